From an optimization exercise on the open Yosys and OpenROAD flow, aimed at small area and a short achievable clock period; shortcuts taken in it are not production practice.
At most, simulation tests tie the RTL to the original design; equivalence was not proved.
Runs are listed by start time; runs that overlapped did not see each other's results, and the first one shown may already differ from the original design.
Not every run is shown, and edits may drop behaviour that the tests do not exercise.
For runs 2 to 5, 16 and 20 to 25, only the layout was checked, not whether the RTL still works.
Power is estimated from default activity; no workload was simulated.

--- design/flow/config.mk ---
export PLATFORM = sky130hd
export DESIGN_NAME = cpu
export DESIGN_NICKNAME = cpu
export VERILOG_FILES = /design/flow/design.v
export SDC_FILE = /design/flow/constraint.sdc
export NUM_CORES = 4
export LEC_CHECK = 0
export CAP_MARGIN = 20
export CORE_MARGIN = 2
export CORE_UTILIZATION = 40
export SLEW_MARGIN = 20
--- design/flow/design.v ---
module cpu(
input [15:0] instruction,
input [15:0] memIn,
input reset,
input clk,
output reg [15:0] memOut,
output reg writeM,
output reg [15:0] memAddress,
output reg [15:0] pc);
reg [15:0] regA;
reg [15:0] regD;
reg [15:0] result;
reg not_implemented;
always @ (posedge clk) 
    if ( reset )
    begin
        regA <= 0;
        regD <= 0;
        result = 0;
        pc <= 0;
        writeM <= 0;    
        not_implemented <= 0;
    end else begin
        if ( instruction[15] == 0 )
        begin
            regA <= instruction & 16'b0111111111111111;   
            pc <= pc + 1;          
            writeM <= 0;               
        end
        else begin
            case( instruction[12:6] ) 
                7'b0101010: result = 0;
                7'b0111111: result = 1;
                7'b0111010: result = -1;
                7'b0001100: result = regD;
                7'b0110000: result = regA;
                7'b1110000: result = memIn;
                7'b0001101: result = ~regD;
                7'b0110001: result = ~regA;
                7'b1110001: result = ~memIn;
                7'b0001111: result = 0 - regD;
                7'b0110011: result = 0 - regA;
                7'b1110011: result = 0 - memIn;
                7'b0011111: result = regD + 1;
                7'b0110111: result = regA + 1;
                7'b1110111: result =  memIn + 1;
                7'b0001110: result = regD - 1;
                7'b0110010: result = regA - 1;
                7'b1110010: result =  memIn - 1;
                7'b0000010: result = regD + regA;
                7'b1000010: result = regD + memIn;
                7'b0010011: result = regD - regA;
                7'b1010011: result = regD - memIn;
                7'b0000111: result = regA - regD;
                7'b1000111: result = memIn - regD;
                7'b0000000: result = regD & regA;
                7'b1000000: result = regD & memIn;
                7'b0010101: result = regD | regA;
                7'b1010101: result = regD | memIn;
                default: not_implemented = 1;                 
            endcase
            writeM <= 0;
            case ( instruction[5:3] ) 
                3'b001: begin  
                    memOut <= result;
                    memAddress <= regA;
                    writeM <= 1;
                end
                3'b010: regD <= result;  
                3'b011: begin  
                    memOut <= result;
                    memAddress <= regA;
                    writeM <= 1;
                    regD <= result;
                end
                3'b100: regA <= result;  
                3'b101: begin;  
                    memOut <= result;
                    memAddress <= regA;
                    writeM <= 1;
                    regA <= result;
                end
                3'b110: begin  
                    regA <= result;
                    regD <= result;
                end
                3'b111: begin
                    memOut <= result;
                    memAddress <= regA;
                    writeM <= 1;
                    regA <= result;
                    regD <= result;
                end
                default: begin
                    writeM <= 0;            
                end
            endcase
            case( instruction[2:0] )
                3'b000: begin
                    pc <= pc + 1;
                end
                3'b001: 
                    if ( $signed(result) > 0 )
                        pc <= regA;
                    else
                        pc <= pc + 1;
                3'b010:
                    if ( result == 0 )
                        pc <= regA;      
                    else
                        pc <= pc + 1;                        
                3'b011:
                    if ( $signed(result) >= 0 )
                        pc <= regA;    
                    else
                        pc <= pc + 1;                        
                3'b100:
                    if ( $signed(result) < 0 )
                        pc <= regA;  
                    else
                        pc <= pc + 1;                        
                3'b101: 
                    if ( result != 0 )
                        pc <= regA;         
                    else
                        pc <= pc + 1;                        
                3'b110:
                    if ( $signed(result) <= 0 )
                        pc <= regA;                 
                    else
                        pc <= pc + 1;                        
                3'b111:
                    pc <= regA;                
            endcase        
        end  
    end  
endmodule
--- design/flow/run.sh ---
#!/bin/bash
# synth_recipe.tcl (not shown) runs the flow's synth.tcl, then flattens the netlist and writes it again
# the make line also repeats each setting of config.mk as NAME=value (left out here)
make -C /OpenROAD-flow-scripts/flow DESIGN_CONFIG=/design/flow/config.mk WORK_HOME=/design/flow/orfs CLKGATE_MAP_FILE= SYNTH_SCRIPT=/design/flow/synth_recipe.tcl finish
--- design/flow/constraint.sdc ---
create_clock -name core_clock -period 8.0 [get_ports {clk}]
set_input_delay 1.6000 -clock core_clock [delete_from_list [all_inputs] [get_ports {clk}]]
set_output_delay 1.6000 -clock core_clock [all_outputs]
set_load 0.01 [all_outputs]
==> results.txt, run 1 <==
class of the worst hold path register to register; part of the power in combinational logic a little over a third; detail-routed net length per standard cell around 25 um; Crit path top cell by count sky130_fd_sc_hd__buf_4; number of library cell types mapped by synthesis 90; I/O pins just over 80; setup repair after global routing missed its margin no; number of buffers inserted by port buffering 82; Overflow after GRT 0; post-synth top area share 12.67%; clock tree from TritonCTS built; half-perimeter wire length after detailed placement around 34 mm; synthesized-area fraction occupied by adder cells 6.796%; Compound-Gate Fraction of Synth Area approximately 30%; vias in the first global route approximately 11k; CTS sink count between 90 and 100; first-pass GRT wire length between 60 and 70 mm; arrival time at the worst endpoint 7.64 ns; number of violations of the max-capacitance limit 0; total power of the final layout 1.604 mW; multiplexer area fraction after synthesis 6.345%; setup violation total in the final timing report 0; reg-to-reg endpoint pc[0]; worst hold slack after final layout 0.4949 ns; critical-path cell list clkdlybuf4s50_1, buf_4, nor4bb_1, nand3_1, buf_4, and2_1, fa_1, nor2b_1, o21a_1, nor2_1, xnor2_1, a222oi_1, a41oi_1, buf_4, or3_1, or4_4, nor4b_4, nand2_1, o211ai_1, nor2_1, a311o_1; Synth warnings 1; Area growth, synth to finish 15.76%; top cell type by total area after synthesis sky130_fd_sc_hd__dfxtp_1; Final Critical Period 7.408 ns; die outline width about 160 um; cells resized by post-CTS repair 0; Slowest Stage Delay on Critical Path around 0.80 ns; dominant delay contributor by cell family on the critical path simple AND/OR/NAND/NOR gates; maximum fanout encountered on the critical timing path 16; buffers inserted by post-CTS timing repair 0; final clock period utilization by the worst path around 93%; DRC violations left 0; count of non-filler cells in the finished layout ~1.8k; overall die height roughly 160 um; core area 0.02518 mm^2; std cell rows 58; sum of buffers and inverters on the critical path 4; number of buffers on the longest clock path 2; relative max-transition margin a little under a quarter; count of flip-flops with a built-in enable after synthesis 32; starting DRC count in detailed routing ~1.5k; dominant combinational cell family by area after synthesis compound AO/OA/AOI/OAI gates; kind of critical path primary input to register; Antenna Cells 0; cells after synthesis around 1.4k; number of synthesized register bits between 90 and 100; cell internal power dissipation about 1000 uW; largest net degree at the start of global routing 58; remaining number of nets flagged by the antenna check after routing 0; total net switching power about 600 uW; Net count, final around 1.5k; sequential power share a little under two fifths; highest attainable clock frequency roughly 0.13 GHz; wire length reported by the detailed router around 45 mm; final design utilization around 47%; net count after synthesis approximately 1.5k; Synth async-reset ratio 0%; worst voltage drop across the vdd grid just over 0.09 mV; clock root buffer master sky130_fd_sc_hd__clkbuf_16; flop2flop setup slack 0.87 ns; synthesized-area fraction occupied by and/or/nand/nor cells 23.86%; data required time at the worst endpoint just over 8 ns; overall die area roughly 0.027 mm^2; Worst-Margin Slew approximately 1.2 ns; area post-placement 0.01158 mm^2; source of the worst register-to-register timing path regD[3]; initial antenna violation count 0; final clock skew just over 0.01 ns; switch share between 30 and 40%; Total GRT Usage around a third; CP startpoint kind primary input; CP endpoint kind register; part of the Yosys area used for sequential elements 22.02%; # H-tree levels 3; RePlAce Congestion 1.036; Synth Area in XOR/XNOR between 6 and 7%; cell area after layout 0.01189 mm^2; primary flip-flop cell chosen by synthesis mapping sky130_fd_sc_hd__dfxtp_1; via density per instance 6.603; router iterations before antenna repair 6; total power per unit cell area ~130 mW/mm^2; static leakage 4.627 nW; count of cells along the worst register-to-register path 20; Pins Over Slew Limit 0; number of buffers inserted for hold repair after clock tree synthesis 0; post-CTS clock slew at the launch and capture registers of the worst setup and hold paths 0.07 ns; Crit-path slowest cell sky130_fd_sc_hd__nor4bb_1; final hold violation count 0; total negative slack 0 ns; run status complete, no violations; synthesized area per cell approximately 7.5 um^2; dpl ws approximately 0.27 ns; total vias in the final route around 12k; initial core utilization between 40% and 50%; Worst Hold Path Cells 2; terminating pin of the worst hold path result[13]; placed cell count about 1.8k; part of the total power dissipated in the clock network approximately 28%; cell area after synthesis a little over 0.01 mm^2; setup slack of the critical path after layout about 0.6 ns; Clk Latency, worst-skew pair 0.35 ns; total CTS buffers 9; top post-synthesis cells by area sky130_fd_sc_hd__dfxtp_1 13%, sky130_fd_sc_hd__edfxtp_1 9.4%, sky130_fd_sc_hd__ha_1 6.2%; share of post-route cells with drive strength above 1 7.992%; startpoint of the worst hold path result[13]
[power groups by stage]
stage | sequential [mW] | clock, mW | combinational [mW]
2_1_floorplan | 0.576 | 0 | 0.344
3_3_place_gp | 0.598 | 0 | 0.544
3_5_place_dp | 0.598 | 0 | 0.543
4_1_cts | 0.587 | 0.463 | 0.546
5_1_grt | 0.591 | 0.486 | 0.598
6_report | 0.589 | 0.455 | 0.560
[cells by family after synthesis]
| family | count (synthesis) |
|---|---|
| DFF | 97 |
| and+or+nand+nor | 498 |
| buffers and inverters | 129 |
| AOI/OAI and AO/OA | 457 |
| xor gates and xnor gates | 74 |
| adders and majority gates | 54 |
| muxes | 63 |
[placed cells by master (no fill, tap or decap), types with 7 or more instances in the layout]
cell type,netlist,final
sky130_fd_sc_hd__nor2_1,140,140
sky130_fd_sc_hd__nand2_1,123,123
sky130_fd_sc_hd__a21oi_1,104,104
sky130_fd_sc_hd__o21ai_0,97,96
sky130_fd_sc_hd__clkdlybuf4s50_1,0,79
sky130_fd_sc_hd__dfxtp_1,65,65
sky130_fd_sc_hd__buf_4,0,64
sky130_fd_sc_hd__nand3_1,54,54
sky130_fd_sc_hd__ha_1,51,51
sky130_fd_sc_hd__xnor2_1,49,49
sky130_fd_sc_hd__mux2i_1,48,48
sky130_fd_sc_hd__nor3_1,42,42
sky130_fd_sc_hd__a211oi_1,39,39
sky130_fd_sc_hd__inv_1,32,32
sky130_fd_sc_hd__edfxtp_1,32,32
sky130_fd_sc_hd__a221oi_1,25,25
sky130_fd_sc_hd__xor2_1,25,25
sky130_fd_sc_hd__and3_1,23,23
sky130_fd_sc_hd__o22ai_1,22,22
sky130_fd_sc_hd__a31oi_1,22,22
sky130_fd_sc_hd__a21o_1,20,20
sky130_fd_sc_hd__or3_1,17,17
sky130_fd_sc_hd__nor2b_1,16,16
sky130_fd_sc_hd__o2111ai_1,14,14
sky130_fd_sc_hd__nor4_1,14,14
sky130_fd_sc_hd__mux2_2,14,14
sky130_fd_sc_hd__o211ai_1,14,14
sky130_fd_sc_hd__and2_1,13,13
sky130_fd_sc_hd__a22oi_1,12,12
sky130_fd_sc_hd__clkbuf_16,0,9
sky130_fd_sc_hd__nor3b_1,8,8
sky130_fd_sc_hd__o21a_1,8,8
sky130_fd_sc_hd__a21boi_0,7,7
[worst register-to-register path: stages, from the launching register on]
cell,delay [ns]
sky130_fd_sc_hd__dfxtp_1,0.30
sky130_fd_sc_hd__buf_4,0.18
sky130_fd_sc_hd__or3_1,0.44
sky130_fd_sc_hd__nor3_1,0.46
sky130_fd_sc_hd__nand3_1,0.44
sky130_fd_sc_hd__or3_1,0.53
sky130_fd_sc_hd__or3_1,0.45
sky130_fd_sc_hd__a221oi_1,0.38
sky130_fd_sc_hd__ha_1,0.40
sky130_fd_sc_hd__a21oi_1,0.28
sky130_fd_sc_hd__o21ai_0,0.23
sky130_fd_sc_hd__or3b_2,0.47
sky130_fd_sc_hd__o21ai_0,0.45
sky130_fd_sc_hd__xnor2_1,0.21
sky130_fd_sc_hd__o221ai_1,0.42
sky130_fd_sc_hd__o21ai_2,0.13
sky130_fd_sc_hd__buf_4,0.23
sky130_fd_sc_hd__nor2_1,0.39
sky130_fd_sc_hd__nor2_1,0.12
sky130_fd_sc_hd__mux2i_1,0.15
sky130_fd_sc_hd__a311o_1,0.35
[layer usage]
metal / global-route usage, % / part of all wire, %
met3: 5.859 / 9.2
met5: 0 / 0
met4: 15.99 / 5.5
met2: 47.45 / 41
met1: 47.12 / 44
[state kept, by name (all words and copies together) (netlist names)]
name	cells
regA	16
memAddress	16
regD	16
result	16
writeM	1
pc	16
memOut	16
[area by class of cell]
type                    count  area, um^2
well taps                 330       412.9
clock inverters             7       83.83
clock buffers               9       225.2
inverters                  34       127.6
repair buffers            146        1286
fillers                  2575       13290
multi-input cells        1146        7495
flip-flops and latches     97        2262
[worst max path at each step]
stage                          startpoint  endpoint  cells after the start
final                      instruction[9]     pc[0]                     21
after global routing       instruction[8]     pc[4]                     21
after CTS                  instruction[8]     pc[0]                     21
after detailed placement   instruction[8]     pc[0]                     21
after global placement     instruction[8]     pc[0]                     21
after floorplan           instruction[12]     pc[2]                     23
[cells in the mapped netlist (25+ instances only)]
master	instances
sky130_fd_sc_hd__nor2_1	140
sky130_fd_sc_hd__nand2_1	123
sky130_fd_sc_hd__a21oi_1	104
sky130_fd_sc_hd__o21ai_0	97
sky130_fd_sc_hd__clkbuf_1	68
sky130_fd_sc_hd__dfxtp_1	65
sky130_fd_sc_hd__nand3_1	54
sky130_fd_sc_hd__ha_1	51
sky130_fd_sc_hd__xnor2_1	49
sky130_fd_sc_hd__mux2i_1	48
sky130_fd_sc_hd__nor3_1	42
sky130_fd_sc_hd__a211oi_1	39
sky130_fd_sc_hd__edfxtp_1	32
sky130_fd_sc_hd__inv_1	32
sky130_fd_sc_hd__a221oi_1	25
sky130_fd_sc_hd__xor2_1	25
==> inputs of run 2 (changes only) <==
==> design/flow/design.v (replaced) <==
module cpu(
input [15:0] instruction,
input [15:0] memIn,
input reset,
input clk,
output [15:0] memOut,
output reg writeM,
output [15:0] memAddress,
output reg [15:0] pc);
reg [15:0] regA;
reg        aInR;
reg [15:0] regD;
reg [15:0] R;       
wire [15:0] A = aInR ? R : regA;
assign memOut = R;
assign memAddress = regA;
wire isC = instruction[15];
wire [6:0] comp = instruction[12:6];
wire a  = comp[6];
wire zx = comp[5];
wire nx = comp[4];
wire zy = comp[3];
wire ny = comp[2];
wire f  = comp[1];
wire no = comp[0];
reg valid;
always @* begin
    case (comp)
        7'b0101010, 7'b0111111, 7'b0111010, 7'b0001100, 7'b0110000, 7'b1110000,
        7'b0001101, 7'b0110001, 7'b1110001, 7'b0001111, 7'b0110011, 7'b1110011,
        7'b0011111, 7'b0110111, 7'b1110111, 7'b0001110, 7'b0110010, 7'b1110010,
        7'b0000010, 7'b1000010, 7'b0010011, 7'b1010011, 7'b0000111, 7'b1000111,
        7'b0000000, 7'b1000000, 7'b0010101, 7'b1010101: valid = 1'b1;
        default: valid = 1'b0;
    endcase
end
wire [15:0] Y = a ? memIn : A;
wire [15:0] x = (regD & {16{~zx}}) ^ {16{nx}};
wire [15:0] y = (Y & {16{~zy}}) ^ {16{ny}};
wire [15:0] p = x ^ y;
wire [15:0] g = x & y;
wire [15:0] G1, P1, G2, P2, G4, P4, G8;
genvar i;
generate
    for (i = 0; i < 16; i = i + 1) begin : pf
        if (i >= 1) begin
            assign G1[i] = g[i] | (p[i] & g[i-1]);
            assign P1[i] = p[i] & p[i-1];
        end else begin
            assign G1[i] = g[i];
            assign P1[i] = p[i];
        end
        if (i >= 2) begin
            assign G2[i] = G1[i] | (P1[i] & G1[i-2]);
            assign P2[i] = P1[i] & P1[i-2];
        end else begin
            assign G2[i] = G1[i];
            assign P2[i] = P1[i];
        end
        if (i >= 4) begin
            assign G4[i] = G2[i] | (P2[i] & G2[i-4]);
            assign P4[i] = P2[i] & P2[i-4];
        end else begin
            assign G4[i] = G2[i];
            assign P4[i] = P2[i];
        end
        if (i >= 8) begin
            assign G8[i] = G4[i] | (P4[i] & G4[i-8]);
        end else begin
            assign G8[i] = G4[i];
        end
    end
endgenerate
wire [15:0] c = {G8[14:0], 1'b0};     
wire vC = valid & isC;    
wire [15:0] pn = p ^ {16{no}};
wire [15:0] early0 = vC ? (f ? pn : (g ^ {16{no}})) : R;    
wire [15:0] early1 = vC ? (f ? ~pn : (g ^ {16{no}})) : R;   
wire [15:0] r;
generate
    for (i = 0; i < 16; i = i + 1) begin : rs
        assign r[i] = c[i] ? early1[i] : early0[i];
    end
endgenerate
wire zr = (r == 16'd0);
wire ng = r[15];
wire jmp = isC & ((instruction[2] & ng) | (instruction[1] & zr) | (instruction[0] & ~ng & ~zr));
wire [15:0] pc1 = pc + 16'd1;
always @(posedge clk) begin
    if (reset) begin
        aInR <= 1'b1;       
        regD <= 16'd0;
        R <= 16'd0;
        pc <= 16'd0;
        writeM <= 1'b0;
    end else begin
        aInR <= isC ? instruction[5] : 1'b0;
        R <= r;
        if (isC && instruction[4]) regD <= r;
        pc <= jmp ? A : pc1;
        writeM <= isC & instruction[3];
    end
    regA <= isC ? A : {1'b0, instruction[14:0]};
end
endmodule
==> run 2 against run 1 <==
Still clean on timing, DRC and antenna. Sequential power down 35%. Non-clock buffer count shrank 55. Worst setup slack improved by 0.48 ns. Global-route usage decreased by 10 points. Clock power is 11% lower. Critical path type unchanged. Critical endpoint unchanged.
==> results.txt, run 2 <==
setup repair after global routing missed its margin no; primary flip-flop cell chosen by synthesis mapping sky130_fd_sc_hd__dfxtp_1; half-perimeter wire length after detailed placement 10.67 mm; part of the Yosys area used for sequential elements 26.73%; maximum fanout encountered on the critical timing path 32; overall die area roughly 0.013 mm^2; post-synth top area share 26.73%; total power of the final layout 1.180 mW; initial antenna violation count 0; commonest non-fill, non-tap cells in the layout 121 x sky130_fd_sc_hd__nor2_1, 81 x sky130_fd_sc_hd__clkdlybuf4s50_1, 66 x sky130_fd_sc_hd__dfxtp_1, 49 x sky130_fd_sc_hd__a21oi_1, 32 x sky130_fd_sc_hd__xnor2_1; clock tree from TritonCTS built; largest net degree at the start of global routing 67; top cell type by total area after synthesis sky130_fd_sc_hd__dfxtp_1; cells after synthesis 615; via density per instance 5.733; synthesized area per cell roughly 8 um^2; core area approximately 0.012 mm^2; kind of critical path primary input to register; highest attainable clock frequency approximately 0.14 GHz; number of buffers inserted for hold repair after clock tree synthesis 0; static leakage 2.378 nW; Filler Cells Inserted roughly 1.2k; number of buffers inserted by port buffering about 80; GRT busiest layer met2; CTS sink count 66; dominant delay contributor by cell family on the critical path simple AND/OR/NAND/NOR gates; arrival time at the worst endpoint around 7 ns; final hold violation count 0; Total GRT Usage between 20 and 25%; worst voltage drop across the vdd grid roughly 0.10 mV; Worst Hold Path Cells 2; first-pass GRT wire length between 20 and 25 mm; share of post-route cells with drive strength above 1 a little under 9%; overall die height approximately 120 um; area post-placement ~0.0057 mm^2; Net count, final 726; die outline width roughly 120 um; number of synthesized register bits 66; RePlAce Congestion a little under 0.9; most common cell after layout, fill and taps aside sky130_fd_sc_hd__nor2_1; cell internal power dissipation 781.7 uW; critical-path cell list clkdlybuf4s50_1, buf_4, nor2_1, a21oi_1, nor2_1, xor2_1, ha_1, and2_4, a221o_1, or4_2, o211ai_1, mux2i_1, o211ai_1, nor4_1, o311ai_1, or4_4, a31oi_4, mux2_2; switch share roughly 34%; total vias in the final route ~4.7k; run status complete, no violations; cell area after synthesis 0.004942 mm^2; count of flip-flops with a built-in enable after synthesis 0; number of violations of the max-capacitance limit 0; post-CTS clock slew at the launch and capture registers of the worst setup and hold paths about 0.06 ns; cells resized by post-CTS repair 0; sequential power share between 30% and 40%; vias in the first global route 4498; detail-routed net length per standard cell between 15 and 20 um; Overflow after GRT 0; starting DRC count in detailed routing just under 400; worst hold slack after final layout 0.4526 ns; GRT met2 Usage roughly two fifths; Pins Over Slew Limit 0; fraction of met3 tracks used by global routing under 10%; CP startpoint kind primary input; data required time at the worst endpoint 8.22 ns; router iterations before antenna repair 5; part of the power in combinational logic between 30 and 40%; I/O pins 83; Crit-path slowest cell sky130_fd_sc_hd__or4_2; sum of buffers and inverters on the critical path 2; total CTS buffers 9; final clock skew between 0.004 and 0.005 ns; cell area after layout slightly above 0.006 mm^2; CP endpoint kind register; Clk Latency, worst-skew pair ~0.34 ns; buffers inserted by post-CTS timing repair 0; wire length reported by the detailed router about 15 mm; total power per unit cell area 195.5 mW/mm^2; Post-synth top cells 121 x sky130_fd_sc_hd__nor2_1, 66 x sky130_fd_sc_hd__dfxtp_1, 49 x sky130_fd_sc_hd__a21oi_1; number of buffers on the longest clock path 2; final design utilization 50.27%; Worst-Margin Slew 1.002 ns; std cell rows 40; Antenna Cells 0; part of the total power dissipated in the clock network 34.4%; remaining number of nets flagged by the antenna check after routing 0; clock root buffer master sky130_fd_sc_hd__clkbuf_16; Synth warnings 1; Synth async-reset ratio 0%; net count after synthesis between 600 and 700; relative max-transition margin about a third; total net switching power around 400 uW; Area growth, synth to finish 22.18%; count of cells along the worst register-to-register path 17; instance count on the critical path 18; met1 Use GR ~30%; number of library cell types mapped by synthesis 70; total negative slack 0 ns; initial core utilization around two fifths; class of the worst hold path register to register; Final Critical Period between 6 and 7 ns; top post-synthesis cells by area sky130_fd_sc_hd__dfxtp_1 27%, sky130_fd_sc_hd__nor2_1 9.2%, sky130_fd_sc_hd__xnor2_1 5.7%; final clock period utilization by the worst path 86.66%; Slowest Stage Delay on Critical Path approximately 0.67 ns; most common cell in the synthesized netlist sky130_fd_sc_hd__nor2_1; DRC violations left 0; # H-tree levels 3; setup violation total in the final timing report 0
## run 2: cell count changes after synthesis, moves of 32 or more
cell | before | now
sky130_fd_sc_hd__o21ai_0 | 97 | 15
sky130_fd_sc_hd__a21oi_1 | 104 | 49
sky130_fd_sc_hd__nand3_1 | 54 | 15
sky130_fd_sc_hd__clkbuf_1 | 68 | 18
sky130_fd_sc_hd__ha_1 | 51 | 17
sky130_fd_sc_hd__nand2_1 | 123 | 30
sky130_fd_sc_hd__edfxtp_1 | 32 | 0
## run 2: path summary, 6_finish.rpt
kind | endpoint | slack [ns] | start
worst min-delay path | regD[12] | 0.45 | regD[12]
worst min register to register | regD[12] | 0.45 | regD[12]
worst max-delay path | pc[0] | 1.07 | instruction[12]
worst max register to register | pc[0] | 1.80 | aInR
## run 2: per-stage QoR
step | std cells | setup slack [ns]
detailed placement | 811 | 0.7529
CTS | 827 | 1.113
global placement | 811 | 0.8551
global route | 827 | 0.8407
floorplan | 615 | 1.897
finish | 827 | 1.067
## run 2: worst register-to-register path, cell delays in order, from the launching register on
cell and delay (ns):
sky130_fd_sc_hd__dfxtp_1 0.97, sky130_fd_sc_hd__mux2i_1 0.39, sky130_fd_sc_hd__nor2_1 0.07, sky130_fd_sc_hd__a21oi_1 0.14
sky130_fd_sc_hd__nor2_1 0.07, sky130_fd_sc_hd__xor2_1 0.16, sky130_fd_sc_hd__ha_1 0.40, sky130_fd_sc_hd__and2_4 0.19
sky130_fd_sc_hd__a221o_1 0.41, sky130_fd_sc_hd__or4_2 0.67, sky130_fd_sc_hd__o211ai_1 0.13, sky130_fd_sc_hd__mux2i_1 0.26
sky130_fd_sc_hd__o211ai_1 0.13, sky130_fd_sc_hd__nor4_1 0.31, sky130_fd_sc_hd__o311ai_1 0.24, sky130_fd_sc_hd__or4_4 0.49
sky130_fd_sc_hd__a31oi_4 0.64, sky130_fd_sc_hd__mux2_2 0.42
## run 2: per-layer routing
layer  share of wire, %  up-vias  routed length, um
met4               0.99        0                146
met3                4.7       16                684
met2                 49      140               7261
li1                   -     2287                  -
met1                 45     2298               6586
met5                  0        -                  0
## run 2: logic make-up after synthesis
family / after synthesis / share of synthesized area, %
compound gates: 131 / 18.43
flops: 66 / 26.73
buf+inv: 50 / 6.202
xor+xnor: 58 / 10.28
fa+ha+maj: 17 / 4.304
simple gates: 249 / 23.87
mux: 44 / 10.18
## run 2: final cells by class
cell class,instances,area [um^2],area share (%)
multi-input cells,499,3314,54.89
flip-flops and latches,66,1321,21.88
repair buffers,91,883.3,14.63
clock buffers,9,225.2,3.730
well taps,147,183.9,3.046
clock inverters,7,80.08,1.326
inverters,8,30.03,0.4973
## run 2: power groups by stage
stage / registers [mW] / logic [mW] / clock network (mW)
2_1_floorplan: 0.389 / 0.274 / 0
3_3_place_gp: 0.389 / 0.383 / 0
3_5_place_dp: 0.390 / 0.388 / 0
4_1_cts: 0.383 / 0.390 / 0.409
5_1_grt: 0.385 / 0.429 / 0.424
6_report: 0.382 / 0.392 / 0.406
==> inputs of run 3 (changes only) <==
--- a/design/flow/design.v
+++ b/design/flow/design.v
@@ -82,9 +82,17 @@
         assign r[i] = c[i] ? early1[i] : early0[i];
     end
 endgenerate
-wire zr = (r == 16'd0);
-wire ng = r[15];
-wire jmp = isC & ((instruction[2] & ng) | (instruction[1] & zr) | (instruction[0] & ~ng & ~zr));
+wire arith = vC & f;
+wire [15:0] t = x | y;
+wire [15:0] k = {t[14:0], 1'b0} | {16{no}};
+wire zA = &(p ~^ k);
+wire zE = ~|early0;
+wire zr = arith ? zA : zE;
+wire [2:0] j = instruction[2:0];
+wire s1 = early1[15];
+wire s0 = early0[15];
+wire jmp1 = isC & ((j[2] & s1) | (j[1] & zr) | (j[0] & ~s1 & ~zr));
+wire jmp0 = isC & ((j[2] & s0) | (j[1] & zr) | (j[0] & ~s0 & ~zr));
 wire [15:0] pc1 = pc + 16'd1;
 always @(posedge clk) begin
     if (reset) begin
@@ -97,7 +105,7 @@
         aInR <= isC ? instruction[5] : 1'b0;
         R <= r;
         if (isC && instruction[4]) regD <= r;
-        pc <= jmp ? A : pc1;
+        pc <= c[15] ? (jmp1 ? A : pc1) : (jmp0 ? A : pc1);
         writeM <= isC & instruction[3];
     end
     regA <= isC ? A : {1'b0, instruction[14:0]};
--- a/design/flow/config.mk
+++ b/design/flow/config.mk
@@ -8,4 +8,5 @@
 export CAP_MARGIN = 20
 export CORE_MARGIN = 2
 export CORE_UTILIZATION = 40
+export SETUP_SLACK_MARGIN = 3
 export SLEW_MARGIN = 20
==> run 3 against run 2 <==
Still clean on timing, DRC and antenna. Worst hold slack better by 0.0077 ns. Combinational power grew 43%. Non-clock buffer count increased by 12. Critical path type unchanged. Highest routed layer unchanged.
==> results.txt, run 3 <==
Synth warnings 1; most common cell after layout, fill and taps aside sky130_fd_sc_hd__nor2_1; overall die area 0.01404 mm^2; cell area after synthesis 0.005245 mm^2; Overflow after GRT 0; vias in the first global route slightly below 5k; setup violation total in the final timing report 0; I/O pins just over 80; Worst Hold Path Cells 2; Worst-Margin Slew between 1 and 1.5 ns; via density per instance 5.482; clock tree from TritonCTS built; terminating pin of the worst hold path regD[15]; std cell rows 41; post-synth top area share 25.19%; starting DRC count in detailed routing around 320; total negative slack 0 ns; number of synthesized register bits 66; post-CTS clock slew at the launch and capture registers of the worst setup and hold paths roughly 0.06 ns; synthesized area per cell between 7 and 8 um^2; maximum fanout encountered on the critical timing path 10; final clock skew ~0.0054 ns; source of the worst register-to-register timing path aInR; count of non-filler cells in the finished layout around 910; most common cell in the synthesized netlist sky130_fd_sc_hd__nor2_1; Clk Latency, worst-skew pair ~0.33 ns; Area growth, synth to finish 28.75%; initial core utilization roughly two fifths; overall die height 118.5 um; primary flip-flop cell chosen by synthesis mapping sky130_fd_sc_hd__dfxtp_1; flop2flop setup slack 3.44 ns; commonest non-fill, non-tap cells in the layout 103 x sky130_fd_sc_hd__nor2_1, 76 x sky130_fd_sc_hd__clkdlybuf4s50_1, 65 x sky130_fd_sc_hd__dfxtp_1, 38 x sky130_fd_sc_hd__inv_1, 38 x sky130_fd_sc_hd__a21oi_1; final clock period utilization by the worst path around 61%; largest net degree at the start of global routing between 50 and 60; top cell type by total area after synthesis sky130_fd_sc_hd__dfxtp_1; Final Critical Period between 4 and 5 ns; remaining number of nets flagged by the antenna check after routing 0; part of the Yosys area used for sequential elements around 25%; total CTS buffers 9; router iterations before antenna repair 5; number of library cell types mapped by synthesis 69; detail-routed net length per standard cell about 19 um; final hold violation count 0; Pins Over Slew Limit 0; top post-synthesis cells by area sky130_fd_sc_hd__dfxtp_1 25%, sky130_fd_sc_hd__ha_1 7.6%, sky130_fd_sc_hd__nor2_1 7.5%; initial antenna violation count 0; DRC violations left 0; wire length reported by the detailed router 17.48 mm; setup repair after global routing missed its margin no; cells after synthesis around 660; Filler Cells Inserted roughly 1.3k; Total GRT Usage 24.96%; number of violations of the max-capacitance limit 0; RePlAce Congestion about 1; first-pass GRT wire length between 20 and 30 mm; CP endpoint kind register; total vias in the final route ~5.0k; worst voltage drop across the vdd grid about 0.11 mV; kind of critical path primary input to register; relative max-transition margin 28.57%; die outline width roughly 120 um; core area roughly 0.013 mm^2; Antenna Cells 0; count of flip-flops with a built-in enable after synthesis 0; highest attainable clock frequency approximately 0.2 GHz; placed cell count roughly 880; class of the worst hold path register to register; CP startpoint kind primary input; static leakage between 2 and 3 nW; number of buffers on the longest clock path 2; net count after synthesis between 700 and 800; Synth async-reset ratio 0%; CTS sink count between 60 and 70; count of cells along the worst register-to-register path 17; Net count, final around 800; share of post-route cells with drive strength above 1 13.84%; reg-to-reg endpoint pc[9]; startpoint of the worst hold path regD[15]; data required time at the worst endpoint around 8 ns; clock root buffer master sky130_fd_sc_hd__clkbuf_16; run status complete, no violations; half-perimeter wire length after detailed placement about 13 mm; total power per unit cell area approximately 200 mW/mm^2; arrival time at the worst endpoint 5.11 ns; # H-tree levels 3; number of buffers inserted by port buffering ~80; Post-synth top cells 105 x sky130_fd_sc_hd__nor2_1, 66 x sky130_fd_sc_hd__dfxtp_1, 40 x sky130_fd_sc_hd__a21oi_1, 40 x sky130_fd_sc_hd__xnor2_1, 38 x sky130_fd_sc_hd__inv_1
==> run 3: cell count changes in the layout (fill, tap and decap cells not counted), sizes merged, moves of 7 or more <==
cell / change
nor2b: -16
and2: +12
inv: +31
mux2: -17
nor2: -16
nand2b: +15
buf: +16
a221oi: +7
nand4: +7
xnor2: +8
ha: +15
==> run 3: kinds of logic after synthesis <==
kind of cell             Yosys count  share of synthesized area, %
XOR/XNOR                          70                         11.69
multiplexers                      30                         5.725
buffers and inverters             83                         6.703
AO/OA/AOI/OAI                    140                         20.42
adder cells (fa/ha/maj)           32                         7.634
AND/OR/NAND/NOR                  240                         22.64
flip-flops                        66                         25.19
==> run 3: through the flow <==
step                hold WS, ns  total power, mW  setup slack (ns)  area, um^2  util (%)
global placement         0.4477           0.8952             1.351        6116     48.07
finish                   0.4603            1.324             3.126        6753     53.08
detailed placement       0.4503           0.8971             1.221        6116     48.07
floorplan                0.4318           0.7427             3.004        5269         -
CTS                      0.4583            1.297             3.010        6576     51.69
global route             0.4724            1.396             2.963        6753     53.08
==> run 3: critical path: stages <==
cell,delay [ns]
sky130_fd_sc_hd__clkdlybuf4s50_1,0.42
sky130_fd_sc_hd__a21oi_1,0.16
sky130_fd_sc_hd__nor2_1,0.06
sky130_fd_sc_hd__xor2_1,0.19
sky130_fd_sc_hd__ha_2,0.44
sky130_fd_sc_hd__o21a_1,0.16
sky130_fd_sc_hd__o2bb2ai_2,0.10
sky130_fd_sc_hd__nor3_4,0.23
sky130_fd_sc_hd__a211oi_4,0.11
sky130_fd_sc_hd__buf_4,0.15
sky130_fd_sc_hd__o211a_1,0.26
sky130_fd_sc_hd__or4_4,0.57
sky130_fd_sc_hd__o211ai_4,0.15
sky130_fd_sc_hd__nand2_4,0.10
sky130_fd_sc_hd__buf_12,0.17
sky130_fd_sc_hd__a221oi_2,0.22
==> run 3: layer usage <==
layer / track usage [%] / vias to the layer above / share of wire (%)
met4: 8.557 / 0 / 2.4
met3: 4.681 / 22 / 5.6
met5: 0 / - / 0
li1: - / 2432 / -
met2: 39.74 / 129 / 46
met1: 33.79 / 2400 / 46
==> run 3: worst max-delay path by stage <==
| stage | endpoint | from | slack, ns |
|---|---|---|---|
| 6_report | pc[9] | memIn[5] | 3.13 |
| 2_1_floorplan | pc[1] | instruction[10] | 3.00 |
| 3_5_place_dp | pc[4] | instruction[12] | 1.22 |
| 5_1_grt | pc[3] | memIn[1] | 2.96 |
| 3_3_place_gp | pc[0] | instruction[12] | 1.35 |
| 4_1_cts | pc[3] | memIn[11] | 3.01 |
==> run 3: report_power, final <==
part / switching, mW / internal [mW]
clock: 0.152 / 0.209
combinational: 0.300 / 0.262
sequential: 0.0375 / 0.364
==> run 3: cell type report <==
cell class / instances / area [um^2] / share of cell area [%]
flip-flops and latches: 66 / 1323 / 19.58
repair buffers: 103 / 991.0 / 14.67
well taps: 172 / 215.2 / 3.187
clock inverters: 6 / 43.79 / 0.6485
inverters: 39 / 151.4 / 2.242
multi-input cells: 513 / 3800 / 56.27
clock buffers: 10 / 229.0 / 3.391
==> run 3: timing repair <==
| action | 4_1_cts | 5_1_grt |
|---|---|---|
| setup buffers | 10 | 5 |
| gates cloned | 1 | 0 |
| hold endpoints to repair | 0 | 0 |
| setup endpoints to repair | 36 | 17 |
| pin swaps | 8 | 13 |
| hold buffers | 0 | 0 |
| resized for setup | 32 | 40 |
==> inputs of run 4 (changes only) <==
==> design/flow/design.v (replaced) <==
module cpu(
input [15:0] instruction,
input [15:0] memIn,
input reset,
input clk,
output [15:0] memOut,
output reg writeM,
output [15:0] memAddress,
output reg [15:0] pc);
reg [15:0] regA;
reg        aInR;
reg [15:0] regD;
reg [15:0] R;       
wire [15:0] A = aInR ? R : regA;
assign memOut = R;
assign memAddress = regA;
wire isC = instruction[15];
wire [6:0] comp = instruction[12:6];
wire a  = comp[6];
wire zx = comp[5];
wire nx = comp[4];
wire zy = comp[3];
wire ny = comp[2];
wire f  = comp[1];
wire no = comp[0];
reg valid;
always @* begin
    case (comp)
        7'b0101010, 7'b0111111, 7'b0111010, 7'b0001100, 7'b0110000, 7'b1110000,
        7'b0001101, 7'b0110001, 7'b1110001, 7'b0001111, 7'b0110011, 7'b1110011,
        7'b0011111, 7'b0110111, 7'b1110111, 7'b0001110, 7'b0110010, 7'b1110010,
        7'b0000010, 7'b1000010, 7'b0010011, 7'b1010011, 7'b0000111, 7'b1000111,
        7'b0000000, 7'b1000000, 7'b0010101, 7'b1010101: valid = 1'b1;
        default: valid = 1'b0;
    endcase
end
wire vC = valid & isC;    
wire [15:0] x = (regD & {16{~zx}}) ^ {16{nx}};
wire [15:0] y = a ? (memIn ^ {16{ny}}) : ((A & {16{~zy}}) ^ {16{ny}});
wire [15:0] p = x ^ y;
wire [15:0] h = x & y;
wire [15:0] g = h & {16{f}};    
wire [15:0] G1, P1, G2, P2, G3, P3, G4;
genvar i;
generate
    for (i = 0; i < 16; i = i + 1) begin : pf
        if (i % 2 == 1) begin
            assign G1[i] = g[i] | (p[i] & g[i-1]);
            assign P1[i] = p[i] & p[i-1];
        end else begin
            assign G1[i] = g[i];
            assign P1[i] = p[i];
        end
        if (i % 4 >= 2) begin
            assign G2[i] = G1[i] | (P1[i] & G1[i - i % 4 + 1]);
            assign P2[i] = P1[i] & P1[i - i % 4 + 1];
        end else begin
            assign G2[i] = G1[i];
            assign P2[i] = P1[i];
        end
        if (i % 8 >= 4) begin
            assign G3[i] = G2[i] | (P2[i] & G2[i - i % 8 + 3]);
            assign P3[i] = P2[i] & P2[i - i % 8 + 3];
        end else begin
            assign G3[i] = G2[i];
            assign P3[i] = P2[i];
        end
        if (i >= 8) begin
            assign G4[i] = G3[i] | (P3[i] & G3[7]);
        end else begin
            assign G4[i] = G3[i];
        end
    end
endgenerate
wire [15:0] c = {G4[14:0], 1'b0};     
wire [15:0] q = (f ? p : h) ^ {16{no}};
wire [15:0] r = vC ? (q ^ c) : R;
wire s = c[15] ? (vC ? ~q[15] : R[15]) : (vC ? q[15] : R[15]);
wire [15:0] t = x | y;
wire [15:0] k = {t[14:0], 1'b0} | {16{no}};
wire zA = &(p ~^ k);
wire zr = vC ? (f ? zA : ~|q) : ~|R;
wire [2:0] j = instruction[2:0];
wire jmp = isC & ((j[2] & s) | (j[1] & zr) | (j[0] & ~s & ~zr));
always @(posedge clk) begin
    if (reset) begin
        aInR <= 1'b1;       
        regD <= 16'd0;
        R <= 16'd0;
        pc <= 16'd0;
        writeM <= 1'b0;
    end else begin
        aInR <= isC & instruction[5];
        R <= r;
        if (isC && instruction[4]) regD <= r;
        pc <= jmp ? A : pc + 16'd1;
        writeM <= isC & instruction[3];
    end
    regA <= isC ? A : {1'b0, instruction[14:0]};
end
endmodule
==> design/flow/flow/run.sh (new file) <==
#!/bin/bash
# Layout flow: the standard flow (standard.sh) with these changes:
#  - ports are buffered with sky130_fd_sc_hd__buf_2 instead of the delay
#    buffers buffer_ports picks by default;
#  - clock tree synthesis inserts no dummy loads;
#  - if flow/abc.script exists, the standard synthesis maps the logic with
#    that ABC script instead of ORFS's abc_speed.script (nothing else in the
#    synthesis changes, so the registers are the standard synthesis's).
set -euo pipefail
here=$(pwd)
cp standard.sh standard_sh.log
if [[ -f flow/abc.script ]]; then
  cp flow/abc.script "$here/my_abc.script"
  {
    head -n 1 synth_recipe.tcl
    cat <<'EOT'
proc abc {args} {
  set i [lsearch -exact $args -script]
  if { $i >= 0 } { lset args [expr {$i + 1}] $::env(FLOW_ABC_SCRIPT) }
  yosys abc {*}$args
}
EOT
    tail -n +2 synth_recipe.tcl
  } > "$here/my_synth.tcl"
  export FLOW_ABC_SCRIPT="$here/my_abc.script"
  sed -e "s#SYNTH_SCRIPT=[^ ]*#SYNTH_SCRIPT=$here/my_synth.tcl#" standard.sh > my_standard.sh
else
  cp standard.sh my_standard.sh
fi
export BUFFER_PORTS_ARGS="-buffer_cell sky130_fd_sc_hd__buf_2"
cts_bufs=${CTS_BUFS:-}
if [[ -f flow/cts_bufs.txt ]]; then cts_bufs=$(cat flow/cts_bufs.txt); fi
if [[ -n "$cts_bufs" ]]; then
  export CTS_ARGS="-sink_clustering_enable -repair_clock_nets -dont_use_dummy_load -buf_list {$cts_bufs}"
else
  export CTS_ARGS="-sink_clustering_enable -repair_clock_nets -dont_use_dummy_load"
fi
bash my_standard.sh > flow.log 2>&1
==> design/flow/flow/abc.script (new file) <==
strash
dch
map -a
topo
==> design/flow/flow/cts_bufs.txt (new file) <==
sky130_fd_sc_hd__clkbuf_4 sky130_fd_sc_hd__clkbuf_8
==> design/flow/standard.sh (new file) <==
#!/bin/bash
# synth_recipe.tcl (not shown) runs the flow's synth.tcl, then flattens the netlist and writes it again
# the make line also repeats each setting of config.mk as NAME=value (left out here)
make -C /OpenROAD-flow-scripts/flow DESIGN_CONFIG=/design/flow/config.mk WORK_HOME=/design/flow/orfs CLKGATE_MAP_FILE= SYNTH_SCRIPT=/design/flow/synth_recipe.tcl "${@:-finish}"
--- a/design/flow/config.mk
+++ b/design/flow/config.mk
@@ -8,5 +8,5 @@
 export CAP_MARGIN = 20
 export CORE_MARGIN = 2
 export CORE_UTILIZATION = 40
-export SETUP_SLACK_MARGIN = 3
+export SETUP_SLACK_MARGIN = 3.3
 export SLEW_MARGIN = 20
removed: design/flow/run.sh
==> run 4 against run 3 <==
Clock-buffer cell count is 1 lower. Largest power group unchanged. Maximum frequency is 0.45% lower. Still clean on timing, DRC and antenna. Highest routed layer unchanged. Clock skew is 0.023 ns higher. Critical endpoint is now pc[2]. Sequential share of layout area is 2.1 points higher. Die area is 12% lower. Non-clock buffer count is 26 higher. Sequential cell count stayed put. Design area is 9.9% lower.
==> results.txt, run 4 <==
run status complete, no violations; Clk Latency, worst-skew pair 0.37 ns; switch share between 40% and 50%; largest net degree at the start of global routing 40; net count after synthesis 732; cell area after synthesis between 0.004 and 0.005 mm^2; synthesized area per cell between 6 and 7 um^2; startpoint of the worst hold path pc[0]; final clock skew 0.02824 ns; class of the worst hold path register to register; setup slack of the critical path after layout 3.104 ns; final clock period utilization by the worst path 61.20%; I/O pins 83; total power of the final layout between 1 and 1.5 mW; top post-synthesis cells by area sky130_fd_sc_hd__dfxtp_1 29%, sky130_fd_sc_hd__nand2_1 11%, sky130_fd_sc_hd__o21ai_0 10%; half-perimeter wire length after detailed placement roughly 11 mm; CP endpoint kind register; number of synthesized register bits 66; maximum fanout encountered on the critical timing path 6; flop2flop setup slack between 3 and 4 ns; part of the power in combinational logic between 40 and 50%; router iterations before antenna repair 7; total CTS buffers 9; Worst-Margin Slew 0.9355 ns; DRC violations left 0; die outline width around 110 um; initial core utilization between 40% and 50%; CP startpoint kind primary input; Net count, final just under 900; Antenna Cells 0; Synth warnings 1; std cell rows 39; core area approximately 0.011 mm^2; total net switching power 459.0 uW; part of the Yosys area used for sequential elements between 20% and 30%; final hold violation count 0; vias in the first global route between 4k and 5k; capturing instance or port of the critical path pc[2]; count of cells along the worst register-to-register path 25; area post-placement roughly 0.0053 mm^2; number of buffers inserted by port buffering ~80; starting DRC count in detailed routing 367; RePlAce Congestion 0.9044; worst hold slack after final layout between 0.5 and 0.6 ns; detail-routed net length per standard cell approximately 17 um; overall die height approximately 110 um; arrival time at the worst endpoint between 5 and 6 ns; clock root buffer master sky130_fd_sc_hd__clkbuf_8; Overflow after GRT 0; most common cell after layout, fill and taps aside sky130_fd_sc_hd__nand2_1; Post-synth top cells 134 x sky130_fd_sc_hd__nand2_1, 95 x sky130_fd_sc_hd__o21ai_0, 90 x sky130_fd_sc_hd__clkinv_1; reg-to-reg endpoint pc[2]; CTS sink count 66; primary flip-flop cell chosen by synthesis mapping sky130_fd_sc_hd__dfxtp_1; total power per unit cell area about 190 mW/mm^2; via density per instance approximately 5.4; relative max-transition margin between 30% and 40%; source of the worst register-to-register timing path aInR; # H-tree levels 3; setup repair after global routing missed its margin yes; number of buffers inserted for hold repair after clock tree synthesis 0; commonest non-fill, non-tap cells in the layout 130 x sky130_fd_sc_hd__nand2_1, 81 x sky130_fd_sc_hd__o21ai_0, 79 x sky130_fd_sc_hd__buf_2, 77 x sky130_fd_sc_hd__clkinv_1, 66 x sky130_fd_sc_hd__dfxtp_1; total negative slack 0 ns; worst voltage drop across the vdd grid around 0.12 mV; Pins Over Slew Limit 0; post-synth top area share about 29%; Area growth, synth to finish 32.87%; remaining number of nets flagged by the antenna check after routing 0; post-CTS clock slew at the launch and capture registers of the worst setup and hold paths 0.08 ns; share of post-route cells with drive strength above 1 25.00%; number of violations of the max-capacitance limit 0; first-pass GRT wire length 24.80 mm; Total GRT Usage about 26%; total vias in the final route slightly above 5k; static leakage approximately 2.7 nW; wire length reported by the detailed router roughly 16 mm; dpl ws roughly 2.2 ns; cells after synthesis between 600 and 700; Synth async-reset ratio 0%; cell internal power dissipation a little under 700 uW; setup violation total in the final timing report 0; kind of critical path primary input to register; overall die area roughly 0.012 mm^2; count of flip-flops with a built-in enable after synthesis 0; number of library cell types mapped by synthesis 28; most common cell in the synthesized netlist sky130_fd_sc_hd__nand2_1; critical path launch point instruction[12]; sequential power share 34.7%; clock tree from TritonCTS built; top cell type by total area after synthesis sky130_fd_sc_hd__dfxtp_1; Final Critical Period around 4.9 ns; data required time at the worst endpoint about 8.3 ns; number of buffers on the longest clock path 2; highest attainable clock frequency around 0.2 GHz; cell area after layout a little over 0.006 mm^2; initial antenna violation count 0; part of the total power dissipated in the clock network between 20% and 30%
==> run 4: cell count changes after synthesis, sizes merged, moves of 32 or more <==
| cell | change |
|---|---|
| nand2 | +102 |
| inv | -39 |
| o21ai | +79 |
| nor2 | -50 |
| xnor2 | -32 |
| clkinv | +90 |
==> run 4: worst min-delay path by stage <==
stage / end / slack, ns / depth (start not counted)
floorplan: pc[0] / 0.49 / 1
detailed placement: pc[0] / 0.49 / 1
global placement: pc[0] / 0.48 / 1
finish: pc[0] / 0.51 / 1
CTS: pc[0] / 0.51 / 1
global route: pc[0] / 0.52 / 1
==> run 4: layout make-up <==
| type | count | area, um^2 |
|---|---|---|
| inverters | 90 | 376.6 |
| well taps | 143 | 178.9 |
| fillers | 1129 | 5187 |
| clock buffers | 9 | 123.9 |
| repair buffers | 129 | 790.8 |
| repair inverters | 3 | 33.78 |
| multi-input cells | 511 | 3259 |
| flip-flops and latches | 66 | 1321 |
==> run 4: timing repair <==
item,4_1_cts,5_1_grt
endpoints found under the setup margin,22,25
pin swaps,24,12
cloned,4,0
setup buffers,29,12
resized for setup,41,30
==> run 4: power by group through the flow <==
stage          clock network, mW  logic, mW  registers, mW
3_5_place_dp                   0      0.402          0.400
4_1_cts                    0.233      0.474          0.393
6_report                   0.228      0.512          0.394
2_1_floorplan                  0      0.263          0.410
5_1_grt                    0.243      0.561          0.398
3_3_place_gp                   0      0.399          0.399
==> run 4: cell families (layout without fill, tap and decap cells) <==
| group | Yosys count | in the layout | share of synthesized area [%] |
|---|---|---|---|
| and+or+nand+nor | 227 | 228 | 20.36 |
| AOI/OAI and AO/OA | 190 | 190 | 23.01 |
| buffers and inverters | 90 | 231 | 7.377 |
| DFF | 66 | 66 | 28.85 |
| xor gates and xnor gates | 61 | 61 | 11.67 |
| adders and majority gates | 32 | 32 | 8.743 |
==> run 4: worst max-delay path: stages <==
cell and delay [ns]:
sky130_fd_sc_hd__buf_12 0.10, sky130_fd_sc_hd__or2_4 0.29, sky130_fd_sc_hd__buf_6 0.14, sky130_fd_sc_hd__o21ai_1 0.15, sky130_fd_sc_hd__xor2_1 0.29, sky130_fd_sc_hd__clkinv_1 0.18
sky130_fd_sc_hd__ha_4 0.32, sky130_fd_sc_hd__a21oi_1 0.04, sky130_fd_sc_hd__or4_2 0.63, sky130_fd_sc_hd__nor4_1 0.20, sky130_fd_sc_hd__nand4_1 0.18, sky130_fd_sc_hd__a31oi_4 0.29
sky130_fd_sc_hd__nand2_1 0.13, sky130_fd_sc_hd__o221ai_4 0.12, sky130_fd_sc_hd__nand2_8 0.14, sky130_fd_sc_hd__or2_4 0.28, sky130_fd_sc_hd__a21oi_2 0.12
==> run 4: routing by layer <==
metal	vias to the layer above	GRT usage, %	part of all wire, %
li1	2514	-	-
met1	2381	34.19	45
met2	171	41.60	46
met3	30	3.718	5.8
met4	0	10.42	2.6
met5	-	0	0
==> run 4: per-stage QoR <==
stage               cells  util (%)
global placement      897     47.06
finish                951     53.98
floorplan             666         -
global route          951     53.98
CTS                   939     51.98
detailed placement    897     47.06
==> inputs of run 5 (changes only) <==
==> design/flow/flow/abc.script (replaced) <==
strash
dch
map
topo
stime -c
buffer -c
upsize -c
dnsize -c
==> run 5 against run 4 <==
Non-clock buffer count shrank 28. Worst hold slack gained 0.020 ns. Highest routed layer unchanged. Clock power is essentially flat. Die area grew 15%. Final cell count grew 11%.
==> results.txt, run 5 <==
run status complete, no violations; source of the worst register-to-register timing path aInR; cell area after synthesis 0.005303 mm^2; final design utilization 46.52%; remaining number of nets flagged by the antenna check after routing 0; setup repair after global routing missed its margin no; count of cells along the worst register-to-register path 16; area post-placement ~0.0057 mm^2; highest attainable clock frequency around 0.22 GHz; maximum fanout encountered on the critical timing path 18; half-perimeter wire length after detailed placement 12.42 mm; static leakage 2.917 nW; cells after synthesis 811; Slowest Stage Delay on Critical Path ~0.32 ns; CTS sink count 66; DRC violations left 0; data required time at the worst endpoint 8.27 ns; Pins Over Slew Limit 0; net count after synthesis roughly 880; Overflow after GRT 0; overall die height ~120 um; commonest non-fill, non-tap cells in the layout 175 x sky130_fd_sc_hd__nand2_1, 83 x sky130_fd_sc_hd__inv_1, 81 x sky130_fd_sc_hd__buf_2, 77 x sky130_fd_sc_hd__o21ai_0, 66 x sky130_fd_sc_hd__dfxtp_1; I/O pins 83; part of the Yosys area used for sequential elements ~25%; die outline width around 120 um; std cell rows 42; flop2flop setup slack ~3.8 ns; vias in the first global route roughly 5.2k; number of violations of the max-capacitance limit 0; # H-tree levels 3; instance count on the critical path 18; most common cell after layout, fill and taps aside sky130_fd_sc_hd__nand2_1; setup slack of the critical path after layout around 3.5 ns; router iterations before antenna repair 5; most common cell in the synthesized netlist sky130_fd_sc_hd__nand2_1; post-CTS clock slew at the launch and capture registers of the worst setup and hold paths ~0.080 ns; Area growth, synth to finish 14.79%; largest net degree at the start of global routing 69; Synth async-reset ratio 0%; count of flip-flops with a built-in enable after synthesis 0; combined area of the multi-input logic cells 0.003508 mm^2; cell area after layout about 0.0061 mm^2; number of buffers on the longest clock path 2; Filler Cells Inserted about 1.4k; total negative slack 0 ns; dpl ws ~2.2 ns; total power per unit cell area 181.9 mW/mm^2; number of synthesized register bits 66; share of post-route cells with drive strength above 1 about 16%; overall die area 0.01419 mm^2; clock tree from TritonCTS built; class of the worst hold path register to register; RePlAce Congestion roughly 0.95; Crit-path slowest cell sky130_fd_sc_hd__ha_1; clock root buffer master sky130_fd_sc_hd__clkbuf_8; arrival time at the worst endpoint roughly 4.7 ns; initial core utilization roughly 41%; relative max-transition margin between 30 and 40%; Antenna Cells 0; Clk Latency, worst-skew pair 0.37 ns; CP endpoint kind register; initial antenna violation count 0; first-pass GRT wire length between 20 and 30 mm; reg-to-reg endpoint pc[12]; critical-path cell list clkbuf_4, inv_2, nand2_4, o21ai_0, xor2_1, inv_1, ha_1, nand3_1, a21oi_1, o21bai_1, nand2_2, a21oi_1, nand3_1, nand4_1, buf_4, o211ai_2, a21oi_1, nor2_1; setup violation total in the final timing report 0; total CTS buffers 9; number of buffers inserted by port buffering a little over 80; Total GRT Usage roughly 25%; total vias in the final route ~5.7k; number of library cell types mapped by synthesis 42; total power of the final layout about 1.1 mW; sum of buffers and inverters on the critical path 4; dominant delay contributor by cell family on the critical path compound AO/OA/AOI/OAI gates; final clock skew 0.01812 ns; synthesized area per cell 6.538 um^2; CP startpoint kind primary input; detail-routed net length per standard cell about 17 um; final clock period utilization by the worst path 55.91%; Synth warnings 1; post-synth top area share between 20% and 30%; core area approximately 0.013 mm^2; Final Critical Period around 4.5 ns; worst voltage drop across the vdd grid a little under 0.1 mV; top post-synthesis cells by area sky130_fd_sc_hd__dfxtp_1 25%, sky130_fd_sc_hd__nand2_1 13%, sky130_fd_sc_hd__o21ai_0 8.2%; wire length reported by the detailed router roughly 18 mm; critical path launch point instruction[12]; primary flip-flop cell chosen by synthesis mapping sky130_fd_sc_hd__dfxtp_1; starting DRC count in detailed routing 460; Net count, final 944; kind of critical path primary input to register; top cell type by total area after synthesis sky130_fd_sc_hd__dfxtp_1; sequential standard cell area about 0.0013 mm^2; capturing instance or port of the critical path pc[12]; final hold violation count 0; Post-synth top cells 177 x sky130_fd_sc_hd__nand2_1, 87 x sky130_fd_sc_hd__o21ai_0, 86 x sky130_fd_sc_hd__inv_1; via density per instance between 5 and 6; Worst-Margin Slew ~1 ns; Crit path top cell by count sky130_fd_sc_hd__a21oi_1
## run 5: logic make-up (layout without fill, tap and decap cells)
kind of cell,count (synthesis),in the layout,share of synthesized area (%)
DFF,66,66,24.92
AOI/OAI and AO/OA,213,215,23.74
xor gates and xnor gates,40,40,6.607
and+or+nand+nor,316,317,25.34
adders and majority gates,32,32,7.551
buffers and inverters,140,202,11.09
muxes,4,4,0.7551
## run 5: worst min-delay path by stage
stage	start	endpoint	slack, ns	cells after the start
2_1_floorplan	regD[15]	regD[15]	0.52	2
3_3_place_gp	R[5]	R[5]	0.51	2
3_5_place_dp	R[5]	R[5]	0.52	2
4_1_cts	R[5]	R[5]	0.53	2
5_1_grt	R[5]	R[5]	0.56	2
6_report	R[5]	R[5]	0.53	2
## run 5: layout make-up
| class | instances | area share, % |
|---|---|---|
| repair buffers | 101 | 9.250 |
| flip-flops and latches | 66 | 21.71 |
| inverters | 92 | 5.755 |
| clock buffers | 9 | 2.035 |
| multi-input cells | 608 | 57.64 |
| well taps | 176 | 3.618 |
## run 5: per-layer routing
layer  vias up  routed length (um)  track usage, %
met3        35                1283           5.843
li1       2855                   -               -
met4         0                 377           7.068
met1      2594                8181           35.41
met5         -                   0               0
met2       201                7729           38.33
## run 5: repair_timing
action	in CTS	in global routing
gates cloned	2	1
endpoints found under the setup margin	16	17
hold buffers	0	0
gates resized for setup	8	28
pin swaps	3	6
buffers inserted	4	10
## run 5: worst min-delay path, stage by stage, from the launching register on
cell                      delay [ns]
sky130_fd_sc_hd__dfxtp_1        0.33
sky130_fd_sc_hd__nand2_1        0.08
sky130_fd_sc_hd__a21oi_1        0.06
## run 5: power breakdown
part           switching (mW)  internal, mW  leakage, nW
Sequential             0.0326         0.363        0.545
Clock                   0.128         0.100       0.0647
Combinational           0.300         0.184         2.31
## run 5: stage by stage
step                      instances  hold slack [ns]
after floorplan                 811           0.5219
after global placement         1025           0.5068
after detailed placement       1026           0.5177
after CTS                      1041           0.5285
after global routing           1052           0.5602
final                          1052           0.5299
==> inputs of run 6 (changes only) <==
--- a/design/flow/design.v
+++ b/design/flow/design.v
@@ -35,21 +35,26 @@
     endcase
 end
 wire vC = valid & isC;    
-wire [15:0] x = (regD & {16{~zx}}) ^ {16{nx}};
-wire [15:0] y = a ? (memIn ^ {16{ny}}) : ((A & {16{~zy}}) ^ {16{ny}});
+wire nxo = nx ^ no;
+wire nyo = ny ^ no;
+wire [15:0] x = (regD & {16{~zx}}) ^ {16{nxo}};
+wire [15:0] y = a ? (memIn ^ {16{nyo}}) : ((A & {16{~zy}}) ^ {16{nyo}});
 wire [15:0] p = x ^ y;
 wire [15:0] h = x & y;
 wire [15:0] g = h & {16{f}};    
-wire [15:0] G1, P1, G2, P2, G3, P3, G4;
+wire cin = f & no;
+wire [15:0] gg = {g[14:0], cin};
+wire [15:0] pp = {p[14:0], 1'b0};
+wire [15:0] G1, P1, G2, P2, G3, P3, C;
 genvar i;
 generate
     for (i = 0; i < 16; i = i + 1) begin : pf
         if (i % 2 == 1) begin
-            assign G1[i] = g[i] | (p[i] & g[i-1]);
-            assign P1[i] = p[i] & p[i-1];
+            assign G1[i] = gg[i] | (pp[i] & gg[i-1]);
+            assign P1[i] = pp[i] & pp[i-1];
         end else begin
-            assign G1[i] = g[i];
-            assign P1[i] = p[i];
+            assign G1[i] = gg[i];
+            assign P1[i] = pp[i];
         end
         if (i % 4 >= 2) begin
             assign G2[i] = G1[i] | (P1[i] & G1[i - i % 4 + 1]);
@@ -66,19 +71,18 @@
             assign P3[i] = P2[i];
         end
         if (i >= 8) begin
-            assign G4[i] = G3[i] | (P3[i] & G3[7]);
+            assign C[i] = G3[i] | (P3[i] & G3[7]);
         end else begin
-            assign G4[i] = G3[i];
+            assign C[i] = G3[i];
         end
     end
 endgenerate
-wire [15:0] c = {G4[14:0], 1'b0};     
-wire [15:0] q = (f ? p : h) ^ {16{no}};
-wire [15:0] r = vC ? (q ^ c) : R;
-wire s = c[15] ? (vC ? ~q[15] : R[15]) : (vC ? q[15] : R[15]);
+wire fo = f | no;
+wire [15:0] q = (p & {16{fo}}) | (h & {16{~f}});
+wire [15:0] r = vC ? (q ^ C) : R;
+wire s = C[15] ? (vC ? ~q[15] : R[15]) : (vC ? q[15] : R[15]);
 wire [15:0] t = x | y;
-wire [15:0] k = {t[14:0], 1'b0} | {16{no}};
-wire zA = &(p ~^ k);
+wire zA = &(p ~^ {t[14:0], cin});
 wire zr = vC ? (f ? zA : ~|q) : ~|R;
 wire [2:0] j = instruction[2:0];
 wire jmp = isC & ((j[2] & s) | (j[1] & zr) | (j[0] & ~s & ~zr));
--- a/design/flow/config.mk
+++ b/design/flow/config.mk
@@ -8,5 +8,5 @@
 export CAP_MARGIN = 20
 export CORE_MARGIN = 2
 export CORE_UTILIZATION = 40
-export SETUP_SLACK_MARGIN = 3.3
+export SETUP_SLACK_MARGIN = 3.5
 export SLEW_MARGIN = 20
==> run 6 against run 5 <==
Via count shrank 6.4%. Design area grew 0.55%. Sequential power grew 3%. Largest cell class unchanged. Largest power group unchanged.
==> results.txt, run 6 <==
Net count, final between 800 and 900; total negative slack 0 ns; kind of critical path primary input to register; remaining number of nets flagged by the antenna check after routing 0; dominant combinational cell family by area after synthesis simple AND/OR/NAND/NOR gates; static leakage a little under 3 nW; critical-path cell list buf_12, nor2_4, clkinvlp_4, o21ai_2, xnor2_2, ha_1, ha_2, a21oi_4, nor2_2, o211ai_1, buf_4, a41oi_2, o21bai_2, nand4_4, a31oi_4, buf_6, o211a_1; Clk Latency, worst-skew pair around 0.36 ns; count of cells along the worst register-to-register path 15; data required time at the worst endpoint 8.29 ns; worst voltage drop across the vdd grid 0.1004 mV; Worst Hold Path Cells 2; I/O pins 83; cell internal power dissipation between 600 and 700 uW; Filler Cells Inserted 1256; CTS sink count 66; total vias in the final route around 5.3k; number of buffers inserted by port buffering 82; overall die area approximately 0.013 mm^2; count of flip-flops with a built-in enable after synthesis 0; synthesized area per cell about 7 um^2; total net switching power between 500 and 600 uW; core area between 0.01 and 0.015 mm^2; CP startpoint kind primary input; part of the Yosys area used for sequential elements 26.27%; commonest non-fill, non-tap cells in the layout 112 x sky130_fd_sc_hd__nand2_1, 78 x sky130_fd_sc_hd__buf_2, 71 x sky130_fd_sc_hd__inv_1, 65 x sky130_fd_sc_hd__dfxtp_1, 58 x sky130_fd_sc_hd__o21ai_0; Post-synth top cells 114 x sky130_fd_sc_hd__nand2_1, 73 x sky130_fd_sc_hd__inv_1, 72 x sky130_fd_sc_hd__o21ai_0; setup repair after global routing missed its margin yes; flop2flop setup slack approximately 3.9 ns; via density per instance ~5.6; number of buffers inserted for hold repair after clock tree synthesis 0; primary flip-flop cell chosen by synthesis mapping sky130_fd_sc_hd__dfxtp_1; number of synthesized register bits 66; initial antenna violation count 0; initial core utilization between 40% and 50%; die outline width between 100 and 150 um; relative max-transition margin about 33%; most common cell in the synthesized netlist sky130_fd_sc_hd__nand2_1; std cell rows 40; clock tree from TritonCTS built; net count after synthesis between 700 and 800; Compound-Gate Fraction of Synth Area a little under a quarter; final hold violation count 0; class of the worst hold path register to register; source of the worst register-to-register timing path aInR; vias in the first global route ~5k; clock root buffer master sky130_fd_sc_hd__clkbuf_8; synthesized-area fraction occupied by and/or/nand/nor cells between 20% and 30%; Area growth, synth to finish 21.69%; synthesized-area fraction occupied by adder cells under 10%; Worst-Margin Slew ~1.0 ns; number of buffers on the longest clock path 2; Total GRT Usage 27.58%; area post-placement 0.005490 mm^2; RePlAce Congestion approximately 1.1; half-perimeter wire length after detailed placement roughly 14 mm; Overflow after GRT 0; count of non-filler cells in the finished layout between 900 and 1k; router iterations before antenna repair 5; final clock skew 0.02824 ns; wire length reported by the detailed router around 19 mm; most common cell after layout, fill and taps aside sky130_fd_sc_hd__nand2_1; top cell type by total area after synthesis sky130_fd_sc_hd__dfxtp_1; total power per unit cell area between 150 and 200 mW/mm^2; highest attainable clock frequency around 0.22 GHz; overall die height around 120 um; run status complete, no violations; CP endpoint kind register; final clock period utilization by the worst path between 50% and 60%; multiplexer area fraction after synthesis less than 1%; Crit-path slowest cell sky130_fd_sc_hd__ha_1; detail-routed net length per standard cell just under 20 um; # H-tree levels 3; setup violation total in the final timing report 0; number of library cell types mapped by synthesis 55; Synth warnings 1; startpoint of the worst hold path R[12]; Antenna Cells 0; post-synth top area share around a quarter; sequential power share between 30% and 40%; part of the power in combinational logic approximately 48%; cells after synthesis roughly 700; total CTS buffers 9; placed cell count ~920; post-CTS clock slew at the launch and capture registers of the worst setup and hold paths around 0.060 ns; starting DRC count in detailed routing approximately 370; Pins Over Slew Limit 0; cell area after synthesis ~0.0050 mm^2; Synth Area in XOR/XNOR about a tenth; share of post-route cells with drive strength above 1 between 20 and 25%; first-pass GRT wire length about 28 mm; arrival time at the worst endpoint between 4 and 5 ns; largest net degree at the start of global routing 34; number of violations of the max-capacitance limit 0; total power of the final layout between 1 and 1.5 mW; maximum fanout encountered on the critical timing path 7; terminating pin of the worst hold path R[12]; top post-synthesis cells by area sky130_fd_sc_hd__dfxtp_1 26%, sky130_fd_sc_hd__nand2_1 8.5%, sky130_fd_sc_hd__ha_1 7.5%; Synth async-reset ratio 0%; DRC violations left 0; part of the total power dissipated in the clock network 18.3%; Slowest Stage Delay on Critical Path roughly 0.33 ns; cell area after layout around 0.006 mm^2; reg-to-reg endpoint pc[14]; Final Critical Period approximately 4.5 ns; switch share 42.45%
-- run 6: cell types whose count changed after synthesis, sizes merged, moves of 5 or more --
cell    change
buf         -8
a21oi      -19
nand3      -12
xnor2      +11
o211a      +16
o211ai     -19
o21a       -10
o21ai      -15
nand2      -61
a22oi       +5
inv        -13
clkbuf      -5
a41oi       +5
-- run 6: cells by family (layout without fill, tap and decap cells) --
logic type               after synthesis  in the layout
buffers and inverters                114            198
XOR/XNOR                              55             55
AND/OR/NAND/NOR                      252            253
AO/OA/AOI/OAI                        177            177
flip-flops                            66             66
multiplexers                           4              4
adder cells (fa/ha/maj)               30             30
-- run 6: power groups by stage --
stage	sequential, mW	clock [mW]	combinational [mW]
2_1_floorplan	0.417	0	0.334
3_3_place_gp	0.412	0	0.481
3_5_place_dp	0.413	0	0.485
4_1_cts	0.406	0.224	0.508
5_1_grt	0.412	0.235	0.622
6_report	0.408	0.220	0.572
-- run 6: metal layers --
metal / routed length (um) / vias to the layer above / GRT usage [%]
met4: 489 / 0 / 8.810
met3: 1747 / 36 / 4.722
li1: - / 2528 / -
met1: 8392 / 2507 / 40.90
met2: 7936 / 250 / 40.62
met5: 0 / - / 0
-- run 6: metrics by stage --
stage	hold WS (ns)	utilization, %	setup slack (ns)
floorplan	0.4364	-	3.507
global placement	0.5121	45.14	2.715
detailed placement	0.5142	45.14	2.594
CTS	0.5276	47.25	3.504
global route	0.5474	50.33	3.359
finish	0.5343	50.33	3.497
-- run 6: critical path, delay by kind of cell --
family | cells | cell delay [ns]
compound gates | 7 | 1.45
xor+xnor | 1 | 0.12
fa+ha+maj | 2 | 0.54
buf+inv | 4 | 0.64
simple gates | 3 | 0.43
-- run 6: what timing repair did --
action | in CTS | in global routing
endpoints found under the hold margin | 0 | 0
endpoints found under the setup margin | 34 | 31
gates cloned | 0 | 3
pin swaps | 4 | 21
resized for setup | 12 | 62
setup buffers | 8 | 16
-- run 6: worst max-delay path by stage --
stage | from | cells after the start | end
final | instruction[9] | 17 | pc[14]
after global routing | instruction[9] | 17 | pc[8]
after CTS | instruction[12] | 17 | pc[14]
after detailed placement | instruction[6] | 18 | pc[8]
after global placement | instruction[6] | 18 | pc[15]
after floorplan | instruction[12] | 20 | pc[10]
-- run 6: area by class of cell --
class | count | area, um^2 | area share [%]
Multi-Input combinational cell | 519 | 3472 | 56.73
Sequential cell | 66 | 1323 | 21.61
Timing Repair Buffer | 109 | 684.4 | 11.18
Inverter | 79 | 302.8 | 4.947
Tap cell | 168 | 210.2 | 3.434
Clock buffer | 9 | 123.9 | 2.024
Timing Repair inverter | 1 | 5.005 | 0.08177
==> inputs of run 7 (changes only) <==
removed: design/flow/flow/abc.script
==> run 7 against run 6 <==
Still clean on timing, DRC and antenna. Combinational power is 15% higher. Clock skew down 0.013 ns. Final cell count fell by 1.4%. Maximum frequency fell by 6.0%. Synthesized cell count shrank 3.4%. Utilization increased by 1.5 points. Register-to-register slack lost 0.50 ns. Non-clock buffer count is 19 higher. Sequential power decreased by 4%. Via count down 0.90%. Critical endpoint is now pc[5]. Largest power group unchanged. Highest routed layer unchanged.
==> results.txt, run 7 <==
kind of critical path primary input to register; std cell rows 41; total vias in the final route ~5.3k; sequential power share a little under a third; CP endpoint kind register; first-pass GRT wire length around 27 mm; die outline width approximately 120 um; post-CTS clock slew at the launch and capture registers of the worst setup and hold paths around 0.070 ns; final clock skew between 0.015 and 0.02 ns; total power per unit cell area 195.2 mW/mm^2; data required time at the worst endpoint 8.26 ns; top post-synthesis cells by area sky130_fd_sc_hd__dfxtp_1 26%, sky130_fd_sc_hd__ha_1 7.3%, sky130_fd_sc_hd__nor2_1 7.2%; clock root buffer master sky130_fd_sc_hd__clkbuf_8; starting DRC count in detailed routing 407; clock tree from TritonCTS built; wire length reported by the detailed router 17.56 mm; total negative slack 0 ns; total CTS buffers 9; synthesized area per cell 7.600 um^2; Pins Over Slew Limit 0; worst voltage drop across the vdd grid about 0.13 mV; # H-tree levels 3; total net switching power around 520 uW; Total GRT Usage 25.88%; dominant delay contributor by cell family on the critical path compound AO/OA/AOI/OAI gates; GRT busiest layer met2; Worst-Margin Slew 1.125 ns; Clk Latency, worst-skew pair ~0.37 ns; CP startpoint kind primary input; number of buffers inserted by port buffering a little over 80; final hold violation count 0; GRT met2 Usage approximately two fifths; Synth warnings 1; Area growth, synth to finish 27.28%; static leakage between 2 and 3 nW; Post-synth top cells 98 x sky130_fd_sc_hd__nor2_1, 66 x sky130_fd_sc_hd__dfxtp_1, 58 x sky130_fd_sc_hd__nand2_1; relative max-transition margin 24.88%; net count after synthesis between 700 and 800; number of violations of the max-capacitance limit 0; initial core utilization ~40%; share of post-route cells with drive strength above 1 27.94%; run status complete, no violations; I/O pins slightly above 80; setup violation total in the final timing report 0; Overflow after GRT 0; critical-path cell list buf_12, or2_4, o21ai_2, xor2_1, inv_1, ha_4, ha_4, a32oi_2, o22ai_2, a41oi_2, buf_4, nor3b_2, a221oi_2, mux2i_2, nor2_4, a21o_4, mux2_4; arrival time at the worst endpoint roughly 5.1 ns; Synth async-reset ratio 0%; sum of buffers and inverters on the critical path 3; setup repair after global routing missed its margin yes; Antenna Cells 0; remaining number of nets flagged by the antenna check after routing 0; highest attainable clock frequency approximately 0.21 GHz; Final Critical Period about 4.8 ns; number of synthesized register bits 66; switch share about two fifths; CTS sink count 66; DRC violations left 0; count of flip-flops with a built-in enable after synthesis 0; number of library cell types mapped by synthesis 63; total power of the final layout between 1 and 1.5 mW; final design utilization between 50% and 60%; top cell type by total area after synthesis sky130_fd_sc_hd__dfxtp_1; number of buffers inserted for hold repair after clock tree synthesis 0; detail-routed net length per standard cell between 15 and 20 um; final clock period utilization by the worst path 59.87%; post-synth top area share approximately 26%; via density per instance 5.622; class of the worst hold path register to register; fraction of met3 tracks used by global routing 6.797%; vias in the first global route about 4.9k; largest net degree at the start of global routing 64; overall die height approximately 120 um; Crit path top cell by count sky130_fd_sc_hd__ha_4; cells after synthesis ~670; initial antenna violation count 0; core area between 0.01 and 0.015 mm^2; overall die area 0.01373 mm^2; commonest non-fill, non-tap cells in the layout 96 x sky130_fd_sc_hd__nor2_1, 78 x sky130_fd_sc_hd__buf_2, 66 x sky130_fd_sc_hd__dfxtp_1, 58 x sky130_fd_sc_hd__nand2_1, 51 x sky130_fd_sc_hd__a21oi_1; Slowest Stage Delay on Critical Path 0.34 ns; part of the total power dissipated in the clock network 17.6%; maximum fanout encountered on the critical timing path 8; part of the Yosys area used for sequential elements around a quarter; most common cell in the synthesized netlist sky130_fd_sc_hd__nor2_1; part of the power in combinational logic 51.5%; number of buffers on the longest clock path 2; met1 Use GR a little over a third; cell area after synthesis just over 0.005 mm^2; half-perimeter wire length after detailed placement approximately 12 mm; Net count, final around 830; most common cell after layout, fill and taps aside sky130_fd_sc_hd__nor2_1; Crit-path slowest cell sky130_fd_sc_hd__mux2i_2; primary flip-flop cell chosen by synthesis mapping sky130_fd_sc_hd__dfxtp_1; cell internal power dissipation roughly 750 uW; RePlAce Congestion approximately 0.89; router iterations before antenna repair 6
==> run 7: final timing paths <==
kind / start / to / slack, ns / depth (start not counted)
setup / recovery: instruction[12] / pc[5] / 3.21 / 17
hold / removal: regD[13] / regD[13] / 0.46 / 2
setup reg to reg: aInR / pc[5] / 3.40 / 16
hold reg to reg: regD[13] / regD[13] / 0.46 / 2
==> run 7: area by class of cell <==
cell class / instances / area [um^2]
multi-input cells: 529 / 3865
clock buffers: 9 / 123.9
inverters: 34 / 132.6
repair buffers: 128 / 862.1
fillers: 1224 / 6048
flip-flops and latches: 66 / 1321
well taps: 172 / 215.2
==> run 7: worst min-delay path: stages, from the launching register on <==
cell and delay (ns):
sky130_fd_sc_hd__dfxtp_1 0.31, sky130_fd_sc_hd__nand2_1 0.05, sky130_fd_sc_hd__a21oi_1 0.05
==> run 7: power by group through the flow <==
| stage | combinational [mW] | sequential, mW | clock, mW |
|---|---|---|---|
| final | 0.655 | 0.393 | 0.224 |
| after detailed placement | 0.509 | 0.399 | 0 |
| after CTS | 0.609 | 0.392 | 0.231 |
| after global routing | 0.709 | 0.396 | 0.244 |
| after floorplan | 0.374 | 0.400 | 0 |
| after global placement | 0.507 | 0.398 | 0 |
==> run 7: what timing repair did <==
item | 4_1_cts | 5_1_grt
cloned | 3 | 0
endpoints found under the setup margin | 41 | 31
pin swaps | 28 | 14
setup buffers | 36 | 7
gates resized for setup | 64 | 27
==> run 7: layer usage <==
metal / vias to the layer above / wire length, um
li1: 2502 / -
met1: 2523 / 7824
met2: 214 / 7898
met3: 34 / 1368
met4: 0 / 465
met5: - / 0
==> run 7: through the flow <==
step                cell area [um^2]  std cells  worst slack (ns)  hold slack (ns)
detailed placement              5629        883             1.616           0.4460
global route                    6520        938             3.168           0.4902
floorplan                       5231        674             2.957           0.4318
finish                          6520        938             3.210           0.4589
CTS                             6340        931             3.359           0.4570
global placement                5629        883             1.808           0.4423
==> run 7: kinds of logic (layout without fill, tap and decap cells) <==
kind of cell / after synthesis / after routing / synth area share [%]
simple gates: 240 / 241 / 21.40
compound gates: 156 / 157 / 19.54
buf+inv: 81 / 171 / 6.424
xor+xnor: 69 / 69 / 12.53
flops: 66 / 66 / 25.79
mux: 32 / 32 / 6.986
fa+ha+maj: 30 / 30 / 7.328
==> inputs of run 8 (changes only) <==
--- a/design/flow/flow/run.sh
+++ b/design/flow/flow/run.sh
@@ -23,7 +23,7 @@
     tail -n +2 synth_recipe.tcl
   } > "$here/my_synth.tcl"
   export FLOW_ABC_SCRIPT="$here/my_abc.script"
-  sed -e "s#SYNTH_SCRIPT=[^ ]*#SYNTH_SCRIPT=$here/my_synth.tcl#" standard.sh > my_standard.sh
+  sed -e "s#SYNTH_SCRIPT=[^ ]*#SYNTH_SCRIPT=$here/my_synth.tcl ADDER_MAP_FILE=#" standard.sh > my_standard.sh
 else
   cp standard.sh my_standard.sh
 fi
==> design/flow/flow/abc.script (new file) <==
strash
&get -n
&st
&dch
&nf
&put
topo
stime -c
buffer -c
upsize -c
dnsize -c
--- a/design/flow/config.mk
+++ b/design/flow/config.mk
@@ -8,5 +8,5 @@
 export CAP_MARGIN = 20
 export CORE_MARGIN = 2
 export CORE_UTILIZATION = 40
-export SETUP_SLACK_MARGIN = 3.5
+export SETUP_SLACK_MARGIN = 3.6
 export SLEW_MARGIN = 20
==> run 8 against run 7 <==
Clock-buffer cell count did not move. Largest power group unchanged. Register-to-register slack improved by 0.24 ns. Routed wire length fell by 8.4%. Maximum frequency rose by 7.6%. Global-route usage fell by 1.5 points. Utilization rose by 4.1 points. Die area fell by 8.2%. Critical path depth fell by 2. Sequential cell count did not move. Final cell count fell by 13%. First-iteration DRC count rose by 23%.
==> results.txt, run 8 <==
Pins Over Slew Limit 0; maximum fanout encountered on the critical timing path 7; share of post-route cells with drive strength above 1 about 37%; Synth warnings 1; met1 Use GR 34.72%; instance count on the critical path 15; number of library cell types mapped by synthesis 64; capturing instance or port of the critical path pc[12]; detail-routed net length per standard cell ~20 um; count of cells along the worst register-to-register path 13; Synth Area in XOR/XNOR 21.16%; setup repair after global routing missed its margin yes; source of the worst register-to-register timing path aInR; RePlAce Congestion about 0.90; total negative slack 0 ns; std cell rows 39; largest net degree at the start of global routing 53; initial antenna violation count 0; post-CTS clock slew at the launch and capture registers of the worst setup and hold paths 0.06 ns; Worst Hold Path Cells 2; number of buffers on the longest clock path 2; dominant combinational cell family by area after synthesis compound AO/OA/AOI/OAI gates; DRC violations left 0; kind of critical path primary input to register; class of the worst hold path register to register; sum of buffers and inverters on the critical path 4; Final Critical Period roughly 4.5 ns; total power per unit cell area roughly 220 mW/mm^2; relative max-transition margin a little under a third; cell area after synthesis about 0.0047 mm^2; highest attainable clock frequency approximately 0.22 GHz; combined area of the multi-input logic cells ~0.0037 mm^2; Post-synth top cells 85 x sky130_fd_sc_hd__nor2_1, 66 x sky130_fd_sc_hd__dfxtp_1, 47 x sky130_fd_sc_hd__xnor2_1; Crit-path slowest cell sky130_fd_sc_hd__xor3_2; overall die area about 0.013 mm^2; multiplexer area fraction after synthesis around 5.4%; remaining number of nets flagged by the antenna check after routing 0; critical-path cell list buf_16, xor2_4, buf_12, buf_12, xnor2_4, xor3_2, xnor2_2, nand4_1, o41ai_4, a31oi_4, o32ai_4, a31oi_4, nor2_4, clkbuf_16, a211oi_2; critical path launch point instruction[6]; dpl ws between 2 and 2.5 ns; Slowest Stage Delay on Critical Path approximately 0.5 ns; part of the Yosys area used for sequential elements between 20% and 30%; cells after synthesis around 570; number of violations of the max-capacitance limit 0; Filler Cells Inserted approximately 1.0k; setup slack of the critical path after layout between 3 and 4 ns; wire length reported by the detailed router ~16 mm; final hold violation count 0; Antenna Cells 0; sequential standard cell area around 0.0013 mm^2; initial core utilization between 40 and 50%; router iterations before antenna repair 5; synthesized-area fraction occupied by and/or/nand/nor cells 18.76%; number of synthesized register bits 66; number of buffers inserted by port buffering between 80 and 90; CP startpoint kind primary input; cell area after layout ~0.0064 mm^2; most common cell after layout, fill and taps aside sky130_fd_sc_hd__nor2_1; flop2flop setup slack 3.64 ns; static leakage ~2.7 nW; post-synth top area share between 20% and 30%; fraction of met3 tracks used by global routing about 4%; total vias in the final route around 4.6k; commonest non-fill, non-tap cells in the layout 82 x sky130_fd_sc_hd__nor2_1, 75 x sky130_fd_sc_hd__buf_2, 66 x sky130_fd_sc_hd__dfxtp_1, 36 x sky130_fd_sc_hd__nand2_1, 36 x sky130_fd_sc_hd__buf_4; clock root buffer master sky130_fd_sc_hd__clkbuf_8; arrival time at the worst endpoint between 4 and 5 ns; final clock period utilization by the worst path a little under three fifths; GRT busiest layer met2; Area growth, synth to finish 36.35%; dominant delay contributor by cell family on the critical path XOR/XNOR gates; overall die height around 110 um; Synth async-reset ratio 0%; number of buffers inserted for hold repair after clock tree synthesis 0; area post-placement 0.005368 mm^2; run status complete, no violations; die outline width 112.3 um; Compound-Gate Fraction of Synth Area ~22%; Total GRT Usage between 20% and 30%; top post-synthesis cells by area sky130_fd_sc_hd__dfxtp_1 28%, sky130_fd_sc_hd__xnor2_1 8.8%, sky130_fd_sc_hd__nor2_1 6.8%; final design utilization 55.98%; total CTS buffers 9; primary flip-flop cell chosen by synthesis mapping sky130_fd_sc_hd__dfxtp_1; Overflow after GRT 0; top cell type by total area after synthesis sky130_fd_sc_hd__dfxtp_1; worst voltage drop across the vdd grid 0.1607 mV; starting DRC count in detailed routing 500; GRT met2 Usage 37.59%; vias in the first global route ~4.4k; Worst-Margin Slew 1.043 ns; setup violation total in the final timing report 0; Clk Latency, worst-skew pair between 0.3 and 0.4 ns; Net count, final between 700 and 800; clock tree from TritonCTS built; half-perimeter wire length after detailed placement roughly 11 mm; CTS sink count 66; synthesized-area fraction occupied by adder cells 0%; CP endpoint kind register; I/O pins 83; first-pass GRT wire length roughly 24 mm; via density per instance around 5.7; synthesized area per cell ~8.3 um^2; net count after synthesis roughly 600; core area 0.01142 mm^2; data required time at the worst endpoint slightly above 8 ns; reg-to-reg endpoint pc[0]; most common cell in the synthesized netlist sky130_fd_sc_hd__nor2_1; final clock skew between 0.02 and 0.025 ns; # H-tree levels 3; count of flip-flops with a built-in enable after synthesis 0
[run 8: through the flow]
| step | instances | hold slack [ns] | total power, mW |
|---|---|---|---|
| floorplan | 565 | 0.4640 | 0.9036 |
| global placement | 756 | 0.4795 | 1.043 |
| detailed placement | 756 | 0.4846 | 1.048 |
| CTS | 789 | 0.4948 | 1.351 |
| global route | 812 | 0.5135 | 1.502 |
| finish | 812 | 0.4888 | 1.424 |
[run 8: what timing repair did]
action / CTS / global route
gates resized for setup: 43 / 41
setup endpoints to repair: 38 / 19
pin swaps: 26 / 35
gates cloned: 3 / 4
buffers inserted: 21 / 19
[run 8: area by class of cell]
class                      instances  area share, %
clock buffer                       9          1.938
inverter                           9         0.5285
multi-input combinational        456          58.60
sequential                        66          20.67
tap                              143          2.799
timing repair buffer             129          15.46
[run 8: per-layer routing]
layer  wire, um  up-vias  part of all wire, %
met5          0        -                    0
met1       7282     2204                   45
li1           -     2204                    -
met3       1055       27                  6.6
met4        378        0                  2.4
met2       7365      173                   46
[run 8: worst min-delay path by stage]
stage / startpoint / to / slack (ns)
finish: regD[5] / regD[5] / 0.49
global placement: regD[5] / regD[5] / 0.48
CTS: regD[13] / regD[13] / 0.49
detailed placement: regD[13] / regD[13] / 0.48
global route: regD[5] / regD[5] / 0.51
floorplan: regD[5] / regD[5] / 0.46
[run 8: cell families after synthesis]
logic type,after synthesis
XOR/XNOR,89
buffers and inverters,46
flip-flops,66
AND/OR/NAND/NOR,192
AO/OA/AOI/OAI,147
multiplexers,25
[run 8: power breakdown]
| part | switching, mW | internal, mW |
|---|---|---|
| sequential | 0.0448 | 0.373 |
| clock | 0.110 | 0.0999 |
| combinational | 0.429 | 0.368 |
| total | 0.584 | 0.841 |
[run 8: worst register-to-register path, delay by kind of cell (launching register included)]
kind | cells | cell delay (ns)
buffers and inverters | 1 | 0.15
DFF | 1 | 0.97
xor gates and xnor gates | 2 | 0.43
muxes | 1 | 0.74
AOI/OAI and AO/OA | 7 | 1.61
and+or+nand+nor | 2 | 0.36
==> inputs of run 9 (changes only) <==
==> design/flow/flow/abc.script (replaced) <==
strash
dch
map -B 0.9
topo
stime -c
buffer -c
upsize -c
dnsize -c
--- a/design/flow/config.mk
+++ b/design/flow/config.mk
@@ -8,5 +8,5 @@
 export CAP_MARGIN = 20
 export CORE_MARGIN = 2
 export CORE_UTILIZATION = 40
-export SETUP_SLACK_MARGIN = 3.6
+export SETUP_SLACK_MARGIN = 3.8
 export SLEW_MARGIN = 20
==> run 9 against run 8 <==
Maximum frequency grew 13%. Die area grew 15%. Highest routed layer unchanged. Design area shrank 1.5%. Largest power group unchanged. Worst setup slack gained 0.50 ns. Power shrank 24%. Final cell count grew 50%. Combinational power shrank about 40%.
==> results.txt, run 9 <==
clock root buffer master sky130_fd_sc_hd__clkbuf_8; maximum fanout encountered on the critical timing path 10; wire length reported by the detailed router between 15 and 20 mm; Synth async-reset ratio 0%; overall die height roughly 120 um; class of the worst hold path register to register; number of buffers on the longest clock path 2; arrival time at the worst endpoint around 4.2 ns; highest attainable clock frequency between 0.2 and 0.3 GHz; die outline width 120.5 um; top post-synthesis cells by area sky130_fd_sc_hd__nand2_1 26%, sky130_fd_sc_hd__dfxtp_1 24%, sky130_fd_sc_hd__nand3_1 9.8%; router iterations before antenna repair 7; sequential standard cell area about 0.0013 mm^2; area post-placement between 0.005 and 0.006 mm^2; Final Critical Period 3.950 ns; share of post-route cells with drive strength above 1 between 15 and 20%; final clock skew about 0.015 ns; initial core utilization 40.97%; multiplexer area fraction after synthesis 0%; worst voltage drop across the vdd grid slightly below 0.1 mV; dominant combinational cell family by area after synthesis simple AND/OR/NAND/NOR gates; commonest non-fill, non-tap cells in the layout 363 x sky130_fd_sc_hd__nand2_1, 114 x sky130_fd_sc_hd__inv_1, 99 x sky130_fd_sc_hd__nand3_1, 92 x sky130_fd_sc_hd__nor2_1, 79 x sky130_fd_sc_hd__buf_2; total vias in the final route about 6.1k; Post-synth top cells 371 x sky130_fd_sc_hd__nand2_1, 115 x sky130_fd_sc_hd__inv_1, 106 x sky130_fd_sc_hd__nand3_1; most common cell after layout, fill and taps aside sky130_fd_sc_hd__nand2_1; placed cell count ~1.2k; CP startpoint kind primary input; Compound-Gate Fraction of Synth Area between 8 and 9%; synthesized area per cell ~5.6 um^2; final hold violation count 0; Total GRT Usage about a quarter; dpl ws about 2.7 ns; initial antenna violation count 0; number of buffers inserted by port buffering 82; largest net degree at the start of global routing 28; number of synthesized register bits 66; I/O pins 83; Clk Latency, worst-skew pair ~0.35 ns; core area between 0.01 and 0.015 mm^2; top cell type by total area after synthesis sky130_fd_sc_hd__nand2_1; CTS sink count 66; Pins Over Slew Limit 0; overall die area approximately 0.015 mm^2; # H-tree levels 3; synthesized-area fraction occupied by and/or/nand/nor cells ~48%; most common cell in the synthesized netlist sky130_fd_sc_hd__nand2_1; remaining number of nets flagged by the antenna check after routing 0; Net count, final ~1.1k; total negative slack 0 ns; detail-routed net length per standard cell about 14 um; run status complete, no violations; Worst-Margin Slew 0.8717 ns; setup slack of the critical path after layout roughly 4 ns; RePlAce Congestion ~0.9; cell area after layout between 0.006 and 0.007 mm^2; vias in the first global route roughly 5.4k; Overflow after GRT 0; Filler Cells Inserted ~1.5k; cells after synthesis approximately 960; via density per instance 5.024; primary flip-flop cell chosen by synthesis mapping sky130_fd_sc_hd__dfxtp_1; static leakage 3.493 nW; CP endpoint kind register; first-pass GRT wire length between 20 and 30 mm; net count after synthesis ~1000; cell area after synthesis 0.005425 mm^2; Synth Area in XOR/XNOR between 5 and 6%; std cell rows 42; part of the Yosys area used for sequential elements approximately 24%; total power per unit cell area about 170 mW/mm^2; count of non-filler cells in the finished layout around 1.2k; clock tree from TritonCTS built; post-CTS clock slew at the launch and capture registers of the worst setup and hold paths around 0.07 ns; count of flip-flops with a built-in enable after synthesis 0; number of violations of the max-capacitance limit 0; setup violation total in the final timing report 0; Synth warnings 1; worst hold slack after final layout between 0.5 and 0.6 ns; DRC violations left 0; total CTS buffers 9; synthesized-area fraction occupied by adder cells 0%; relative max-transition margin approximately two fifths; Antenna Cells 0; Area growth, synth to finish 16.10%; number of library cell types mapped by synthesis 36; starting DRC count in detailed routing 450; kind of critical path primary input to register; setup repair after global routing missed its margin no; half-perimeter wire length after detailed placement ~13 mm; post-synth top area share between 20 and 30%; combined area of the multi-input logic cells 0.003555 mm^2; data required time at the worst endpoint around 8.3 ns; final clock period utilization by the worst path 49.38%
## run 9: path summary, 6_finish.rpt
kind,endpoint,depth (start not counted),start,slack [ns]
hold / removal,regD[5],2,regD[5],0.50
hold reg to reg,regD[5],2,regD[5],0.50
setup / recovery,pc[9],21,instruction[6],4.05
setup reg to reg,pc[9],20,aInR,4.65
## run 9: logic make-up after synthesis
logic type	after synthesis
buffers and inverters	164
flip-flops	66
AND/OR/NAND/NOR	614
XOR/XNOR	30
AO/OA/AOI/OAI	88
## run 9: final cells by class
cell class / instances / area share (%)
clock buffers: 9 / 1.967
inverters: 128 / 7.807
multi-input cells: 736 / 56.44
flip-flops and latches: 66 / 20.98
well taps: 176 / 3.496
repair buffers: 100 / 9.237
repair inverters: 1 / 0.07946
## run 9: through the flow
step | utilization, % | power (mW)
6_report | 47.56 | 1.082
5_1_grt | 47.56 | 1.166
4_1_cts | 45.57 | 1.051
3_5_place_dp | 43.96 | 0.8297
3_3_place_gp | 43.96 | 0.8293
2_1_floorplan | - | 0.7216
## run 9: where the power goes
| part | total [mW] | internal, mW | switching, mW |
|---|---|---|---|
| logic | 0.474 | 0.166 | 0.308 |
| clock network | 0.214 | 0.100 | 0.114 |
| registers | 0.394 | 0.365 | 0.0292 |
## run 9: repair_timing
action                     in CTS  in global routing
hold buffers                    0                  0
cloned                          1                  4
resized for setup               7                 27
setup endpoints to repair      17                 17
buffers inserted                6                 12
pin swaps                       2                  7
## run 9: worst max-delay path, cell delays in order
cell and delay (ns):
sky130_fd_sc_hd__clkbuf_4 0.18, sky130_fd_sc_hd__inv_4 0.11, sky130_fd_sc_hd__nand2_1 0.10, sky130_fd_sc_hd__nand2_4 0.13
sky130_fd_sc_hd__buf_4 0.16, sky130_fd_sc_hd__o21ai_1 0.07, sky130_fd_sc_hd__nand2_1 0.12, sky130_fd_sc_hd__nand3_2 0.13
sky130_fd_sc_hd__nand3_1 0.12, sky130_fd_sc_hd__nand2_1 0.06, sky130_fd_sc_hd__nor2_1 0.14, sky130_fd_sc_hd__nand2_1 0.09
sky130_fd_sc_hd__nor2_1 0.17, sky130_fd_sc_hd__nand3_1 0.09, sky130_fd_sc_hd__nand3_1 0.14, sky130_fd_sc_hd__nand3_1 0.19
sky130_fd_sc_hd__nand3_4 0.23, sky130_fd_sc_hd__nand2_8 0.10, sky130_fd_sc_hd__nand2_1 0.09, sky130_fd_sc_hd__nand2_1 0.06
sky130_fd_sc_hd__nor2_1 0.13
## run 9: routing by layer
layer | global-route usage (%) | wire length, um | vias up
li1 | - | - | 3164
met1 | 30.88 | 8077 | 2713
met2 | 39.58 | 7877 | 190
met3 | 4.340 | 951 | 42
met4 | 8.285 | 723 | 0
met5 | 0 | 0 | -
==> inputs of run 10 (changes only) <==
--- a/design/flow/config.mk
+++ b/design/flow/config.mk
@@ -8,5 +8,5 @@
 export CAP_MARGIN = 20
 export CORE_MARGIN = 2
 export CORE_UTILIZATION = 40
-export SETUP_SLACK_MARGIN = 3.8
+export SETUP_SLACK_MARGIN = 4.2
 export SLEW_MARGIN = 20
==> run 10 against run 9 <==
Area after synthesis is the same. Worst setup slack gained 0.18 ns. Still clean. Routed wire length grew 5.8%. First-iteration DRC count decreased by 8.4%. Sequential cell count unchanged. Sequential share of layout area is 2.6 points lower. Critical path type unchanged. Critical path depth grew 4.
==> results.txt, run 10 <==
number of buffers on the longest clock path 2; Post-synth top cells 371 x sky130_fd_sc_hd__nand2_1, 115 x sky130_fd_sc_hd__inv_1, 106 x sky130_fd_sc_hd__nand3_1; final hold violation count 0; core area 0.01324 mm^2; Crit-path slowest cell sky130_fd_sc_hd__nor2_4; synthesized area per cell 5.640 um^2; CP startpoint kind primary input; std cell rows between 40 and 50; kind of critical path primary input to register; number of buffers inserted for hold repair after clock tree synthesis 0; maximum fanout encountered on the critical timing path 8; relative max-transition margin approximately two fifths; flop2flop setup slack approximately 4.8 ns; static leakage around 3.7 nW; initial antenna violation count 0; most common cell after layout, fill and taps aside sky130_fd_sc_hd__nand2_1; initial core utilization just over 40%; cell area after synthesis around 0.0054 mm^2; Worst Hold Path Cells 2; most common cell in the synthesized netlist sky130_fd_sc_hd__nand2_1; Crit path top cell by count sky130_fd_sc_hd__nand2_2; run status complete, no violations; top cell type by total area after synthesis sky130_fd_sc_hd__nand2_1; Net count, final roughly 1.1k; post-CTS clock slew at the launch and capture registers of the worst setup and hold paths 0.07 ns; Clk Latency, worst-skew pair 0.35 ns; net count after synthesis approximately 1000; number of buffers inserted by port buffering ~80; Slowest Stage Delay on Critical Path 0.19 ns; startpoint of the worst hold path regD[3]; reg-to-reg endpoint pc[13]; Antenna Cells 0; I/O pins 83; number of library cell types mapped by synthesis 36; top post-synthesis cells by area sky130_fd_sc_hd__nand2_1 26%, sky130_fd_sc_hd__dfxtp_1 24%, sky130_fd_sc_hd__nand3_1 9.8%; DRC violations left 0; die outline width about 120 um; part of the Yosys area used for sequential elements roughly a quarter; Overflow after GRT 0; overall die height 120.5 um; commonest non-fill, non-tap cells in the layout 297 x sky130_fd_sc_hd__nand2_1, 111 x sky130_fd_sc_hd__inv_1, 78 x sky130_fd_sc_hd__nor2_1, 76 x sky130_fd_sc_hd__buf_2, 66 x sky130_fd_sc_hd__dfxtp_1; share of post-route cells with drive strength above 1 28.99%; Synth async-reset ratio 0%; Worst-Margin Slew 0.8823 ns; data required time at the worst endpoint between 8 and 9 ns; total vias in the final route ~6.3k; total negative slack 0 ns; arrival time at the worst endpoint ~4.0 ns; total CTS buffers 9; Pins Over Slew Limit 0; count of cells along the worst register-to-register path 24; RePlAce Congestion a little under 0.9; cells after synthesis 962; Final Critical Period 3.765 ns; largest net degree at the start of global routing 28; Synth warnings 1; final clock period utilization by the worst path 47.07%; count of flip-flops with a built-in enable after synthesis 0; post-synth top area share between 20 and 30%; terminating pin of the worst hold path regD[3]; number of synthesized register bits between 60 and 70; starting DRC count in detailed routing between 400 and 500; final clock skew about 0.016 ns; detail-routed net length per standard cell roughly 15 um; overall die area approximately 0.015 mm^2; first-pass GRT wire length 28.17 mm; highest attainable clock frequency approximately 0.27 GHz; primary flip-flop cell chosen by synthesis mapping sky130_fd_sc_hd__dfxtp_1; clock tree from TritonCTS built; worst voltage drop across the vdd grid between 0.09 and 0.1 mV; wire length reported by the detailed router between 15 and 20 mm; setup violation total in the final timing report 0; setup repair after global routing missed its margin yes; Total GRT Usage around a quarter; total power of the final layout between 1 and 1.5 mW; remaining number of nets flagged by the antenna check after routing 0; number of violations of the max-capacitance limit 0; CTS sink count 66; half-perimeter wire length after detailed placement between 10 and 15 mm; router iterations before antenna repair 5; clock root buffer master sky130_fd_sc_hd__clkbuf_8; source of the worst register-to-register timing path aInR; # H-tree levels 3; vias in the first global route between 5k and 6k; total power per unit cell area around 160 mW/mm^2; class of the worst hold path register to register; CP endpoint kind register; via density per instance 5.125; Area growth, synth to finish 32.26%
[run 10: area by class of cell]
type                            count  area, um^2
Clock buffer                        9       123.9
Fill cell                        1425        6067
Inverter                          128       504.2
Multi-Input combinational cell    736        4218
Sequential cell                    66        1321
Tap cell                          176       220.2
Timing Repair Buffer              112       780.7
Timing Repair inverter              1       7.507
[run 10: worst max-delay path, delay by kind of cell]
kind / cells / cell delay (ns)
simple gates: 22 / 1.94
buf+inv: 3 / 0.44
[run 10: worst max path at each step]
stage                    startpoint  slack, ns     end  cells after the start
finish              instruction[12]       4.23  pc[13]                     25
floorplan           instruction[12]       4.36   pc[8]                     23
global placement     instruction[7]       2.88   pc[8]                     16
global route         instruction[6]       4.10  pc[14]                     26
detailed placement   instruction[7]       2.71   pc[1]                     16
CTS                  instruction[9]       4.21  pc[13]                     22
[run 10: metal layers]
layer | part of all wire, % | wire, um | track usage [%] | vias up
met5 | 0 | 0 | 0 | -
met4 | 3.7 | 687 | 9.811 | 0
met2 | 46 | 8630 | 40.11 | 204
met1 | 44 | 8218 | 32.92 | 2862
met3 | 6.0 | 1116 | 4.528 | 43
li1 | - | - | - | 3184
[run 10: through the flow]
stage | hold WS (ns) | instance area, um^2 | setup WS [ns] | std cells | utilization, %
after global routing | 0.5425 | 7176 | 4.098 | 1228 | 54.19
after detailed placement | 0.4874 | 5822 | 2.706 | 1184 | 43.96
after global placement | 0.4861 | 5822 | 2.880 | 1184 | 43.96
after floorplan | 0.4675 | 5425 | 4.365 | 962 | -
after CTS | 0.5046 | 6311 | 4.211 | 1209 | 47.66
final | 0.5038 | 7176 | 4.235 | 1228 | 54.19
[run 10: kinds of logic (layout without fill, tap and decap cells)]
logic type / Yosys count / in the layout / share of synthesized area [%]
AND/OR/NAND/NOR: 614 / 618 / 47.95
buffers and inverters: 164 / 250 / 13.21
AO/OA/AOI/OAI: 88 / 88 / 8.948
flip-flops: 66 / 66 / 24.35
XOR/XNOR: 30 / 30 / 5.535
[run 10: repair_timing]
item,4_1_cts,5_1_grt
gates cloned,4,2
pin swaps,8,57
setup endpoints to repair,44,26
resized for setup,42,184
buffers inserted,12,17
[run 10: power by group]
part | internal [mW] | switching, mW | total (mW)
clock network | 0.100 | 0.115 | 0.215
logic | 0.210 | 0.357 | 0.566
registers | 0.365 | 0.0297 | 0.395
==> inputs of run 11 (changes only) <==
--- a/design/flow/design.v
+++ b/design/flow/design.v
@@ -34,15 +34,18 @@
         default: valid = 1'b0;
     endcase
 end
-wire vC = valid & isC;    
-wire nxo = nx ^ no;
-wire nyo = ny ^ no;
-wire [15:0] x = (regD & {16{~zx}}) ^ {16{nxo}};
-wire [15:0] y = a ? (memIn ^ {16{nyo}}) : ((A & {16{~zy}}) ^ {16{nyo}});
+wire vC = (valid & isC) | reset;    
+wire nxo = (nx ^ no) & ~reset;
+wire nyo = (ny ^ no) & ~reset;
+wire kx = ~zx & ~reset;
+wire ky = ~zy & ~reset;
+wire aM = a & ~reset;
+wire [15:0] x = (regD & {16{kx}}) ^ {16{nxo}};
+wire [15:0] y = aM ? (memIn ^ {16{nyo}}) : ((A & {16{ky}}) ^ {16{nyo}});
 wire [15:0] p = x ^ y;
 wire [15:0] h = x & y;
 wire [15:0] g = h & {16{f}};    
-wire cin = f & no;
+wire cin = f & no & ~reset;
 wire [15:0] gg = {g[14:0], cin};
 wire [15:0] pp = {p[14:0], 1'b0};
 wire [15:0] G1, P1, G2, P2, G3, P3, C;
@@ -87,16 +90,14 @@
 wire [2:0] j = instruction[2:0];
 wire jmp = isC & ((j[2] & s) | (j[1] & zr) | (j[0] & ~s & ~zr));
 always @(posedge clk) begin
+    R <= r;
+    if (reset || (isC && instruction[4])) regD <= r;
     if (reset) begin
         aInR <= 1'b1;       
-        regD <= 16'd0;
-        R <= 16'd0;
         pc <= 16'd0;
         writeM <= 1'b0;
     end else begin
         aInR <= isC & instruction[5];
-        R <= r;
-        if (isC && instruction[4]) regD <= r;
         pc <= jmp ? A : pc + 16'd1;
         writeM <= isC & instruction[3];
     end
==> design/flow/flow/run.sh (replaced) <==
#!/bin/bash
# Layout flow: the standard flow (standard.sh) with these changes:
#  - ports are buffered with the cell named in flow/port_buf.txt
#    (default sky130_fd_sc_hd__buf_2) instead of the delay buffers that
#    buffer_ports picks by default; every port still gets its buffer;
#  - clock tree synthesis runs with the arguments in flow/cts_args.txt
#    (default: ORFS's, without dummy loads);
#  - if flow/abc.script exists, the standard synthesis maps the logic with
#    that ABC script instead of ORFS's abc_speed.script, and if
#    flow/no_adder_map exists it leaves adders to ABC instead of mapping
#    them to the library's half and full adder cells. Nothing else in the
#    synthesis changes, so the registers are the standard synthesis's.
# Every tool's output goes to ORFS's logs under orfs/logs; make's own output
# goes to flow.log here.
set -euo pipefail
here=$(pwd)
cp standard.sh standard_sh.log
extra=""
if [[ -f flow/no_adder_map ]]; then extra="ADDER_MAP_FILE="; fi
if [[ -f flow/abc.script ]]; then
  cp flow/abc.script "$here/my_abc.script"
  {
    head -n 1 synth_recipe.tcl
    cat <<'EOT'
proc abc {args} {
  set i [lsearch -exact $args -script]
  if { $i >= 0 } { lset args [expr {$i + 1}] $::env(FLOW_ABC_SCRIPT) }
  yosys abc {*}$args
}
EOT
    tail -n +2 synth_recipe.tcl
  } > "$here/my_synth.tcl"
  export FLOW_ABC_SCRIPT="$here/my_abc.script"
  sed -e "s#SYNTH_SCRIPT=[^ ]*#SYNTH_SCRIPT=$here/my_synth.tcl $extra#" standard.sh > my_standard.sh
else
  sed -e "s#SYNTH_SCRIPT=\([^ ]*\)#SYNTH_SCRIPT=\1 $extra#" standard.sh > my_standard.sh
fi
portbuf=sky130_fd_sc_hd__buf_2
if [[ -f flow/port_buf.txt ]]; then portbuf=$(cat flow/port_buf.txt); fi
export BUFFER_PORTS_ARGS="-buffer_cell $portbuf"
if [[ -f flow/cts_args.txt ]]; then
  export CTS_ARGS="$(cat flow/cts_args.txt)"
else
  export CTS_ARGS="-sink_clustering_enable -repair_clock_nets -dont_use_dummy_load"
fi
bash my_standard.sh > flow.log 2>&1
==> design/flow/flow/cts_args.txt (new file) <==
-sink_clustering_enable -repair_clock_nets -dont_use_dummy_load -buf_list {sky130_fd_sc_hd__clkbuf_4 sky130_fd_sc_hd__clkbuf_8}
==> design/flow/flow/no_adder_map (new file) <==
--- a/design/flow/config.mk
+++ b/design/flow/config.mk
@@ -8,5 +8,5 @@
 export CAP_MARGIN = 20
 export CORE_MARGIN = 2
 export CORE_UTILIZATION = 40
-export SETUP_SLACK_MARGIN = 4.2
+export SETUP_SLACK_MARGIN = 3.8
 export SLEW_MARGIN = 20
removed: design/flow/flow/cts_bufs.txt
==> run 11 against run 10 <==
Still clean on timing, DRC and antenna. Via count down 6.0%. Design area down 13%. Sequential share of layout area up 5.2 points. Die area down 3.4%. Clock power up 3%. Synthesized cell count down 9.5%. Register-to-register slack about the same. Critical endpoint is now regD[14]. Largest cell class unchanged. Highest routed layer unchanged.
==> results.txt, run 11 <==
total power per unit cell area between 150 and 200 mW/mm^2; fraction of met3 tracks used by global routing ~5%; final hold violation count 0; wire length reported by the detailed router ~19 mm; setup repair after global routing missed its margin yes; part of the total power dissipated in the clock network 18.7%; detail-routed net length per standard cell about 17 um; cell internal power dissipation 679.9 uW; number of violations of the max-capacitance limit 0; final clock period utilization by the worst path 50.47%; Overflow after GRT 0; Synth async-reset ratio 0%; highest attainable clock frequency roughly 0.25 GHz; GRT busiest layer met2; switch share between 40% and 50%; worst voltage drop across the vdd grid roughly 0.13 mV; startpoint of the worst hold path R[14]; router iterations before antenna repair 5; most common cell after layout, fill and taps aside sky130_fd_sc_hd__nand2_1; number of library cell types mapped by synthesis 43; starting DRC count in detailed routing around 710; part of the Yosys area used for sequential elements roughly 28%; initial antenna violation count 0; met1 Use GR a little under two fifths; placed cell count 1097; Area growth, synth to finish 19.62%; top post-synthesis cells by area sky130_fd_sc_hd__nand2_1 24%, sky130_fd_sc_hd__dfxtp_1 19%, sky130_fd_sc_hd__edfxtp_1 9.2%; total net switching power between 500 and 600 uW; total power of the final layout roughly 1.2 mW; relative max-transition margin between 60% and 70%; clock root buffer master sky130_fd_sc_hd__clkbuf_8; critical path launch point instruction[12]; total vias in the final route just under 6k; setup slack of the critical path after layout a little under 4 ns; kind of critical path primary input to register; vias in the first global route ~5.2k; via density per instance ~5.2; part of the power in combinational logic between 40% and 50%; cell area after synthesis around 0.0052 mm^2; run status complete, no violations; source of the worst register-to-register timing path aInR; number of buffers on the longest clock path 2; Total GRT Usage between 20% and 30%; static leakage about 3.3 nW; class of the worst hold path register to register; final clock skew a little under 0.03 ns; post-synth top area share 24.09%; Pins Over Slew Limit 0; GRT met2 Usage 40.17%; half-perimeter wire length after detailed placement roughly 13 mm; RePlAce Congestion between 0.9 and 1; remaining number of nets flagged by the antenna check after routing 0; cells after synthesis roughly 870; core area 0.01272 mm^2; Net count, final 999; Filler Cells Inserted between 1k and 1.5k; count of flip-flops with a built-in enable after synthesis 16; clock tree from TritonCTS built; # H-tree levels 3; commonest non-fill, non-tap cells in the layout 328 x sky130_fd_sc_hd__nand2_1, 90 x sky130_fd_sc_hd__nand3_1, 85 x sky130_fd_sc_hd__nor2_1, 80 x sky130_fd_sc_hd__buf_2, 77 x sky130_fd_sc_hd__inv_1; dpl ws slightly below 3 ns; Worst-Margin Slew between 0.5 and 0.6 ns; count of non-filler cells in the finished layout between 1k and 1.5k; post-CTS clock slew at the launch and capture registers of the worst setup and hold paths 0.05 ns; primary flip-flop cell chosen by synthesis mapping sky130_fd_sc_hd__dfxtp_1; Synth warnings 1; number of buffers inserted by port buffering 82; share of post-route cells with drive strength above 1 between 20% and 30%; total CTS buffers 9; data required time at the worst endpoint 8.09 ns; Antenna Cells 0; I/O pins 83; arrival time at the worst endpoint ~4.1 ns; std cell rows slightly above 40; most common cell in the synthesized netlist sky130_fd_sc_hd__nand2_1; CP endpoint kind register; CTS sink count 66; cell area after layout 0.006262 mm^2; Clk Latency, worst-skew pair between 0.3 and 0.4 ns; sequential power share 39.1%; total negative slack 0 ns; setup violation total in the final timing report 0; number of synthesized register bits 66; first-pass GRT wire length ~29 mm; net count after synthesis ~910; overall die height between 100 and 150 um; CP startpoint kind primary input; largest net degree at the start of global routing 57; overall die area 0.01402 mm^2; Final Critical Period 4.038 ns; die outline width ~120 um; initial core utilization between 40% and 50%; maximum fanout encountered on the critical timing path 6; area post-placement ~0.0057 mm^2; top cell type by total area after synthesis sky130_fd_sc_hd__nand2_1; Post-synth top cells 336 x sky130_fd_sc_hd__nand2_1, 94 x sky130_fd_sc_hd__nand3_1, 86 x sky130_fd_sc_hd__nor2_1; DRC violations left 0; synthesized area per cell roughly 6 um^2
-- run 11: timing repair --
action,4_1_cts,5_1_grt
pin swaps,1,11
hold buffers,0,0
setup buffers,2,19
gates resized for setup,9,31
cloned,3,5
endpoints found under the setup margin,21,29
-- run 11: power by group through the flow --
stage	clock network [mW]	registers, mW	logic, mW
after floorplan	0	0.472	0.300
after global placement	0	0.470	0.448
after detailed placement	0	0.468	0.449
after CTS	0.222	0.462	0.461
after global routing	0.236	0.469	0.556
final	0.222	0.463	0.501
-- run 11: kinds of logic after synthesis --
family	synth area share, %
and+or+nand+nor	47.51
buffers and inverters	10.25
AOI/OAI and AO/OA	9.298
DFF	28.30
xor gates and xnor gates	4.637
-- run 11: final timing paths --
check,cells after the start,slack [ns],endpoint
worst max register to register,22,4.74,regD[14]
worst max-delay path,23,3.96,regD[14]
worst min register to register,2,0.52,R[14]
worst min-delay path,2,0.52,R[14]
-- run 11: metal layers --
layer	vias up	part of all wire, %	wire length (um)
met4	0	2.0	388
met1	2692	46	8810
li1	2975	-	-
met5	-	0	0
met3	26	8.8	1694
met2	224	44	8402
-- run 11: through the flow --
step	util [%]	hold WS [ns]
finish	49.22	0.5195
global route	49.22	0.5557
CTS	46.24	0.5190
detailed placement	44.64	0.5130
global placement	44.64	0.5122
floorplan	-	0.5145
-- run 11: cell type report --
class	count	area (um^2)	area share [%]
multi-input cells	692	3411	54.47
flip-flops and latches	66	1481	23.66
repair buffers	106	665.6	10.63
inverters	88	351.6	5.614
well taps	172	215.2	3.437
clock buffers	9	123.9	1.978
repair inverters	2	13.76	0.2198
-- run 11: worst max-delay path: stages --
cell	delay, ns
sky130_fd_sc_hd__buf_2	0.12
sky130_fd_sc_hd__inv_2	0.12
sky130_fd_sc_hd__nand2_1	0.10
sky130_fd_sc_hd__nor2_4	0.20
sky130_fd_sc_hd__buf_4	0.14
sky130_fd_sc_hd__nand2_1	0.10
sky130_fd_sc_hd__nand3_1	0.11
sky130_fd_sc_hd__nand3_1	0.19
sky130_fd_sc_hd__nand3_1	0.16
sky130_fd_sc_hd__nand2_1	0.09
sky130_fd_sc_hd__nand2_1	0.07
sky130_fd_sc_hd__nand2_1	0.07
sky130_fd_sc_hd__nand2_1	0.07
sky130_fd_sc_hd__nand2_2	0.11
sky130_fd_sc_hd__nand2_1	0.08
sky130_fd_sc_hd__nand3_1	0.13
sky130_fd_sc_hd__nand2_1	0.09
sky130_fd_sc_hd__nand2_1	0.08
sky130_fd_sc_hd__nand2_1	0.07
sky130_fd_sc_hd__nand2_1	0.06
sky130_fd_sc_hd__xor2_1	0.14
sky130_fd_sc_hd__nand2_1	0.11
sky130_fd_sc_hd__nand2_1	0.08
==> inputs of run 12 (changes only) <==
==> design/flow/flow/abc.script (replaced) <==
strash
dch
map -D 2000
topo
stime -c
buffer -c
upsize -c -D 2000
dnsize -c -D 2000
--- a/design/flow/config.mk
+++ b/design/flow/config.mk
@@ -8,5 +8,5 @@
 export CAP_MARGIN = 20
 export CORE_MARGIN = 2
 export CORE_UTILIZATION = 40
-export SETUP_SLACK_MARGIN = 3.8
+export SETUP_SLACK_MARGIN = 3.6
 export SLEW_MARGIN = 20
==> run 12 against run 11 <==
Worst hold slack got worse by 0.0049 ns. Via count fell by 16%. Non-clock buffer count rose by 28. Sequential share of layout area rose by 0.052 points. Maximum frequency fell by 6.4%. Worst setup slack got worse by 0.27 ns. Power rose by 12%. Clock skew fell by 0.015 ns. Utilization rose by 6.2 points. Combinational power rose by 25%. Highest routed layer unchanged.
==> results.txt, run 12 <==
run status complete, no violations; top cell type by total area after synthesis sky130_fd_sc_hd__dfxtp_1; most common cell in the synthesized netlist sky130_fd_sc_hd__nand2_1; net count after synthesis between 600 and 700; source of the worst register-to-register timing path aInR; startpoint of the worst hold path R[13]; critical-path cell list clkbuf_4, xor2_4, nand2_8, and2_1, o21bai_4, nand2_2, o22ai_4, nand2_2, o21ai_2, nand2_4, nor2_4, o211ai_4, nand2_4, nand3_2, nand3b_1, nand4_4, a31oi_4, buf_12, nand2_1, o211a_1; wire length reported by the detailed router between 15 and 20 mm; total CTS buffers 9; CP startpoint kind primary input; Post-synth top cells 128 x sky130_fd_sc_hd__nand2_1, 72 x sky130_fd_sc_hd__nor2_1, 60 x sky130_fd_sc_hd__inv_1; number of violations of the max-capacitance limit 0; Synth warnings 1; starting DRC count in detailed routing ~350; part of the Yosys area used for sequential elements between 30% and 40%; Overflow after GRT 0; Area growth, synth to finish 36.82%; setup violation total in the final timing report 0; share of post-route cells with drive strength above 1 ~35%; data required time at the worst endpoint 8.24 ns; final hold violation count 0; initial core utilization roughly two fifths; Net count, final roughly 790; terminating pin of the worst hold path R[13]; total negative slack 0 ns; Crit-path slowest cell sky130_fd_sc_hd__a31oi_4; remaining number of nets flagged by the antenna check after routing 0; Worst-Margin Slew around 1.1 ns; instance count on the critical path 20; synthesized area per cell approximately 7.3 um^2; setup repair after global routing missed its margin no; maximum fanout encountered on the critical timing path 12; setup slack of the critical path after layout around 3.7 ns; reg-to-reg endpoint pc[4]; RePlAce Congestion between 0.9 and 1; number of library cell types mapped by synthesis 59; clock tree from TritonCTS built; cell area after synthesis approximately 0.0046 mm^2; sum of buffers and inverters on the critical path 2; Slowest Stage Delay on Critical Path ~0.27 ns; placed cell count around 830; detail-routed net length per standard cell around 18 um; highest attainable clock frequency around 0.23 GHz; commonest non-fill, non-tap cells in the layout 111 x sky130_fd_sc_hd__nand2_1, 78 x sky130_fd_sc_hd__buf_2, 64 x sky130_fd_sc_hd__nor2_1, 55 x sky130_fd_sc_hd__inv_1, 50 x sky130_fd_sc_hd__dfxtp_1; number of buffers inserted by port buffering between 80 and 90; count of flip-flops with a built-in enable after synthesis 16; CTS sink count between 60 and 70; I/O pins 83; worst voltage drop across the vdd grid roughly 0.11 mV; number of buffers inserted for hold repair after clock tree synthesis 0; count of cells along the worst register-to-register path 16; DRC violations left 0; total vias in the final route around 5.0k; relative max-transition margin 28.10%; arrival time at the worst endpoint 4.56 ns; top post-synthesis cells by area sky130_fd_sc_hd__dfxtp_1 22%, sky130_fd_sc_hd__edfxtp_1 11%, sky130_fd_sc_hd__nand2_1 11%; cell area after layout 0.006248 mm^2; vias in the first global route ~4.7k; half-perimeter wire length after detailed placement ~11 mm; Worst Hold Path Cells 2; primary flip-flop cell chosen by synthesis mapping sky130_fd_sc_hd__dfxtp_1; post-CTS clock slew at the launch and capture registers of the worst setup and hold paths about 0.070 ns; number of buffers on the longest clock path 2; first-pass GRT wire length around 25 mm; Pins Over Slew Limit 0; number of synthesized register bits 66; router iterations before antenna repair 5; count of non-filler cells in the finished layout between 800 and 900; std cell rows 39; Final Critical Period 4.312 ns; static leakage approximately 2.8 nW; initial antenna violation count 0; dpl ws 1.915 ns; CP endpoint kind register; post-synth top area share between 20% and 30%; # H-tree levels 3; clock root buffer master sky130_fd_sc_hd__clkbuf_8; overall die height around 110 um; Antenna Cells 0; via density per instance between 5 and 6; final clock period utilization by the worst path a little over half; die outline width 110.9 um; area post-placement between 0.005 and 0.006 mm^2; overall die area 0.01229 mm^2; Filler Cells Inserted 1028; class of the worst hold path register to register; Total GRT Usage 25.78%; dominant delay contributor by cell family on the critical path simple AND/OR/NAND/NOR gates; kind of critical path primary input to register; total power per unit cell area ~210 mW/mm^2; largest net degree at the start of global routing 35; core area approximately 0.011 mm^2; most common cell after layout, fill and taps aside sky130_fd_sc_hd__nand2_1; Clk Latency, worst-skew pair around 0.35 ns; final clock skew between 0.01 and 0.015 ns; flop2flop setup slack a little under 4 ns; Synth async-reset ratio 0%; cells after synthesis 628
-- run 12: repair_timing --
| item | CTS | global route |
|---|---|---|
| setup buffers | 12 | 37 |
| gates cloned | 4 | 2 |
| gates resized for setup | 32 | 113 |
| endpoints found under the hold margin | 0 | 0 |
| setup endpoints to repair | 41 | 28 |
| pin swaps | 5 | 45 |
-- run 12: cell type report --
| cell class | count | area [um^2] | area share, % |
|---|---|---|---|
| repair buffers | 134 | 914.6 | 14.64 |
| inverters | 66 | 275.3 | 4.405 |
| clock buffers | 9 | 123.9 | 1.982 |
| multi-input cells | 472 | 3253 | 52.06 |
| flip-flops and latches | 66 | 1481 | 23.71 |
| repair inverters | 3 | 21.27 | 0.3404 |
| well taps | 143 | 178.9 | 2.863 |
-- run 12: per-stage QoR --
step / total power [mW] / hold WS, ns / util [%]
2_1_floorplan: 0.8044 / 0.5143 / -
3_3_place_gp: 0.9585 / 0.5002 / 44.43
3_5_place_dp: 0.9617 / 0.5057 / 44.43
4_1_cts: 1.222 / 0.5139 / 48.29
5_1_grt: 1.405 / 0.5583 / 55.43
6_report: 1.328 / 0.5146 / 55.43
-- run 12: cell families after synthesis --
family	share of synthesized area, %
flip-flops	32.44
XOR/XNOR	10.49
buffers and inverters	8.986
multiplexers	1.753
AO/OA/AOI/OAI	22.52
AND/OR/NAND/NOR	23.81
-- run 12: worst max-delay path by stage --
stage	start	end	slack [ns]
after floorplan	instruction[6]	pc[6]	3.83
after global placement	reset	pc[2]	1.97
after CTS	reset	pc[6]	3.59
final	instruction[8]	pc[4]	3.69
after global routing	instruction[12]	pc[4]	3.56
after detailed placement	reset	pc[12]	1.91
-- run 12: worst register-to-register path: stages, from the launching register on --
cell,delay (ns)
sky130_fd_sc_hd__dfxtp_1,1.03
sky130_fd_sc_hd__o21ai_0,0.52
sky130_fd_sc_hd__o21ai_4,0.28
sky130_fd_sc_hd__xnor2_2,0.10
sky130_fd_sc_hd__buf_4,0.14
sky130_fd_sc_hd__inv_1,0.07
sky130_fd_sc_hd__nand2_1,0.08
sky130_fd_sc_hd__nand2_2,0.13
sky130_fd_sc_hd__o22ai_2,0.09
sky130_fd_sc_hd__nor4_2,0.30
sky130_fd_sc_hd__nand3_1,0.14
sky130_fd_sc_hd__o211ai_2,0.29
sky130_fd_sc_hd__nand3_4,0.15
sky130_fd_sc_hd__a31oi_4,0.32
sky130_fd_sc_hd__buf_12,0.17
sky130_fd_sc_hd__nand2_1,0.06
sky130_fd_sc_hd__o211a_1,0.13
-- run 12: power by group --
group / total (mW) / internal [mW] / switching (mW) / leakage (nW)
clock network: 0.221 / 0.100 / 0.121 / 0.0647
logic: 0.626 / 0.244 / 0.382 / 2.11
registers: 0.481 / 0.422 / 0.0584 / 0.582
-- run 12: layer usage --
metal  share of wire [%]  wire [um]  up-vias  global-route usage (%)
met5                   0          0        -                       0
met3                 6.8       1115       38                   4.975
met1                  42       6858     2342                   33.88
li1                    -          -     2345                       -
met4                 3.3        550        0                   8.750
met2                  48       7931      226                   42.58
==> inputs of run 13 (changes only) <==
==> design/flow/flow/abc.script (replaced) <==
strash
dch
map -B 0.9
topo
stime -c
buffer -c
upsize -c
dnsize -c
--- a/design/flow/config.mk
+++ b/design/flow/config.mk
@@ -8,5 +8,5 @@
 export CAP_MARGIN = 20
 export CORE_MARGIN = 2
 export CORE_UTILIZATION = 40
-export SETUP_SLACK_MARGIN = 3.6
+export SETUP_SLACK_MARGIN = 3.5
 export SLEW_MARGIN = 20
==> run 13 against run 12 <==
Largest power group unchanged. First-iteration DRC count increased by 63%. Combinational power down 26%. Sequential cell count did not move. Clock skew is 0.014 ns higher. Power shrank 13%. Largest cell class unchanged. Synthesized cell count up 39%.
==> results.txt, run 13 <==
number of library cell types mapped by synthesis 43; cells after synthesis 871; commonest non-fill, non-tap cells in the layout 336 x sky130_fd_sc_hd__nand2_1, 94 x sky130_fd_sc_hd__nand3_1, 86 x sky130_fd_sc_hd__nor2_1, 82 x sky130_fd_sc_hd__buf_2, 79 x sky130_fd_sc_hd__inv_1; worst voltage drop across the vdd grid between 0.1 and 0.15 mV; Area growth, synth to finish 12.60%; # H-tree levels 3; RePlAce Congestion about 0.94; total power per unit cell area between 150 and 200 mW/mm^2; Worst-Margin Slew ~0.56 ns; clock root buffer master sky130_fd_sc_hd__clkbuf_8; first-pass GRT wire length 27.66 mm; most common cell after layout, fill and taps aside sky130_fd_sc_hd__nand2_1; kind of critical path primary input to register; overall die area 0.01402 mm^2; total power of the final layout 1.150 mW; detail-routed net length per standard cell 16.40 um; final clock period utilization by the worst path ~53%; detailed route wirelength on metal2 just under 8 mm; total vias in the final route approximately 5.7k; Antenna Cells 0; remaining number of nets flagged by the antenna check after routing 0; vias in the first global route between 5k and 6k; data required time at the worst endpoint just over 8 ns; wire length reported by the detailed router 18.22 mm; relative max-transition margin around 63%; Slowest Stage Delay on Critical Path 0.39 ns; number of synthesized register bits 66; std cell rows between 40 and 50; CP startpoint kind primary input; Pins Over Slew Limit 0; Final Critical Period around 4.2 ns; cell area after layout 0.005894 mm^2; highest attainable clock frequency approximately 0.24 GHz; net count after synthesis just over 900; setup violation total in the final timing report 0; Crit path top cell by count sky130_fd_sc_hd__nand3_1; most common cell in the synthesized netlist sky130_fd_sc_hd__nand2_1; top cell type by total area after synthesis sky130_fd_sc_hd__nand2_1; initial core utilization roughly 40%; CP endpoint kind register; number of buffers on the longest clock path 2; DRC violations left 0; CTS sink count 66; count of flip-flops with a built-in enable after synthesis 16; Net count, final ~980; cell area after synthesis between 0.005 and 0.006 mm^2; detailed-route wire length on metal 1 between 8 and 9 mm; Filler Cells Inserted 1417; largest net degree at the start of global routing 57; static leakage about 3.1 nW; number of violations of the max-capacitance limit 0; synthesized area per cell about 6 um^2; Post-synth top cells 336 x sky130_fd_sc_hd__nand2_1, 94 x sky130_fd_sc_hd__nand3_1, 86 x sky130_fd_sc_hd__nor2_1; I/O pins 83; Clk Latency, worst-skew pair around 0.37 ns; die outline width 118.4 um; share of post-route cells with drive strength above 1 roughly 16%; primary flip-flop cell chosen by synthesis mapping sky130_fd_sc_hd__dfxtp_1; Top Metal Used met4; top post-synthesis cells by area sky130_fd_sc_hd__nand2_1 24%, sky130_fd_sc_hd__dfxtp_1 19%, sky130_fd_sc_hd__edfxtp_1 9.2%; worst hold slack after final layout around 0.52 ns; overall die height between 100 and 150 um; met3 wirelength from detailed routing 1.415 mm; run status complete, no violations; Overflow after GRT 0; router iterations before antenna repair 5; total negative slack 0 ns; starting DRC count in detailed routing roughly 580; setup repair after global routing missed its margin no; clock tree from TritonCTS built; Total GRT Usage roughly 25%; arrival time at the worst endpoint roughly 4.5 ns; Synth async-reset ratio 0%; class of the worst hold path register to register; final hold violation count 0; core area around 0.013 mm^2; number of buffers inserted for hold repair after clock tree synthesis 0; Crit-path slowest cell sky130_fd_sc_hd__buf_2; final clock skew about 0.028 ns; part of the Yosys area used for sequential elements 28.30%; maximum fanout encountered on the critical timing path 26; post-CTS clock slew at the launch and capture registers of the worst setup and hold paths 0.06 ns; critical-path cell list buf_2, inv_6, nand3_4, xor2_1, nand3_1, nand3_1, nand2_1, nor2_1, nand2_1, nor2_1, nand3_1, nand3_1, nand3_1, nand3_4, nand3_1, nand2_1, nor2_1; final design utilization 46.33%; via density per instance about 5.2; total CTS buffers 9; initial antenna violation count 0; number of buffers inserted by port buffering 82; post-synth top area share 24.09%; half-perimeter wire length after detailed placement around 13 mm; Synth warnings 1; area post-placement about 0.0057 mm^2
==> run 13: cell types whose count changed after synthesis, sizes merged, moves of 10 or more <==
| cell | change |
|---|---|
| o21ai | -23 |
| nand2 | +214 |
| o22ai | -17 |
| xnor2 | -17 |
| xor2 | -10 |
| nand3 | +94 |
| nor2 | +24 |
| inv | +22 |
==> run 13: critical path, delay by kind of cell <==
kind | cells | cell delay (ns)
XOR/XNOR | 1 | 0.29
buffers and inverters | 2 | 0.59
AND/OR/NAND/NOR | 14 | 1.99
==> run 13: path summary, 6_finish.rpt <==
path | startpoint | end | slack (ns) | cells past startpoint
setup / recovery | reset | pc[1] | 3.75 | 17
hold / removal | R[14] | R[14] | 0.52 | 2
setup reg to reg | aInR | pc[1] | 4.68 | 20
hold reg to reg | R[14] | R[14] | 0.52 | 2
==> run 13: final cells by class <==
class | instances | area, um^2 | area share (%)
Inverter | 88 | 341.6 | 5.795
Tap cell | 172 | 215.2 | 3.651
Timing Repair Buffer | 87 | 464.2 | 7.875
Timing Repair inverter | 1 | 5.005 | 0.08491
Multi-Input combinational cell | 688 | 3263 | 55.36
Clock buffer | 9 | 123.9 | 2.101
Sequential cell | 66 | 1481 | 25.13
==> run 13: where the power goes <==
group | internal (mW) | switching, mW | leakage, nW
clock network | 0.100 | 0.121 | 0.0647
logic | 0.153 | 0.313 | 2.48
registers | 0.409 | 0.0539 | 0.583
==> run 13: kinds of logic after synthesis <==
family	count (synthesis)	share of synthesized area, %
buf+inv	119	10.25
simple gates	573	47.51
compound gates	87	9.298
flops	66	28.30
xor+xnor	26	4.637
==> run 13: repair_timing <==
| action | CTS | global route |
|---|---|---|
| gates resized for setup | 1 | 8 |
| endpoints found under the setup margin | 16 | 21 |
| pin swaps | 0 | 2 |
| buffers inserted | 0 | 2 |
| gates cloned | 0 | 3 |
==> run 13: per-stage QoR <==
step           setup slack (ns)  std cells
3_5_place_dp              2.901       1097
2_1_floorplan             4.262        871
3_3_place_gp              3.013       1097
5_1_grt                   3.523       1111
4_1_cts                   3.504       1106
6_report                  3.755       1111
==> run 13: metal layers <==
metal | vias to the layer above | GRT usage, %
met3 | 26 | 4.971
met2 | 225 | 38.51
met5 | - | 0
met1 | 2577 | 36.36
met4 | 0 | 6.696
li1 | 2912 | -
==> inputs of run 14 (changes only) <==
==> design/flow/flow/cts_args.txt (replaced) <==
-sink_clustering_enable -repair_clock_nets -dont_use_dummy_load -sink_clustering_size 24 -sink_clustering_max_diameter 80 -buf_list {sky130_fd_sc_hd__clkbuf_4 sky130_fd_sc_hd__clkbuf_8}
==> design/flow/flow/port_buf.txt (new file) <==
sky130_fd_sc_hd__buf_1
--- a/design/flow/config.mk
+++ b/design/flow/config.mk
@@ -7,6 +7,6 @@
 export LEC_CHECK = 0
 export CAP_MARGIN = 20
 export CORE_MARGIN = 2
-export CORE_UTILIZATION = 40
-export SETUP_SLACK_MARGIN = 3.5
+export CORE_UTILIZATION = 65
+export SETUP_SLACK_MARGIN = 3.8
 export SLEW_MARGIN = 20
==> run 14 against run 13 <==
Worst setup slack improved by 0.086 ns. First-iteration DRC count increased by 21%. Sequential share of layout area shrank 0.55 points. Area after synthesis unchanged. Die area down 37%. Critical path type unchanged. Critical endpoint is now pc[5]. Highest routed layer unchanged. Clock skew fell by 0.0092 ns. Clock power fell by 7%. Global-route usage increased by 14 points. Clock-buffer cell count did not move. Combinational power rose by 5.4%. Utilization grew 31 points. Via count up 9.9%.
==> results.txt, run 14 <==
Worst-Margin Slew ~0.67 ns; DRC violations left 0; Synth async-reset ratio 0%; std cell rows 32; fraction of met3 tracks used by global routing under 10%; GRT met2 Usage slightly above 60%; highest attainable clock frequency 0.2404 GHz; synthesized area per cell ~6.0 um^2; overall die height 93.75 um; CP startpoint kind primary input; number of buffers inserted by port buffering just over 80; Final Critical Period around 4.2 ns; top cell type by total area after synthesis sky130_fd_sc_hd__nand2_1; total power per unit cell area between 150 and 200 mW/mm^2; number of buffers on the longest clock path 2; final design utilization slightly below 80%; part of the total power dissipated in the clock network ~18%; total CTS buffers 9; combined area of the multi-input logic cells roughly 0.0034 mm^2; Area growth, synth to finish 15.13%; wire length reported by the detailed router ~18 mm; primary flip-flop cell chosen by synthesis mapping sky130_fd_sc_hd__dfxtp_1; Crit-path slowest cell sky130_fd_sc_hd__nand2_2; number of library cell types mapped by synthesis 43; part of the power in combinational logic 42.3%; maximum fanout encountered on the critical timing path 13; Synth warnings 1; cell area after synthesis between 0.005 and 0.006 mm^2; static leakage ~3.0 nW; flop2flop setup slack 4.36 ns; Pins Over Slew Limit 0; sequential power share about two fifths; RePlAce Congestion 0.9767; class of the worst hold path register to register; worst voltage drop across the vdd grid approximately 0.15 mV; run status complete, no violations; post-synth top area share 24.09%; core area roughly 0.0078 mm^2; setup violation total in the final timing report 0; number of buffers inserted for hold repair after clock tree synthesis 0; most common cell after layout, fill and taps aside sky130_fd_sc_hd__nand2_1; via density per instance 5.938; source of the worst register-to-register timing path aInR; overall die area around 0.009 mm^2; total net switching power a little under 500 uW; I/O pins a little over 80; startpoint of the worst hold path R[14]; net count after synthesis 905; final hold violation count 0; total negative slack 0 ns; commonest non-fill, non-tap cells in the layout 325 x sky130_fd_sc_hd__nand2_1, 89 x sky130_fd_sc_hd__nand3_1, 82 x sky130_fd_sc_hd__nor2_1, 77 x sky130_fd_sc_hd__buf_1, 76 x sky130_fd_sc_hd__inv_1; remaining number of nets flagged by the antenna check after routing 0; clock tree from TritonCTS built; vias in the first global route ~5.4k; data required time at the worst endpoint 8.27 ns; setup repair after global routing missed its margin no; final clock skew ~0.019 ns; number of violations of the max-capacitance limit 0; number of synthesized register bits 66; reg-to-reg endpoint pc[5]; Antenna Cells 0; CP endpoint kind register; switch share a little over two fifths; initial core utilization between 60% and 70%; Clk Latency, worst-skew pair roughly 0.34 ns; largest net degree at the start of global routing 57; cell internal power dissipation approximately 670 uW; Slowest Stage Delay on Critical Path about 0.3 ns; CTS sink count 66; die outline width between 90 and 100 um; Total GRT Usage roughly 39%; post-CTS clock slew at the launch and capture registers of the worst setup and hold paths roughly 0.07 ns; starting DRC count in detailed routing about 700; clock root buffer master sky130_fd_sc_hd__clkbuf_8; share of post-route cells with drive strength above 1 about an eighth; met1 Use GR 51.06%; final clock period utilization by the worst path just over 50%; placed cell count 1027; relative max-transition margin between 50% and 60%; detail-routed net length per standard cell ~17 um; cells after synthesis 871; half-perimeter wire length after detailed placement between 10 and 15 mm; terminating pin of the worst hold path R[14]; count of flip-flops with a built-in enable after synthesis 16; # H-tree levels 3; Filler Cells Inserted between 600 and 700; arrival time at the worst endpoint between 4 and 5 ns; total vias in the final route approximately 6.3k; count of cells along the worst register-to-register path 21; first-pass GRT wire length between 20 and 30 mm; most common cell in the synthesized netlist sky130_fd_sc_hd__nand2_1; critical-path cell list clkbuf_2, inv_2, nand2_1, nand2_2, nor2_1, nor2_1, nand3_1, nand3_1, nand2_1, nor2_1, nand2_1, nor2_1, nand3_1, nand3_2, nand2_1, nand2_4, nand3_4, buf_4, nand3_1, nand2_1, nor2_1; Overflow after GRT 0; Post-synth top cells 336 x sky130_fd_sc_hd__nand2_1, 94 x sky130_fd_sc_hd__nand3_1, 86 x sky130_fd_sc_hd__nor2_1; router iterations before antenna repair 6; top post-synthesis cells by area sky130_fd_sc_hd__nand2_1 24%, sky130_fd_sc_hd__dfxtp_1 19%, sky130_fd_sc_hd__edfxtp_1 9.2%; Net count, final around 1000; Worst Hold Path Cells 2; GRT busiest layer met2; count of non-filler cells in the finished layout 1062; total power of the final layout 1.162 mW; sequential standard cell area between 0.001 and 0.0015 mm^2; kind of critical path primary input to register; part of the Yosys area used for sequential elements roughly 28%; initial antenna violation count 0
run 14: cell counts after synthesis:
Identical to the previous run, type by type.
run 14: worst max-delay path by stage:
stage,slack [ns],cells after the start,start,to
finish,3.84,21,instruction[10],pc[5]
global route,3.74,22,instruction[10],pc[8]
CTS,3.80,22,instruction[6],pc[1]
detailed placement,2.86,18,instruction[7],pc[0]
global placement,2.94,18,instruction[7],pc[1]
floorplan,4.26,4,instruction[15],regD[0]
run 14: per-stage QoR:
step	cell area, um^2	hold WS (ns)	worst slack, ns
floorplan	5235	0.5145	4.262
global placement	5490	0.5105	2.936
detailed placement	5490	0.5362	2.862
CTS	5712	0.5491	3.805
global route	6027	0.5972	3.743
finish	6027	0.5512	3.841
run 14: power by group through the flow:
stage	sequential (mW)	combinational (mW)	clock, mW
2_1_floorplan	0.472	0.300	0
3_3_place_gp	0.464	0.419	0
3_5_place_dp	0.465	0.427	0
4_1_cts	0.459	0.440	0.208
5_1_grt	0.467	0.537	0.220
6_report	0.463	0.491	0.207
run 14: layout make-up:
| class | instances | area share [%] |
|---|---|---|
| timing repair buffer | 106 | 9.238 |
| timing repair inverter | 1 | 0.08304 |
| tap | 102 | 2.117 |
| inverter | 88 | 5.792 |
| clock buffer | 9 | 2.055 |
| multi-input combinational | 690 | 56.13 |
| sequential | 66 | 24.58 |
run 14: timing repair:
| action | CTS | global route |
|---|---|---|
| endpoints found under the setup margin | 34 | 24 |
| cloned | 3 | 2 |
| pin swaps | 2 | 10 |
| resized for setup | 9 | 40 |
| endpoints found under the hold margin | 0 | 0 |
| setup buffers | 3 | 18 |
run 14: layer usage:
layer	wire [um]	vias to the layer above	share of wire, %
li1	-	2962	-
met1	7043	2827	38
met2	8240	444	45
met3	2394	73	13
met4	722	0	3.9
met5	0	-	0
run 14: kinds of logic after synthesis:
kind of cell	share of synthesized area, %
compound gates	9.298
xor+xnor	4.637
buf+inv	10.25
flops	28.30
simple gates	47.51
run 14: critical path: cells and delay by family:
kind | cells | cell delay (ns)
and+or+nand+nor | 18 | 2.32
buffers and inverters | 3 | 0.49
==> inputs of run 15 (changes only) <==
--- a/design/flow/config.mk
+++ b/design/flow/config.mk
@@ -7,6 +7,7 @@
 export LEC_CHECK = 0
 export CAP_MARGIN = 20
 export CORE_MARGIN = 2
-export CORE_UTILIZATION = 65
+export CORE_UTILIZATION = 55
+export PLACE_DENSITY = 0.75
 export SETUP_SLACK_MARGIN = 3.8
 export SLEW_MARGIN = 20
==> run 15 against run 14 <==
Via count shrank 2.6%. Sequential cell count is the same. Design area shrank 0.93%. Global-route usage shrank 5.9 points. Sequential share of layout area grew 0.23 points. Routed wire length shrank 3.5%. Clock power grew 4%. Sequential power is essentially flat. Maximum frequency grew 2.6%. Critical endpoint is now pc[1]. Highest routed layer unchanged.
==> results.txt, run 15 <==
CP endpoint kind register; share of post-route cells with drive strength above 1 10.95%; static leakage 2.981 nW; largest net degree at the start of global routing 57; initial core utilization between 50% and 60%; part of the power in combinational logic about two fifths; Net count, final between 900 and 1k; via density per instance around 5.7; Total GRT Usage between 30% and 40%; detailed-route wire length on metal 1 roughly 7.5 mm; cell area after layout around 0.006 mm^2; total negative slack 0 ns; maximum fanout encountered on the critical timing path 22; overall die height about 100 um; cells after synthesis slightly below 900; total CTS buffers 9; router iterations before antenna repair 7; post-CTS clock slew at the launch and capture registers of the worst setup and hold paths 0.07 ns; cell area after synthesis 0.005235 mm^2; # H-tree levels 3; Overflow after GRT 0; final design utilization ~65%; Antenna Cells 0; data required time at the worst endpoint ~8.3 ns; sequential power share 40.2%; number of buffers inserted by port buffering a little over 80; commonest non-fill, non-tap cells in the layout 329 x sky130_fd_sc_hd__nand2_1, 91 x sky130_fd_sc_hd__nand3_1, 84 x sky130_fd_sc_hd__nor2_1, 76 x sky130_fd_sc_hd__inv_1, 76 x sky130_fd_sc_hd__buf_1; starting DRC count in detailed routing 645; std cell rows 35; total vias in the final route 6142; number of violations of the max-capacitance limit 0; area post-placement roughly 0.0055 mm^2; met3 wirelength from detailed routing around 1.7 mm; DRC violations left 0; initial antenna violation count 0; RePlAce Congestion ~1; primary flip-flop cell chosen by synthesis mapping sky130_fd_sc_hd__dfxtp_1; final clock skew 0.02539 ns; wire length reported by the detailed router 17.75 mm; top cell type by total area after synthesis sky130_fd_sc_hd__nand2_1; synthesized area per cell about 6.0 um^2; CP startpoint kind primary input; detail-routed net length per standard cell around 16 um; Pins Over Slew Limit 0; arrival time at the worst endpoint 4.32 ns; kind of critical path primary input to register; Post-synth top cells 336 x sky130_fd_sc_hd__nand2_1, 94 x sky130_fd_sc_hd__nand3_1, 86 x sky130_fd_sc_hd__nor2_1; first-pass GRT wire length approximately 26 mm; worst hold slack after final layout between 0.5 and 0.6 ns; I/O pins slightly above 80; part of the Yosys area used for sequential elements between 20% and 30%; Synth async-reset ratio 0%; overall die area roughly 0.010 mm^2; CTS sink count between 60 and 70; remaining number of nets flagged by the antenna check after routing 0; Synth warnings 1; cell internal power dissipation 660.2 uW; number of buffers inserted for hold repair after clock tree synthesis 0; post-synth top area share around a quarter; relative max-transition margin between 50 and 60%; clock tree from TritonCTS built; Worst-Margin Slew 0.5987 ns; core area 0.009240 mm^2; final hold violation count 0; total net switching power approximately 500 uW; number of synthesized register bits 66; most common cell after layout, fill and taps aside sky130_fd_sc_hd__nand2_1; setup repair after global routing missed its margin no; number of library cell types mapped by synthesis 43; setup slack of the critical path after layout about 3.9 ns; most common cell in the synthesized netlist sky130_fd_sc_hd__nand2_1; part of the total power dissipated in the clock network 18.7%; die outline width a little over 100 um; Area growth, synth to finish 14.05%; Top Metal Used met4; highest attainable clock frequency 0.2468 GHz; half-perimeter wire length after detailed placement roughly 13 mm; worst voltage drop across the vdd grid 0.1516 mV; number of buffers on the longest clock path 2; final clock period utilization by the worst path roughly 51%; vias in the first global route 5379; Clk Latency, worst-skew pair about 0.34 ns; detailed route wirelength on metal2 between 7 and 8 mm; setup violation total in the final timing report 0; dpl ws roughly 2.8 ns; run status complete, no violations; total power per unit cell area between 150 and 200 mW/mm^2; count of flip-flops with a built-in enable after synthesis 16; net count after synthesis 905; top post-synthesis cells by area sky130_fd_sc_hd__nand2_1 24%, sky130_fd_sc_hd__dfxtp_1 19%, sky130_fd_sc_hd__edfxtp_1 9.2%; clock root buffer master sky130_fd_sc_hd__clkbuf_8; switch share approximately 43%; Final Critical Period between 4 and 5 ns; class of the worst hold path register to register
## run 15: through the flow
step / power, mW / cells
after floorplan: 0.7721 / 871
after global placement: 0.8876 / 1054
after detailed placement: 0.8939 / 1054
after CTS: 1.112 / 1069
after global routing: 1.222 / 1079
final: 1.152 / 1079
## run 15: cells by family (layout without fill, tap and decap cells)
| logic type | after synthesis | after routing | share of synthesized area, % |
|---|---|---|---|
| buf+inv | 119 | 193 | 10.25 |
| flops | 66 | 66 | 28.30 |
| xor+xnor | 26 | 26 | 4.637 |
| simple gates | 573 | 577 | 47.51 |
| compound gates | 87 | 88 | 9.298 |
## run 15: power groups by stage
stage	clock network (mW)	logic [mW]	registers [mW]
final	0.215	0.474	0.463
after global routing	0.228	0.524	0.470
after CTS	0.216	0.435	0.461
after detailed placement	0	0.426	0.468
after global placement	0	0.421	0.467
after floorplan	0	0.300	0.472
## run 15: area by class of cell
class / count / area, um^2
flip-flops and latches: 66 / 1481
multi-input cells: 691 / 3388
fillers: 874 / 3269
repair inverters: 1 / 5.005
clock buffers: 9 / 123.9
repair buffers: 95 / 459.2
inverters: 88 / 351.6
well taps: 129 / 161.4
## run 15: path summary, 6_finish.rpt
path                       start     to  slack (ns)  depth (start not counted)
setup / recovery  instruction[7]  pc[1]        3.95                         17
hold / removal             R[14]  R[14]        0.53                          2
setup reg to reg            aInR  pc[1]        4.57                         21
hold reg to reg            R[14]  R[14]        0.53                          2
## run 15: layer usage
layer | vias to the layer above | GRT usage [%]
li1 | 2943 | -
met1 | 2812 | 45.32
met2 | 328 | 52.63
met3 | 59 | 4.279
met4 | 0 | 12.99
met5 | - | 0
## run 15: critical path, cell delays in order
cell	delay, ns
sky130_fd_sc_hd__buf_1	0.07
sky130_fd_sc_hd__buf_4	0.22
sky130_fd_sc_hd__nor2_1	0.44
sky130_fd_sc_hd__inv_1	0.40
sky130_fd_sc_hd__nand3_1	0.19
sky130_fd_sc_hd__nand2_1	0.12
sky130_fd_sc_hd__nor2_1	0.13
sky130_fd_sc_hd__nand2_1	0.07
sky130_fd_sc_hd__nor2_1	0.11
sky130_fd_sc_hd__nand3_1	0.10
sky130_fd_sc_hd__nand3_2	0.12
sky130_fd_sc_hd__nand2_1	0.10
sky130_fd_sc_hd__nand2_4	0.15
sky130_fd_sc_hd__nand3_4	0.15
sky130_fd_sc_hd__nand3_1	0.12
sky130_fd_sc_hd__nand2_1	0.11
sky130_fd_sc_hd__nor2_1	0.09
## run 15: repair_timing
item | CTS | global route
gates resized for setup | 8 | 36
pin swaps | 2 | 8
setup buffers | 4 | 6
cloned | 2 | 4
endpoints found under the setup margin | 34 | 23
==> inputs of run 16 (changes only) <==
--- a/design/flow/design.v
+++ b/design/flow/design.v
@@ -84,9 +84,7 @@
 wire [15:0] q = (p & {16{fo}}) | (h & {16{~f}});
 wire [15:0] r = vC ? (q ^ C) : R;
 wire s = C[15] ? (vC ? ~q[15] : R[15]) : (vC ? q[15] : R[15]);
-wire [15:0] t = x | y;
-wire zA = &(p ~^ {t[14:0], cin});
-wire zr = vC ? (f ? zA : ~|q) : ~|R;
+wire zr = ~|r;
 wire [2:0] j = instruction[2:0];
 wire jmp = isC & ((j[2] & s) | (j[1] & zr) | (j[0] & ~s & ~zr));
 always @(posedge clk) begin
--- a/design/flow/config.mk
+++ b/design/flow/config.mk
@@ -8,6 +8,5 @@
 export CAP_MARGIN = 20
 export CORE_MARGIN = 2
 export CORE_UTILIZATION = 55
-export PLACE_DENSITY = 0.75
 export SETUP_SLACK_MARGIN = 3.8
 export SLEW_MARGIN = 20
==> run 16 against run 15 <==
Routed wire length grew 9.0%. Register-to-register slack got worse by 0.64 ns. Global-route usage up 0.75 points. Die area fell by 6.2%. Utilization is 14 points higher. Maximum frequency is 5.3% lower. Critical path type unchanged. Combinational power increased by 17%.
==> results.txt, run 16 <==
run status complete, no violations; number of synthesized register bits 66; number of buffers on the longest clock path 2; commonest non-fill, non-tap cells in the layout 235 x sky130_fd_sc_hd__nand2_1, 84 x sky130_fd_sc_hd__inv_1, 74 x sky130_fd_sc_hd__buf_1, 70 x sky130_fd_sc_hd__nand2_2, 64 x sky130_fd_sc_hd__nor2_1; RePlAce Congestion 0.9208; std cell rows 34; detail-routed net length per standard cell about 18 um; clock root buffer master sky130_fd_sc_hd__clkbuf_8; final hold violation count 0; most common cell after layout, fill and taps aside sky130_fd_sc_hd__nand2_1; largest net degree at the start of global routing 40; critical path launch point instruction[12]; Antenna Cells 0; data required time at the worst endpoint 8.26 ns; CP startpoint kind primary input; Final Critical Period 4.278 ns; share of post-route cells with drive strength above 1 slightly above 30%; Area growth, synth to finish 40.08%; Synth async-reset ratio 0%; remaining number of nets flagged by the antenna check after routing 0; Total GRT Usage 33.76%; count of flip-flops with a built-in enable after synthesis 16; CTS sink count 66; I/O pins a little over 80; part of the Yosys area used for sequential elements between 30% and 40%; class of the worst hold path register to register; count of cells along the worst register-to-register path 25; final clock period utilization by the worst path a little over half; Worst-Margin Slew about 0.74 ns; Post-synth top cells 319 x sky130_fd_sc_hd__nand2_1, 94 x sky130_fd_sc_hd__inv_1, 90 x sky130_fd_sc_hd__nor2_1; synthesized area per cell about 6.0 um^2; cell area after synthesis between 0.004 and 0.005 mm^2; setup slack of the critical path after layout about 3.7 ns; final design utilization about four fifths; clock tree from TritonCTS built; arrival time at the worst endpoint roughly 4.5 ns; router iterations before antenna repair 6; wire length reported by the detailed router about 19 mm; number of library cell types mapped by synthesis 40; startpoint of the worst hold path regA[14]; source of the worst register-to-register timing path aInR; static leakage between 3 and 4 nW; relative max-transition margin roughly half; DRC violations left 0; total power per unit cell area roughly 180 mW/mm^2; total CTS buffers 9; highest attainable clock frequency 0.2338 GHz; core area just under 0.009 mm^2; number of buffers inserted by port buffering just over 80; total vias in the final route between 6k and 7k; CP endpoint kind register; post-synth top area share between 20% and 30%; total negative slack 0 ns; final clock skew roughly 0.024 ns; number of violations of the max-capacitance limit 0; net count after synthesis around 850; # H-tree levels 3; top cell type by total area after synthesis sky130_fd_sc_hd__nand2_1; Overflow after GRT 0; dpl ws ~2.4 ns; most common cell in the synthesized netlist sky130_fd_sc_hd__nand2_1; overall die area ~0.0097 mm^2; setup repair after global routing missed its margin yes; flop2flop setup slack about 4 ns; initial antenna violation count 0; die outline width approximately 98 um; vias in the first global route around 5.3k; Net count, final roughly 1000; top post-synthesis cells by area sky130_fd_sc_hd__nand2_1 24%, sky130_fd_sc_hd__dfxtp_1 20%, sky130_fd_sc_hd__edfxtp_1 9.8%; capturing instance or port of the critical path pc[1]; Synth warnings 1; Clk Latency, worst-skew pair 0.36 ns; setup violation total in the final timing report 0; maximum fanout encountered on the critical timing path 6; overall die height ~98 um; worst voltage drop across the vdd grid about 0.12 mV; kind of critical path primary input to register; primary flip-flop cell chosen by synthesis mapping sky130_fd_sc_hd__dfxtp_1; reg-to-reg endpoint pc[1]; via density per instance 5.942; half-perimeter wire length after detailed placement ~11 mm; starting DRC count in detailed routing 729; total power of the final layout around 1.2 mW; post-CTS clock slew at the launch and capture registers of the worst setup and hold paths ~0.09 ns; first-pass GRT wire length 26.05 mm; cells after synthesis 818; Pins Over Slew Limit 0; initial core utilization approximately 56%
==> run 16: changes by cell type in the layout (fill, tap and decap cells not counted), moves of 20 or more <==
cell                      delta
sky130_fd_sc_hd__nor2_1     -20
sky130_fd_sc_hd__nand2_2    +55
sky130_fd_sc_hd__o21ai_0    -22
sky130_fd_sc_hd__nand2_1    -94
sky130_fd_sc_hd__buf_4      +45
sky130_fd_sc_hd__nand3_1    -38
==> run 16: kinds of logic after synthesis <==
| kind of cell | count (synthesis) | synth area share, % |
|---|---|---|
| xor+xnor | 15 | 2.838 |
| buf+inv | 131 | 11.63 |
| compound gates | 70 | 8.333 |
| simple gates | 536 | 46.93 |
| flops | 66 | 30.27 |
==> run 16: per-stage QoR <==
step / cells / area (um^2) / hold slack, ns
after floorplan: 818 / 4895 / 0.5119
after global placement: 985 / 5187 / 0.4843
after detailed placement: 985 / 5187 / 0.4978
after CTS: 1029 / 5837 / 0.5102
after global routing: 1070 / 6857 / 0.5369
final: 1070 / 6857 / 0.5053
==> run 16: area by class of cell <==
class / instances / area [um^2]
Multi-Input combinational cell: 627 / 3623
Sequential cell: 66 / 1481
Timing Repair Buffer: 153 / 1026
Inverter: 105 / 451.7
Fill cell: 587 / 1822
Clock buffer: 9 / 123.9
Tap cell: 108 / 135.1
Timing Repair inverter: 2 / 15.01
==> run 16: repair_timing <==
item                       in CTS  in global routing
resized for setup              65                207
setup endpoints to repair      25                 16
pin swaps                      21                 61
hold buffers                    0                  0
cloned                          6                  3
setup buffers                  29                 38
==> run 16: critical path, stage by stage <==
cell                      delay, ns
sky130_fd_sc_hd__buf_6         0.11
sky130_fd_sc_hd__inv_6         0.07
sky130_fd_sc_hd__nand2_4       0.05
sky130_fd_sc_hd__nor2_4        0.21
sky130_fd_sc_hd__buf_6         0.17
sky130_fd_sc_hd__nand2_4       0.07
sky130_fd_sc_hd__nand3_2       0.10
sky130_fd_sc_hd__nand2_1       0.09
sky130_fd_sc_hd__nand2_2       0.08
sky130_fd_sc_hd__nand2_2       0.08
sky130_fd_sc_hd__nor2_4        0.14
sky130_fd_sc_hd__inv_2         0.06
sky130_fd_sc_hd__nor2_4        0.10
sky130_fd_sc_hd__nand2_4       0.09
sky130_fd_sc_hd__nand2_8       0.09
sky130_fd_sc_hd__nand2_2       0.06
sky130_fd_sc_hd__nand3_1       0.06
sky130_fd_sc_hd__nand3_1       0.09
sky130_fd_sc_hd__nand2_1       0.10
sky130_fd_sc_hd__nand2_1       0.08
sky130_fd_sc_hd__nor2_2        0.18
sky130_fd_sc_hd__nand3_1       0.14
sky130_fd_sc_hd__nand2_2       0.11
sky130_fd_sc_hd__nand3_4       0.19
sky130_fd_sc_hd__nand2_4       0.20
sky130_fd_sc_hd__nand2_1       0.08
sky130_fd_sc_hd__nand2_1       0.07
sky130_fd_sc_hd__nor2_1        0.04
==> run 16: per-layer routing <==
| layer | GRT usage [%] | wire length (um) | up-vias |
|---|---|---|---|
| met4 | 16.65 | 1298 | 0 |
| li1 | - | - | 2875 |
| met1 | 43.96 | 7035 | 2832 |
| met2 | 55.15 | 8903 | 504 |
| met5 | 0 | 0 | - |
| met3 | 4.510 | 2115 | 147 |
==> run 16: power breakdown <==
part | total, mW | switching [mW] | internal (mW)
registers | 0.451 | 0.0428 | 0.408
clock network | 0.225 | 0.125 | 0.101
logic | 0.555 | 0.361 | 0.193
total | 1.23 | 0.529 | 0.702
==> run 16: worst min-delay path by stage <==
stage / to / depth (start not counted)
floorplan: regA[1] / 2
global placement: regA[14] / 2
detailed placement: regA[14] / 2
CTS: regA[14] / 2
global route: regA[2] / 2
finish: regA[14] / 2
==> inputs of run 17 (changes only) <==
--- a/design/flow/design.v
+++ b/design/flow/design.v
@@ -84,7 +84,9 @@
 wire [15:0] q = (p & {16{fo}}) | (h & {16{~f}});
 wire [15:0] r = vC ? (q ^ C) : R;
 wire s = C[15] ? (vC ? ~q[15] : R[15]) : (vC ? q[15] : R[15]);
-wire zr = ~|r;
+wire [15:0] t = x | y;
+wire zA = &(p ~^ {t[14:0], cin});
+wire zr = vC ? (f ? zA : ~|q) : ~|R;
 wire [2:0] j = instruction[2:0];
 wire jmp = isC & ((j[2] & s) | (j[1] & zr) | (j[0] & ~s & ~zr));
 always @(posedge clk) begin
--- a/design/flow/config.mk
+++ b/design/flow/config.mk
@@ -8,5 +8,5 @@
 export CAP_MARGIN = 20
 export CORE_MARGIN = 2
 export CORE_UTILIZATION = 55
-export SETUP_SLACK_MARGIN = 3.8
+export SETUP_SLACK_MARGIN = 3.6
 export SLEW_MARGIN = 20
==> run 17 against run 16 <==
Clock power hardly changed. Worst hold slack gained 0.032 ns. Worst setup slack better by 0.066 ns. Critical path depth is 9 lower. Critical path type unchanged. Largest cell class unchanged.
==> results.txt, run 17 <==
multiplexer area fraction after synthesis 0%; via density per instance around 5.4; total power per unit cell area 193.5 mW/mm^2; terminating pin of the worst hold path R[14]; cells after synthesis slightly below 900; core area 0.009240 mm^2; sequential power share roughly 41%; synthesized-area fraction occupied by and/or/nand/nor cells around 48%; final clock period utilization by the worst path a little over half; total CTS buffers 9; arrival time at the worst endpoint around 4.5 ns; setup violation total in the final timing report 0; reg-to-reg endpoint pc[0]; Worst-Margin Slew between 0.5 and 0.6 ns; largest net degree at the start of global routing between 50 and 60; I/O pins a little over 80; number of buffers on the longest clock path 2; CTS sink count 66; DRC violations left 0; wire length reported by the detailed router 16.75 mm; std cell rows 35; data required time at the worst endpoint between 8 and 9 ns; Antenna Cells 0; Overflow after GRT 0; number of buffers inserted by port buffering 82; top cell type by total area after synthesis sky130_fd_sc_hd__nand2_1; total vias in the final route 5796; cell area after synthesis ~0.0052 mm^2; area post-placement around 0.0055 mm^2; number of violations of the max-capacitance limit 0; CP startpoint kind primary input; Worst Hold Path Cells 2; Synth Area in XOR/XNOR 4.637%; Clk Latency, worst-skew pair around 0.35 ns; count of cells along the worst register-to-register path 19; remaining number of nets flagged by the antenna check after routing 0; source of the worst register-to-register timing path aInR; kind of critical path primary input to register; worst voltage drop across the vdd grid about 0.11 mV; maximum fanout encountered on the critical timing path 26; Crit-path slowest cell sky130_fd_sc_hd__clkbuf_4; static leakage just under 3 nW; most common cell after layout, fill and taps aside sky130_fd_sc_hd__nand2_1; detail-routed net length per standard cell between 15 and 20 um; class of the worst hold path register to register; Area growth, synth to finish 12.28%; Slowest Stage Delay on Critical Path between 0.3 and 0.4 ns; run status complete, no violations; Net count, final 982; final hold violation count 0; cell area after layout around 0.0059 mm^2; Pins Over Slew Limit 0; synthesized area per cell ~6 um^2; relative max-transition margin 61.15%; post-synth top area share between 20% and 30%; setup repair after global routing missed its margin no; initial antenna violation count 0; primary flip-flop cell chosen by synthesis mapping sky130_fd_sc_hd__dfxtp_1; CP endpoint kind register; dominant combinational cell family by area after synthesis simple AND/OR/NAND/NOR gates; setup slack of the critical path after layout roughly 3.8 ns; overall die area about 0.010 mm^2; Synth async-reset ratio 0%; sum of buffers and inverters on the critical path 4; commonest non-fill, non-tap cells in the layout 336 x sky130_fd_sc_hd__nand2_1, 94 x sky130_fd_sc_hd__nand3_1, 86 x sky130_fd_sc_hd__nor2_1, 78 x sky130_fd_sc_hd__inv_1, 77 x sky130_fd_sc_hd__buf_1; synthesized-area fraction occupied by adder cells 0%; count of non-filler cells in the finished layout around 1.1k; Synth warnings 1; overall die height 101.6 um; top post-synthesis cells by area sky130_fd_sc_hd__nand2_1 24%, sky130_fd_sc_hd__dfxtp_1 19%, sky130_fd_sc_hd__edfxtp_1 9.2%; switch share 42.35%; total negative slack 0 ns; Compound-Gate Fraction of Synth Area a little under a tenth; flop2flop setup slack around 4.6 ns; vias in the first global route ~5.2k; Total GRT Usage around a third; router iterations before antenna repair 6; clock root buffer master sky130_fd_sc_hd__clkbuf_8; placed cell count 1052; final clock skew about 0.024 ns; final design utilization a little under two thirds; starting DRC count in detailed routing 413; Post-synth top cells 336 x sky130_fd_sc_hd__nand2_1, 94 x sky130_fd_sc_hd__nand3_1, 86 x sky130_fd_sc_hd__nor2_1; dpl ws about 2.3 ns; total net switching power about 480 uW; part of the Yosys area used for sequential elements between 20 and 30%; # H-tree levels 3; die outline width 101.6 um; count of flip-flops with a built-in enable after synthesis 16; Final Critical Period roughly 4.2 ns; initial core utilization 56.66%; half-perimeter wire length after detailed placement ~12 mm; RePlAce Congestion roughly 0.91; cell internal power dissipation 655.7 uW; share of post-route cells with drive strength above 1 under 10%; startpoint of the worst hold path R[14]; highest attainable clock frequency 0.2375 GHz; post-CTS clock slew at the launch and capture registers of the worst setup and hold paths roughly 0.070 ns; number of synthesized register bits 66; net count after synthesis ~910; dominant delay contributor by cell family on the critical path simple AND/OR/NAND/NOR gates; part of the power in combinational logic ~39%; number of library cell types mapped by synthesis 43; number of buffers inserted for hold repair after clock tree synthesis 0; Crit path top cell by count sky130_fd_sc_hd__nand2_1; first-pass GRT wire length about 25 mm; most common cell in the synthesized netlist sky130_fd_sc_hd__nand2_1; critical-path cell list clkbuf_4, clkinv_8, nand3_4, xor2_1, inv_1, nand2_1, inv_1, nand2_1, nand2_1, nor2_1, nand2_1, nor2_1, nand3_1, nand3_1, nand3_1, nand3_4, nand3_1, nand2_1, nor2_1; part of the total power dissipated in the clock network roughly a fifth; clock tree from TritonCTS built
run 17: cell count changes after synthesis, sizes merged, moves of 6 or more:
cell   before  now
or2         8    0
o22ai      12    3
o21ai      31   52
a21oi      13   23
nand2     330  349
nand3      87  107
inv       104   87
xor2        8   14
run 17: kinds of logic (layout without fill, tap and decap cells):
family | count (synthesis) | in the layout
AND/OR/NAND/NOR | 573 | 574
AO/OA/AOI/OAI | 87 | 88
buffers and inverters | 119 | 192
XOR/XNOR | 26 | 26
flip-flops | 66 | 66
run 17: metal layers:
| layer | global-route usage, % | vias up | wire (um) |
|---|---|---|---|
| li1 | - | 2929 | - |
| met1 | 43.46 | 2607 | 7385 |
| met2 | 50.56 | 224 | 7631 |
| met3 | 4.279 | 36 | 1229 |
| met4 | 13.10 | 0 | 502 |
| met5 | 0 | - | 0 |
run 17: timing repair:
action                                  in CTS  in global routing
setup buffers                                0                 11
resized for setup                           10                 13
pin swaps                                    0                  6
cloned                                       0                  3
endpoints found under the setup margin      46                 26
run 17: how the worst max path moves through the flow:
stage | startpoint | endpoint | slack (ns) | depth (start not counted)
6_report | reset | pc[0] | 3.79 | 19
5_1_grt | reset | pc[3] | 3.60 | 20
4_1_cts | instruction[7] | pc[0] | 3.61 | 17
3_5_place_dp | instruction[7] | pc[7] | 2.28 | 16
3_3_place_gp | instruction[7] | pc[7] | 2.50 | 16
2_1_floorplan | instruction[15] | regD[0] | 4.26 | 4
run 17: metrics by stage:
step,hold WS (ns),power (mW)
floorplan,0.5145,0.7721
global placement,0.5147,0.8778
detailed placement,0.5220,0.8877
CTS,0.5320,1.113
global route,0.5873,1.215
finish,0.5369,1.137
run 17: tightest hold or removal path, cell delays in order, from the launching register on:
cell                      delay (ns)
sky130_fd_sc_hd__dfxtp_1        0.35
sky130_fd_sc_hd__nand2_1        0.08
sky130_fd_sc_hd__nand2_1        0.06
run 17: layout make-up:
type,instances,area (um^2)
clock buffer,9,123.9
multi-input combinational,688,3277
timing repair buffer,94,478.0
timing repair inverter,1,5.005
sequential,66,1481
inverter,88,351.6
fill,920,3362
tap,129,161.4
run 17: power by group through the flow:
stage	clock, mW	sequential (mW)	combinational [mW]
CTS	0.228	0.462	0.423
global placement	0	0.468	0.410
detailed placement	0	0.469	0.419
floorplan	0	0.472	0.300
global route	0.240	0.470	0.506
finish	0.227	0.463	0.447
==> inputs of run 18 (changes only) <==
--- a/design/flow/config.mk
+++ b/design/flow/config.mk
@@ -8,5 +8,6 @@
 export CAP_MARGIN = 20
 export CORE_MARGIN = 2
 export CORE_UTILIZATION = 55
-export SETUP_SLACK_MARGIN = 3.6
+export SETUP_SLACK_MARGIN = 3.8
 export SLEW_MARGIN = 20
+export TNS_END_PERCENT = 0
==> run 18 against run 17 <==
Largest cell class unchanged. Sequential power about the same. Clock skew shrank 0.0020 ns. Design area up 1.7%. Worst setup slack better by 0.14 ns. Global-route usage is 1.6 points higher. Final cell count is 0.74% higher. Critical endpoint unchanged. Power up 1.3%. Critical path depth grew 2. Sequential share of layout area decreased by 0.43 points.
==> results.txt, run 18 <==
run status complete, no violations; initial antenna violation count 0; DRC violations left 0; vias in the first global route around 5.3k; CTS sink count 66; class of the worst hold path register to register; Overflow after GRT 0; detail-routed net length per standard cell about 16 um; Clk Latency, worst-skew pair around 0.35 ns; net count after synthesis 905; worst hold slack after final layout between 0.5 and 0.6 ns; worst voltage drop across the vdd grid approximately 0.11 mV; initial core utilization 56.66%; final clock skew between 0.02 and 0.025 ns; Synth warnings 1; final design utilization approximately two thirds; Filler Cells Inserted around 900; remaining number of nets flagged by the antenna check after routing 0; number of buffers inserted by port buffering between 80 and 90; arrival time at the worst endpoint roughly 4.3 ns; first-pass GRT wire length 26.52 mm; Antenna Cells 0; Final Critical Period just over 4 ns; Post-synth top cells 336 x sky130_fd_sc_hd__nand2_1, 94 x sky130_fd_sc_hd__nand3_1, 86 x sky130_fd_sc_hd__nor2_1; RePlAce Congestion 0.9085; total negative slack 0 ns; cell area after synthesis around 0.0052 mm^2; data required time at the worst endpoint around 8.2 ns; area post-placement 0.005509 mm^2; count of flip-flops with a built-in enable after synthesis 16; die outline width 101.6 um; relative max-transition margin between 50% and 60%; CP startpoint kind primary input; clock tree from TritonCTS built; synthesized area per cell 6.010 um^2; final hold violation count 0; post-CTS clock slew at the launch and capture registers of the worst setup and hold paths roughly 0.070 ns; Net count, final around 1000; highest attainable clock frequency approximately 0.25 GHz; starting DRC count in detailed routing 487; I/O pins between 80 and 90; Worst-Margin Slew between 0.6 and 0.7 ns; cells after synthesis slightly below 900; total power of the final layout 1.152 mW; std cell rows 35; most common cell after layout, fill and taps aside sky130_fd_sc_hd__nand2_1; primary flip-flop cell chosen by synthesis mapping sky130_fd_sc_hd__dfxtp_1; # H-tree levels 3; combined area of the multi-input logic cells ~0.0033 mm^2; post-synth top area share about a quarter; router iterations before antenna repair 6; static leakage 2.987 nW; clock root buffer master sky130_fd_sc_hd__clkbuf_8; core area about 0.0092 mm^2; part of the Yosys area used for sequential elements about 28%; sequential standard cell area 0.001481 mm^2; number of synthesized register bits between 60 and 70; top cell type by total area after synthesis sky130_fd_sc_hd__nand2_1; wire length reported by the detailed router approximately 17 mm; Synth async-reset ratio 0%; number of violations of the max-capacitance limit 0; cell area after layout between 0.005 and 0.006 mm^2; final clock period utilization by the worst path roughly half; Area growth, synth to finish 14.22%; largest net degree at the start of global routing between 50 and 60; CP endpoint kind register; total CTS buffers 9; Pins Over Slew Limit 0; share of post-route cells with drive strength above 1 around 11%; maximum fanout encountered on the critical timing path 8; total vias in the final route 5869; number of library cell types mapped by synthesis 43; setup violation total in the final timing report 0; via density per instance about 5.4; overall die area between 0.01 and 0.015 mm^2; Total GRT Usage about a third; commonest non-fill, non-tap cells in the layout 331 x sky130_fd_sc_hd__nand2_1, 91 x sky130_fd_sc_hd__nand3_1, 86 x sky130_fd_sc_hd__nor2_1, 76 x sky130_fd_sc_hd__buf_1, 75 x sky130_fd_sc_hd__inv_1; kind of critical path primary input to register; overall die height 101.6 um; half-perimeter wire length after detailed placement 11.88 mm; top post-synthesis cells by area sky130_fd_sc_hd__nand2_1 24%, sky130_fd_sc_hd__dfxtp_1 19%, sky130_fd_sc_hd__edfxtp_1 9.2%; most common cell in the synthesized netlist sky130_fd_sc_hd__nand2_1; setup repair after global routing missed its margin yes; number of buffers on the longest clock path 2; total power per unit cell area between 150 and 200 mW/mm^2
## run 18: critical path, stage by stage
cell and delay, ns:
sky130_fd_sc_hd__buf_2 0.19, sky130_fd_sc_hd__inv_2 0.10, sky130_fd_sc_hd__nand2_2 0.11, sky130_fd_sc_hd__nand2_2 0.14, sky130_fd_sc_hd__nor2_4 0.19, sky130_fd_sc_hd__buf_12 0.15
sky130_fd_sc_hd__nand2_1 0.05, sky130_fd_sc_hd__nand2_1 0.08, sky130_fd_sc_hd__nand3_1 0.13, sky130_fd_sc_hd__nand3_1 0.10, sky130_fd_sc_hd__o21ai_0 0.17, sky130_fd_sc_hd__nor2_1 0.13
sky130_fd_sc_hd__nand2_1 0.07, sky130_fd_sc_hd__nor2_1 0.13, sky130_fd_sc_hd__nand3_1 0.10, sky130_fd_sc_hd__nand3_1 0.14, sky130_fd_sc_hd__nand2_1 0.08, sky130_fd_sc_hd__nand2_2 0.22
sky130_fd_sc_hd__nand3_4 0.18, sky130_fd_sc_hd__a21oi_1 0.18, sky130_fd_sc_hd__nor2_1 0.06
## run 18: worst paths after layout
check / slack, ns / from / end / cells past startpoint
worst max-delay path: 3.93 / instruction[6] / pc[0] / 21
worst min-delay path: 0.54 / R[14] / R[14] / 2
worst max register to register: 4.57 / aInR / pc[0] / 19
worst min register to register: 0.54 / R[14] / R[14] / 2
## run 18: cell families after synthesis
group / count (synthesis) / synth area share [%]
xor gates and xnor gates: 26 / 4.637
DFF: 66 / 28.30
buffers and inverters: 119 / 10.25
and+or+nand+nor: 573 / 47.51
AOI/OAI and AO/OA: 87 / 9.298
## run 18: per-stage QoR
step                      setup slack (ns)  cells
after detailed placement             2.278   1052
after floorplan                      4.262    871
after global placement               2.500   1052
after CTS                            3.825   1072
after global routing                 3.749   1083
final                                3.933   1083
## run 18: final cells by class
type	instances	area share, %
Multi-Input combinational cell	690	55.93
Sequential cell	66	24.78
Timing Repair Buffer	99	8.537
Inverter	88	5.796
Tap cell	129	2.699
Clock buffer	9	2.072
Timing Repair inverter	2	0.1883
## run 18: timing repair
| item | in CTS | in global routing |
|---|---|---|
| cloned | 4 | 2 |
| resized for setup | 18 | 23 |
| hold buffers | 0 | 0 |
| pin swaps | 4 | 6 |
| buffers inserted | 7 | 9 |
| endpoints found under the setup margin | 46 | 25 |
## run 18: metal layers
| layer | wire length, um | GRT usage, % | up-vias |
|---|---|---|---|
| met1 | 7330 | 46.26 | 2617 |
| met2 | 7765 | 52.83 | 262 |
| li1 | - | - | 2951 |
| met4 | 540 | 13.10 | 0 |
| met3 | 1509 | 4.072 | 39 |
| met5 | 0 | 0 | - |
## run 18: report_power, final
group / switching, mW / total, mW / internal (mW)
logic: 0.310 / 0.463 / 0.153
registers: 0.0544 / 0.463 / 0.409
clock network: 0.126 / 0.226 / 0.101
total: 0.490 / 1.15 / 0.662
==> inputs of run 19 (changes only) <==
--- a/design/flow/config.mk
+++ b/design/flow/config.mk
@@ -10,4 +10,3 @@
 export CORE_UTILIZATION = 55
 export SETUP_SLACK_MARGIN = 3.8
 export SLEW_MARGIN = 20
-export TNS_END_PERCENT = 0
==> run 19 against run 18 <==
Still clean on timing, DRC and antenna. Combinational power barely moved. Sequential share of layout area is essentially flat. Sequential cell count is the same. Power about the same. Register-to-register slack is essentially flat. Worst hold slack improved by 0.0010 ns. Clock-buffer cell count unchanged. Worst setup slack improved by 0.039 ns. Design area about the same. Sequential power about the same. First-iteration DRC count is 1.6% higher. Largest cell class unchanged.
==> results.txt, run 19 <==
number of buffers on the longest clock path 2; number of library cell types mapped by synthesis 43; largest net degree at the start of global routing 57; CP endpoint kind register; Antenna Cells 0; setup repair after global routing missed its margin yes; net count after synthesis a little over 900; dpl ws about 2.3 ns; die outline width between 100 and 150 um; Crit path top cell by count sky130_fd_sc_hd__nand3_1; final hold violation count 0; critical-path cell list buf_2, inv_2, nand2_2, nand2_2, nor2_4, buf_12, nand2_1, nand2_1, nand3_1, nand3_1, o21ai_0, nor2_1, nand2_1, nor2_1, nand3_1, nand3_1, nand3_2, nand3_4, nand3_1, nand2_1, nor2_1; DRC violations left 0; most common cell after layout, fill and taps aside sky130_fd_sc_hd__nand2_1; highest attainable clock frequency 0.2483 GHz; setup slack of the critical path after layout ~4.0 ns; final design utilization 64.77%; number of buffers inserted for hold repair after clock tree synthesis 0; instance count on the critical path 21; total negative slack 0 ns; top post-synthesis cells by area sky130_fd_sc_hd__nand2_1 24%, sky130_fd_sc_hd__dfxtp_1 19%, sky130_fd_sc_hd__edfxtp_1 9.2%; Clk Latency, worst-skew pair ~0.36 ns; worst voltage drop across the vdd grid between 0.1 and 0.15 mV; Net count, final a little under 1k; Worst Hold Path Cells 2; synthesized-area fraction occupied by adder cells 0%; synthesized area per cell 6.010 um^2; Slowest Stage Delay on Critical Path approximately 0.26 ns; Pins Over Slew Limit 0; Total GRT Usage about 33%; total power per unit cell area ~190 mW/mm^2; number of violations of the max-capacitance limit 0; remaining number of nets flagged by the antenna check after routing 0; I/O pins 83; number of synthesized register bits 66; multiplexer area fraction after synthesis 0%; setup violation total in the final timing report 0; router iterations before antenna repair 5; clock tree from TritonCTS built; part of the Yosys area used for sequential elements roughly 28%; data required time at the worst endpoint 8.23 ns; Synth async-reset ratio 0%; detail-routed net length per standard cell ~16 um; commonest non-fill, non-tap cells in the layout 331 x sky130_fd_sc_hd__nand2_1, 91 x sky130_fd_sc_hd__nand3_1, 86 x sky130_fd_sc_hd__nor2_1, 76 x sky130_fd_sc_hd__buf_1, 75 x sky130_fd_sc_hd__inv_1; vias in the first global route 5338; dominant combinational cell family by area after synthesis simple AND/OR/NAND/NOR gates; primary flip-flop cell chosen by synthesis mapping sky130_fd_sc_hd__dfxtp_1; Area growth, synth to finish 14.32%; post-synth top area share 24.09%; Worst-Margin Slew between 0.6 and 0.7 ns; # H-tree levels 3; final clock skew ~0.023 ns; first-pass GRT wire length between 20 and 30 mm; wire length reported by the detailed router ~17 mm; Synth warnings 1; Overflow after GRT 0; Filler Cells Inserted 916; top cell type by total area after synthesis sky130_fd_sc_hd__nand2_1; Crit-path slowest cell sky130_fd_sc_hd__nand3_2; number of buffers inserted by port buffering 82; CTS sink count 66; synthesized-area fraction occupied by and/or/nand/nor cells ~48%; overall die area around 0.010 mm^2; sum of buffers and inverters on the critical path 3; share of post-route cells with drive strength above 1 roughly 11%; overall die height 101.6 um; maximum fanout encountered on the critical timing path 8; Post-synth top cells 336 x sky130_fd_sc_hd__nand2_1, 94 x sky130_fd_sc_hd__nand3_1, 86 x sky130_fd_sc_hd__nor2_1; relative max-transition margin between 50% and 60%; RePlAce Congestion roughly 0.9; dominant delay contributor by cell family on the critical path simple AND/OR/NAND/NOR gates; arrival time at the worst endpoint around 4.3 ns; class of the worst hold path register to register; static leakage 2.990 nW; initial core utilization 56.66%; most common cell in the synthesized netlist sky130_fd_sc_hd__nand2_1; Compound-Gate Fraction of Synth Area 9.297%; Synth Area in XOR/XNOR under 10%; Final Critical Period between 4 and 5 ns; cells after synthesis between 800 and 900; post-CTS clock slew at the launch and capture registers of the worst setup and hold paths about 0.070 ns; core area 0.009240 mm^2; worst hold slack after final layout about 0.54 ns; count of cells along the worst register-to-register path 19; total vias in the final route around 6k; std cell rows 35; kind of critical path primary input to register; total CTS buffers 9; count of flip-flops with a built-in enable after synthesis 16; initial antenna violation count 0; via density per instance approximately 5.4; clock root buffer master sky130_fd_sc_hd__clkbuf_8; cell area after synthesis about 0.0052 mm^2; half-perimeter wire length after detailed placement about 12 mm; final clock period utilization by the worst path around 50%; CP startpoint kind primary input; starting DRC count in detailed routing a little under 500; run status complete, no violations
[run 19: cell counts after synthesis]
Identical to the previous run, type by type.
[run 19: final timing paths]
| path | startpoint | end | slack [ns] |
|---|---|---|---|
| worst min register to register | R[14] | R[14] | 0.54 |
| worst max register to register | aInR | pc[0] | 4.58 |
| worst max-delay path | instruction[6] | pc[0] | 3.97 |
| worst min-delay path | R[14] | R[14] | 0.54 |
[run 19: power breakdown]
group | internal (mW) | total [mW] | switching, mW | leakage, nW
clock | 0.101 | 0.226 | 0.126 | 0.0647
sequential | 0.409 | 0.463 | 0.0544 | 0.583
combinational | 0.153 | 0.464 | 0.310 | 2.34
total | 0.663 | 1.15 | 0.490 | 2.99
[run 19: worst reg2reg max path, stage by stage, from the launching register on]
cell                      delay [ns]
sky130_fd_sc_hd__dfxtp_1        0.70
sky130_fd_sc_hd__inv_2          0.29
sky130_fd_sc_hd__o21ai_1        0.29
sky130_fd_sc_hd__nand2_1        0.19
sky130_fd_sc_hd__nand2_1        0.12
sky130_fd_sc_hd__nand2_1        0.05
sky130_fd_sc_hd__nand2_1        0.08
sky130_fd_sc_hd__nand2_2        0.09
sky130_fd_sc_hd__nand3_1        0.09
sky130_fd_sc_hd__nand2_1        0.10
sky130_fd_sc_hd__nor2_1         0.15
sky130_fd_sc_hd__nand2_1        0.09
sky130_fd_sc_hd__nor2_1         0.13
sky130_fd_sc_hd__nand3_1        0.10
sky130_fd_sc_hd__nand3_1        0.15
sky130_fd_sc_hd__nand3_2        0.26
sky130_fd_sc_hd__nand3_4        0.22
sky130_fd_sc_hd__nand3_1        0.10
sky130_fd_sc_hd__nand2_1        0.09
sky130_fd_sc_hd__nor2_1         0.04
[run 19: final cells by class]
cell class                      instances  area, um^2  area share, %
Timing Repair Buffer                   99       510.5          8.530
Tap cell                              129       161.4          2.697
Timing Repair inverter                  2       11.26         0.1882
Multi-Input combinational cell        690        3349          55.97
Sequential cell                        66        1481          24.75
Inverter                               88       346.6          5.791
Clock buffer                            9       123.9          2.070
[run 19: logic make-up (layout without fill, tap and decap cells)]
group,count (synthesis),in the layout
buffers and inverters,119,198
AO/OA/AOI/OAI,87,88
XOR/XNOR,26,26
AND/OR/NAND/NOR,573,576
flip-flops,66,66
[run 19: layer usage]
metal | vias up | share of wire [%] | global-route usage (%)
met4 | 0 | 3.4 | 13.10
met1 | 2634 | 43 | 46.26
met5 | - | 0 | 0
met3 | 39 | 8.3 | 4.072
li1 | 2949 | - | -
met2 | 258 | 45 | 52.83
[run 19: repair_timing]
action                     in CTS  in global routing
setup endpoints to repair      46                 25
resized for setup              18                 24
pin swaps                       4                  6
buffers inserted                7                  9
cloned                          4                  2
[run 19: through the flow]
stage	instance area (um^2)	cells	power, mW
after CTS	5799	1072	1.126
final	5984	1083	1.153
after detailed placement	5509	1052	0.8877
after global routing	5984	1083	1.231
after floorplan	5235	871	0.7721
after global placement	5509	1052	0.8778
==> inputs of run 20 (changes only) <==
--- a/design/flow/design.v
+++ b/design/flow/design.v
@@ -35,17 +35,15 @@
     endcase
 end
 wire vC = (valid & isC) | reset;    
-wire nxo = (nx ^ no) & ~reset;
-wire nyo = (ny ^ no) & ~reset;
-wire kx = ~zx & ~reset;
-wire ky = ~zy & ~reset;
-wire aM = a & ~reset;
-wire [15:0] x = (regD & {16{kx}}) ^ {16{nxo}};
-wire [15:0] y = aM ? (memIn ^ {16{nyo}}) : ((A & {16{ky}}) ^ {16{nyo}});
+wire nxo = nx ^ no;
+wire nyo = ny ^ no;
+wire [15:0] x = (regD & {16{~zx}}) ^ {16{nxo}};
+wire [15:0] y = a ? (memIn ^ {16{nyo}}) : ((A & {16{~zy}}) ^ {16{nyo}});
 wire [15:0] p = x ^ y;
 wire [15:0] h = x & y;
-wire [15:0] g = h & {16{f}};    
-wire cin = f & no & ~reset;
+wire fr = f & ~reset;
+wire [15:0] g = h & {16{fr}};   
+wire cin = fr & no;
 wire [15:0] gg = {g[14:0], cin};
 wire [15:0] pp = {p[14:0], 1'b0};
 wire [15:0] G1, P1, G2, P2, G3, P3, C;
@@ -80,8 +78,9 @@
         end
     end
 endgenerate
-wire fo = f | no;
-wire [15:0] q = (p & {16{fo}}) | (h & {16{~f}});
+wire fo = (f | no) & ~reset;
+wire nf = ~f & ~reset;
+wire [15:0] q = (p & {16{fo}}) | (h & {16{nf}});
 wire [15:0] r = vC ? (q ^ C) : R;
 wire s = C[15] ? (vC ? ~q[15] : R[15]) : (vC ? q[15] : R[15]);
 wire [15:0] t = x | y;
==> run 20 against run 19 <==
Critical path type unchanged. Routed wire length decreased by 0.35%. Largest cell class unchanged. Critical endpoint is now pc[2]. Area after synthesis increased by 2.4%. Clock-buffer cell count unchanged.
==> results.txt, run 20 <==
Synth async-reset ratio 0%; Synth Area in XOR/XNOR 4.202%; Final Critical Period 4.045 ns; final hold violation count 0; CP startpoint kind primary input; number of buffers on the longest clock path 2; CP endpoint kind register; DRC violations left 0; RePlAce Congestion 0.9187; post-CTS clock slew at the launch and capture registers of the worst setup and hold paths 0.08 ns; number of buffers inserted for hold repair after clock tree synthesis 0; setup repair after global routing missed its margin no; part of the total power dissipated in the clock network between 10% and 20%; cell area after synthesis ~0.0054 mm^2; number of library cell types mapped by synthesis 40; CTS sink count 66; router iterations before antenna repair 5; I/O pins 83; part of the Yosys area used for sequential elements ~28%; flop2flop setup slack 4.67 ns; cells after synthesis 890; net count after synthesis just over 900; worst hold slack after final layout ~0.57 ns; relative max-transition margin between 30% and 40%; part of the power in combinational logic 44.1%; remaining number of nets flagged by the antenna check after routing 0; synthesized area per cell between 6 and 7 um^2; total CTS buffers 9; detail-routed net length per standard cell between 15 and 20 um; multiplexer area fraction after synthesis 0%; count of cells along the worst register-to-register path 23; starting DRC count in detailed routing slightly below 400; total negative slack 0 ns; Compound-Gate Fraction of Synth Area under 10%; half-perimeter wire length after detailed placement approximately 13 mm; sequential power share 37.7%; Area growth, synth to finish 11.83%; Pins Over Slew Limit 0; total net switching power around 540 uW; via density per instance ~5.5; number of synthesized register bits between 60 and 70; Overflow after GRT 0; share of post-route cells with drive strength above 1 11.43%; initial core utilization 55.87%; largest net degree at the start of global routing 31; Worst-Margin Slew 0.9811 ns; number of buffers inserted by port buffering 82; number of violations of the max-capacitance limit 0; total vias in the final route 5996; Post-synth top cells 332 x sky130_fd_sc_hd__nand2_1, 121 x sky130_fd_sc_hd__nand3_1, 79 x sky130_fd_sc_hd__nor2_1; setup violation total in the final timing report 0; run status complete, no violations; clock root buffer master sky130_fd_sc_hd__clkbuf_8; dpl ws a little over 3 ns; core area roughly 0.0096 mm^2; Crit path top cell by count sky130_fd_sc_hd__nand2_1; post-synth top area share a little under a quarter; setup slack of the critical path after layout about 4 ns; top cell type by total area after synthesis sky130_fd_sc_hd__nand2_1; Clk Latency, worst-skew pair 0.36 ns; highest attainable clock frequency roughly 0.25 GHz; dominant combinational cell family by area after synthesis simple AND/OR/NAND/NOR gates; std cell rows 36; overall die height a little over 100 um; cell internal power dissipation 686.7 uW; Slowest Stage Delay on Critical Path 0.22 ns; most common cell after layout, fill and taps aside sky130_fd_sc_hd__nand2_1; arrival time at the worst endpoint about 4.3 ns; vias in the first global route between 5k and 6k; clock tree from TritonCTS built; worst voltage drop across the vdd grid between 0.15 and 0.2 mV; Synth warnings 1; class of the worst hold path register to register; Total GRT Usage 31.15%; # H-tree levels 3; Net count, final around 1000; kind of critical path primary input to register; synthesized-area fraction occupied by and/or/nand/nor cells 51.03%; synthesized-area fraction occupied by adder cells 0%; switch share 44.15%; wire length reported by the detailed router approximately 17 mm; data required time at the worst endpoint approximately 8.3 ns; total power per unit cell area 205.1 mW/mm^2; Crit-path slowest cell sky130_fd_sc_hd__clkbuf_2; most common cell in the synthesized netlist sky130_fd_sc_hd__nand2_1; count of flip-flops with a built-in enable after synthesis 16; top post-synthesis cells by area sky130_fd_sc_hd__nand2_1 23%, sky130_fd_sc_hd__dfxtp_1 19%, sky130_fd_sc_hd__nand3_1 11%; primary flip-flop cell chosen by synthesis mapping sky130_fd_sc_hd__dfxtp_1; first-pass GRT wire length roughly 25 mm; final clock period utilization by the worst path around half; die outline width 102.7 um; initial antenna violation count 0; critical-path cell list clkbuf_2, nor2_8, buf_12, nand3_1, nand2_1, nand2_1, nand3_1, nand2_1, inv_2, nand2_1, nor2_1, nand2_1, nand2_1, nand2_1, nand3_2, nand2_2, nand2_2, nand2_2, nor2_4, nor2_4, nor2_1, nor2_1; commonest non-fill, non-tap cells in the layout 330 x sky130_fd_sc_hd__nand2_1, 119 x sky130_fd_sc_hd__nand3_1, 78 x sky130_fd_sc_hd__nor2_1, 77 x sky130_fd_sc_hd__buf_1, 76 x sky130_fd_sc_hd__inv_1; final clock skew approximately 0.025 ns; static leakage approximately 3.1 nW; Worst Hold Path Cells 2; Antenna Cells 0; overall die area around 0.011 mm^2; maximum fanout encountered on the critical timing path 8
run 20: changes by cell type after synthesis, sizes merged, moves of 2 or more:
cell	change
xnor2	-2
and2	+2
nand2	+5
nand4	+5
o22ai	-2
inv	+11
or2	+6
o211ai	+2
nand3	+32
a21oi	-15
buf	+2
o21ai	-9
nor2	-14
run 20: worst max-delay path, delay by kind of cell:
kind | cells | cell delay (ns)
and+or+nand+nor | 19 | 2.22
buffers and inverters | 3 | 0.46
run 20: final cells by class:
cell class | instances | area (um^2)
well taps | 133 | 166.4
clock buffers | 9 | 123.9
inverters | 99 | 390.4
multi-input cells | 697 | 3425
flip-flops and latches | 66 | 1481
repair buffers | 90 | 402.9
fillers | 988 | 3600
repair inverters | 1 | 5.005
run 20: routing by layer:
layer  global-route usage [%]  vias up  wire length, um
li1                         -     2983                -
met2                    51.58      246             7885
met4                    13.03        0              644
met1                    40.26     2719             7353
met3                    5.288       48             1258
met5                        0        -                0
run 20: power by group through the flow:
stage               Clock (mW)  Sequential [mW]  Combinational [mW]
floorplan                    0            0.476               0.367
global placement             0            0.468               0.506
detailed placement           0            0.470               0.513
CTS                      0.224            0.462               0.518
global route             0.235            0.470               0.607
finish                   0.223            0.464               0.543
run 20: kinds of logic after synthesis:
family | Yosys count
flops | 66
xor+xnor | 24
compound gates | 62
simple gates | 607
buf+inv | 131
run 20: per-stage QoR:
stage / power (mW) / std cells / cell area [um^2] / utilization, %
floorplan: 0.8431 / 890 / 5360 / -
finish: 1.230 / 1095 / 5995 / 62.48
detailed placement: 0.9831 / 1077 / 5660 / 59.00
global placement: 0.9739 / 1077 / 5660 / 59.00
CTS: 1.204 / 1086 / 5817 / 60.63
global route: 1.312 / 1095 / 5995 / 62.48
run 20: final timing paths:
kind	startpoint	end
setup / recovery	instruction[9]	pc[2]
hold / removal	R[14]	R[14]
setup reg to reg	aInR	pc[2]
hold reg to reg	R[14]	R[14]
run 20: timing repair:
action / CTS / global route
setup buffers: 0 / 4
endpoints found under the setup margin: 23 / 23
gates resized for setup: 8 / 23
cloned: 0 / 5
pin swaps: 0 / 6
endpoints found under the hold margin: 0 / 0
==> inputs of run 21 (changes only) <==
--- a/design/flow/config.mk
+++ b/design/flow/config.mk
@@ -8,5 +8,5 @@
 export CAP_MARGIN = 20
 export CORE_MARGIN = 2
 export CORE_UTILIZATION = 55
-export SETUP_SLACK_MARGIN = 3.8
+export SETUP_SLACK_MARGIN = 4.0
 export SLEW_MARGIN = 20
==> run 21 against run 20 <==
Synthesized cell count unchanged. Still clean. Largest cell class unchanged. Via count is 3.7% higher. Non-clock buffer count is 15 higher.
==> results.txt, run 21 <==
# H-tree levels 3; half-perimeter wire length after detailed placement between 10 and 15 mm; Net count, final around 1.0k; Worst-Margin Slew 0.9951 ns; core area approximately 0.0096 mm^2; total CTS buffers 9; count of flip-flops with a built-in enable after synthesis 16; Clk Latency, worst-skew pair about 0.36 ns; top post-synthesis cells by area sky130_fd_sc_hd__nand2_1 23%, sky130_fd_sc_hd__dfxtp_1 19%, sky130_fd_sc_hd__nand3_1 11%; first-pass GRT wire length roughly 26 mm; number of library cell types mapped by synthesis 40; kind of critical path primary input to register; overall die height 102.7 um; critical path launch point instruction[7]; final hold violation count 0; class of the worst hold path register to register; number of buffers inserted for hold repair after clock tree synthesis 0; commonest non-fill, non-tap cells in the layout 316 x sky130_fd_sc_hd__nand2_1, 91 x sky130_fd_sc_hd__nand3_1, 76 x sky130_fd_sc_hd__inv_1, 73 x sky130_fd_sc_hd__buf_1, 67 x sky130_fd_sc_hd__nor2_1; setup repair after global routing missed its margin no; I/O pins 83; final clock skew between 0.02 and 0.03 ns; initial core utilization roughly 56%; cell area after layout ~0.0065 mm^2; clock root buffer master sky130_fd_sc_hd__clkbuf_8; DRC violations left 0; data required time at the worst endpoint 8.24 ns; cell area after synthesis 0.005360 mm^2; setup violation total in the final timing report 0; arrival time at the worst endpoint 4.16 ns; total vias in the final route about 6.2k; run status complete, no violations; die outline width 102.7 um; sequential power share 35.9%; vias in the first global route 5337; Overflow after GRT 0; CP startpoint kind primary input; Pins Over Slew Limit 0; Final Critical Period roughly 3.9 ns; switch share between 40% and 50%; Synth warnings 1; remaining number of nets flagged by the antenna check after routing 0; std cell rows 36; CTS sink count 66; cells after synthesis just under 900; Post-synth top cells 332 x sky130_fd_sc_hd__nand2_1, 121 x sky130_fd_sc_hd__nand3_1, 79 x sky130_fd_sc_hd__nor2_1; most common cell in the synthesized netlist sky130_fd_sc_hd__nand2_1; Total GRT Usage about a third; primary flip-flop cell chosen by synthesis mapping sky130_fd_sc_hd__dfxtp_1; number of buffers inserted by port buffering 82; share of post-route cells with drive strength above 1 between 10% and 20%; startpoint of the worst hold path R[8]; area post-placement 0.005660 mm^2; overall die area 0.01055 mm^2; RePlAce Congestion between 0.9 and 1; part of the total power dissipated in the clock network 17.2%; clock tree from TritonCTS built; worst voltage drop across the vdd grid 0.1477 mV; CP endpoint kind register; total net switching power about 580 uW; initial antenna violation count 0; most common cell after layout, fill and taps aside sky130_fd_sc_hd__nand2_1; synthesized area per cell about 6 um^2; top cell type by total area after synthesis sky130_fd_sc_hd__nand2_1; total power per unit cell area slightly below 200 mW/mm^2; number of buffers on the longest clock path 2; number of synthesized register bits between 60 and 70; post-synth top area share about 23%; net count after synthesis 924; router iterations before antenna repair 7; final clock period utilization by the worst path 48.92%; post-CTS clock slew at the launch and capture registers of the worst setup and hold paths about 0.070 ns; static leakage 3.278 nW; Antenna Cells 0; starting DRC count in detailed routing between 400 and 500; Synth async-reset ratio 0%; maximum fanout encountered on the critical timing path 13; relative max-transition margin roughly 34%; number of violations of the max-capacitance limit 0; detail-routed net length per standard cell between 15 and 20 um; cell internal power dissipation just over 700 uW; largest net degree at the start of global routing 31; part of the Yosys area used for sequential elements between 20 and 30%; part of the power in combinational logic a little under half; total negative slack 0 ns; highest attainable clock frequency roughly 0.26 GHz; source of the worst register-to-register timing path aInR; Area growth, synth to finish 21.48%; via density per instance about 5.6; wire length reported by the detailed router 18.37 mm
## run 21: changes by cell type in the layout (fill, tap and decap cells not counted), moves of 3 or more
| cell | previous run | this run |
|---|---|---|
| sky130_fd_sc_hd__nand3_4 | 1 | 9 |
| sky130_fd_sc_hd__buf_12 | 1 | 4 |
| sky130_fd_sc_hd__nor2_1 | 78 | 67 |
| sky130_fd_sc_hd__buf_2 | 0 | 4 |
| sky130_fd_sc_hd__buf_1 | 77 | 73 |
| sky130_fd_sc_hd__nand2_2 | 19 | 29 |
| sky130_fd_sc_hd__nand3_1 | 119 | 91 |
| sky130_fd_sc_hd__nand3_2 | 19 | 40 |
| sky130_fd_sc_hd__nand2_1 | 330 | 316 |
| sky130_fd_sc_hd__buf_4 | 5 | 17 |
| sky130_fd_sc_hd__nand2_4 | 3 | 8 |
| sky130_fd_sc_hd__nor2_2 | 4 | 14 |
## run 21: routing by layer
metal	wire, um	GRT usage (%)	vias to the layer above
met2	8543	52.09	313
met4	646	13.03	0
met1	7432	41.14	2809
li1	-	-	3034
met3	1747	4.610	59
met5	0	0	-
## run 21: stage by stage
stage | hold WS (ns) | worst slack, ns | total power [mW] | utilization [%] | instances
finish | 0.5596 | 4.086 | 1.292 | 67.87 | 1114
global route | 0.5856 | 3.963 | 1.372 | 67.87 | 1114
CTS | 0.5590 | 4.007 | 1.211 | 61.55 | 1091
detailed placement | 0.5514 | 3.109 | 0.9831 | 59.00 | 1077
global placement | 0.5462 | 3.129 | 0.9739 | 59.00 | 1077
floorplan | 0.5404 | 4.234 | 0.8431 | - | 890
## run 21: path summary, 6_finish.rpt
| kind | end | slack [ns] | cells after the start |
|---|---|---|---|
| setup / recovery | pc[2] | 4.09 | 15 |
| hold / removal | R[8] | 0.56 | 2 |
| setup reg to reg | pc[2] | 4.80 | 23 |
| hold reg to reg | R[8] | 0.56 | 2 |
## run 21: timing repair
action / CTS / global route
gates cloned: 2 / 8
buffers inserted: 3 / 15
pin swaps: 1 / 17
resized for setup: 21 / 96
setup endpoints to repair: 29 / 23
hold endpoints to repair: 0 / 0
## run 21: layout make-up
type | count | area, um^2
inverters | 99 | 395.4
well taps | 133 | 166.4
repair buffers | 105 | 575.6
clock buffers | 9 | 123.9
flip-flops and latches | 66 | 1481
repair inverters | 2 | 11.26
multi-input cells | 700 | 3757
fillers | 916 | 3083
## run 21: cell families (layout without fill, tap and decap cells)
logic type | count (synthesis) | count (layout) | share of synthesized area [%]
DFF | 66 | 66 | 27.64
and+or+nand+nor | 607 | 614 | 51.03
buffers and inverters | 131 | 215 | 10.83
AOI/OAI and AO/OA | 62 | 62 | 6.303
xor gates and xnor gates | 24 | 24 | 4.202
## run 21: critical path, stage by stage
cell and delay, ns:
sky130_fd_sc_hd__clkbuf_2 0.19, sky130_fd_sc_hd__nor2_2 0.62, sky130_fd_sc_hd__inv_1 0.20, sky130_fd_sc_hd__o21ai_0 0.32, sky130_fd_sc_hd__nor2_1 0.10, sky130_fd_sc_hd__nand2_1 0.08, sky130_fd_sc_hd__nor2_1 0.05, sky130_fd_sc_hd__nand3_1 0.10
sky130_fd_sc_hd__nand3_2 0.14, sky130_fd_sc_hd__nand3_4 0.13, sky130_fd_sc_hd__nand2_2 0.08, sky130_fd_sc_hd__nor2_4 0.22, sky130_fd_sc_hd__nor2_4 0.11, sky130_fd_sc_hd__nor2_1 0.16, sky130_fd_sc_hd__nor2_1 0.06
## run 21: power by group through the flow
stage                     clock network (mW)  logic (mW)  registers [mW]
final                                  0.222       0.606           0.464
after global routing                   0.233       0.668           0.470
after CTS                              0.224       0.525           0.462
after detailed placement                   0       0.513           0.470
after global placement                     0       0.506           0.468
after floorplan                            0       0.367           0.476
==> inputs of run 22 (changes only) <==
--- a/design/flow/config.mk
+++ b/design/flow/config.mk
@@ -8,5 +8,6 @@
 export CAP_MARGIN = 20
 export CORE_MARGIN = 2
 export CORE_UTILIZATION = 55
-export SETUP_SLACK_MARGIN = 4.0
+export GPL_ROUTABILITY_DRIVEN = 0
+export SETUP_SLACK_MARGIN = 3.8
 export SLEW_MARGIN = 20
==> run 22 against run 21 <==
Area after synthesis did not move. Non-clock buffer count down 10. Die area did not move. Worst setup slack worse by 0.091 ns. Combinational power is 9.7% lower. Routed wire length decreased by 6.4%. Clock-buffer cell count unchanged. Clock power barely moved. Utilization decreased by 5.0 points. Global-route usage is 0.18 points lower. Sequential power about the same. Critical endpoint is now pc[4]. Largest power group unchanged.
==> results.txt, run 22 <==
Clk Latency, worst-skew pair 0.35 ns; total power per unit cell area 204.8 mW/mm^2; critical-path cell list clkbuf_2, nor2_8, buf_12, nand3_1, nand2_1, nand2_2, nand2_1, nand2_1, nand3_1, nand2_1, nor2_1, nand2_1, nor2_1, nand3_1, nand3_1, nand3_2, nand2_2, nor2_4, nor2_4, nor2_1, nor2_1; Area growth, synth to finish 12.46%; setup repair after global routing missed its margin no; largest net degree at the start of global routing 31; total vias in the final route between 6k and 7k; most common cell in the synthesized netlist sky130_fd_sc_hd__nand2_1; die outline width 102.7 um; half-perimeter wire length after detailed placement ~13 mm; cell area after layout 0.006028 mm^2; primary flip-flop cell chosen by synthesis mapping sky130_fd_sc_hd__dfxtp_1; relative max-transition margin between 30% and 40%; total negative slack 0 ns; initial core utilization between 50% and 60%; Synth async-reset ratio 0%; via density per instance between 5 and 6; class of the worst hold path register to register; std cell rows 36; number of buffers inserted for hold repair after clock tree synthesis 0; most common cell after layout, fill and taps aside sky130_fd_sc_hd__nand2_1; # H-tree levels 3; highest attainable clock frequency 0.2497 GHz; top cell type by total area after synthesis sky130_fd_sc_hd__nand2_1; post-CTS clock slew at the launch and capture registers of the worst setup and hold paths 0.07 ns; CTS sink count 66; part of the Yosys area used for sequential elements 27.64%; worst voltage drop across the vdd grid ~0.12 mV; cells after synthesis 890; overall die area approximately 0.011 mm^2; CP endpoint kind register; Overflow after GRT 0; Worst-Margin Slew 1.017 ns; number of synthesized register bits 66; I/O pins 83; vias in the first global route roughly 5.3k; router iterations before antenna repair 5; count of non-filler cells in the finished layout 1100; data required time at the worst endpoint between 8 and 9 ns; starting DRC count in detailed routing around 500; arrival time at the worst endpoint between 4 and 5 ns; number of buffers on the longest clock path 2; Slowest Stage Delay on Critical Path 0.25 ns; wire length reported by the detailed router 17.19 mm; Antenna Cells 0; cell area after synthesis roughly 0.0054 mm^2; first-pass GRT wire length between 20 and 30 mm; setup violation total in the final timing report 0; placed cell count approximately 1.1k; CP startpoint kind primary input; final design utilization between 60% and 70%; number of violations of the max-capacitance limit 0; Crit-path slowest cell sky130_fd_sc_hd__nor2_4; total power of the final layout between 1 and 1.5 mW; initial antenna violation count 0; kind of critical path primary input to register; setup slack of the critical path after layout between 3 and 4 ns; detail-routed net length per standard cell between 15 and 20 um; Synth warnings 1; final hold violation count 0; Net count, final 1003; final clock skew between 0.02 and 0.03 ns; count of flip-flops with a built-in enable after synthesis 16; post-synth top area share between 20% and 30%; number of buffers inserted by port buffering between 80 and 90; maximum fanout encountered on the critical timing path 8; Filler Cells Inserted 983; remaining number of nets flagged by the antenna check after routing 0; worst hold slack after final layout roughly 0.58 ns; DRC violations left 0; static leakage between 3 and 4 nW; Final Critical Period between 4 and 5 ns; net count after synthesis 924; Post-synth top cells 332 x sky130_fd_sc_hd__nand2_1, 121 x sky130_fd_sc_hd__nand3_1, 79 x sky130_fd_sc_hd__nor2_1; Total GRT Usage 31.27%; core area 0.009594 mm^2; synthesized area per cell roughly 6 um^2; clock root buffer master sky130_fd_sc_hd__clkbuf_8; clock tree from TritonCTS built; top post-synthesis cells by area sky130_fd_sc_hd__nand2_1 23%, sky130_fd_sc_hd__dfxtp_1 19%, sky130_fd_sc_hd__nand3_1 11%; area post-placement between 0.005 and 0.006 mm^2; overall die height approximately 100 um; commonest non-fill, non-tap cells in the layout 332 x sky130_fd_sc_hd__nand2_1, 118 x sky130_fd_sc_hd__nand3_1, 78 x sky130_fd_sc_hd__nor2_1, 76 x sky130_fd_sc_hd__inv_1, 74 x sky130_fd_sc_hd__buf_1; Pins Over Slew Limit 0; dpl ws between 3 and 4 ns; run status complete, no violations; share of post-route cells with drive strength above 1 12.10%; final clock period utilization by the worst path between 50% and 60%; total CTS buffers 9; Crit path top cell by count sky130_fd_sc_hd__nand2_1; number of library cell types mapped by synthesis 40
## run 22: cell counts after synthesis
No cell type changed its count.
## run 22: layout make-up
| cell class | instances | area [um^2] | area share, % |
|---|---|---|---|
| timing repair inverter | 2 | 11.26 | 0.1868 |
| tap | 133 | 166.4 | 2.760 |
| timing repair buffer | 95 | 441.7 | 7.327 |
| sequential | 66 | 1481 | 24.57 |
| clock buffer | 9 | 123.9 | 2.055 |
| inverter | 99 | 399.1 | 6.621 |
| multi-input combinational | 696 | 3405 | 56.48 |
## run 22: power breakdown
part,internal (mW),switching (mW),leakage [nW],total (mW)
Clock,0.100,0.120,0.0647,0.221
Combinational,0.177,0.370,2.46,0.547
Sequential,0.412,0.0552,0.584,0.467
Total,0.689,0.545,3.11,1.23
## run 22: final timing paths
check	start	to	slack, ns	cells after the start
worst max-delay path	instruction[9]	pc[4]	3.99	21
worst min-delay path	R[8]	R[8]	0.58	2
worst max register to register	aInR	pc[2]	4.63	23
worst min register to register	R[8]	R[8]	0.58	2
## run 22: metal layers
metal	track usage (%)	up-vias	wire (um)	share of wire [%]
met4	12.51	0	519	3.0
met2	54.20	268	8051	47
met3	3.932	44	1370	8.0
met1	39.45	2760	7250	42
li1	-	3002	-	-
met5	0	-	0	0
## run 22: worst max-delay path, delay by kind of cell
family	cells	cell delay (ns)
buffers and inverters	2	0.35
AND/OR/NAND/NOR	19	2.31
## run 22: what timing repair did
action | 4_1_cts | 5_1_grt
gates resized for setup | 7 | 31
buffers inserted | 0 | 9
setup endpoints to repair | 22 | 25
pin swaps | 0 | 6
cloned | 0 | 5
## run 22: kinds of logic (layout without fill, tap and decap cells)
logic type / after synthesis / in the layout / synth area share (%)
xor gates and xnor gates: 24 / 24 / 4.202
and+or+nand+nor: 607 / 610 / 51.03
buffers and inverters: 131 / 205 / 10.83
DFF: 66 / 66 / 27.64
AOI/OAI and AO/OA: 62 / 62 / 6.303
==> inputs of run 23 (changes only) <==
--- a/design/flow/config.mk
+++ b/design/flow/config.mk
@@ -7,7 +7,6 @@
 export LEC_CHECK = 0
 export CAP_MARGIN = 20
 export CORE_MARGIN = 2
-export CORE_UTILIZATION = 55
-export GPL_ROUTABILITY_DRIVEN = 0
+export CORE_UTILIZATION = 60
 export SETUP_SLACK_MARGIN = 3.8
 export SLEW_MARGIN = 20
==> run 23 against run 22 <==
Largest cell class unchanged. Combinational power about the same. Clock power about the same. Still clean. Sequential share of layout area about the same. Critical path depth decreased by 3. Clock skew decreased by 0.0032 ns. Sequential cell count unchanged. Critical path type unchanged. Clock-buffer cell count unchanged. Maximum frequency decreased by 2.8%. Register-to-register slack improved by 0.06 ns.
==> results.txt, run 23 <==
Area growth, synth to finish 12.54%; cell area after synthesis between 0.005 and 0.006 mm^2; final hold violation count 0; Worst-Margin Slew about 0.67 ns; arrival time at the worst endpoint 4.38 ns; top post-synthesis cells by area sky130_fd_sc_hd__nand2_1 23%, sky130_fd_sc_hd__dfxtp_1 19%, sky130_fd_sc_hd__nand3_1 11%; multiplexer area fraction after synthesis 0%; CTS sink count 66; highest attainable clock frequency about 0.24 GHz; count of flip-flops with a built-in enable after synthesis 16; Final Critical Period between 4 and 5 ns; placed cell count around 1.1k; setup repair after global routing missed its margin no; number of synthesized register bits between 60 and 70; initial antenna violation count 0; kind of critical path primary input to register; DRC violations left 0; count of cells along the worst register-to-register path 22; overall die height 98.52 um; reg-to-reg endpoint pc[2]; top cell type by total area after synthesis sky130_fd_sc_hd__nand2_1; maximum fanout encountered on the critical timing path 19; net count after synthesis 924; detail-routed net length per standard cell ~16 um; starting DRC count in detailed routing 629; half-perimeter wire length after detailed placement roughly 12 mm; worst voltage drop across the vdd grid roughly 0.17 mV; number of violations of the max-capacitance limit 0; data required time at the worst endpoint slightly above 8 ns; wire length reported by the detailed router 17.24 mm; # H-tree levels 3; die outline width between 90 and 100 um; Crit-path slowest cell sky130_fd_sc_hd__buf_1; run status complete, no violations; via density per instance 5.781; number of buffers inserted by port buffering 82; count of non-filler cells in the finished layout between 1k and 1.5k; dominant combinational cell family by area after synthesis simple AND/OR/NAND/NOR gates; initial core utilization between 60 and 70%; Synth Area in XOR/XNOR approximately 4.2%; cell area after layout 0.006032 mm^2; static leakage 3.120 nW; I/O pins 83; source of the worst register-to-register timing path aInR; share of post-route cells with drive strength above 1 12.59%; final clock period utilization by the worst path a little over 50%; relative max-transition margin between 50% and 60%; Synth warnings 1; core area 0.008678 mm^2; synthesized-area fraction occupied by and/or/nand/nor cells about half; synthesized area per cell 6.023 um^2; total power per unit cell area just over 200 mW/mm^2; vias in the first global route about 5.7k; overall die area 0.009705 mm^2; sum of buffers and inverters on the critical path 2; Antenna Cells 0; std cell rows 34; remaining number of nets flagged by the antenna check after routing 0; primary flip-flop cell chosen by synthesis mapping sky130_fd_sc_hd__dfxtp_1; Compound-Gate Fraction of Synth Area between 6 and 7%; worst hold slack after final layout about 0.58 ns; post-synth top area share between 20% and 30%; setup violation total in the final timing report 0; area post-placement between 0.005 and 0.006 mm^2; post-CTS clock slew at the launch and capture registers of the worst setup and hold paths about 0.080 ns; synthesized-area fraction occupied by adder cells 0%; critical-path cell list buf_1, nor2_1, o21ai_0, nand2_1, nor2_1, o211ai_1, nand2_2, inv_4, nand2_1, nand2_1, nand3_2, nand2_2, nand2_2, nand2_2, nor2_4, nor2_4, nor2_1, nor2_1; critical path launch point instruction[7]; largest net degree at the start of global routing 30; first-pass GRT wire length approximately 27 mm; total vias in the final route 6226; commonest non-fill, non-tap cells in the layout 330 x sky130_fd_sc_hd__nand2_1, 115 x sky130_fd_sc_hd__nand3_1, 79 x sky130_fd_sc_hd__nor2_1, 76 x sky130_fd_sc_hd__inv_1, 75 x sky130_fd_sc_hd__buf_1; RePlAce Congestion ~0.96; Post-synth top cells 332 x sky130_fd_sc_hd__nand2_1, 121 x sky130_fd_sc_hd__nand3_1, 79 x sky130_fd_sc_hd__nor2_1; total negative slack 0 ns; Pins Over Slew Limit 0; Overflow after GRT 0; Net count, final between 1k and 1.5k; router iterations before antenna repair 6; clock root buffer master sky130_fd_sc_hd__clkbuf_8; most common cell in the synthesized netlist sky130_fd_sc_hd__nand2_1; CP endpoint kind register; clock tree from TritonCTS built; number of buffers on the longest clock path 2; flop2flop setup slack about 4.7 ns; Synth async-reset ratio 0%; cells after synthesis 890; Clk Latency, worst-skew pair roughly 0.35 ns; most common cell after layout, fill and taps aside sky130_fd_sc_hd__nand2_1; class of the worst hold path register to register; CP startpoint kind primary input; number of library cell types mapped by synthesis 40; Total GRT Usage between 30% and 40%; total CTS buffers 9; Slowest Stage Delay on Critical Path ~0.4 ns; capturing instance or port of the critical path pc[1]; dominant delay contributor by cell family on the critical path simple AND/OR/NAND/NOR gates; instance count on the critical path 18; part of the Yosys area used for sequential elements approximately 28%; final clock skew roughly 0.023 ns
## run 23: how the worst min path moves through the flow
stage               depth (start not counted)   from  slack, ns    end
global placement                            3  pc[0]       0.54  pc[0]
CTS                                         2  R[14]       0.56  R[14]
global route                                2   R[1]       0.61   R[1]
detailed placement                          2  R[14]       0.55  R[14]
floorplan                                   2   R[0]       0.54   R[0]
finish                                      2  R[14]       0.58  R[14]
## run 23: cell families (layout without fill, tap and decap cells)
family	Yosys count	after routing
AND/OR/NAND/NOR	607	610
buffers and inverters	131	207
flip-flops	66	66
AO/OA/AOI/OAI	62	62
XOR/XNOR	24	24
## run 23: power breakdown
part | total [mW] | internal (mW) | switching (mW) | leakage [nW]
Sequential | 0.469 | 0.412 | 0.0568 | 0.584
Clock | 0.220 | 0.100 | 0.119 | 0.0647
Combinational | 0.550 | 0.179 | 0.371 | 2.47
Total | 1.24 | 0.691 | 0.547 | 3.12
## run 23: cell type report
class	instances	area [um^2]
Clock buffer	9	123.9
Fill cell	788	2646
Inverter	99	396.6
Multi-Input combinational cell	696	3421
Sequential cell	66	1481
Tap cell	108	135.1
Timing Repair Buffer	98	469.2
Timing Repair inverter	1	5.005
## run 23: worst register-to-register path, cell delays in order, from the launching register on
cell and delay, ns:
sky130_fd_sc_hd__dfxtp_1 0.76, sky130_fd_sc_hd__inv_4 0.20, sky130_fd_sc_hd__nand2_1 0.13, sky130_fd_sc_hd__nand3_1 0.13, sky130_fd_sc_hd__nand2_1 0.11, sky130_fd_sc_hd__nand2_1 0.05, sky130_fd_sc_hd__nand3_1 0.19, sky130_fd_sc_hd__nand3_1 0.11
sky130_fd_sc_hd__nand2_1 0.11, sky130_fd_sc_hd__nand2_1 0.08, sky130_fd_sc_hd__nand2_2 0.11, sky130_fd_sc_hd__nand2_1 0.11, sky130_fd_sc_hd__nand2_4 0.12, sky130_fd_sc_hd__nand2_2 0.10, sky130_fd_sc_hd__nand2_1 0.08, sky130_fd_sc_hd__nand2_2 0.07
sky130_fd_sc_hd__nand2_2 0.10, sky130_fd_sc_hd__nand2_2 0.12, sky130_fd_sc_hd__nand2_2 0.12, sky130_fd_sc_hd__nor2_4 0.06, sky130_fd_sc_hd__nor2_4 0.22, sky130_fd_sc_hd__nor2_1 0.08, sky130_fd_sc_hd__nor2_1 0.11
## run 23: per-stage QoR
step / worst slack, ns / util, % / total power, mW
global route: 3.695 / 69.51 / 1.320
global placement: 3.177 / 65.04 / 0.9728
detailed placement: 3.142 / 65.04 / 0.9856
finish: 3.879 / 69.51 / 1.238
CTS: 3.802 / 66.93 / 1.202
floorplan: 4.234 / - / 0.8431
## run 23: repair_timing
| action | in CTS | in global routing |
|---|---|---|
| hold buffers | 0 | 0 |
| buffers inserted | 0 | 10 |
| endpoints found under the setup margin | 23 | 24 |
| pin swaps | 0 | 5 |
| cloned | 0 | 4 |
| resized for setup | 9 | 28 |
## run 23: per-layer routing
layer  track usage, %  share of wire (%)
met1            43.82                 40
met2            59.76                 47
met3            4.468                8.8
met4            14.44                3.9
met5                0                  0
==> inputs of run 24 (changes only) <==
--- a/design/flow/design.v
+++ b/design/flow/design.v
@@ -50,29 +50,29 @@
 genvar i;
 generate
     for (i = 0; i < 16; i = i + 1) begin : pf
-        if (i % 2 == 1) begin
+        if (i >= 1) begin
             assign G1[i] = gg[i] | (pp[i] & gg[i-1]);
             assign P1[i] = pp[i] & pp[i-1];
         end else begin
             assign G1[i] = gg[i];
             assign P1[i] = pp[i];
         end
-        if (i % 4 >= 2) begin
-            assign G2[i] = G1[i] | (P1[i] & G1[i - i % 4 + 1]);
-            assign P2[i] = P1[i] & P1[i - i % 4 + 1];
+        if (i >= 2) begin
+            assign G2[i] = G1[i] | (P1[i] & G1[i-2]);
+            assign P2[i] = P1[i] & P1[i-2];
         end else begin
             assign G2[i] = G1[i];
             assign P2[i] = P1[i];
         end
-        if (i % 8 >= 4) begin
-            assign G3[i] = G2[i] | (P2[i] & G2[i - i % 8 + 3]);
-            assign P3[i] = P2[i] & P2[i - i % 8 + 3];
+        if (i >= 4) begin
+            assign G3[i] = G2[i] | (P2[i] & G2[i-4]);
+            assign P3[i] = P2[i] & P2[i-4];
         end else begin
             assign G3[i] = G2[i];
             assign P3[i] = P2[i];
         end
         if (i >= 8) begin
-            assign C[i] = G3[i] | (P3[i] & G3[7]);
+            assign C[i] = G3[i] | (P3[i] & G3[i-8]);
         end else begin
             assign C[i] = G3[i];
         end
--- a/design/flow/config.mk
+++ b/design/flow/config.mk
@@ -7,6 +7,6 @@
 export LEC_CHECK = 0
 export CAP_MARGIN = 20
 export CORE_MARGIN = 2
-export CORE_UTILIZATION = 60
+export CORE_UTILIZATION = 55
 export SETUP_SLACK_MARGIN = 3.8
 export SLEW_MARGIN = 20
==> run 24 against run 23 <==
Non-clock buffer count increased by 9. Clock skew decreased by 0.0077 ns. Routed wire length decreased by 0.81%. Largest power group unchanged. Area after synthesis decreased by 2.8%. Critical path type unchanged.
==> results.txt, run 24 <==
overall die area 0.01027 mm^2; first-pass GRT wire length roughly 26 mm; class of the worst hold path register to register; detail-routed net length per standard cell about 16 um; Pins Over Slew Limit 0; Antenna Cells 0; run status complete, no violations; synthesized area per cell 6.053 um^2; worst voltage drop across the vdd grid ~0.13 mV; multiplexer area fraction after synthesis 0%; Total GRT Usage 32.57%; setup violation total in the final timing report 0; primary flip-flop cell chosen by synthesis mapping sky130_fd_sc_hd__dfxtp_1; Clk Latency, worst-skew pair between 0.3 and 0.4 ns; data required time at the worst endpoint 8.28 ns; relative max-transition margin 57.92%; RePlAce Congestion slightly below 1; Net count, final roughly 1000; starting DRC count in detailed routing about 560; Worst-Margin Slew approximately 0.63 ns; number of buffers on the longest clock path 2; initial core utilization around 57%; net count after synthesis 895; Crit-path slowest cell sky130_fd_sc_hd__buf_4; synthesized-area fraction occupied by and/or/nand/nor cells about half; total CTS buffers 9; Synth warnings 1; Synth async-reset ratio 0%; cells after synthesis ~860; Compound-Gate Fraction of Synth Area under 10%; total power per unit cell area 210.5 mW/mm^2; critical-path cell list buf_1, inv_1, nand2_2, nand2_8, buf_4, nand3_1, nand3b_1, nand2_1, nor2_1, nand2_1, nand2_1, nand2_1, nand2_2, nand2_1, nand2_1, nand2_1, nand2_2, nor2_2, nand2_2, nand3_4, buf_4, nand3_1, nand2_1, nor2_1; final clock skew around 0.015 ns; maximum fanout encountered on the critical timing path 8; post-synth top area share a little under a quarter; final hold violation count 0; overall die height about 100 um; clock tree from TritonCTS built; number of library cell types mapped by synthesis 39; top cell type by total area after synthesis sky130_fd_sc_hd__nand2_1; remaining number of nets flagged by the antenna check after routing 0; synthesized-area fraction occupied by adder cells 0%; setup slack of the critical path after layout 3.928 ns; Post-synth top cells 323 x sky130_fd_sc_hd__nand2_1, 99 x sky130_fd_sc_hd__nand3_1, 89 x sky130_fd_sc_hd__nor2_1; via density per instance around 5.6; half-perimeter wire length after detailed placement about 12 mm; I/O pins 83; CP endpoint kind register; cell area after synthesis between 0.005 and 0.006 mm^2; most common cell after layout, fill and taps aside sky130_fd_sc_hd__nand2_1; Area growth, synth to finish 13.95%; final clock period utilization by the worst path 50.89%; CTS sink count 66; Overflow after GRT 0; post-CTS clock slew at the launch and capture registers of the worst setup and hold paths roughly 0.070 ns; highest attainable clock frequency about 0.25 GHz; setup repair after global routing missed its margin no; Synth Area in XOR/XNOR under 10%; number of buffers inserted by port buffering 82; DRC violations left 0; number of violations of the max-capacitance limit 0; kind of critical path primary input to register; Slowest Stage Delay on Critical Path approximately 0.20 ns; share of post-route cells with drive strength above 1 10.49%; die outline width 101.3 um; std cell rows 35; part of the Yosys area used for sequential elements roughly 28%; commonest non-fill, non-tap cells in the layout 318 x sky130_fd_sc_hd__nand2_1, 98 x sky130_fd_sc_hd__nand3_1, 88 x sky130_fd_sc_hd__nor2_1, 80 x sky130_fd_sc_hd__inv_1, 77 x sky130_fd_sc_hd__buf_1; static leakage 3.006 nW; core area between 0.009 and 0.01 mm^2; arrival time at the worst endpoint ~4.4 ns; total vias in the final route between 5k and 6k; top post-synthesis cells by area sky130_fd_sc_hd__nand2_1 23%, sky130_fd_sc_hd__dfxtp_1 19%, sky130_fd_sc_hd__nand3_1 9.5%; Crit path top cell by count sky130_fd_sc_hd__nand2_1; most common cell in the synthesized netlist sky130_fd_sc_hd__nand2_1; clock root buffer master sky130_fd_sc_hd__clkbuf_8; # H-tree levels 3; total negative slack 0 ns; initial antenna violation count 0; count of flip-flops with a built-in enable after synthesis 16; vias in the first global route 5222; largest net degree at the start of global routing 29; wire length reported by the detailed router between 15 and 20 mm; Final Critical Period between 4 and 5 ns; number of synthesized register bits 66; CP startpoint kind primary input; dpl ws 2.915 ns; dominant combinational cell family by area after synthesis simple AND/OR/NAND/NOR gates; router iterations before antenna repair 5
[run 24: power breakdown]
group / switching (mW) / total, mW / internal (mW)
sequential: 0.0571 / 0.472 / 0.415
combinational: 0.374 / 0.557 / 0.182
clock: 0.121 / 0.221 / 0.100
[run 24: final timing paths]
| kind | depth (start not counted) | slack [ns] | start | end |
|---|---|---|---|---|
| setup / recovery | 24 | 3.93 | instruction[8] | pc[6] |
| hold / removal | 2 | 0.50 | regA[15] | regA[15] |
| setup reg to reg | 23 | 4.62 | aInR | pc[6] |
| hold reg to reg | 2 | 0.50 | regA[15] | regA[15] |
[run 24: per-stage QoR]
step	util (%)	cells	instance area [um^2]	hold slack [ns]	power (mW)
finish	64.57	1064	5938	0.4989	1.250
global route	64.57	1064	5938	0.5212	1.333
CTS	62.18	1044	5718	0.5035	1.218
detailed placement	59.74	1028	5494	0.4925	0.9903
global placement	59.74	1028	5494	0.4844	0.9812
floorplan	-	861	5211	0.5050	0.8454
[run 24: layout make-up]
| type | count | area [um^2] |
|---|---|---|
| clock buffers | 9 | 123.9 |
| fillers | 924 | 3258 |
| inverters | 88 | 356.6 |
| multi-input cells | 682 | 3324 |
| flip-flops and latches | 66 | 1481 |
| well taps | 111 | 138.9 |
| repair buffers | 107 | 508.0 |
| repair inverters | 1 | 5.005 |
[run 24: repair_timing]
item / CTS / global route
resized for setup: 18 / 16
cloned: 2 / 2
pin swaps: 1 / 6
hold endpoints to repair: 0 / 0
endpoints found under the setup margin: 25 / 25
hold buffers: 0 / 0
buffers inserted: 5 / 18
[run 24: cell families (layout without fill, tap and decap cells)]
| logic type | Yosys count | in the layout |
|---|---|---|
| AOI/OAI and AO/OA | 75 | 75 |
| xor gates and xnor gates | 28 | 28 |
| buffers and inverters | 116 | 205 |
| DFF | 66 | 66 |
| and+or+nand+nor | 576 | 579 |
[run 24: metal layers]
layer | up-vias | share of wire, % | GRT usage [%]
met5 | - | 0 | 0
met4 | 0 | 2.3 | 9.459
li1 | 2942 | - | -
met2 | 280 | 45 | 52.47
met3 | 39 | 8.3 | 5.314
met1 | 2686 | 45 | 45.16
[run 24: worst max-delay path: cells and delay by family]
| kind | cells | cell delay (ns) |
|---|---|---|
| buffers and inverters | 4 | 0.66 |
| AND/OR/NAND/NOR | 20 | 2.09 |
==> inputs of run 25 (changes only) <==
--- a/design/flow/design.v
+++ b/design/flow/design.v
@@ -35,71 +35,75 @@
     endcase
 end
 wire vC = (valid & isC) | reset;    
-wire nxo = nx ^ no;
-wire nyo = ny ^ no;
-wire [15:0] x = (regD & {16{~zx}}) ^ {16{nxo}};
-wire [15:0] y = a ? (memIn ^ {16{nyo}}) : ((A & {16{~zy}}) ^ {16{nyo}});
+wire nxo = (nx ^ no) & ~reset;
+wire nyo = (ny ^ no) & ~reset;
+wire kx = ~zx & ~reset;
+wire ky = ~zy & ~reset;
+wire aM = a & ~reset;
+wire [15:0] x = (regD & {16{kx}}) ^ {16{nxo}};
+wire [15:0] y = aM ? (memIn ^ {16{nyo}}) : ((A & {16{ky}}) ^ {16{nyo}});
 wire [15:0] p = x ^ y;
 wire [15:0] h = x & y;
-wire fr = f & ~reset;
-wire [15:0] g = h & {16{fr}};   
-wire cin = fr & no;
+wire [15:0] g = h & {16{f}};    
+wire cin = f & no & ~reset;
 wire [15:0] gg = {g[14:0], cin};
 wire [15:0] pp = {p[14:0], 1'b0};
 wire [15:0] G1, P1, G2, P2, G3, P3, C;
 genvar i;
 generate
     for (i = 0; i < 16; i = i + 1) begin : pf
-        if (i >= 1) begin
+        if (i % 2 == 1) begin
             assign G1[i] = gg[i] | (pp[i] & gg[i-1]);
             assign P1[i] = pp[i] & pp[i-1];
         end else begin
             assign G1[i] = gg[i];
             assign P1[i] = pp[i];
         end
-        if (i >= 2) begin
-            assign G2[i] = G1[i] | (P1[i] & G1[i-2]);
-            assign P2[i] = P1[i] & P1[i-2];
+        if (i % 4 >= 2) begin
+            assign G2[i] = G1[i] | (P1[i] & G1[i - i % 4 + 1]);
+            assign P2[i] = P1[i] & P1[i - i % 4 + 1];
         end else begin
             assign G2[i] = G1[i];
             assign P2[i] = P1[i];
         end
-        if (i >= 4) begin
-            assign G3[i] = G2[i] | (P2[i] & G2[i-4]);
-            assign P3[i] = P2[i] & P2[i-4];
+        if (i % 8 >= 4) begin
+            assign G3[i] = G2[i] | (P2[i] & G2[i - i % 8 + 3]);
+            assign P3[i] = P2[i] & P2[i - i % 8 + 3];
         end else begin
             assign G3[i] = G2[i];
             assign P3[i] = P2[i];
         end
         if (i >= 8) begin
-            assign C[i] = G3[i] | (P3[i] & G3[i-8]);
+            assign C[i] = G3[i] | (P3[i] & G3[7]);
         end else begin
             assign C[i] = G3[i];
         end
     end
 endgenerate
-wire fo = (f | no) & ~reset;
-wire nf = ~f & ~reset;
-wire [15:0] q = (p & {16{fo}}) | (h & {16{nf}});
+wire fo = f | no;
+wire [15:0] q = (p & {16{fo}}) | (h & {16{~f}});
 wire [15:0] r = vC ? (q ^ C) : R;
 wire s = C[15] ? (vC ? ~q[15] : R[15]) : (vC ? q[15] : R[15]);
 wire [15:0] t = x | y;
 wire zA = &(p ~^ {t[14:0], cin});
 wire zr = vC ? (f ? zA : ~|q) : ~|R;
 wire [2:0] j = instruction[2:0];
-wire jmp = isC & ((j[2] & s) | (j[1] & zr) | (j[0] & ~s & ~zr));
+wire jmp1 = isC & (j[2] | (j[1] & zr));
+wire jmp0 = isC & ((j[1] & zr) | (j[0] & ~zr));
+wire [15:0] pc1 = pc + 16'd1;
+wire [15:0] pcn1 = reset ? 16'd0 : jmp1 ? A : pc1;
+wire [15:0] pcn0 = reset ? 16'd0 : jmp0 ? A : pc1;
 always @(posedge clk) begin
     R <= r;
     if (reset || (isC && instruction[4])) regD <= r;
     if (reset) begin
         aInR <= 1'b1;       
-        pc <= 16'd0;
         writeM <= 1'b0;
     end else begin
         aInR <= isC & instruction[5];
-        pc <= jmp ? A : pc + 16'd1;
         writeM <= isC & instruction[3];
     end
+    pc <= s ? pcn1 : pcn0;
     regA <= isC ? A : {1'b0, instruction[14:0]};
 end
 endmodule
==> run 25 against run 24 <==
Largest power group unchanged. Worst hold slack gained 0.027 ns. Clock power shrank 4%. Critical path type unchanged. Still clean on timing, DRC and antenna. Combinational power grew 4.8%. Die area grew 5.3%.
==> results.txt, run 25 <==
run status complete, no violations; half-perimeter wire length after detailed placement ~13 mm; core area roughly 0.01 mm^2; first-pass GRT wire length 27.58 mm; CP endpoint kind register; post-synth top area share 24.37%; number of buffers inserted by port buffering approximately 80; primary flip-flop cell chosen by synthesis mapping sky130_fd_sc_hd__dfxtp_1; clock root buffer master sky130_fd_sc_hd__clkbuf_8; RePlAce Congestion about 0.95; data required time at the worst endpoint 8.25 ns; synthesized area per cell 6.035 um^2; CTS sink count 66; clock tree from TritonCTS built; most common cell after layout, fill and taps aside sky130_fd_sc_hd__nand2_1; setup repair after global routing missed its margin no; top post-synthesis cells by area sky130_fd_sc_hd__nand2_1 24%, sky130_fd_sc_hd__dfxtp_1 18%, sky130_fd_sc_hd__nand3_1 9.6%; combined area of the multi-input logic cells 0.003884 mm^2; die outline width just over 100 um; Antenna Cells 0; # H-tree levels 3; class of the worst hold path register to register; final design utilization between 60 and 70%; post-CTS clock slew at the launch and capture registers of the worst setup and hold paths roughly 0.07 ns; static leakage around 3.5 nW; initial antenna violation count 0; maximum fanout encountered on the critical timing path 8; Worst-Margin Slew about 0.92 ns; Area growth, synth to finish 22.64%; kind of critical path primary input to register; router iterations before antenna repair 8; Pins Over Slew Limit 0; highest attainable clock frequency approximately 0.25 GHz; std cell rows 36; final hold violation count 0; Overflow after GRT 0; commonest non-fill, non-tap cells in the layout 321 x sky130_fd_sc_hd__nand2_1, 91 x sky130_fd_sc_hd__nand3_1, 77 x sky130_fd_sc_hd__buf_1, 73 x sky130_fd_sc_hd__nor2_1, 67 x sky130_fd_sc_hd__inv_1; largest net degree at the start of global routing 32; vias in the first global route 5668; wire length reported by the detailed router ~19 mm; number of violations of the max-capacitance limit 0; most common cell in the synthesized netlist sky130_fd_sc_hd__nand2_1; final clock skew around 0.023 ns; Net count, final 1052; detail-routed net length per standard cell approximately 16 um; number of buffers on the longest clock path 2; total negative slack 0 ns; overall die height ~100 um; Synth warnings 1; count of flip-flops with a built-in enable after synthesis 16; net count after synthesis roughly 950; final clock period utilization by the worst path ~51%; relative max-transition margin between 30% and 40%; cells after synthesis approximately 910; arrival time at the worst endpoint about 4.3 ns; placed cell count approximately 1.1k; CP startpoint kind primary input; overall die area around 0.011 mm^2; Synth async-reset ratio 0%; via density per instance 5.694; Clk Latency, worst-skew pair around 0.35 ns; Final Critical Period 4.080 ns; total power per unit cell area 189.6 mW/mm^2; DRC violations left 0; cell area after synthesis 0.005498 mm^2; initial core utilization a little under three fifths; count of non-filler cells in the finished layout roughly 1.1k; remaining number of nets flagged by the antenna check after routing 0; Post-synth top cells 357 x sky130_fd_sc_hd__nand2_1, 106 x sky130_fd_sc_hd__nand3_1, 80 x sky130_fd_sc_hd__nor2_1; top cell type by total area after synthesis sky130_fd_sc_hd__nand2_1; worst voltage drop across the vdd grid between 0.1 and 0.15 mV; total power of the final layout about 1.3 mW; I/O pins a little over 80; share of post-route cells with drive strength above 1 a little under a fifth; Filler Cells Inserted around 900; number of library cell types mapped by synthesis 40; total vias in the final route around 6.5k; setup violation total in the final timing report 0; total CTS buffers 9; part of the Yosys area used for sequential elements roughly 27%; sequential standard cell area 0.001481 mm^2; Total GRT Usage between 30% and 40%; number of synthesized register bits 66; starting DRC count in detailed routing 492
==> run 25: cell types whose count changed in the layout (fill, tap and decap cells not counted), sizes merged, moves of 3 or more <==
| cell | change |
|---|---|
| o211ai | -4 |
| nand4 | +12 |
| o21ai | -13 |
| nand3 | +6 |
| buf | +15 |
| nor2 | -7 |
| and2 | -3 |
| nand2 | +43 |
| a21boi | +3 |
| a21oi | +22 |
| nand3b | -5 |
| inv | -6 |
| clkinvlp | -3 |
==> run 25: kinds of logic (layout without fill, tap and decap cells) <==
logic type,after synthesis,after routing,synth area share (%)
and+or+nand+nor,620,624,50.39
buffers and inverters,112,213,9.308
AOI/OAI and AO/OA,85,85,8.626
DFF,66,66,26.95
xor gates and xnor gates,28,28,4.734
==> run 25: stage by stage <==
stage | hold WS (ns) | setup slack (ns) | area (um^2)
3_3_place_gp | 0.5042 | 2.881 | 5782
6_report | 0.5257 | 3.920 | 6743
4_1_cts | 0.5183 | 3.797 | 6040
3_5_place_dp | 0.5110 | 2.807 | 5782
5_1_grt | 0.5453 | 3.769 | 6743
2_1_floorplan | 0.5143 | 4.228 | 5498
==> run 25: path summary, 6_finish.rpt <==
| kind | start | to | slack (ns) | cells after the start |
|---|---|---|---|---|
| worst min-delay path | R[13] | R[13] | 0.53 | 2 |
| worst max-delay path | reset | pc[2] | 3.92 | 24 |
| worst min register to register | R[13] | R[13] | 0.53 | 2 |
| worst max register to register | aInR | pc[2] | 4.68 | 20 |
==> run 25: worst max-delay path, cell delays in order <==
cell and delay (ns):
sky130_fd_sc_hd__buf_4 0.15, sky130_fd_sc_hd__buf_12 0.15, sky130_fd_sc_hd__inv_12 0.07, sky130_fd_sc_hd__nand2_2 0.06, sky130_fd_sc_hd__nor2_4 0.24, sky130_fd_sc_hd__buf_8 0.19
sky130_fd_sc_hd__nand2_2 0.08, sky130_fd_sc_hd__nand2_1 0.09, sky130_fd_sc_hd__nand2_1 0.08, sky130_fd_sc_hd__nand3_2 0.09, sky130_fd_sc_hd__nand2_1 0.07, sky130_fd_sc_hd__inv_1 0.06
sky130_fd_sc_hd__nand2_1 0.04, sky130_fd_sc_hd__nand2_1 0.08, sky130_fd_sc_hd__nand4_1 0.12, sky130_fd_sc_hd__nor2_1 0.13, sky130_fd_sc_hd__nand3_1 0.13, sky130_fd_sc_hd__nand3_4 0.15
sky130_fd_sc_hd__nand3_4 0.19, sky130_fd_sc_hd__buf_4 0.20, sky130_fd_sc_hd__nand2_4 0.10, sky130_fd_sc_hd__nand2_1 0.06, sky130_fd_sc_hd__nand4_1 0.10, sky130_fd_sc_hd__nand2_1 0.06
==> run 25: cell type report <==
cell class | count | area share, %
Timing Repair Buffer | 124 | 11.21
Timing Repair inverter | 2 | 0.2598
Inverter | 78 | 4.658
Multi-Input combinational cell | 737 | 57.60
Clock buffer | 9 | 1.837
Tap cell | 133 | 2.468
Sequential cell | 66 | 21.97
==> run 25: timing repair <==
action	in CTS	in global routing
endpoints found under the setup margin	40	31
setup buffers	9	28
gates resized for setup	10	101
gates cloned	1	7
hold buffers	0	0
pin swaps	3	29
==> run 25: where the power goes <==
part / switching [mW] / internal [mW] / total (mW)
logic: 0.386 / 0.198 / 0.584
registers: 0.0635 / 0.418 / 0.482
clock network: 0.112 / 0.100 / 0.212
total: 0.561 / 0.717 / 1.28
==> run 25: routing by layer <==
| metal | global-route usage, % | share of wire, % | routed length (um) |
|---|---|---|---|
| met1 | 40.85 | 41 | 7756 |
| met2 | 53.20 | 48 | 9080 |
| met3 | 5.702 | 7.9 | 1499 |
| met4 | 12.16 | 3.1 | 595 |
| met5 | 0 | 0 | 0 |

==> separate check: timing with driven ports <==
The results above use ideal ports. As a check the final layouts listed here were re-extracted and re-timed, cells and wires unchanged. Step 1: set_driving_cell puts a clkbuf_16 on clk and a buf_2 on each other input, an assumption about the parent block. Step 2 moves the port delays by t, midway between the first and last clock arrival at a register: inputs arrive t later, outputs are due t later. That takes back most of the time a late clock gives input paths. Slacks: ideal ports / drivers / drivers and shift; pairs: ideal ports / drivers.
run	t (ns)	slack for setup (ns)	worst setup path at the end	cell pins on the clock port's net
run 1	0.381	0.592 / 0.608 / 0.227	input to register	1
run 2	0.371	1.067 / 1.077 / 0.706	input to register	1
run 3	0.371	3.126 / 3.147 / 2.775	input to register	1
run 4	0.396	3.104 / 3.095 / 2.698	input to register	1
run 5	0.401	3.527 / 3.542 / 3.140	input to register	1
run 6	0.381	3.497 / 3.481 / 3.100	input to register	1
run 7	0.402	3.210 / 3.162 / 2.759	input to register	1
run 8	0.374	3.548 / 3.515 / 3.141	input to register	1
run 9	0.373	4.050 / 4.062 / 3.688	input to register	1
run 10	0.376	4.235 / 4.206 / 3.830	input to register	1
run 11	0.391	3.962 / 3.974 / 3.583	input to register	1
run 12	0.382	3.688 / 3.660 / 3.278	input to register	1
run 13	0.393	3.755 / 3.768 / 3.374	input to register	1
run 14	0.354	3.841 / 3.845 / 3.491	input to register	1
run 15	0.359	3.948 / 3.958 / 3.599	input to register	1
run 16	0.375	3.722 / 3.705 / 3.330	input to register	1
run 17	0.376	3.789 / 3.796 / 3.420	input to register	1
run 18	0.377	3.933 / 3.945 / 3.568	input to register	1
run 19	0.378	3.973 / 3.985 / 3.607	input to register	1
run 20	0.377	3.955 / 3.949 / 3.572	input to register	1
run 21	0.374	4.086 / 4.090 / 3.716	input to register	1
run 22	0.370	3.995 / 3.999 / 3.629	input to register	1
run 23	0.369	3.879 / 3.882 / 3.512	input to register	1
run 24	0.373	3.928 / 3.944 / 3.570	input to register	1
run 25	0.380	3.920 / 3.933 / 3.554	input to register	1
After both steps setup and hold are still met in every run listed. The setup slack of run 7, which loses most, moves by -0.048 ns with the drivers and by -0.451 ns with both steps.
